Source: an optimization exercise on an open RTL-to-GDS flow (aim: small area, a short achievable clock period and few clock cycles). Production flows keep margins and buffers that such runs may drop.
At most, simulation tests tie the RTL to the original design; equivalence was not proved.
Runs are listed by start time; runs that overlapped did not see each other's results, and the first one shown may already differ from the original design.
Not every run is shown, and edits may drop behaviour that the tests do not exercise.
No functional check of the RTL was part of run 3.
Power and IR drop assume default switching activity.

### design/flow/design.v
module ALU(
	input wire[3:0] ALUOp,
	input wire[31:0] InputA,
	input wire[31:0] InputB,
	output wire[31:0] Output
	);
wire [31:0]ans0000;	 
wire [31:0]ans0001;	 
wire [31:0]ans0010;	 
wire [31:0]ans0011;	 
wire [31:0]ans0100;	 
wire [31:0]ans0101;  
wire [31:0]ans0110;  
wire [31:0]ans0111;  
wire [31:0]ans1000;  
wire [31:0]ans1001;  
wire [31:0]ans1010;  
wire [31:0]ans1011;  
wire [31:0]ans1100;  
wire [31:0]ans1101;  
wire [31:0]ans000;	 
wire [31:0]ans001;	 
wire [31:0]ans010;	 
wire [31:0]ans011;	 
wire [31:0]ans100;	 
wire [31:0]ans101;	 
wire [31:0]ans110;	 
wire [31:0]ans00;
wire [31:0]ans01;
wire [31:0]ans10;
wire [31:0]ans11;
wire [31:0]ans0;
wire [31:0]ans1;
assign ans0000 = 0;
assign ans0001 = InputA;
assign ans0010 = InputB;
assign ans0011 = InputA + InputB;
assign ans0100 = InputA & InputB;
assign ans0101 = InputA | InputB;
assign ans0110 = InputA ^ InputB;
assign ans0111 = ~(InputA | InputB);
assign ans1000 = InputA << InputB[4:0];
assign ans1001 = InputA >> InputB[4:0];
assign ans1010 = ($signed(InputA)) >>> InputB[4:0];
assign ans1011 = InputA[31] ? 32'b0:(InputA[30] ? 32'b1:(InputA[29] ? 32'b10:(InputA[28] ? 32'b11:(InputA[27] ? 32'b100:(InputA[26] ? 32'b101:(InputA[25] ? 32'b110:(InputA[24] ? 32'b111:(InputA[23] ? 32'b1000:(InputA[22] ? 32'b1001:(InputA[21] ? 32'b1010:(InputA[20] ? 32'b1011:(InputA[19] ? 32'b1100:(InputA[18] ? 32'b1101:(InputA[17] ? 32'b1110:(InputA[16] ? 32'b1111:(InputA[15] ? 32'b10000:(InputA[14] ? 32'b10001:(InputA[13] ? 32'b10010:(InputA[12] ? 32'b10011:(InputA[11] ? 32'b10100:(InputA[10] ? 32'b10101:(InputA[9] ? 32'b10110:(InputA[8] ? 32'b10111:(InputA[7] ? 32'b11000:(InputA[6] ? 32'b11001:(InputA[5] ? 32'b11010:(InputA[4] ? 32'b11011:(InputA[3] ? 32'b11100:(InputA[2] ? 32'b11101:(InputA[1] ? 32'b11110:(InputA[0] ? 32'b11111:32'b100000)))))))))))))))))))))))))))))));
assign ans1100 = (InputA==32'b0) ? 32'b1:32'b0 ;
assign ans1101 = {InputB[15:0],16'b0};
assign ans000 = ALUOp[0] ? ans0001:ans0000;
assign ans001 = ALUOp[0] ? ans0011:ans0010;
assign ans010 = ALUOp[0] ? ans0101:ans0100;
assign ans011 = ALUOp[0] ? ans0111:ans0110;
assign ans100 = ALUOp[0] ? ans1001:ans1000;
assign ans101 = ALUOp[0] ? ans1011:ans1010;
assign ans110 = ALUOp[0] ? ans1101:ans1100;
assign ans00 = ALUOp[1] ? ans001:ans000;
assign ans01 = ALUOp[1] ? ans011:ans010;
assign ans10 = ALUOp[1] ? ans101:ans100;
assign ans11 = ans110;
assign ans0 = ALUOp[2] ? ans01:ans00;
assign ans1 = ALUOp[2] ? ans11:ans10;
assign Output = ALUOp[3] ? ans1:ans0;
endmodule
`timescale 1ns / 1ps
module Adder32(
	input wire[31:0] InputA,
	input wire[31:0] InputB,
	output reg[31:0] Output
    );
always @(*) begin
	Output<=InputB+InputA;
end
endmodule
`timescale 1ns / 1ps
module BranchSelector(
	input wire[1:0] BranchType,
	input wire[1:0] JumpType,
	input wire[31:0] EXRegA,
	input wire[31:0] EXRegB,
	output reg [1:0]BranchSelect, 
	output reg BranchHappen
    );
reg ShouldBranch;
reg ShouldJump;
always @(*) begin
	case (BranchType)
		0:ShouldBranch=0;
		1:ShouldBranch=EXRegA==EXRegB?1:0;
		2:ShouldBranch=EXRegA!=EXRegB?1:0;
		3:ShouldBranch=((EXRegA[31] == 0) && (EXRegA != 0)) ?1:0;
	endcase
end
always @(*) begin
	if (JumpType==0)
		ShouldJump=0;
	else 
		ShouldJump=1;
end
always @(*) begin
	if(ShouldJump || ShouldBranch)
		BranchHappen=1;
	else
		BranchHappen=0;
end
always @(*) begin 
	if (!BranchHappen) begin
		BranchSelect=0;
	end
	else begin
		if(BranchType!=0)
			BranchSelect=1;
		else begin
			if (JumpType==1) begin
				BranchSelect=3;
			end
			else begin
				BranchSelect=2;
			end
		end
	end
end
endmodule
`timescale 1ns / 1ps
module Controller(
	input wire[31:0] Instruction,
	output reg[1:0] ExResultSelect,
	output reg RegWrite,
	output reg MemRead,
	output reg MemWrite,
	output reg[1:0] BranchType,
	output reg[1:0] JumpType,
	output reg[5:0] RegSrcA,
	output reg[5:0] RegSrcB,
	output reg[5:0] RegDest,
	output reg ALUSrc,
	output reg MemToReg,
	output reg[1:0] MemReadSelect,
	output reg MemWriteSelect,
	output reg IsMOVZ,
	output reg[3:0] ALUOp
	);
always@(*)begin
	{ExResultSelect,RegWrite,MemRead,MemWrite,BranchType[1:0],JumpType[1:0],RegSrcA[5:0],RegSrcB[5:0],RegDest[5:0],ALUSrc,MemToReg,MemReadSelect,MemWriteSelect,IsMOVZ,ALUOp[3:0]}=0;
	case (Instruction[31:26])
		6'b0:begin
			case (Instruction[5:0])
				6'b100001: 
				begin
					{ExResultSelect,RegWrite,MemRead,MemWrite,BranchType[1:0],JumpType[1:0],RegSrcA[5:0],RegSrcB[5:0],RegDest[5:0],ALUSrc,MemToReg,MemReadSelect,MemWriteSelect,IsMOVZ,ALUOp[3:0]}=
					{2'b0,1'b1,1'b0,1'b0,2'b0,2'b0, 1'b0,Instruction[25:21], 1'b0,Instruction[20:16], 1'b0,Instruction[15:11],1'b0,1'b0,2'b0,1'b0,1'b0,4'h3};
				end
				6'b100100: 
				begin
					{ExResultSelect,RegWrite,MemRead,MemWrite,BranchType[1:0],JumpType[1:0],RegSrcA[5:0],RegSrcB[5:0],RegDest[5:0],ALUSrc,MemToReg,MemReadSelect,MemWriteSelect,IsMOVZ,ALUOp[3:0]}=
					{2'b00,1'b1,1'b0,1'b0,2'b0,2'b0, 1'b0,Instruction[25:21], 1'b0,Instruction[20:16], 1'b0,Instruction[15:11],1'b0,1'b0,2'b0,1'b0,1'b0,4'h4};
				end
				6'b001000: 
				begin
					{ExResultSelect,RegWrite,MemRead,MemWrite,BranchType[1:0],JumpType[1:0],RegSrcA[5:0],RegSrcB[5:0],RegDest[5:0],ALUSrc,MemToReg,MemReadSelect,MemWriteSelect,IsMOVZ,ALUOp[3:0]}=
					{2'b00,1'b0,1'b0,1'b0,2'b0,2'b10, 1'b0,Instruction[25:21], 1'b0,Instruction[25:21], 1'b0,5'b0,1'b0,1'b0,2'b0,1'b0,1'b0,4'h0};
				end
				6'b100101: 
				begin
					{ExResultSelect,RegWrite,MemRead,MemWrite,BranchType[1:0],JumpType[1:0],RegSrcA[5:0],RegSrcB[5:0],RegDest[5:0],ALUSrc,MemToReg,MemReadSelect,MemWriteSelect,IsMOVZ,ALUOp[3:0]}=
					{2'b00,1'b1,1'b0,1'b0,2'b0,2'b0, 1'b0,Instruction[25:21], 1'b0,Instruction[20:16], 1'b0,Instruction[15:11],1'b0,1'b0,2'b0,1'b0,1'b0,4'h5};
				end
				6'b000000: 
				begin
					if(Instruction!=0)
                        begin
                            {ExResultSelect,RegWrite,MemRead,MemWrite,BranchType[1:0],JumpType[1:0],RegSrcA[5:0],RegSrcB[5:0],RegDest[5:0],ALUSrc,MemToReg,MemReadSelect,MemWriteSelect,IsMOVZ,ALUOp[3:0]}=
                            {2'b00,1'b1,1'b0,1'b0,2'b0,2'b0, 1'b0,Instruction[20:16], 1'b0,Instruction[20:16], 1'b0,Instruction[15:11],1'b1,1'b0,2'b0,1'b0,1'b0,4'h8};
                        end
                    else
                        begin
                            {ExResultSelect,RegWrite,MemRead,MemWrite,BranchType[1:0],JumpType[1:0],RegSrcA[5:0],RegSrcB[5:0],RegDest[5:0],ALUSrc,MemToReg,MemReadSelect,MemWriteSelect,IsMOVZ,ALUOp[3:0]}=
                            {2'b00,1'b0,1'b0,1'b0,2'b0,2'b0, 1'b0,5'b0, 1'b0,5'b0, 1'b0,5'b0,1'b0,1'b0,2'b0,1'b0,1'b0,4'h0};
                        end
				end
				6'b000010: 
				begin
					{ExResultSelect,RegWrite,MemRead,MemWrite,BranchType[1:0],JumpType[1:0],RegSrcA[5:0],RegSrcB[5:0],RegDest[5:0],ALUSrc,MemToReg,MemReadSelect,MemWriteSelect,IsMOVZ,ALUOp[3:0]}=
					{2'b00,1'b1,1'b0,1'b0,2'b0,2'b0, 1'b0,Instruction[20:16], 1'b0,Instruction[20:16], 1'b0,Instruction[15:11],1'b1,1'b0,2'b0,1'b0,1'b0,4'h9};
				end
				6'b100110: 
				begin
					{ExResultSelect,RegWrite,MemRead,MemWrite,BranchType[1:0],JumpType[1:0],RegSrcA[5:0],RegSrcB[5:0],RegDest[5:0],ALUSrc,MemToReg,MemReadSelect,MemWriteSelect,IsMOVZ,ALUOp[3:0]}=
					{2'b00,1'b1,1'b0,1'b0,2'b0,2'b0, 1'b0,Instruction[25:21], 1'b0,Instruction[20:16], 1'b0,Instruction[15:11],1'b0,1'b0,2'b0,1'b0,1'b0,4'h6};
				end
				6'b000011: 
				begin
					{ExResultSelect,RegWrite,MemRead,MemWrite,BranchType[1:0],JumpType[1:0],RegSrcA[5:0],RegSrcB[5:0],RegDest[5:0],ALUSrc,MemToReg,MemReadSelect,MemWriteSelect,IsMOVZ,ALUOp[3:0]}=
					{2'b00,1'b1,1'b0,1'b0,2'b0,2'b0, 1'b0,Instruction[20:16], 1'b0,Instruction[20:16], 1'b0,Instruction[15:11],1'b1,1'b0,2'b0,1'b0,1'b0,4'ha};
				end
				6'b100111: 
				begin
					{ExResultSelect,RegWrite,MemRead,MemWrite,BranchType[1:0],JumpType[1:0],RegSrcA[5:0],RegSrcB[5:0],RegDest[5:0],ALUSrc,MemToReg,MemReadSelect,MemWriteSelect,IsMOVZ,ALUOp[3:0]}=
					{2'b00,1'b1,1'b0,1'b0,2'b0,2'b0, 1'b0,Instruction[25:21], 1'b0,Instruction[20:16], 1'b0,Instruction[15:11],1'b0,1'b0,2'b0,1'b0,1'b0,4'h7};
				end
				6'b001010: 
				begin
					{ExResultSelect,RegWrite,MemRead,MemWrite,BranchType[1:0],JumpType[1:0],RegSrcA[5:0],RegSrcB[5:0],RegDest[5:0],ALUSrc,MemToReg,MemReadSelect,MemWriteSelect,IsMOVZ,ALUOp[3:0]}=
					{2'b10,1'b1,1'b0,1'b0,2'b0,2'b0, 1'b0,Instruction[20:16], 1'b0,Instruction[25:21], 1'b0,Instruction[15:11],1'b0,1'b0,2'b0,1'b0,1'b1,4'hc};
				end
			endcase
		end
		6'b001001 : 
		begin
			{ExResultSelect,RegWrite,MemRead,MemWrite,BranchType[1:0],JumpType[1:0],RegSrcA[5:0],RegSrcB[5:0],RegDest[5:0],ALUSrc,MemToReg,MemReadSelect,MemWriteSelect,IsMOVZ,ALUOp[3:0]}=
			{2'b00,1'b1,1'b0,1'b0,2'b0,2'b0, 1'b0,Instruction[25:21], 1'b0,Instruction[25:21], 1'b0,Instruction[20:16],1'b1,1'b0,2'b0,1'b0,1'b0,4'h3};
		end
		6'b001100 : 
		begin
			{ExResultSelect,RegWrite,MemRead,MemWrite,BranchType[1:0],JumpType[1:0],RegSrcA[5:0],RegSrcB[5:0],RegDest[5:0],ALUSrc,MemToReg,MemReadSelect,MemWriteSelect,IsMOVZ,ALUOp[3:0]}=
			{2'b00,1'b1,1'b0,1'b0,2'b0,2'b0, 1'b0,Instruction[25:21], 1'b0,Instruction[25:21], 1'b0,Instruction[20:16],1'b1,1'b0,2'b0,1'b0,1'b0,4'h4};
		end
		6'b000100 : 
		begin
			{ExResultSelect,RegWrite,MemRead,MemWrite,BranchType[1:0],JumpType[1:0],RegSrcA[5:0],RegSrcB[5:0],RegDest[5:0],ALUSrc,MemToReg,MemReadSelect,MemWriteSelect,IsMOVZ,ALUOp[3:0]}=
			{2'b00,1'b0,1'b0,1'b0,2'b1,2'b0, 1'b0,Instruction[25:21], 1'b0,Instruction[20:16], 1'b0,5'b0,1'b1,1'b0,2'b0,1'b0,1'b0,4'h0};
		end
		6'b000111 : 
		begin
			{ExResultSelect,RegWrite,MemRead,MemWrite,BranchType[1:0],JumpType[1:0],RegSrcA[5:0],RegSrcB[5:0],RegDest[5:0],ALUSrc,MemToReg,MemReadSelect,MemWriteSelect,IsMOVZ,ALUOp[3:0]}=
			{2'b00,1'b0,1'b0,1'b0,2'b11,2'b0, 1'b0,Instruction[25:21], 1'b0,Instruction[25:21], 1'b0,5'b0,1'b1,1'b0,2'b0,1'b0,1'b0,4'h0};
		end
		6'b000101 : 
		begin
			{ExResultSelect,RegWrite,MemRead,MemWrite,BranchType[1:0],JumpType[1:0],RegSrcA[5:0],RegSrcB[5:0],RegDest[5:0],ALUSrc,MemToReg,MemReadSelect,MemWriteSelect,IsMOVZ,ALUOp[3:0]}=
			{2'b00,1'b0,1'b0,1'b0,2'b10,2'b0, 1'b0,Instruction[25:21], 1'b0,Instruction[20:16], 1'b0,5'b0,1'b1,1'b0,2'b0,1'b0,1'b0,4'h0};
		end
		6'b000010 : 
		begin
			{ExResultSelect,RegWrite,MemRead,MemWrite,BranchType[1:0],JumpType[1:0],RegSrcA[5:0],RegSrcB[5:0],RegDest[5:0],ALUSrc,MemToReg,MemReadSelect,MemWriteSelect,IsMOVZ,ALUOp[3:0]}=
			{2'b00,1'b0,1'b0,1'b0,2'b0,2'b1, 1'b0,5'b0, 1'b0,5'b0, 1'b0,5'b0,1'b0,1'b0,2'b0,1'b0,1'b0,4'h0};
		end
		6'b000011 : 
		begin
			{ExResultSelect,RegWrite,MemRead,MemWrite,BranchType[1:0],JumpType[1:0],RegSrcA[5:0],RegSrcB[5:0],RegDest[5:0],ALUSrc,MemToReg,MemReadSelect,MemWriteSelect,IsMOVZ,ALUOp[3:0]}=
			{2'b11,1'b1,1'b0,1'b0,2'b0,2'b1, 1'b0,5'b0, 1'b0,5'b0, 1'b0,5'b11111,1'b0,1'b0,2'b0,1'b0,1'b0,4'h0};
		end
		6'b100000 : 
		begin
			{ExResultSelect,RegWrite,MemRead,MemWrite,BranchType[1:0],JumpType[1:0],RegSrcA[5:0],RegSrcB[5:0],RegDest[5:0],ALUSrc,MemToReg,MemReadSelect,MemWriteSelect,IsMOVZ,ALUOp[3:0]}=
			{2'b00,1'b1,1'b1,1'b0,2'b0,2'b0, 1'b0,Instruction[25:21], 1'b0,Instruction[25:21], 1'b0,Instruction[20:16],1'b1,1'b1,2'b1,1'b0,1'b0,4'h3};
		end
		6'b001111 : 
		begin
			{ExResultSelect,RegWrite,MemRead,MemWrite,BranchType[1:0],JumpType[1:0],RegSrcA[5:0],RegSrcB[5:0],RegDest[5:0],ALUSrc,MemToReg,MemReadSelect,MemWriteSelect,IsMOVZ,ALUOp[3:0]}=
			{2'b00,1'b1,1'b0,1'b0,2'b0,2'b0, 1'b0,5'b0, 1'b0,5'b0, 1'b0,Instruction[20:16],1'b1,1'b0,2'b0,1'b0,1'b0,4'hd};
		end
		6'b100011 : 
		begin
			{ExResultSelect,RegWrite,MemRead,MemWrite,BranchType[1:0],JumpType[1:0],RegSrcA[5:0],RegSrcB[5:0],RegDest[5:0],ALUSrc,MemToReg,MemReadSelect,MemWriteSelect,IsMOVZ,ALUOp[3:0]}=
			{2'b00,1'b1,1'b1,1'b0,2'b0,2'b0, 1'b0,Instruction[25:21], 1'b0,Instruction[25:21], 1'b0,Instruction[20:16],1'b1,1'b1,2'b0,1'b0,1'b0,4'h3};
		end
		6'b001101 : 
		begin
			{ExResultSelect,RegWrite,MemRead,MemWrite,BranchType[1:0],JumpType[1:0],RegSrcA[5:0],RegSrcB[5:0],RegDest[5:0],ALUSrc,MemToReg,MemReadSelect,MemWriteSelect,IsMOVZ,ALUOp[3:0]}=
			{2'b00,1'b1,1'b0,1'b0,2'b0,2'b0, 1'b0,Instruction[25:21], 1'b0,Instruction[25:21], 1'b0,Instruction[20:16],1'b1,1'b0,2'b0,1'b0,1'b0,4'h5};
		end
		6'b101000 : 
		begin
			{ExResultSelect,RegWrite,MemRead,MemWrite,BranchType[1:0],JumpType[1:0],RegSrcA[5:0],RegSrcB[5:0],RegDest[5:0],ALUSrc,MemToReg,MemReadSelect,MemWriteSelect,IsMOVZ,ALUOp[3:0]}=
			{2'b00,1'b0,1'b0,1'b1,2'b0,2'b0, 1'b0,Instruction[25:21], 1'b0,Instruction[20:16], 1'b0,5'b0,1'b1,1'b0,2'b0,1'b1,1'b0,4'h3};
		end
		6'b101011 : 
		begin
			{ExResultSelect,RegWrite,MemRead,MemWrite,BranchType[1:0],JumpType[1:0],RegSrcA[5:0],RegSrcB[5:0],RegDest[5:0],ALUSrc,MemToReg,MemReadSelect,MemWriteSelect,IsMOVZ,ALUOp[3:0]}=
			{2'b00,1'b0,1'b0,1'b1,2'b0,2'b0, 1'b0,Instruction[25:21], 1'b0,Instruction[20:16], 1'b0,5'b0,1'b1,1'b0,2'b0,1'b0,1'b0,4'h3};
		end
		6'b001110 : 
		begin
			{ExResultSelect,RegWrite,MemRead,MemWrite,BranchType[1:0],JumpType[1:0],RegSrcA[5:0],RegSrcB[5:0],RegDest[5:0],ALUSrc,MemToReg,MemReadSelect,MemWriteSelect,IsMOVZ,ALUOp[3:0]}=
			{2'b00,1'b1,1'b0,1'b0,2'b0,2'b0, 1'b0,Instruction[25:21], 1'b0,Instruction[25:21], 1'b0,Instruction[20:16],1'b1,1'b0,2'b0,1'b0,1'b0,4'h6};
		end
		6'b100100 : 
		begin
			{ExResultSelect,RegWrite,MemRead,MemWrite,BranchType[1:0],JumpType[1:0],RegSrcA[5:0],RegSrcB[5:0],RegDest[5:0],ALUSrc,MemToReg,MemReadSelect,MemWriteSelect,IsMOVZ,ALUOp[3:0]}=
			{2'b00,1'b1,1'b1,1'b0,2'b0,2'b0, 1'b0,Instruction[25:21], 1'b0,Instruction[25:21], 1'b0,Instruction[20:16],1'b1,1'b1,2'b10,1'b0,1'b0,4'h3};
		end
		6'b011100:begin
			case (Instruction[5:0])
				6'b100000: 
				begin
					{ExResultSelect,RegWrite,MemRead,MemWrite,BranchType[1:0],JumpType[1:0],RegSrcA[5:0],RegSrcB[5:0],RegDest[5:0],ALUSrc,MemToReg,MemReadSelect,MemWriteSelect,IsMOVZ,ALUOp[3:0]}=
			        {2'b00,1'b1,1'b0,1'b0,2'b0,2'b0, 1'b0,Instruction[25:21], 1'b0,Instruction[20:16], 1'b0,Instruction[15:11],1'b0,1'b0,2'b0,1'b0,1'b0,4'hb};
				end
			endcase
		end
		default:;
	endcase;
end
endmodule
`timescale 1ns / 1ps
module Extender(
	input [31:0]PC,
	input [31:0]Instruction,
	output reg[31:0]ExtendImm 
    );
function [31:0] ZeroExtend_5to32; 
   input [4:0]InImm;
   begin
		ZeroExtend_5to32={27'b000000000000000000000000000,InImm};
	end
endfunction
function [31:0] Extend_26to32; 
   input [25:0]InImm;
   input [31:0]PC;
   begin
		Extend_26to32={PC[31:28],InImm,2'b00};
	end
endfunction
function [31:0] ZeroExtend_16to32; 
   input [15:0]InImm;
	begin
		ZeroExtend_16to32={16'b0000000000000000,InImm};
	end
endfunction
function [31:0] SignExtend_16to32; 
   input [15:0]InImm;
	begin
		if (InImm[15]==0) begin
			SignExtend_16to32={16'b0000000000000000,InImm};
		end
		else begin
			SignExtend_16to32={16'b1111111111111111,InImm};
		end
	end
endfunction
function [31:0] ShiftLeft2_SignExtend_16to32; 
   input [15:0]InImm;
	begin
		if (InImm[15]==0) begin
			ShiftLeft2_SignExtend_16to32={14'b00000000000000,InImm,2'b00};
		end
		else begin
			ShiftLeft2_SignExtend_16to32={14'b11111111111111,InImm,2'b00};
		end
	end
endfunction
always @(*) begin
	case (Instruction[31:26])
		6'b000000:begin
			case (Instruction[5:0])
				6'b000000,6'b000010,6'b000011:ExtendImm<=ZeroExtend_5to32(Instruction[10:6]); 
				default:ExtendImm<=0;
			endcase
		end
		6'b000100,6'b000111,6'b000101:
		begin
			ExtendImm<=ShiftLeft2_SignExtend_16to32(Instruction[15:0]);
		end
		6'b001001,6'b100000,6'b100011,6'b101000,6'b101011,6'b100100:
		begin
			ExtendImm<=SignExtend_16to32(Instruction[15:0]);
		end
		6'b001100,6'b001111,6'b001101,6'b001110:
		begin
			ExtendImm<=ZeroExtend_16to32(Instruction[15:0]);
		end
		6'b000010,6'b000011 : 
		begin
			ExtendImm<=Extend_26to32(Instruction[25:0],PC[31:0]);
		end
		default:ExtendImm<=0;
	endcase;
end
endmodule
`timescale 1ns / 1ps
module ForwardUnit(
    input wire EXMEMRegWrite,
    input wire MEMWBRegWrite,
    input wire [5:0]EXMEMRegDest,
    input wire [5:0]MEMWBRegDest,
    input wire [5:0]IDEXRegSrcA,
    input wire [5:0]IDEXRegSrcB,
    output reg [1:0]ForwardA, 
    output reg [1:0]ForwardB
);
always @(*) begin
	ForwardA=0;
	ForwardB=0;
	if(EXMEMRegWrite && EXMEMRegDest!=0)begin
		if(EXMEMRegDest==IDEXRegSrcA)
			ForwardA=1;
		if(EXMEMRegDest==IDEXRegSrcB)
			ForwardB=1;
	end
	if(MEMWBRegWrite && MEMWBRegDest!=0)begin
		if(MEMWBRegDest==IDEXRegSrcA && ForwardA==0)
			ForwardA=2;
		if(MEMWBRegDest==IDEXRegSrcB && ForwardB==0)
			ForwardB=2;
	end
end
endmodule
`timescale 1ns / 1ps
module HazardUnit(
	input wire IDEXMemRead,
	input wire [5:0]IDEXRegDest,
	input wire [5:0]IDRegSrcA,
	input wire [5:0]IDRegSrcB,
	output reg HazardHappen
);
always @(*) begin
	HazardHappen<=IDEXMemRead && (IDEXRegDest==IDRegSrcA || IDEXRegDest==IDRegSrcB);
end
endmodule
`timescale 1ns / 1ps
module MOVZController(
    input wire[31:0] EXResult,
    input wire IsMOVZ,
    input wire OldRegWrite,
    output reg NewRegWrite
    );
always @(*) begin
    if(IsMOVZ)begin
        if (EXResult==0) begin
            NewRegWrite=0;
        end
        else begin
            NewRegWrite=OldRegWrite;
        end
    end
    else begin
        NewRegWrite=OldRegWrite;
    end
end
endmodule
`timescale 1ns / 1ps
module RegEXMEM(
    input wire clk,
    input wire rst,
    input wire clr,
    input wire writeEN,
    input wire[31:0] EXResultInput,
    input wire[5:0] RegDestInput,
    input wire[31:0] RegDataBInput,
    input wire MemReadInput,
    input wire MemWriteInput,
    input wire[1:0] BranchTypeInput,
    input wire[1:0] JumpTypeInput,
    input wire[1:0] MemReadSelectInput,
    input wire MemWriteSelectInput,
    input wire RegWriteInput,
    input wire MemToRegInput,
    output wire[31:0] EXResultOutput,
    output wire[5:0] RegDestOutput,
    output wire[31:0] RegDataBOutput,
    output wire MemReadOutput,
    output wire MemWriteOutput,
    output wire[1:0] BranchTypeOutput,
    output wire[1:0] JumpTypeOutput,
    output wire[1:0] MemReadSelectOutput,
    output wire MemWriteSelectOutput,
    output wire RegWriteOutput,
    output wire MemToRegOutput
    );
reg[31:0] EXResult;
reg[5:0] RegDest;
reg[31:0] RegDataB;
reg MemRead;
reg MemWrite;
reg[1:0] BranchType;
reg[1:0] JumpType;
reg[1:0] MemReadSelect;
reg MemWriteSelect;
reg RegWrite;
reg MemToReg;
assign EXResultOutput=EXResult;
assign RegDestOutput=RegDest;
assign RegDataBOutput=RegDataB;
assign MemReadOutput=MemRead;
assign MemWriteOutput=MemWrite;
assign BranchTypeOutput=BranchType;
assign JumpTypeOutput=JumpType;
assign MemReadSelectOutput=MemReadSelect;
assign MemWriteSelectOutput=MemWriteSelect;
assign RegWriteOutput=RegWrite;
assign MemToRegOutput=MemToReg;
always@(posedge clk or posedge rst) begin
    if (rst) begin
        EXResult<=0;
        RegDest<=0;
        RegDataB<=0;
        MemRead<=0;
        MemWrite<=0;
        BranchType<=0;
        JumpType<=0;
        MemReadSelect<=0;
        MemWriteSelect<=0;
        RegWrite<=0;
        MemToReg<=0;
    end else begin
        if (clr) begin
            EXResult<=0;
            RegDest<=0;
            RegDataB<=0;
            MemRead<=0;
            MemWrite<=0;
            BranchType<=0;
            JumpType<=0;
            MemReadSelect<=0;
            MemWriteSelect<=0;
            RegWrite<=0;
            MemToReg<=0;
        end else if (writeEN) begin
            EXResult<=EXResultInput;
            RegDest<=RegDestInput;
            RegDataB<=RegDataBInput;
            MemRead<=MemReadInput;
            MemWrite<=MemWriteInput;
            BranchType<=BranchTypeInput;
            JumpType<=JumpTypeInput;
            MemReadSelect<=MemReadSelectInput;
            MemWriteSelect<=MemWriteSelectInput;
            RegWrite<=RegWriteInput;
            MemToReg<=MemToRegInput;
        end
    end
end
endmodule
`timescale 1ns / 1ps
module RegIDEX(
    input wire clk,
    input wire rst,
    input wire clr,
    input wire writeEN,
    input wire[31:0] NPCInput,
    input wire[5:0] RegSrcAInput,
    input wire[5:0] RegSrcBInput,
    input wire[5:0] RegDestInput,
    input wire[31:0] RegDataAInput,
    input wire[31:0] RegDataBInput,
    input wire[31:0] ExtendImmInput,
    input wire[3:0] ALUOpInput,
    input wire ALUSrcInput,
    input wire[1:0] EXResultSelectInput,
    input wire MemReadInput,
    input wire MemWriteInput,
    input wire[1:0] BranchTypeInput,
    input wire[1:0] JumpTypeInput,
    input wire[1:0] MemReadSelectInput,
    input wire MemWriteSelectInput,
    input wire RegWriteInput,
    input wire MemToRegInput,
    input wire IsMOVZInput,
    output wire[31:0] NPCOutput,
    output wire[5:0] RegSrcAOutput,
    output wire[5:0] RegSrcBOutput,
    output wire[5:0] RegDestOutput,
    output wire[31:0] RegDataAOutput,
    output wire[31:0] RegDataBOutput,
    output wire[31:0] ExtendImmOutput,
    output wire[3:0] ALUOpOutput,
    output wire ALUSrcOutput,
    output wire[1:0] EXResultSelectOutput,
    output wire MemReadOutput,
    output wire MemWriteOutput,
    output wire[1:0] BranchTypeOutput,
    output wire[1:0] JumpTypeOutput,
    output wire[1:0] MemReadSelectOutput,
    output wire MemWriteSelectOutput,
    output wire RegWriteOutput,
    output wire MemToRegOutput,
    output wire IsMOVZOutput
    );
reg[31:0] NPC;
reg[5:0] RegSrcA;
reg[5:0] RegSrcB;
reg[5:0] RegDest;
reg[31:0] RegDataA;
reg[31:0] RegDataB;
reg[31:0] ExtendImm;
reg[3:0] ALUOp;
reg ALUSrc;
reg[1:0] EXResultSelect;
reg MemRead;
reg MemWrite;
reg[1:0] BranchType;
reg[1:0] JumpType;
reg[1:0] MemReadSelect;
reg MemWriteSelect;
reg RegWrite;
reg MemToReg;
reg IsMOVZ;
assign NPCOutput=NPC;
assign RegSrcAOutput=RegSrcA;
assign RegSrcBOutput=RegSrcB;
assign RegDestOutput=RegDest;
assign RegDataAOutput=RegDataA;
assign RegDataBOutput=RegDataB;
assign ExtendImmOutput=ExtendImm;
assign ALUOpOutput=ALUOp;
assign ALUSrcOutput=ALUSrc;
assign EXResultSelectOutput=EXResultSelect;
assign MemReadOutput=MemRead;
assign MemWriteOutput=MemWrite;
assign BranchTypeOutput=BranchType;
assign JumpTypeOutput=JumpType;
assign MemReadSelectOutput=MemReadSelect;
assign MemWriteSelectOutput=MemWriteSelect;
assign RegWriteOutput=RegWrite;
assign MemToRegOutput=MemToReg;
assign IsMOVZOutput=IsMOVZ;
always@(posedge clk or posedge rst) begin
    if (rst) begin
        NPC<=0;
        RegSrcA<=0;
        RegSrcB<=0;
        RegDest<=0;
        RegDataA<=0;
        RegDataB<=0;
        ExtendImm<=0;
        ALUOp<=0;
        ALUSrc<=0;
        EXResultSelect<=0;
        MemRead<=0;
        MemWrite<=0;
        BranchType<=0;
        JumpType<=0;
        MemReadSelect<=0;
        MemWriteSelect<=0;
        RegWrite<=0;
        MemToReg<=0;
        IsMOVZ<=0;
    end 
    else begin
        if (clr) begin
            NPC<=0;
            RegSrcA<=0;
            RegSrcB<=0;
            RegDest<=0;
            RegDataA<=0;
            RegDataB<=0;
            ExtendImm<=0;
            ALUOp<=0;
            ALUSrc<=0;
            EXResultSelect<=0;
            MemRead<=0;
            MemWrite<=0;
            BranchType<=0;
            JumpType<=0;
            MemReadSelect<=0;
            MemWriteSelect<=0;
            RegWrite<=0;
            MemToReg<=0;
            IsMOVZ<=0;
        end 
        else if (writeEN) begin
            NPC<=NPCInput;
            RegSrcA<=RegSrcAInput;
            RegSrcB<=RegSrcBInput;
            RegDest<=RegDestInput;
            RegDataA<=RegDataAInput;
            RegDataB<=RegDataBInput;
            ExtendImm<=ExtendImmInput;
            ALUOp<=ALUOpInput;
            ALUSrc<=ALUSrcInput;
            EXResultSelect<=EXResultSelectInput;
            MemRead<=MemReadInput;
            MemWrite<=MemWriteInput;
            BranchType<=BranchTypeInput;
            JumpType<=JumpTypeInput;
            MemReadSelect<=MemReadSelectInput;
            MemWriteSelect<=MemWriteSelectInput;
            RegWrite<=RegWriteInput;
            MemToReg<=MemToRegInput;
            IsMOVZ<=IsMOVZInput;
        end
    end
end
endmodule
`timescale 1ns / 1ps
module RegIFID(
    input wire clk,
    input wire rst,
    input wire clr,
    input wire writeEN,
    input wire[31:0] InstructionInput,
    input wire[31:0] NPCInput,
    output wire[31:0] InstructionOutput,
    output wire[31:0] NPCOutput
    );
reg[31:0] NPC;
reg[31:0] Instruction;
assign NPCOutput=NPC;
assign InstructionOutput=Instruction;
always@(posedge clk or posedge rst) begin
    if (rst) begin
        NPC <= 0;
        Instruction <= 0;
    end else begin
        if (clr) begin
            NPC <= 0;
            Instruction <= 0;
        end else if (writeEN) begin
            NPC <= NPCInput;
            Instruction <= InstructionInput;
        end
    end
end
endmodule
`timescale 1ns / 1ps
module RegMEMWB(
    input wire clk,
    input wire rst,
    input wire clr,
    input wire writeEN,
    input wire[31:0] MemReadDataInput,
    input wire[31:0] EXResultInput,
    input wire[5:0] RegDestInput,
    input wire RegWriteInput,
    input wire MemToRegInput,
    output wire[31:0] MemReadDataOutput,    
    output wire[31:0] EXResultOutput,
    output wire[5:0] RegDestOutput,
    output wire RegWriteOutput,
    output wire MemToRegOutput
    );
reg[31:0] MemReadData;
reg[31:0] EXResult;
reg[5:0] RegDest;
reg RegWrite;
reg MemToReg;
assign MemReadDataOutput=MemReadData;
assign EXResultOutput=EXResult;
assign RegDestOutput=RegDest;
assign RegWriteOutput=RegWrite;
assign MemToRegOutput=MemToReg;
always@(posedge clk or posedge rst) begin
    if (rst) begin
        MemReadData<=0;
        EXResult<=0;
        RegDest<=0;
        RegWrite<=0;
        MemToReg<=0;
    end else begin
        if (clr) begin
            MemReadData<=0;
            EXResult<=0;
            RegDest<=0;
            RegWrite<=0;
            MemToReg<=0;
        end else if (writeEN) begin
            MemReadData<=MemReadDataInput;
            EXResult<=EXResultInput;
            RegDest<=RegDestInput;
            RegWrite<=RegWriteInput;
            MemToReg<=MemToRegInput;
        end
    end
end
endmodule
`timescale 1ns / 1ps
module RegPC(
    input wire clk,
    input wire rst,
    input wire clr,
    input wire writeEN,
    input wire PCControl,
    input wire[31:0] ExceptionPC,
    input wire[31:0] PCInput,
    output wire[31:0] PCOutput
    );
reg[31:0] PC;
assign PCOutput=PC;
always@(posedge clk or posedge rst) begin    
    if (rst) begin
        PC <= 0;
    end else begin
        if (clr) begin
            if(PCControl) begin
                PC <= ExceptionPC;
            end
            else begin
                PC <= 0;
            end
        end else if (writeEN) begin
            PC <= PCInput;
        end
    end
end
endmodule
`timescale 1ns / 1ps
module RegisterFile(
    input wire clk,
    input wire [5:0]ReadRegA,
    input wire [5:0]ReadRegB,
    input wire [31:0]NPCInput,
    input wire [5:0]WriteReg,
    input wire [31:0]WriteData,
    input wire RegWrite,
    output reg [31:0]ReadDataA,
    output reg [31:0]ReadDataB
    );
reg [31:0] registers [0:31];
wire BypassA = RegWrite && WriteReg[5]==0 && WriteReg[4:0]!=0 && WriteReg==ReadRegA;
wire BypassB = RegWrite && WriteReg[5]==0 && WriteReg[4:0]!=0 && WriteReg==ReadRegB;
always @(*)begin
    if(BypassA)
        ReadDataA=WriteData;
    else if(ReadRegA[5]==0)
        ReadDataA=(ReadRegA[4:0]==0) ? 32'b0 : registers[ReadRegA[4:0]];
    else begin
        if(ReadRegA[4:0]==0)
            ReadDataA=NPCInput;
        else begin
            ReadDataA=0;
        end
    end
    if(BypassB)
        ReadDataB=WriteData;
    else if(ReadRegB[5]==0)
        ReadDataB=(ReadRegB[4:0]==0) ? 32'b0 : registers[ReadRegB[4:0]];
    else begin
        if(ReadRegB[4:0]==0)
            ReadDataB=NPCInput;
        else begin
            ReadDataB=0;
        end
    end
end
always@(posedge clk)begin
    if(RegWrite)
        if(WriteReg[5]==0)
            if(WriteReg[4:0]==0)
                ;
            else begin
                registers[WriteReg[4:0]]<=WriteData;
            end
        else begin
        end
    else
        ;
end
endmodule
`timescale 1ns / 1ps
module Selector32_2to1(
	input wire[31:0]InputA,
	input wire[31:0]InputB,
	input wire Control,
	output reg[31:0]Output
    );
always @(*) begin
	case (Control)
		0:Output<=InputA;
		1:Output<=InputB;
	endcase
end
endmodule
`timescale 1ns / 1ps
module Selector32_4to1(
	input wire[31:0]InputA,
	input wire[31:0]InputB,
	input wire[31:0]InputC,
	input wire[31:0]InputD,
	input wire[1:0]Control,
	output reg[31:0]Output
    );
always @(*) begin
	case (Control)
		0:Output<=InputA;
		1:Output<=InputB;
		2:Output<=InputC;
		3:Output<=InputD;
	endcase
end
endmodule
`timescale 1ns / 1ps
module StallUnit(
	input wire BranchHappen,
    input wire HazardHappen,
    output reg PCWriteEN,
    output reg PCClear,
    output reg IFIDWriteEN,
    output reg IFIDClear,
    output reg IDEXWriteEN,
    output reg IDEXClear,
    output reg EXMEMWriteEN,
    output reg EXMEMClear,
    output reg MEMWBWriteEN,
    output reg MEMWBClear,
    output reg BothBranchAndHazard
    );
always @(*) begin
	PCWriteEN=1;
	IFIDWriteEN=1;
	IDEXWriteEN=1;
	EXMEMWriteEN=1;
	MEMWBWriteEN=1;
	PCClear=0;
	IFIDClear=0;
	IDEXClear=0;
	EXMEMClear=0;
	MEMWBClear=0;
	BothBranchAndHazard=0;
	if(BranchHappen)begin
		if(HazardHappen)
			BothBranchAndHazard=1;
		else begin
			IFIDClear=1;
		end
	end
	else if(HazardHappen)begin
		IFIDWriteEN=0;
		IDEXClear=1;
		PCWriteEN=0;
	end
end
endmodule
`timescale 1ns / 1ps
module CPU(
    input wire clk,
    input wire rst,
    output wire[31:0] InstAddress,
    input wire[31:0] InstInput,
    output wire[31:0] MemAddress,
    input wire[31:0] MemReadData,
    output wire[31:0] MemWriteData,
    output wire MemReadEN,
    output wire MemWriteEN,
    output wire[1:0] MemReadSelect,
    output wire MemWriteSelect
    );
wire[31:0] PC;
wire[31:0] IFIDNPC;
wire[31:0] IFIDInstruction;
wire[31:0] IDEXNPC;
wire[5:0] IDEXRegSrcA;
wire[5:0] IDEXRegSrcB;
wire[5:0] IDEXRegDest;
wire[31:0] IDEXRegDataA;
wire[31:0] IDEXRegDataB;
wire[31:0] IDEXExtendImm;
wire[3:0] IDEXALUOp;
wire IDEXALUSrc;
wire[1:0] IDEXEXResultSelect;
wire IDEXMemRead;
wire IDEXMemWrite;
wire[1:0] IDEXBranchType;
wire[1:0] IDEXJumpType;
wire[1:0] IDEXMemReadSelect;
wire IDEXMemWriteSelect;
wire IDEXRegWrite;
wire IDEXMemToReg;
wire IDEXIsMOVZ;
wire[31:0] EXMEMEXResult;
wire[5:0] EXMEMRegDest;
wire[31:0] EXMEMRegDataB;
wire EXMEMMemRead;
wire EXMEMMemWrite;
wire[1:0] EXMEMBranchType;
wire[1:0] EXMEMJumpType;
wire[1:0] EXMEMMemReadSelect;
wire EXMEMMemWriteSelect;
wire EXMEMRegWrite;
wire EXMEMMemToReg;
wire[31:0] MEMWBMemReadData;
wire[31:0] MEMWBEXResult;
wire[5:0] MEMWBRegDest;
wire MEMWBRegWrite;
wire MEMWBMemToReg;
wire[31:0] NewPC;
wire PCclr;
wire PCwriteEN;
wire IFIDclr, IFIDwriteEN, IDEXclr, IDEXwriteEN;
wire EXMEMclr, EXMEMwriteEN, MEMWBclr, MEMWBwriteEN;
RegPC RegPC_c(
    .clk(clk),
    .rst(rst),
    .clr(PCclr),
    .writeEN(PCwriteEN),
    .PCControl(1'b0),
    .ExceptionPC(32'b0),
    .PCInput(NewPC),
    .PCOutput(PC)
);
assign InstAddress=PC;
wire[31:0] IFNPC;
Adder32 PCAdder(
    .InputA(PC),
    .InputB(32'd4),
    .Output(IFNPC)
);
RegIFID RegIFID_c(
    .clk(clk),
    .rst(rst),
    .clr(IFIDclr),
    .writeEN(IFIDwriteEN),
    .NPCInput(IFNPC),
    .InstructionInput(InstInput),
    .NPCOutput(IFIDNPC),
    .InstructionOutput(IFIDInstruction)
);
wire[31:0] IDExtendImm;
Extender Extender_c(
    .PC(IFNPC-4),
    .Instruction(IFIDInstruction),
    .ExtendImm(IDExtendImm)
);
wire[1:0] IDEXResultSelect;
wire IDRegWrite;
wire IDMemRead;
wire IDMemWrite;
wire[1:0] IDBranchType;
wire[1:0] IDJumpType;
wire[5:0] IDRegSrcA;
wire[5:0] IDRegSrcB;
wire[5:0] IDRegDest;
wire IDALUSrc;
wire IDMemToReg;
wire[1:0] IDMemReadSelect;
wire IDMemWriteSelect;
wire IDIsMOVZ;
wire[3:0] IDALUOp;
Controller Controller_c(
    .Instruction(IFIDInstruction),
    .ExResultSelect(IDEXResultSelect),
    .RegWrite(IDRegWrite),
    .MemRead(IDMemRead),
    .MemWrite(IDMemWrite),
    .BranchType(IDBranchType),
    .JumpType(IDJumpType),
    .RegSrcA(IDRegSrcA),
    .RegSrcB(IDRegSrcB),
    .RegDest(IDRegDest),
    .ALUSrc(IDALUSrc),
    .MemToReg(IDMemToReg),
    .MemReadSelect(IDMemReadSelect),
    .MemWriteSelect(IDMemWriteSelect),
    .IsMOVZ(IDIsMOVZ),
    .ALUOp(IDALUOp)
);
wire[31:0] IDRegDataA;
wire[31:0] IDRegDataB;
wire[31:0] WBWriteData;  
RegisterFile RegisterFile_c(
    .clk(clk),
    .ReadRegA(IDRegSrcA),
    .ReadRegB(IDRegSrcB),
    .NPCInput(IFIDNPC),
    .ReadDataA(IDRegDataA),
    .ReadDataB(IDRegDataB),
    .RegWrite(MEMWBRegWrite),
    .WriteReg(MEMWBRegDest),
    .WriteData(WBWriteData)
);
wire IDHazardHappen;
HazardUnit HazardUnit_c(
    .IDEXMemRead(IDEXMemRead),
    .IDEXRegDest(IDEXRegDest),
    .IDRegSrcA(IDRegSrcA),
    .IDRegSrcB(IDRegSrcB),
    .HazardHappen(IDHazardHappen)
);
RegIDEX RegIDEX_c(
    .clk(clk),
    .rst(rst),
    .clr(IDEXclr),
    .writeEN(IDEXwriteEN),
    .NPCInput(IFIDNPC),
    .RegSrcAInput(IDRegSrcA),
    .RegSrcBInput(IDRegSrcB),
    .RegDestInput(IDRegDest),
    .RegDataAInput(IDRegDataA),
    .RegDataBInput(IDRegDataB),
    .ExtendImmInput(IDExtendImm),
    .ALUOpInput(IDALUOp),
    .ALUSrcInput(IDALUSrc),
    .EXResultSelectInput(IDEXResultSelect),
    .MemReadInput(IDMemRead),
    .MemWriteInput(IDMemWrite),
    .BranchTypeInput(IDBranchType),
    .JumpTypeInput(IDJumpType),
    .MemReadSelectInput(IDMemReadSelect),
    .MemWriteSelectInput(IDMemWriteSelect),
    .RegWriteInput(IDRegWrite),
    .MemToRegInput(IDMemToReg),
    .IsMOVZInput(IDIsMOVZ),
    .NPCOutput(IDEXNPC),
    .RegSrcAOutput(IDEXRegSrcA),
    .RegSrcBOutput(IDEXRegSrcB),
    .RegDestOutput(IDEXRegDest),
    .RegDataAOutput(IDEXRegDataA),
    .RegDataBOutput(IDEXRegDataB),
    .ExtendImmOutput(IDEXExtendImm),
    .ALUOpOutput(IDEXALUOp),
    .ALUSrcOutput(IDEXALUSrc),
    .EXResultSelectOutput(IDEXEXResultSelect),
    .MemReadOutput(IDEXMemRead),
    .MemWriteOutput(IDEXMemWrite),
    .BranchTypeOutput(IDEXBranchType),
    .JumpTypeOutput(IDEXJumpType),
    .MemReadSelectOutput(IDEXMemReadSelect),
    .MemWriteSelectOutput(IDEXMemWriteSelect),
    .RegWriteOutput(IDEXRegWrite),
    .MemToRegOutput(IDEXMemToReg),
    .IsMOVZOutput(IDEXIsMOVZ)
);
wire[1:0] EXForwardA;
wire[1:0] EXForwardB;
ForwardUnit ForwardUnit_c(
    .EXMEMRegWrite(EXMEMRegWrite),
    .MEMWBRegWrite(MEMWBRegWrite),
    .EXMEMRegDest(EXMEMRegDest),
    .MEMWBRegDest(MEMWBRegDest),
    .IDEXRegSrcA(IDEXRegSrcA),
    .IDEXRegSrcB(IDEXRegSrcB),
    .ForwardA(EXForwardA),
    .ForwardB(EXForwardB)
);
wire[31:0] EXRegA;
wire[31:0] EXRegB;
Selector32_4to1 EXRegASelector(
    .InputA(IDEXRegDataA),
    .InputB(EXMEMEXResult),
    .InputC(WBWriteData),
    .InputD(32'b0),
    .Control(EXForwardA),
    .Output(EXRegA)
);
Selector32_4to1 EXRegBSelector(
    .InputA(IDEXRegDataB),
    .InputB(EXMEMEXResult),
    .InputC(WBWriteData),
    .InputD(32'b0),
    .Control(EXForwardB),
    .Output(EXRegB)
);
wire[31:0] EXInputB;
Selector32_2to1 EXInputBSelector(
    .InputA(EXRegB),
    .InputB(IDEXExtendImm),
    .Control(IDEXALUSrc),
    .Output(EXInputB)
);
wire[31:0] EXOutput;
ALU ALU_c(
    .ALUOp(IDEXALUOp),
    .InputA(EXRegA),
    .InputB(EXInputB),
    .Output(EXOutput)
);
wire[31:0] EXEXResult;
Selector32_4to1 EXEXResultSelector(
    .InputA(EXOutput),
    .InputB(32'b0),
    .InputC(EXInputB),
    .InputD(IDEXNPC+4),
    .Control(IDEXEXResultSelect),
    .Output(EXEXResult)
);
wire EXRegWrite;
MOVZController MOVZController_c(
    .EXResult(EXOutput),
    .IsMOVZ(IDEXIsMOVZ),
    .OldRegWrite(IDEXRegWrite),
    .NewRegWrite(EXRegWrite)
);
wire[31:0] EXBranchPC;
Adder32 BranchPCAdder(
    .InputA(IDEXNPC),
    .InputB(IDEXExtendImm),
    .Output(EXBranchPC)
);
wire[1:0] EXBranchSelect;
wire EXBranchHappen;
BranchSelector BranchSelector_c(
    .BranchType(IDEXBranchType),
    .JumpType(IDEXJumpType),
    .EXRegA(EXRegA),
    .EXRegB(EXRegB),
    .BranchSelect(EXBranchSelect),
    .BranchHappen(EXBranchHappen)
);
Selector32_4to1 NewPCSelector(
    .InputA(IFNPC),
    .InputB(EXBranchPC),
    .InputC(EXRegA),
    .InputD(IDEXExtendImm),
    .Control(EXBranchSelect),
    .Output(NewPC)
);
RegEXMEM RegEXMEM_c(
    .clk(clk),
    .rst(rst),
    .clr(EXMEMclr),
    .writeEN(EXMEMwriteEN),
    .EXResultInput(EXEXResult),
    .RegDestInput(IDEXRegDest),
    .RegDataBInput(EXRegB),
    .MemReadInput(IDEXMemRead),
    .MemWriteInput(IDEXMemWrite),
    .BranchTypeInput(IDEXBranchType),
    .JumpTypeInput(IDEXJumpType),
    .MemReadSelectInput(IDEXMemReadSelect),
    .MemWriteSelectInput(IDEXMemWriteSelect),
    .RegWriteInput(EXRegWrite),
    .MemToRegInput(IDEXMemToReg),
    .EXResultOutput(EXMEMEXResult),
    .RegDestOutput(EXMEMRegDest),
    .RegDataBOutput(EXMEMRegDataB),
    .MemReadOutput(EXMEMMemRead),
    .MemWriteOutput(EXMEMMemWrite),
    .BranchTypeOutput(EXMEMBranchType),
    .JumpTypeOutput(EXMEMJumpType),
    .MemReadSelectOutput(EXMEMMemReadSelect),
    .MemWriteSelectOutput(EXMEMMemWriteSelect),
    .RegWriteOutput(EXMEMRegWrite),
    .MemToRegOutput(EXMEMMemToReg)
);
assign MemAddress=EXMEMEXResult;
assign MemWriteData=EXMEMRegDataB;
assign MemReadEN=EXMEMMemRead;
assign MemWriteEN=EXMEMMemWrite;
assign MemReadSelect=EXMEMMemReadSelect;
assign MemWriteSelect=EXMEMMemWriteSelect;
RegMEMWB RegMEMWB_c(
    .clk(clk),
    .rst(rst),
    .clr(MEMWBclr),
    .writeEN(MEMWBwriteEN),
    .MemReadDataInput(MemReadData),
    .EXResultInput(EXMEMEXResult),
    .RegDestInput(EXMEMRegDest),
    .RegWriteInput(EXMEMRegWrite),
    .MemToRegInput(EXMEMMemToReg),
    .MemReadDataOutput(MEMWBMemReadData),
    .EXResultOutput(MEMWBEXResult),
    .RegDestOutput(MEMWBRegDest),
    .RegWriteOutput(MEMWBRegWrite),
    .MemToRegOutput(MEMWBMemToReg)
);
Selector32_2to1 WBWriteDataSelector(
    .InputA(MEMWBEXResult),
    .InputB(MEMWBMemReadData),
    .Control(MEMWBMemToReg),
    .Output(WBWriteData)
);
StallUnit StallUnit_c(
    .BranchHappen(EXBranchHappen),
    .HazardHappen(IDHazardHappen),
    .PCWriteEN(PCwriteEN),
    .PCClear(PCclr),
    .IFIDWriteEN(IFIDwriteEN),
    .IFIDClear(IFIDclr),
    .IDEXWriteEN(IDEXwriteEN),
    .IDEXClear(IDEXclr),
    .EXMEMWriteEN(EXMEMwriteEN),
    .EXMEMClear(EXMEMclr),
    .MEMWBWriteEN(MEMWBwriteEN),
    .MEMWBClear(MEMWBclr)
);
endmodule
`timescale 1ns / 1ps
module mips_core(
    input wire clk,
    input wire rst,
    output wire[31:0] imem_addr,
    input wire[31:0] imem_rdata,
    output wire[31:0] dmem_addr,
    input wire[31:0] dmem_rdata,
    output reg[31:0] dmem_wdata,
    output reg[3:0] dmem_we
    );
wire[31:0] MemAddress;
wire[31:0] MemWriteData;
wire MemReadEN;
wire MemWriteEN;
wire[1:0] MemReadSelect;
wire MemWriteSelect;
reg[31:0] MemReadData;
CPU CPU_c(
    .clk(clk),
    .rst(rst),
    .InstAddress(imem_addr),
    .InstInput(imem_rdata),
    .MemAddress(MemAddress),
    .MemReadData(MemReadData),
    .MemWriteData(MemWriteData),
    .MemReadEN(MemReadEN),
    .MemWriteEN(MemWriteEN),
    .MemReadSelect(MemReadSelect),
    .MemWriteSelect(MemWriteSelect)
);
assign dmem_addr=MemAddress;
reg[7:0] ReadByte;
always @(*) begin
    case (MemAddress[1:0])
        0:ReadByte=dmem_rdata[7:0];
        1:ReadByte=dmem_rdata[15:8];
        2:ReadByte=dmem_rdata[23:16];
        default:ReadByte=dmem_rdata[31:24];
    endcase
    if (MemReadSelect==0)
        MemReadData=dmem_rdata;
    else if (MemReadSelect[0])
        MemReadData={{24{ReadByte[7]}},ReadByte};
    else
        MemReadData={24'b0,ReadByte};
end
always @(*) begin
    if (MemWriteSelect) begin
        case (MemAddress[1:0])
            0:begin dmem_wdata={24'h0,MemWriteData[7:0]}; dmem_we=4'b0001; end
            1:begin dmem_wdata={16'h0,MemWriteData[7:0],8'h0}; dmem_we=4'b0010; end
            2:begin dmem_wdata={8'h0,MemWriteData[7:0],16'h0}; dmem_we=4'b0100; end
            default:begin dmem_wdata={MemWriteData[7:0],24'h0}; dmem_we=4'b1000; end
        endcase
    end else begin
        dmem_wdata=MemWriteData;
        dmem_we=4'b1111;
    end
    if (!MemWriteEN)
        dmem_we=4'b0000;
end
endmodule
### design/flow/run.sh
#!/bin/bash
# synth_recipe.tcl (not shown) runs the flow's synth.tcl, then flattens the netlist and writes it again
# the make line also repeats each setting of config.mk as NAME=value (left out here)
make -C /OpenROAD-flow-scripts/flow DESIGN_CONFIG=/design/flow/config.mk WORK_HOME=/design/flow/orfs CLKGATE_MAP_FILE= SYNTH_SCRIPT=/design/flow/synth_recipe.tcl finish
### design/flow/config.mk
export PLATFORM = sky130hd
export DESIGN_NAME = mips_core
export DESIGN_NICKNAME = mips_core
export VERILOG_FILES = /design/flow/design.v
export SDC_FILE = /design/flow/constraint.sdc
export NUM_CORES = 4
export LEC_CHECK = 0
export CAP_MARGIN = 20
export CORE_MARGIN = 2
export CORE_UTILIZATION = 40
export SLEW_MARGIN = 20
### design/flow/constraint.sdc
create_clock -name core_clock -period 9.5 [get_ports {clk}]
set_input_delay 1.9000 -clock core_clock [delete_from_list [all_inputs] [get_ports {clk}]]
set_output_delay 1.9000 -clock core_clock [all_outputs]
set_load 0.01 [all_outputs]
==> impl_metrics.env, run 1 <==
export IMPL_drive_gt1_share_pct=7.59
export IMPL_grt_pass1_wl_um=531000
export IMPL_nets=8861
export IMPL_cts_setup_buffers=0
export IMPL_num_vias=74000
export IMPL_worstMarginPinSlew_ps=1200
export IMPL_hold_path_class="reg2reg"
export IMPL_viasPerCell=6.44
export IMPL_yosysWarningCount=17
export IMPL_power_mw=28.9
export IMPL_ys_ff_latch=1427
export IMPL_fmax_mhz=116
export IMPL_synth_cells=8822
export IMPL_gp_congestion=1.09
export IMPL_synth_avg_cell_area_um2=9.15
export IMPL_cts_root_buffer="clkbuf_16"
export IMPL_hold_path_cell_count=0
export IMPL_hold_path_end="CPU_c.RegEXMEM_c.MemWrite"
export IMPL_die_w_um=453
export IMPL_ys_seq_area_share_pct=50.6
export IMPL_grt_pass1_vias=69500
export IMPL_netlist_area_um2=80700
export IMPL_worstRegToRegCells=23
export IMPL_ir_worst_vdd_uv=186
export IMPL_clkSlewWorstSetupHoldPaths_ps=70
export IMPL_hold_path_startpoint="CPU_c.RegIDEX_c.MemWrite"
export IMPL_ys_async_sr_fraction_pct=28.2
export IMPL_wl_um=381000
export IMPL_drc=0
export IMPL_avgRoutedWirePerCell_um=33.2
export IMPL_final_common_cell="nand2_1"
export IMPL_start_kind="register"
export IMPL_rows=164
export IMPL_reg2reg_from="CPU_c.RegMEMWB_c.RegDest[2]"
export IMPL_cap_violations=0
export IMPL_maxSlewViolCount=0
export IMPL_start_util_pct=40.3
export IMPL_ant_nets=0
export IMPL_fillers=18900
export IMPL_io_pins=166
export IMPL_drtIter0Drc=10800
export IMPL_cts_buffers=160
export IMPL_timing_final_ws_setup_ps=875
export IMPL_crit_path_end_kind="register"
export IMPL_r2r_end="CPU_c.RegEXMEM_c.RegWrite"
export IMPL_netlist_area_leader_share_pct=38.1
export IMPL_cts_buffer_depth=3
export IMPL_layout_common_cells="nand2_1 (2466), edfxtp_1 (1024), nand3_1 (852)"
export IMPL_clk_latency_ps=850
export IMPL_r2r_slack_ps=880
export IMPL_worstSetupPathType="reg2reg"
export IMPL_cts_sinks=1427
export IMPL_dr_pass1_iters=9
export IMPL_skew_ps=70.7
export IMPL_cp_arrival_ps=9300
export IMPL_grt_antenna_before_repair=28
export IMPL_grt_max_degree=169
export IMPL_synth_edf_count=1024
export IMPL_powerDensity_nw_per_um2=318
export IMPL_gr_total_overflow=0
export IMPL_finalCoreUtilization_pct=45.4
export IMPL_stdcell_count=11500
export IMPL_slew_headroom_pct=19.7
export IMPL_dp_cells=11200
export IMPL_final_min_clock_period_ps=8620
export IMPL_area_growth_pct=12.6
export IMPL_period_share_pct=90.8
export IMPL_whs_ps=372
export IMPL_cts_hold_buf=0
export IMPL_grt_setup_unrepaired="false"
export IMPL_dpl_hpwl_um=249000
export IMPL_ys_types=105
export IMPL_crit_fanout=17
export IMPL_cts_tree="built"
export IMPL_setup_violations=0
export IMPL_placed_cell_area_um2=85400
export IMPL_finalHoldViolations=0
export IMPL_dp_slack_ps=1160
export IMPL_dieArea_um2=205000
export IMPL_synth_flop_cell="edfxtp_1"
export IMPL_htree_levels=4
export IMPL_status="finished clean"
export IMPL_worstPathRequired_ps=10170
export IMPL_p_leak_nw=34.6
export IMPL_synthTopCellsByArea="edfxtp_1 (38%), dfrtp_1 (12%), nand2_1 (11%), nand3_1 (5.3%), a311oi_1 (4.3%)"
export IMPL_die_height_um=453
export IMPL_yosysTopAreaCell="edfxtp_1"
export IMPL_stdcell_area_um2=90900
export IMPL_fp_coreArea_um2=200000
export IMPL_io_buffer_count=165
export IMPL_grt_util_all_layers_pct=36.1
export IMPL_fin_setup_tns_ps=0
export IMPL_cts_repair_resized=0
cell usage after synthesis, types with 16 or more instances:
cell type and number:
ha_1 98, a211oi_1 99, o31ai_1 19, edfxtp_1 1024, nor4_1 25, xor2_1 79
nand2b_1 24, a22oi_1 37, xnor2_1 153, inv_1 141, or3_1 22, nand2_1 2466
mux2i_1 137, nor2b_1 16, o22a_1 24, a222oi_1 20, a311oi_1 393, a31oi_1 112
clkbuf_1 533, o31ai_4 17, o21ai_0 270, o221ai_1 18, buf_1 59, a21o_1 60
nand4_1 43, a221oi_1 40, dfrtp_1 403, o22ai_1 73, nand3_1 852, mux2_2 40
and2_1 54, a21oi_1 276, a22o_1 70, and3_1 218, buf_2 110, o211ai_1 61
nor2_1 378, o21a_1 25, nor3_1 88
worst max-delay path by stage:
stage,from,end
global placement,CPU_c.RegMEMWB_c.RegDest[2],CPU_c.RegEXMEM_c.RegWrite
global route,CPU_c.RegMEMWB_c.RegDest[3],CPU_c.RegEXMEM_c.RegWrite
detailed placement,CPU_c.RegMEMWB_c.RegDest[3],CPU_c.RegEXMEM_c.RegWrite
floorplan,rst,CPU_c.RegEXMEM_c.EXResult[0]
finish,CPU_c.RegMEMWB_c.RegDest[2],CPU_c.RegEXMEM_c.RegWrite
CTS,CPU_c.RegMEMWB_c.RegDest[3],CPU_c.RegEXMEM_c.RegWrite
kinds of logic after synthesis:
| kind of cell | after synthesis | share of synthesized area, % |
|---|---|---|
| compound gates | 1750 | 15.8 |
| xor+xnor | 233 | 2.55 |
| fa+ha+maj | 100 | 1.57 |
| buf+inv | 875 | 4.35 |
| flops | 1427 | 50.6 |
| mux | 180 | 2.33 |
| other cells | 1 | 0.00464 |
| simple gates | 4256 | 22.9 |
power breakdown:
group	leakage, nW	total (mW)	internal (mW)	switching (mW)
registers	14.7	8.74	7.78	0.966
logic	17.3	13.7	3.92	9.75
clock network	2.62	6.46	3.67	2.79
total	34.6	28.9	15.4	13.5
per-layer routing:
layer | share of wire, % | GRT usage, % | vias up | wire [µm]
li1 | - | - | 31700 | -
met1 | 39 | 47.8 | 36600 | 150000
met2 | 44 | 54.8 | 4623 | 167000
met3 | 9.9 | 7.12 | 1071 | 37700
met4 | 7.0 | 21.5 | 12 | 26700
met5 | 0.021 | 0 | - | 81
state kept, by name, indices dropped and copies added (netlist names), 2 cells and up:
signal,count
CPU_c.RegIDEX_c.NPC,32
CPU_c.RegMEMWB_c.EXResult,32
CPU_c.RegIDEX_c.RegDest,5
CPU_c.RegIDEX_c.RegDataA,32
CPU_c.RegIDEX_c.BranchType,2
CPU_c.RegEXMEM_c.RegDataB,32
CPU_c.RegMEMWB_c.RegDest,5
CPU_c.RegIDEX_c.RegSrcA,5
CPU_c.RegEXMEM_c.MemReadSelect,2
CPU_c.RegEXMEM_c.RegDest,5
CPU_c.RegIDEX_c.ALUOp,4
CPU_c.RegIDEX_c.ExtendImm,32
CPU_c.RegMEMWB_c.MemReadData,32
CPU_c.RegIDEX_c.RegDataB,32
CPU_c.RegIFID_c.NPC,32
CPU_c.RegIDEX_c.RegSrcB,5
CPU_c.RegPC_c.PC,32
CPU_c.RegEXMEM_c.EXResult,32
CPU_c.RegIDEX_c.EXResultSelect,2
CPU_c.RegisterFile_c.registers,1024
CPU_c.RegIDEX_c.JumpType,2
CPU_c.RegIFID_c.Instruction,32
CPU_c.RegIDEX_c.MemReadSelect,2
critical path, cell delays in order (launching register included):
cell and delay [ps]:
dfrtp_1 540, or3_1 660, o31ai_4 440, or4_1 420
nand2_1 440, buf_4 330, o221ai_1 630, o21a_1 260
inv_1 100, ha_1 240, a211oi_1 470, nor2_1 220
xor2_1 190, o211a_1 220, o31ai_1 440, buf_4 240
o311ai_1 110, a211oi_1 250, a31oi_1 80, a22oi_1 260
nor4b_1 740, nand4_1 340, nor4_1 610, a41oi_1 200
area by class of cell:
class                      instances  area [µm²]  share of cell area [%]
clock inverter                    89        1160                    1.27
antenna                            9        22.5                  0.0248
timing repair buffer             401        3780                    4.15
tap                             2656        3320                    3.65
multi-input combinational       6551       36900                    40.6
sequential                      1427       40800                    44.9
clock buffer                     205        4270                    4.70
inverter                         154         582                   0.640
Testbench counts, summed over its fixed seeds: cycles 79,232.
==> run 2: changes to the inputs <==
==> design/flow/design.v (replaced) <==
`timescale 1ns / 1ps
module mips_core(
    input wire clk,
    input wire rst,
    output wire[31:0] imem_addr,
    input wire[31:0] imem_rdata,
    output wire[31:0] dmem_addr,
    input wire[31:0] dmem_rdata,
    output wire[31:0] dmem_wdata,
    output wire[3:0] dmem_we
    );
reg [11:0] pc;               
reg        e_we;             
reg [4:0]  e_rd;
reg        e_movz;
reg        e_add, e_and, e_or, e_xor, e_nor, e_passb, e_sh, e_clz;
reg        e_passa, e_link, e_load;
reg        e_sll, e_sra;
reg        e_lw, e_lb;
reg        e_store, e_sb;
reg        e_beq, e_bne, e_bgtz, e_jimm, e_jr;
reg [11:0] e_imm;            
reg [31:0] a;                
reg [31:0] b;                
reg [31:0] s;                
reg [31:0] rf [1:31];
wire [31:0] sum = a + b;
function [31:0] rev32(input [31:0] x);
    integer k;
    for (k = 0; k < 32; k = k + 1) rev32[k] = x[31-k];
endfunction
wire [4:0]  shamt = e_imm[10:6];
wire [31:0] sh_in = e_sll ? rev32(b) : b;
wire [63:0] sh_ext = {{32{e_sra & b[31]}}, sh_in} >> shamt;
wire [31:0] sh_r = sh_ext[31:0];
wire [31:0] sh_out = e_sll ? rev32(sh_r) : sh_r;
wire [15:0] z1; wire [15:0] c1;
wire [7:0]  z2; wire [15:0] c2;
wire [3:0]  z3; wire [11:0] c3;
wire [1:0]  z4; wire [7:0]  c4;
wire        z5; wire [4:0]  c5;
genvar g;
generate
    for (g = 0; g < 16; g = g + 1) begin : clz1
        assign z1[g] = ~a[2*g+1] & ~a[2*g];
        assign c1[g] = ~a[2*g+1];
    end
    for (g = 0; g < 8; g = g + 1) begin : clz2
        assign z2[g] = z1[2*g+1] & z1[2*g];
        assign c2[2*g+1:2*g] = z1[2*g+1] ? {1'b1, c1[2*g]} : {1'b0, c1[2*g+1]};
    end
    for (g = 0; g < 4; g = g + 1) begin : clz3
        assign z3[g] = z2[2*g+1] & z2[2*g];
        assign c3[3*g+2:3*g] = z2[2*g+1] ? {1'b1, c2[4*g+1:4*g]} : {1'b0, c2[4*g+3:4*g+2]};
    end
    for (g = 0; g < 2; g = g + 1) begin : clz4
        assign z4[g] = z3[2*g+1] & z3[2*g];
        assign c4[4*g+3:4*g] = z3[2*g+1] ? {1'b1, c3[6*g+2:6*g]} : {1'b0, c3[6*g+5:6*g+3]};
    end
endgenerate
assign z5 = z4[1] & z4[0];
assign c5 = z4[1] ? {1'b1, c4[3:0]} : {1'b0, c4[7:4]};
wire [5:0] clz = z5 ? 6'd32 : {1'b0, c5};
wire [12:0] pc_inc = {1'b0, pc} + 13'd1;
wire [31:0] alu =
      ({32{e_add}}   & sum)
    | ({32{e_and}}   & (a & b))
    | ({32{e_or}}    & (a | b))
    | ({32{e_xor}}   & (a ^ b))
    | ({32{e_nor}}   & ~(a | b))
    | ({32{e_passb}} & b)
    | ({32{e_passa}} & a)
    | ({32{e_sh}}    & sh_out)
    | ({32{e_clz}}   & {26'b0, clz})
    | ({32{e_link}}  & {17'b0, pc_inc, 2'b00});
reg [7:0] ld_byte;
always @(*) begin
    case (sum[1:0])
        2'd0: ld_byte = dmem_rdata[7:0];
        2'd1: ld_byte = dmem_rdata[15:8];
        2'd2: ld_byte = dmem_rdata[23:16];
        default: ld_byte = dmem_rdata[31:24];
    endcase
end
wire [31:0] ld = e_lw ? dmem_rdata : {{24{e_lb & ld_byte[7]}}, ld_byte};
wire [31:0] wb = e_load ? ld : alu;
wire        wen = e_we & ~(e_movz & (|b));
assign dmem_addr = sum;
assign dmem_wdata = e_sb ? {4{s[7:0]}} : s;
assign dmem_we = ~e_store ? 4'b0000 :
                 ~e_sb ? 4'b1111 : (4'b0001 << sum[1:0]);
wire eq = (a == b);
wire taken = (e_beq & eq) | (e_bne & ~eq) | (e_bgtz & ~a[31] & (|a))
           | e_jimm | e_jr;
wire [11:0] target = e_jimm ? e_imm : e_jr ? a[13:2] : (pc + e_imm);
wire [11:0] pc_next = taken ? target : pc_inc[11:0];
assign imem_addr = {18'b0, pc, 2'b00};
wire [31:0] ins = imem_rdata;
wire [5:0]  op = ins[31:26];
wire [5:0]  fn = ins[5:0];
wire [4:0]  rs = ins[25:21];
wire [4:0]  rt = ins[20:16];
wire [4:0]  rd = ins[15:11];
wire isr     = (op == 6'h00);
wire d_addu  = isr & (fn == 6'h21);
wire d_and   = isr & (fn == 6'h24);
wire d_or    = isr & (fn == 6'h25);
wire d_xor   = isr & (fn == 6'h26);
wire d_nor   = isr & (fn == 6'h27);
wire d_sll   = isr & (fn == 6'h00);
wire d_srl   = isr & (fn == 6'h02);
wire d_sra   = isr & (fn == 6'h03);
wire d_jr    = isr & (fn == 6'h08);
wire d_movz  = isr & (fn == 6'h0A);
wire d_clz   = (op == 6'h1C) & (fn == 6'h20);
wire d_addiu = (op == 6'h09);
wire d_andi  = (op == 6'h0C);
wire d_ori   = (op == 6'h0D);
wire d_xori  = (op == 6'h0E);
wire d_lui   = (op == 6'h0F);
wire d_lw    = (op == 6'h23);
wire d_lb    = (op == 6'h20);
wire d_lbu   = (op == 6'h24);
wire d_sw    = (op == 6'h2B);
wire d_sb    = (op == 6'h28);
wire d_beq   = (op == 6'h04);
wire d_bne   = (op == 6'h05);
wire d_bgtz  = (op == 6'h07);
wire d_j     = (op == 6'h02);
wire d_jal   = (op == 6'h03);
wire d_shift = d_sll | d_srl | d_sra;
wire d_load  = d_lw | d_lb | d_lbu;
wire d_store = d_sw | d_sb;
wire d_wr_rd = d_addu | d_and | d_or | d_xor | d_nor | d_shift | d_movz | d_clz;
wire d_wr_rt = d_addiu | d_andi | d_ori | d_xori | d_lui | d_load;
wire [4:0] d_dst = d_jal ? 5'd31 : d_wr_rd ? rd : rt;
wire d_we = (d_wr_rd | d_wr_rt | d_jal) & (d_dst != 5'd0);
wire d_sext = d_addiu | d_load | d_store;
wire d_zext = d_andi | d_ori | d_xori;
wire [31:0] d_imm = d_lui  ? {ins[15:0], 16'b0} :
                    d_zext ? {16'b0, ins[15:0]} :
                             {{16{ins[15]}}, ins[15:0]};
wire d_useimm = d_sext | d_zext | d_lui;
wire [31:0] rf_rs = (rs == 5'd0) ? 32'b0 : rf[rs];
wire [31:0] rf_rt = (rt == 5'd0) ? 32'b0 : rf[rt];
wire [31:0] rsv = (wen && e_rd == rs) ? wb : rf_rs;
wire [31:0] rtv = (wen && e_rd == rt) ? wb : rf_rt;
always @(posedge clk) begin
    a <= rsv;
    b <= d_useimm ? d_imm : rtv;
    s <= rtv;
    e_rd <= d_dst;
    e_imm <= ins[11:0];
    e_lw <= d_lw;
    e_lb <= d_lb;
    e_sb <= d_sb;
    e_sll <= d_sll;
    e_sra <= d_sra;
    if (wen) rf[e_rd] <= wb;
end
always @(posedge clk or posedge rst) begin
    if (rst) begin
        pc <= 12'd0;
        e_we <= 1'b0;
        e_movz <= 1'b0;
        {e_add, e_and, e_or, e_xor, e_nor, e_passb, e_sh, e_clz} <= 8'b0;
        {e_passa, e_link, e_load} <= 3'b0;
        {e_store, e_beq, e_bne, e_bgtz, e_jimm, e_jr} <= 6'b0;
    end else begin
        pc <= pc_next;
        e_we <= d_we;
        e_movz <= d_movz;
        e_add <= d_addu | d_addiu;
        e_and <= d_and | d_andi;
        e_or <= d_or | d_ori;
        e_xor <= d_xor | d_xori;
        e_nor <= d_nor;
        e_passb <= d_lui;
        e_sh <= d_shift;
        e_clz <= d_clz;
        e_passa <= d_movz;
        e_link <= d_jal;
        e_load <= d_load;
        e_store <= d_store;
        e_beq <= d_beq;
        e_bne <= d_bne;
        e_bgtz <= d_bgtz;
        e_jimm <= d_j | d_jal;
        e_jr <= d_jr;
    end
end
endmodule
==> impl_metrics.env, run 2 <==
export IMPL_status="finished clean"
export IMPL_grt_antenna_before_repair=5
export IMPL_worstRegToRegCells=9
export IMPL_cts_buffer_depth=3
export IMPL_grt_pass1_wl_um=333000
export IMPL_fp_coreArea_um2=154000
export IMPL_synth_common_cells="edfxtp_1 (992), mux4_2 (491), mux2i_1 (357)"
export IMPL_final_min_clock_period_ps=6660
export IMPL_hold_path_cell_count=2
export IMPL_ir_worst_vdd_uv=160
export IMPL_synthTopCellsByArea="edfxtp_1 (48%), mux4_2 (18%), mux2i_1 (5.8%), dfxtp_1 (3.8%), a21oi_1 (2.0%)"
export IMPL_start_util_pct=40.2
export IMPL_pwr_share_comb_pct=21.3
export IMPL_r2r_slack_ps=3940
export IMPL_hold_path_end="pc[2]"
export IMPL_drive_gt1_share_pct=20.8
export IMPL_final_common_cell="edfxtp_1"
export IMPL_nets=4595
export IMPL_skew_ps=62.8
export IMPL_grt_util_all_layers_pct=29.8
export IMPL_synthSimpleGateAreaFrac_pct=5.35
export IMPL_powerDensity_nw_per_um2=192
export IMPL_dieArea_um2=158000
export IMPL_layout_common_cells="edfxtp_1 (992), mux4_2 (491), mux2i_1 (357)"
export IMPL_grt_setup_unrepaired="false"
export IMPL_num_vias=44700
export IMPL_synth_top_family_by_area="multiplexers"
export IMPL_cts_root_buffer="clkbuf_16"
export IMPL_cts_repair_resized=0
export IMPL_gp_congestion=1.02
export IMPL_hold_path_startpoint="e_imm[2]"
export IMPL_io_pins=166
export IMPL_grt_max_degree=121
export IMPL_clkSlewWorstSetupHoldPaths_ps=60
export IMPL_dp_cells=6375
export IMPL_cts_setup_buffers=0
export IMPL_synth_compound_area_share_pct=10.8
export IMPL_max_stage_delay_ps=770
export IMPL_start_kind="register"
export IMPL_clockPowerShare_pct=35.5
export IMPL_synth_flop_cell="edfxtp_1"
export IMPL_dr_pass1_iters=8
export IMPL_crit_path_end_kind="primary output"
export IMPL_yosysTopAreaCell="edfxtp_1"
export IMPL_multi_input_area_um2=27100
export IMPL_finalHoldViolations=0
export IMPL_drtIter0Drc=6215
export IMPL_slowest_stage="dfxtp_1"
export IMPL_worstMarginPinSlew_ps=1210
export IMPL_worstPathRequired_ps=7600
export IMPL_stdcell_count=6600
export IMPL_internal_power_mw=9.39
export IMPL_maxSlewViolCount=0
export IMPL_fin_setup_tns_ps=0
export IMPL_regArea_um2=32900
export IMPL_p_leak_nw=23.7
export IMPL_synthMuxAreaShare_pct=24.6
export IMPL_grt_pass1_vias=42800
export IMPL_slew_headroom_pct=19.0
export IMPL_synth_xor_area_share_pct=0.777
export IMPL_drc=0
export IMPL_synth_cells=4433
export IMPL_sequentialPowerShare_pct=43.2
export IMPL_ys_async_sr_fraction_pct=2.63
export IMPL_cts_hold_buf=0
export IMPL_setup_violations=0
export IMPL_switchingPower_mw=3.96
export IMPL_gr_total_overflow=0
export IMPL_crit_buf_inv=2
export IMPL_cap_violations=0
export IMPL_period_share_pct=70.1
export IMPL_htree_levels=3
export IMPL_dpl_hpwl_um=154000
export IMPL_finalCoreUtilization_pct=45.2
export IMPL_cpLargestDelayFamily="compound AO/OA/AOI/OAI gates"
export IMPL_largest_reg_flops=992
export IMPL_clk_latency_ps=760
export IMPL_reg2reg_from="e_imm[6]"
export IMPL_yosysMostFrequentCell="edfxtp_1"
export IMPL_netlist_area_um2=62000
export IMPL_synth_avg_cell_area_um2=14.0
export IMPL_cts_sinks=1140
export IMPL_fillers=13600
export IMPL_hold_path_class="reg2reg"
export IMPL_wl_um=240000
export IMPL_area_growth_pct=12.4
export IMPL_ys_types=94
export IMPL_cp_arrival_ps=4760
export IMPL_switching_share_pct=29.7
export IMPL_netlist_area_leader_share_pct=48.1
export IMPL_ys_seq_area_share_pct=53.1
export IMPL_r2r_end="rf[16][3]"
export IMPL_io_buffer_count=145
export IMPL_synthAdderAreaFrac_pct=1.59
export IMPL_rows=144
export IMPL_viasPerCell=6.78
export IMPL_worstSetupPathType="reg2out"
export IMPL_ys_ff_latch=1140
export IMPL_ant_nets=0
export IMPL_cts_tree="built"
export IMPL_cp_cell_sequence="inv_1 -> ha_1 -> nand2_1 -> nor4_1 -> a21oi_1 -> o211ai_1 -> a311oi_1 -> a211oi_1 -> clkdlybuf4s50_1"
export IMPL_synth_edf_count=992
export IMPL_avgRoutedWirePerCell_um=36.3
export IMPL_die_w_um=398
export IMPL_crit_fanout=13
export IMPL_fmax_mhz=150
export IMPL_yosysWarningCount=1
export IMPL_cts_buffers=118
export IMPL_die_height_um=398
## run 2: cell count changes after synthesis, moves of 118 or more
cell	change
clkbuf_1	-285
dfxtp_1	+118
and3_1	-200
xnor2_1	-121
dfrtp_1	-373
nand3_1	-800
mux4_2	+489
nand2_1	-2275
mux2i_1	+220
a311oi_1	-382
## run 2: cells by family (layout without fill, tap and decap cells)
family,after synthesis,count (layout)
AOI/OAI and AO/OA,981,981
xor gates and xnor gates,55,55
and+or+nand+nor,728,728
other,1,23
DFF,1140,1140
buffers and inverters,550,651
muxes,900,900
adders and majority gates,78,78
## run 2: final cells by class
type	count	share of cell area, %
flip-flops and latches	1140	47.3
well taps	2044	3.67
repair buffers	282	3.68
clock buffers	156	4.59
clock inverters	66	1.06
inverters	147	0.796
multi-input cells	2762	39.0
diodes	3	0.0108
## run 2: worst max path at each step
stage	startpoint	end	slack [ps]	depth (start not counted)
finish	b[9]	dmem_addr[29]	2840	9
global route	b[9]	dmem_addr[31]	2550	11
CTS	b[9]	dmem_addr[29]	2970	9
detailed placement	b[9]	dmem_addr[29]	3760	9
global placement	b[9]	dmem_addr[29]	3760	9
floorplan	b[5]	dmem_addr[30]	4850	11
## run 2: metal layers
| layer | up-vias | track usage, % | share of wire [%] |
|---|---|---|---|
| met5 | - | 0 | 0.020 |
| met4 | 6 | 14.6 | 5.7 |
| met3 | 595 | 6.27 | 11 |
| met2 | 3002 | 45.4 | 45 |
| met1 | 23200 | 40.6 | 39 |
| li1 | 18000 | - | - |
## run 2: worst register-to-register path: cells and delay by family, from the launching register on
family	cells	cell delay (ps)
DFF	1	700
muxes	3	1360
AOI/OAI and AO/OA	3	1690
buffers and inverters	2	1080
and+or+nand+nor	1	260
## run 2: through the flow
step / hold slack, ps / setup slack [ps] / cell area (µm²) / power, mW
3_5_place_dp: 555 / 3760 / 65700 / 8.63
3_3_place_gp: 536 / 3760 / 65700 / 8.63
2_1_floorplan: 522 / 4850 / 62100 / 7.40
5_1_grt: 609 / 2550 / 69700 / 13.7
6_report: 569 / 2840 / 69700 / 13.4
4_1_cts: 571 / 2970 / 69700 / 13.3
## run 2: power groups by stage
| stage | logic, mW | clock network, mW | registers (mW) |
|---|---|---|---|
| finish | 2.84 | 4.74 | 5.78 |
| global placement | 2.76 | 0 | 5.87 |
| global route | 2.95 | 4.99 | 5.78 |
| floorplan | 1.64 | 0 | 5.77 |
| CTS | 2.77 | 4.79 | 5.77 |
| detailed placement | 2.76 | 0 | 5.87 |
Testbench counts for the RTL of run 2, summed over its fixed seeds: cycles 68,347.
==> run 3: changes to the inputs <==
--- a/design/flow/design.v
+++ b/design/flow/design.v
@@ -25,3 +25,7 @@
 reg [31:0] s;                
-reg [31:0] rf [1:31];
+reg [3:0]  st_we;
+reg [31:2] st_addr;
+reg [31:0] st_data;
+wire [31:0] rf [0:31];
+assign rf[0] = 32'b0;
 wire [31:0] sum = a + b;
@@ -86,7 +90,9 @@
 wire [31:0] wb = e_load ? ld : alu;
-wire        wen = e_we & ~(e_movz & (|b));
-assign dmem_addr = sum;
-assign dmem_wdata = e_sb ? {4{s[7:0]}} : s;
-assign dmem_we = ~e_store ? 4'b0000 :
-                 ~e_sb ? 4'b1111 : (4'b0001 << sum[1:0]);
+wire hold = e_load & (|st_we);
+wire wen = e_we & ~hold & ~(e_movz & (|b));
+assign dmem_addr = {st_addr[31:12], (|st_we) ? {st_addr[11:2], 2'b00} : sum[11:0]};
+assign dmem_wdata = st_data;
+assign dmem_we = st_we;
+wire [3:0] st_we_next = ~e_store ? 4'b0000 :
+                        ~e_sb ? 4'b1111 : (4'b0001 << sum[1:0]);
 wire eq = (a == b);
@@ -95,3 +101,3 @@
 wire [11:0] target = e_jimm ? e_imm : e_jr ? a[13:2] : (pc + e_imm);
-wire [11:0] pc_next = taken ? target : pc_inc[11:0];
+wire [11:0] pc_next = hold ? pc : taken ? target : pc_inc[11:0];
 assign imem_addr = {18'b0, pc, 2'b00};
@@ -143,4 +149,14 @@
 wire d_useimm = d_sext | d_zext | d_lui;
-wire [31:0] rf_rs = (rs == 5'd0) ? 32'b0 : rf[rs];
-wire [31:0] rf_rt = (rt == 5'd0) ? 32'b0 : rf[rt];
+wire [31:0] sel_rs = 32'd1 << rs;
+wire [31:0] sel_rt = 32'd1 << rt;
+reg  [31:0] rf_rs, rf_rt;
+integer i;
+always @(*) begin
+    rf_rs = 32'b0;
+    rf_rt = 32'b0;
+    for (i = 1; i < 32; i = i + 1) begin
+        rf_rs = rf_rs | ({32{sel_rs[i]}} & rf[i]);
+        rf_rt = rf_rt | ({32{sel_rt[i]}} & rf[i]);
+    end
+end
 wire [31:0] rsv = (wen && e_rd == rs) ? wb : rf_rs;
@@ -148,2 +164,6 @@
 always @(posedge clk) begin
+    st_addr <= sum[31:2];
+    st_data <= e_sb ? {4{s[7:0]}} : s;
+end
+always @(posedge clk) if (~hold) begin
     a <= rsv;
@@ -158,4 +178,11 @@
     e_sra <= d_sra;
-    if (wen) rf[e_rd] <= wb;
-end
+end
+generate
+    for (g = 1; g < 32; g = g + 1) begin : gpr
+        reg [31:0] q;
+        always @(posedge clk)
+            if (wen && e_rd == g) q <= wb;
+        assign rf[g] = q;
+    end
+endgenerate
 always @(posedge clk or posedge rst) begin
@@ -163,2 +190,3 @@
         pc <= 12'd0;
+        st_we <= 4'b0000;
         e_we <= 1'b0;
@@ -168,4 +196,8 @@
         {e_store, e_beq, e_bne, e_bgtz, e_jimm, e_jr} <= 6'b0;
+    end else if (hold) begin
+        pc <= pc;
+        st_we <= 4'b0000;
     end else begin
         pc <= pc_next;
+        st_we <= st_we_next;
         e_we <= d_we;
==> impl_metrics.env, run 3 <==
export IMPL_setup_violations=0
export IMPL_cp_cell_sequence="inv_1 -> ha_1 -> a211oi_1 -> o21ai_0 -> a21boi_0 -> xnor2_1 -> mux2_2 -> clkdlybuf4s50_1"
export IMPL_num_vias=51700
export IMPL_drc=0
export IMPL_switchingPower_mw=4.19
export IMPL_nets=4902
export IMPL_die_height_um=388
export IMPL_finalHoldViolations=0
export IMPL_hold_path_class="reg2reg"
export IMPL_cp_arrival_ps=4750
export IMPL_start_kind="register"
export IMPL_stdcell_count=6806
export IMPL_fp_coreArea_um2=147000
export IMPL_htree_levels=4
export IMPL_fin_setup_tns_ps=0
export IMPL_avgRoutedWirePerCell_um=43.9
export IMPL_ys_ff_latch=1206
export IMPL_largest_reg_flops=992
export IMPL_layout_common_cells="edfxtp_1 (1110), a22oi_1 (645), nand2_1 (232)"
export IMPL_ys_types=110
export IMPL_synth_cells=4687
export IMPL_crit_fanout=10
export IMPL_start_util_pct=40.2
export IMPL_fmax_mhz=150
export IMPL_ys_async_sr_fraction_pct=2.82
export IMPL_rows=141
export IMPL_dp_slack_ps=3370
export IMPL_skew_ps=52.0
export IMPL_cts_sinks=1206
export IMPL_switching_share_pct=29.4
export IMPL_hold_path_end="st_data[0]"
export IMPL_drive_gt1_share_pct=13.3
export IMPL_hold_path_cell_count=0
export IMPL_dr_pass1_iters=14
export IMPL_grt_pass1_wl_um=402000
export IMPL_timing_final_ws_setup_ps=2850
export IMPL_clkSlewWorstSetupHoldPaths_ps=60
export IMPL_dpl_hpwl_um=177000
export IMPL_clockPowerShare_pct=37.0
export IMPL_yosysWarningCount=1
export IMPL_period_share_pct=70.0
export IMPL_r2r_slack_ps=3780
export IMPL_worstSetupPathType="reg2out"
export IMPL_maxSlewViolCount=0
export IMPL_internal_power_mw=10.0
export IMPL_grt_max_degree=86
export IMPL_grt_util_met3_pct=17.4
export IMPL_grt_antenna_before_repair=20
export IMPL_synthTopCellsByArea="edfxtp_1 (56%), a22oi_1 (8.2%), a221oi_1 (2.2%), dfxtp_1 (2.1%), mux4_2 (2.1%)"
export IMPL_grt_util_all_layers_pct=38.5
export IMPL_gp_congestion=0.996
export IMPL_clk_latency_ps=790
export IMPL_dp_cells=6551
export IMPL_grt_pass1_vias=48000
export IMPL_yosysMostFrequentCell="edfxtp_1"
export IMPL_yosysTopAreaCell="edfxtp_1"
export IMPL_slowest_stage="edfxtp_1"
export IMPL_worstMarginPinSlew_ps=1250
export IMPL_viasPerCell=7.59
export IMPL_netlist_area_leader_share_pct=56.4
export IMPL_powerDensity_nw_per_um2=210
export IMPL_drtIter0Drc=11100
export IMPL_cts_repair_resized=0
export IMPL_cpLargestDelayFamily="compound AO/OA/AOI/OAI gates"
export IMPL_synth_flop_cell="edfxtp_1"
export IMPL_met1_usage_pct=46.7
export IMPL_grt_setup_unrepaired="false"
export IMPL_sequentialPowerShare_pct=44.8
export IMPL_grt_busiest_layer="met2"
export IMPL_cts_root_buffer="clkbuf_16"
export IMPL_fillers=13100
export IMPL_gr_total_overflow=0
export IMPL_worstPathRequired_ps=7600
export IMPL_slew_headroom_pct=15.9
export IMPL_cts_buffer_depth=3
export IMPL_synth_edf_count=1110
export IMPL_cts_hold_buf=0
export IMPL_die_w_um=388
export IMPL_globalRouteMet2Util_pct=55.3
export IMPL_crit_buf_inv=2
export IMPL_pwr_share_comb_pct=18.2
export IMPL_final_common_cell="edfxtp_1"
export IMPL_cts_setup_buffers=0
export IMPL_final_min_clock_period_ps=6650
export IMPL_crit_path_end_kind="primary output"
export IMPL_ys_seq_area_share_pct=60.0
export IMPL_synth_common_cells="edfxtp_1 (1110), a22oi_1 (647), clkbuf_1 (285)"
export IMPL_netlist_area_um2=59100
export IMPL_ant_nets=0
export IMPL_max_stage_delay_ps=670
export IMPL_p_leak_nw=23.0
export IMPL_io_buffer_count=145
export IMPL_dieArea_um2=151000
export IMPL_ir_worst_vdd_uv=139
export IMPL_r2r_end="b[31]"
export IMPL_wl_um=299000
export IMPL_status="finished clean"
export IMPL_area_growth_pct=14.9
export IMPL_io_pins=166
export IMPL_reg2reg_from="b[1]"
export IMPL_worstRegToRegCells=12
export IMPL_cts_buffers=130
export IMPL_synth_avg_cell_area_um2=12.6
export IMPL_hold_path_startpoint="s[0]"
export IMPL_cap_violations=0
export IMPL_cts_tree="built"
run 3: cells by family (layout without fill, tap and decap cells):
kind of cell,Yosys count,count (layout),share of synthesized area [%]
buffers and inverters,550,705,4.14
adder cells (fa/ha/maj),78,78,1.68
flip-flops,1206,1206,60.0
XOR/XNOR,57,57,0.845
AO/OA/AOI/OAI,1598,1598,20.3
multiplexers,187,187,4.57
AND/OR/NAND/NOR,1010,1010,8.49
other,1,35,0.00635
run 3: final cells by class:
class                      count  area [µm²]  area share, %
clock inverter                73         903           1.33
inverter                     132         500          0.737
multi-input combinational   2950       22200           32.6
tap                         1930        2410           3.56
timing repair buffer         338        2960           4.36
clock buffer                 162        3490           5.14
sequential                  1206       35400           52.2
antenna                       15        37.5         0.0553
run 3: worst max path at each step:
stage                              start      endpoint  slack, ps  cells past startpoint
after floorplan                 st_we[1]        e_load       4290                      6
after global placement    imem_rdata[16]         b[23]       3340                     10
after detailed placement  imem_rdata[16]         b[23]       3370                     10
after CTS                           b[1]  dmem_addr[9]       3080                      8
after global routing                b[1]  dmem_addr[9]       2830                      8
final                               b[1]  dmem_addr[9]       2850                      8
run 3: through the flow:
step	instance area [µm²]	power [mW]	hold slack, ps	utilization [%]
finish	67900	14.2	394	46.1
global route	67900	14.6	399	46.1
CTS	67700	14.1	389	46.0
detailed placement	63400	8.97	372	43.1
global placement	63400	8.96	371	43.1
floorplan	59200	7.76	348	-
run 3: worst reg2reg max path, delay by kind of cell (launching register included):
family / cells / cell delay, ps
AO/OA/AOI/OAI: 7 / 2300
XOR/XNOR: 1 / 830
adder cells (fa/ha/maj): 1 / 640
buffers and inverters: 2 / 640
flip-flops: 1 / 670
AND/OR/NAND/NOR: 1 / 490
run 3: power by group through the flow:
stage / Combinational [mW] / Sequential [mW] / Clock (mW)
floorplan: 1.44 / 6.32 / 0
global placement: 2.49 / 6.46 / 0
detailed placement: 2.50 / 6.47 / 0
CTS: 2.51 / 6.36 / 5.28
global route: 2.70 / 6.38 / 5.49
finish: 2.59 / 6.37 / 5.27
run 3: per-layer routing:
layer	up-vias	wire, µm
met3	1606	50300
li1	19300	-
met2	5652	122000
met4	22	26000
met5	-	345
met1	25100	100000
==> run 4: changes to the inputs <==
--- a/design/flow/design.v
+++ b/design/flow/design.v
@@ -15,5 +15,5 @@
 reg        e_movz;
-reg        e_add, e_and, e_or, e_xor, e_nor, e_passb, e_sh, e_clz;
-reg        e_passa, e_link, e_load;
-reg        e_sll, e_sra;
+reg        e_add, e_clz, e_load;
+reg [3:0]  e_lut;            
+reg        e_srl, e_sll, e_sra;
 reg        e_lw, e_lb;
@@ -30,2 +30,3 @@
 assign rf[0] = 32'b0;
+integer i;
 wire [31:0] sum = a + b;
@@ -36,6 +37,9 @@
 wire [4:0]  shamt = e_imm[10:6];
-wire [31:0] sh_in = e_sll ? rev32(b) : b;
-wire [63:0] sh_ext = {{32{e_sra & b[31]}}, sh_in} >> shamt;
-wire [31:0] sh_r = sh_ext[31:0];
-wire [31:0] sh_out = e_sll ? rev32(sh_r) : sh_r;
+wire        sh_f = e_sra & b[31];
+wire [31:0] sh0 = e_sll ? rev32(b) : b;
+wire [31:0] sh1 = shamt[0] ? {{1{sh_f}},  sh0[31:1]}  : sh0;
+wire [31:0] sh2 = shamt[1] ? {{2{sh_f}},  sh1[31:2]}  : sh1;
+wire [31:0] sh3 = shamt[2] ? {{4{sh_f}},  sh2[31:4]}  : sh2;
+wire [31:0] sh4 = shamt[3] ? {{8{sh_f}},  sh3[31:8]}  : sh3;
+wire [31:0] sh_r = shamt[4] ? {{16{sh_f}}, sh4[31:16]} : sh4;
 wire [15:0] z1; wire [15:0] c1;
@@ -67,2 +71,5 @@
 wire [5:0] clz = z5 ? 6'd32 : {1'b0, c5};
+reg [31:0] lg;
+always @(*)
+    for (i = 0; i < 32; i = i + 1) lg[i] = e_lut[{a[i], b[i]}];
 wire [12:0] pc_inc = {1'b0, pc} + 13'd1;
@@ -70,27 +77,27 @@
       ({32{e_add}}   & sum)
-    | ({32{e_and}}   & (a & b))
-    | ({32{e_or}}    & (a | b))
-    | ({32{e_xor}}   & (a ^ b))
-    | ({32{e_nor}}   & ~(a | b))
-    | ({32{e_passb}} & b)
-    | ({32{e_passa}} & a)
-    | ({32{e_sh}}    & sh_out)
-    | ({32{e_clz}}   & {26'b0, clz})
-    | ({32{e_link}}  & {17'b0, pc_inc, 2'b00});
+    | lg
+    | ({32{e_srl | e_sra}} & sh_r)
+    | ({32{e_sll}}   & rev32(sh_r))
+    | ({32{e_clz}}   & {26'b0, clz});
 reg [7:0] ld_byte;
+wire st_hit = (st_addr[11:2] == sum[11:2]);
+wire [3:0] fwd = st_we & {4{st_hit}};
+wire [31:0] mem_word = {fwd[3] ? st_data[31:24] : dmem_rdata[31:24],
+                        fwd[2] ? st_data[23:16] : dmem_rdata[23:16],
+                        fwd[1] ? st_data[15:8]  : dmem_rdata[15:8],
+                        fwd[0] ? st_data[7:0]   : dmem_rdata[7:0]};
 always @(*) begin
     case (sum[1:0])
-        2'd0: ld_byte = dmem_rdata[7:0];
-        2'd1: ld_byte = dmem_rdata[15:8];
-        2'd2: ld_byte = dmem_rdata[23:16];
-        default: ld_byte = dmem_rdata[31:24];
+        2'd0: ld_byte = mem_word[7:0];
+        2'd1: ld_byte = mem_word[15:8];
+        2'd2: ld_byte = mem_word[23:16];
+        default: ld_byte = mem_word[31:24];
     endcase
 end
-wire [31:0] ld = e_lw ? dmem_rdata : {{24{e_lb & ld_byte[7]}}, ld_byte};
+wire [31:0] ld = e_lw ? mem_word : {{24{e_lb & ld_byte[7]}}, ld_byte};
 wire [31:0] wb = e_load ? ld : alu;
-wire hold = e_load & (|st_we);
-wire wen = e_we & ~hold & ~(e_movz & (|b));
-assign dmem_addr = {st_addr[31:12], (|st_we) ? {st_addr[11:2], 2'b00} : sum[11:0]};
+wire wen = e_we & ~(e_movz & (|b));
+assign dmem_addr = {st_addr[31:12], e_load ? sum[11:0] : {st_addr[11:2], 2'b00}};
 assign dmem_wdata = st_data;
-assign dmem_we = st_we;
+assign dmem_we = e_load ? 4'b0000 : st_we;
 wire [3:0] st_we_next = ~e_store ? 4'b0000 :
@@ -101,3 +108,3 @@
 wire [11:0] target = e_jimm ? e_imm : e_jr ? a[13:2] : (pc + e_imm);
-wire [11:0] pc_next = hold ? pc : taken ? target : pc_inc[11:0];
+wire [11:0] pc_next = taken ? target : pc_inc[11:0];
 assign imem_addr = {18'b0, pc, 2'b00};
@@ -145,6 +152,14 @@
 wire d_zext = d_andi | d_ori | d_xori;
-wire [31:0] d_imm = d_lui  ? {ins[15:0], 16'b0} :
+wire [12:0] d_link = {1'b0, pc} + 13'd2;
+wire [31:0] d_imm = d_jal  ? {17'b0, d_link, 2'b00} :
+                    d_lui  ? {ins[15:0], 16'b0} :
                     d_zext ? {16'b0, ins[15:0]} :
                              {{16{ins[15]}}, ins[15:0]};
-wire d_useimm = d_sext | d_zext | d_lui;
+wire d_useimm = d_sext | d_zext | d_lui | d_jal;
+wire [3:0] d_lut = (d_and | d_andi) ? 4'b1000 :
+                   (d_or | d_ori)   ? 4'b1110 :
+                   (d_xor | d_xori) ? 4'b0110 :
+                   d_nor            ? 4'b0001 :
+                   d_movz           ? 4'b1100 :
+                   (d_lui | d_jal)  ? 4'b1010 : 4'b0000;
 wire [31:0] sel_rs = 32'd1 << rs;
@@ -152,3 +167,2 @@
 reg  [31:0] rf_rs, rf_rt;
-integer i;
 always @(*) begin
@@ -163,3 +177,3 @@
 wire [31:0] rtv = (wen && e_rd == rt) ? wb : rf_rt;
-always @(posedge clk) begin
+always @(posedge clk) if (e_store) begin
     st_addr <= sum[31:2];
@@ -167,3 +181,3 @@
 end
-always @(posedge clk) if (~hold) begin
+always @(posedge clk) begin
     a <= rsv;
@@ -177,2 +191,3 @@
     e_sll <= d_sll;
+    e_srl <= d_srl;
     e_sra <= d_sra;
@@ -193,11 +208,8 @@
         e_movz <= 1'b0;
-        {e_add, e_and, e_or, e_xor, e_nor, e_passb, e_sh, e_clz} <= 8'b0;
-        {e_passa, e_link, e_load} <= 3'b0;
+        {e_add, e_clz, e_load} <= 3'b0;
+        e_lut <= 4'b0000;
         {e_store, e_beq, e_bne, e_bgtz, e_jimm, e_jr} <= 6'b0;
-    end else if (hold) begin
-        pc <= pc;
-        st_we <= 4'b0000;
     end else begin
         pc <= pc_next;
-        st_we <= st_we_next;
+        if (e_store | ~e_load) st_we <= st_we_next;
         e_we <= d_we;
@@ -205,11 +217,4 @@
         e_add <= d_addu | d_addiu;
-        e_and <= d_and | d_andi;
-        e_or <= d_or | d_ori;
-        e_xor <= d_xor | d_xori;
-        e_nor <= d_nor;
-        e_passb <= d_lui;
-        e_sh <= d_shift;
+        e_lut <= d_lut;
         e_clz <= d_clz;
-        e_passa <= d_movz;
-        e_link <= d_jal;
         e_load <= d_load;
--- a/design/flow/config.mk
+++ b/design/flow/config.mk
@@ -7,5 +7,9 @@
 export LEC_CHECK = 0
+export ABC_CLOCK_PERIOD_IN_PS = 4000
 export CAP_MARGIN = 20
 export CORE_MARGIN = 2
-export CORE_UTILIZATION = 40
+export CORE_UTILIZATION = 35
+export PLACE_DENSITY = 0.5
+export SETUP_SLACK_MARGIN = 5
 export SLEW_MARGIN = 20
+export TNS_END_PERCENT = 5
==> impl_metrics.env, run 4 <==
export IMPL_ir_worst_vdd_uv=118
export IMPL_finalHoldViolations=0
export IMPL_yosysTopAreaCell="edfxtp_1"
export IMPL_cts_hold_buf=0
export IMPL_io_pins=166
export IMPL_htree_levels=4
export IMPL_grt_util_all_layers_pct=36.1
export IMPL_drtIter0Drc=10500
export IMPL_sequentialPowerShare_pct=43.8
export IMPL_netlist_area_leader_share_pct=55.5
export IMPL_netlist_area_um2=57000
export IMPL_fmax_mhz=200
export IMPL_layout_common_cells="edfxtp_1 (1054), a22oi_1 (517), buf_4 (249)"
export IMPL_setup_violations=0
export IMPL_crit_end="gpr[17].q[31]"
export IMPL_p_leak_nw=22.9
export IMPL_grt_antenna_before_repair=14
export IMPL_yosysWarningCount=1
export IMPL_ys_types=95
export IMPL_yosysMostFrequentCell="edfxtp_1"
export IMPL_viasPerCell=7.23
export IMPL_timing_final_ws_setup_ps=4510
export IMPL_cts_buffers=135
export IMPL_internal_power_mw=9.96
export IMPL_gp_congestion=0.995
export IMPL_crit_fanout=16
export IMPL_drc=0
export IMPL_cap_violations=0
export IMPL_ys_seq_area_share_pct=61.0
export IMPL_die_w_um=408
export IMPL_largest_reg_flops=992
export IMPL_r2r_slack_ps=4510
export IMPL_pwr_share_comb_pct=18.0
export IMPL_clk_latency_ps=820
export IMPL_io_buffer_count=145
export IMPL_grt_pass1_vias=46700
export IMPL_cp_common_cell="buf_4"
export IMPL_worstPathRequired_ps=9960
export IMPL_slew_headroom_pct=19.2
export IMPL_r2r_end="gpr[17].q[31]"
export IMPL_ys_ff_latch=1204
export IMPL_dieArea_um2=166000
export IMPL_gr_total_overflow=0
export IMPL_synth_edf_count=1054
export IMPL_dp_slack_ps=3310
export IMPL_clkSlewWorstSetupHoldPaths_ps=60
export IMPL_ant_nets=0
export IMPL_max_stage_delay_ps=530
export IMPL_nets=4742
export IMPL_synth_common_cells="edfxtp_1 (1054), a22oi_1 (517), clkbuf_1 (289)"
export IMPL_grt_setup_unrepaired="true"
export IMPL_cts_root_buffer="clkbuf_16"
export IMPL_drive_gt1_share_pct=19.2
export IMPL_crit_start="a[1]"
export IMPL_cp_arrival_ps=5450
export IMPL_worstSetupPathType="reg2reg"
export IMPL_num_vias=50100
export IMPL_grt_pass1_wl_um=411000
export IMPL_synthTopCellsByArea="edfxtp_1 (55%), a22oi_1 (6.8%), dfxtp_1 (4.2%), a221oi_1 (3.3%), mux4_2 (3.1%)"
export IMPL_final_min_clock_period_ps=4990
export IMPL_slowest_stage="o311ai_2"
export IMPL_synth_flop_cell="edfxtp_1"
export IMPL_dpl_hpwl_um=181000
export IMPL_wl_um=313000
export IMPL_synth_cells=4392
export IMPL_avgRoutedWirePerCell_um=45.2
export IMPL_die_height_um=408
export IMPL_switching_share_pct=29.7
export IMPL_period_share_pct=52.6
export IMPL_cts_buffer_depth=3
export IMPL_crit_path_end_kind="register"
export IMPL_status="finished clean"
export IMPL_synth_avg_cell_area_um2=13.0
export IMPL_maxSlewViolCount=0
export IMPL_fillers=14900
export IMPL_clockPowerShare_pct=38.2
export IMPL_fp_coreArea_um2=162000
export IMPL_fin_setup_tns_ps=0
export IMPL_cp_cell_sequence="ha_4 -> a211oi_4 -> o21ai_2 -> a31o_1 -> buf_4 -> buf_4 -> nor3_1 -> o21ai_0 -> o311ai_2 -> nand2_1 -> mux2i_1 -> a221o_1 -> o21ai_1 -> buf_4 -> clkinvlp_4"
export IMPL_area_growth_pct=20.4
export IMPL_grt_max_degree=61
export IMPL_skew_ps=40.5
export IMPL_cts_tree="built"
export IMPL_switchingPower_mw=4.21
export IMPL_powerDensity_nw_per_um2=206
export IMPL_cts_sinks=1204
export IMPL_start_kind="register"
export IMPL_rows=148
export IMPL_start_util_pct=35.2
export IMPL_reg2reg_from="a[1]"
export IMPL_worstRegToRegCells=15
export IMPL_ys_async_sr_fraction_pct=2.57
export IMPL_hold_path_class="reg2reg"
export IMPL_worstMarginPinSlew_ps=1210
export IMPL_final_common_cell="edfxtp_1"
export IMPL_dr_pass1_iters=12
-- run 4: cell types whose count changed after synthesis, moves of 37 or more --
cell,previous run,this run
a22oi_1,647,517
nand2_1,232,154
a21oi_1,183,114
a221oi_1,147,214
a22o_1,133,195
dfxtp_1,62,119
edfxtp_1,1110,1054
inv_1,126,72
nor2_1,228,277
nor3_1,76,39
-- run 4: power by group through the flow --
stage / Sequential (mW) / Clock, mW / Combinational (mW)
floorplan: 6.18 / 0 / 1.26
global placement: 6.30 / 0 / 2.16
detailed placement: 6.30 / 0 / 2.16
CTS: 6.19 / 5.41 / 2.36
global route: 6.21 / 5.62 / 2.63
finish: 6.21 / 5.41 / 2.55
-- run 4: layout make-up --
| type | instances | area, µm² | share of cell area, % |
|---|---|---|---|
| flip-flops and latches | 1204 | 34900 | 50.8 |
| multi-input cells | 2762 | 22100 | 32.2 |
| repair buffers | 445 | 4100 | 5.98 |
| clock buffers | 169 | 3650 | 5.32 |
| well taps | 2175 | 2720 | 3.96 |
| clock inverters | 77 | 838 | 1.22 |
| inverters | 77 | 304 | 0.443 |
| repair inverters | 5 | 35.0 | 0.0510 |
| diodes | 12 | 30.0 | 0.0437 |
-- run 4: cells by family (layout without fill, tap and decap cells) --
group / after synthesis / count (layout) / share of synthesized area [%]
AOI/OAI and AO/OA: 1481 / 1484 / 19.9
DFF: 1204 / 1204 / 61.0
and+or+nand+nor: 943 / 944 / 8.31
buffers and inverters: 449 / 773 / 3.29
muxes: 194 / 194 / 5.19
xor gates and xnor gates: 74 / 74 / 1.22
adders and majority gates: 46 / 46 / 1.04
other: 1 / 32 / 0.00658
-- run 4: critical path: cells and delay by family, from the launching register on --
kind	cells	cell delay [ps]
adders and majority gates	1	250
and+or+nand+nor	2	660
AOI/OAI and AO/OA	7	2200
DFF	1	370
buffers and inverters	4	880
muxes	1	260
-- run 4: worst min-delay path by stage --
stage / start / end / slack [ps] / depth (start not counted)
CTS: s[2] / st_data[2] / 450 / 0
finish: s[2] / st_data[2] / 450 / 0
floorplan: s[6] / st_data[6] / 410 / 0
global placement: s[2] / st_data[2] / 430 / 0
detailed placement: s[2] / st_data[2] / 420 / 0
global route: s[2] / st_data[2] / 460 / 0
-- run 4: per-layer routing --
layer  global-route usage [%]  vias to the layer above  share of wire [%]
li1                         -                    18600                  -
met1                     43.4                    24700                 34
met2                     53.1                     5208                 42
met3                     13.9                     1582                 15
met4                     25.2                       15                9.3
met5                        0                        -              0.068
-- run 4: stage by stage --
step | std cells | total power [mW] | util, % | cell area [µm²] | hold slack, ps
4_1_cts | 6856 | 14.0 | 41.6 | 67500 | 445
5_1_grt | 6914 | 14.5 | 42.3 | 68600 | 457
3_3_place_gp | 6543 | 8.46 | 38.1 | 61900 | 433
6_report | 6926 | 14.2 | 42.3 | 68700 | 450
2_1_floorplan | 4411 | 7.44 | - | 57100 | 408
3_5_place_dp | 6545 | 8.46 | 38.2 | 61900 | 419
-- run 4: what timing repair did --
| item | 4_1_cts | 5_1_grt |
|---|---|---|
| cloned | 7 | 6 |
| resized for setup | 151 | 137 |
| setup endpoints to repair | 1105 | 1062 |
| buffers inserted | 58 | 51 |
| pin swaps | 43 | 31 |
Testbench counts for the RTL of run 4, summed over its fixed seeds: cycles 68,379.
==> run 5: changes to the inputs <==
--- a/design/flow/design.v
+++ b/design/flow/design.v
@@ -82,3 +82,8 @@
 reg [7:0] ld_byte;
-wire st_hit = (st_addr[11:2] == sum[11:2]);
+wire [11:0] hk = {st_addr[11:2], 2'b00};
+wire [11:0] hx = a[11:0] ^ b[11:0];
+wire [11:0] hc = (a[11:0] & b[11:0]) | (hx & ~hk);    
+wire        hc1 = (a[1] & b[1]) | (hx[1] & a[0] & b[0]);
+wire [11:2] hm = hx[11:2] ^ hk[11:2] ^ {hc[10:2], hc1};
+wire st_hit = ~(|hm);
 wire [3:0] fwd = st_we & {4{st_hit}};
--- a/design/flow/config.mk
+++ b/design/flow/config.mk
@@ -11,2 +11,3 @@
 export CORE_UTILIZATION = 35
+export CTS_BUF_LIST = sky130_fd_sc_hd__clkbuf_4 sky130_fd_sc_hd__clkbuf_8
 export PLACE_DENSITY = 0.5
==> impl_metrics.env, run 5 <==
export IMPL_clk_latency_ps=960
export IMPL_globalRouteMet2Util_pct=55.2
export IMPL_setup_violations=0
export IMPL_area_growth_pct=18.1
export IMPL_drive_gt1_share_pct=20.3
export IMPL_powerDensity_nw_per_um2=200
export IMPL_grt_pass1_vias=49400
export IMPL_die_height_um=413
export IMPL_largest_reg_flops=992
export IMPL_final_min_clock_period_ps=5120
export IMPL_ant_nets=0
export IMPL_slowest_stage="dfxtp_4"
export IMPL_synth_compound_area_share_pct=20.0
export IMPL_p_leak_nw=23.3
export IMPL_synth_xor_area_share_pct=1.12
export IMPL_cts_buffer_depth=3
export IMPL_drc=0
export IMPL_ys_types=88
export IMPL_fmax_mhz=195
export IMPL_met1_usage_pct=45.2
export IMPL_fp_coreArea_um2=165000
export IMPL_yosysTopAreaCell="edfxtp_1"
export IMPL_ys_ff_latch=1204
export IMPL_cpLargestDelayFamily="compound AO/OA/AOI/OAI gates"
export IMPL_finalHoldViolations=0
export IMPL_dr_pass1_iters=12
export IMPL_cts_tree="built"
export IMPL_synth_common_cells="edfxtp_1 (1054), a22oi_1 (666), clkbuf_1 (294)"
export IMPL_grt_setup_unrepaired="true"
export IMPL_synth_edf_count=1054
export IMPL_dieArea_um2=170000
export IMPL_wl_um=329000
export IMPL_maxSlewViolCount=0
export IMPL_synthTopCellsByArea="edfxtp_1 (54%), a22oi_1 (8.6%), dfxtp_1 (4.1%), mux4_2 (3.8%), a221oi_1 (1.9%)"
export IMPL_dpl_hpwl_um=193000
export IMPL_synth_top_family_by_area="compound AO/OA/AOI/OAI gates"
export IMPL_rows=149
export IMPL_grt_util_met3_pct=14.8
export IMPL_grt_pass1_wl_um=434000
export IMPL_grt_util_all_layers_pct=37.5
export IMPL_nets=4995
export IMPL_synthSimpleGateAreaFrac_pct=9.04
export IMPL_clkSlewWorstSetupHoldPaths_ps=60
export IMPL_max_stage_delay_ps=360
export IMPL_start_util_pct=35.3
export IMPL_cts_buffers=199
export IMPL_io_pins=166
export IMPL_layout_common_cells="edfxtp_1 (1054), a22oi_1 (666), buf_4 (261)"
export IMPL_avgRoutedWirePerCell_um=45.4
export IMPL_viasPerCell=7.30
export IMPL_die_w_um=413
export IMPL_worstMarginPinSlew_ps=1300
export IMPL_io_buffer_count=145
export IMPL_worstPathRequired_ps=7600
export IMPL_slew_headroom_pct=12.5
export IMPL_ys_seq_area_share_pct=59.6
export IMPL_cts_root_buffer="clkbuf_8"
export IMPL_final_common_cell="edfxtp_1"
export IMPL_gp_congestion=1.00
export IMPL_cts_hold_buf=0
export IMPL_skew_ps=65.2
export IMPL_synthAdderAreaFrac_pct=1.32
export IMPL_finalCoreUtilization_pct=41.7
export IMPL_whs_ps=436
export IMPL_htree_levels=4
export IMPL_yosysWarningCount=1
export IMPL_status="finished clean"
export IMPL_worstSetupPathType="reg2out"
export IMPL_hold_path_class="reg2reg"
export IMPL_cp_arrival_ps=3220
export IMPL_crit_path_end_kind="primary output"
export IMPL_period_share_pct=53.9
export IMPL_ys_async_sr_fraction_pct=2.57
export IMPL_power_mw=13.8
export IMPL_yosysMostFrequentCell="edfxtp_1"
export IMPL_cts_sinks=1204
export IMPL_grt_max_degree=64
export IMPL_num_vias=52900
export IMPL_synthMuxAreaShare_pct=5.79
export IMPL_synth_cells=4620
export IMPL_grt_antenna_before_repair=25
export IMPL_stdcell_area_um2=69000
export IMPL_placed_cell_area_um2=63300
export IMPL_netlist_area_um2=58400
export IMPL_crit_fanout=4
export IMPL_gr_total_overflow=0
export IMPL_cp_cell_sequence="ha_4 -> a211oi_2 -> o21bai_2 -> o211a_4 -> or2_4 -> xor2_4 -> mux2_4 -> buf_6"
export IMPL_synth_flop_cell="edfxtp_1"
export IMPL_start_kind="register"
export IMPL_drtIter0Drc=10700
export IMPL_fin_setup_tns_ps=0
export IMPL_cap_violations=0
export IMPL_r2r_slack_ps=4540
export IMPL_synth_avg_cell_area_um2=12.6
export IMPL_ir_worst_vdd_uv=145
export IMPL_netlist_area_leader_share_pct=54.2
export IMPL_grt_busiest_layer="met2"
export IMPL_crit_buf_inv=1
## run 5: report_power, final
group / switching, mW / leakage (nW) / internal, mW
logic: 1.70 / 10.0 / 0.960
registers: 0.292 / 11.1 / 5.95
clock network: 2.32 / 2.18 / 2.61
total: 4.32 / 23.3 / 9.52
## run 5: final cells by class
class                   count  area (µm²)
fillers                 15300       96300
flip-flops and latches   1204       34900
multi-input cells        2970       23200
repair buffers            421        3620
clock buffers             264        3320
well taps                2189        2740
clock inverters           100         885
inverters                  77         298
diodes                     16        40.0
repair inverters            1        5.00
## run 5: final timing paths
kind	start	to	cells past startpoint
min reg2reg	s[4]	st_data[4]	0
max reg2reg	b[13]	gpr[31].q[14]	9
max	b[1]	dmem_addr[11]	8
min in group asynchronous	rst	e_we	3
max in group asynchronous	rst	e_store	3
min	s[4]	st_data[4]	0
## run 5: cell families (layout without fill, tap and decap cells)
kind of cell | after synthesis | count (layout)
buffers and inverters | 466 | 863
adder cells (fa/ha/maj) | 55 | 55
AO/OA/AOI/OAI | 1546 | 1546
XOR/XNOR | 73 | 73
multiplexers | 212 | 212
flip-flops | 1204 | 1204
other | 1 | 36
AND/OR/NAND/NOR | 1063 | 1064
## run 5: what timing repair did
action / CTS / global route
pin swaps: 32 / 21
setup endpoints to repair: 1160 / 969
gates cloned: 1 / 1
resized for setup: 166 / 51
buffers inserted: 79 / 19
## run 5: metal layers
metal  routed length [µm]  vias up  share of wire (%)
met5                  241        -              0.073
met3                49800     1678                 15
met4                29600       18                9.0
met1               112000    26000                 34
met2               137000     5645                 42
li1                     -    19500                  -
## run 5: through the flow
stage | worst slack [ps] | instances
floorplan | 4410 | 4639
global placement | 3140 | 6761
detailed placement | 3060 | 6762
CTS | 4330 | 7206
global route | 4340 | 7230
finish | 4380 | 7242
Testbench counts for the RTL of run 5, summed over its fixed seeds: cycles 68,379.
==> run 6: changes to the inputs <==
--- a/design/flow/config.mk
+++ b/design/flow/config.mk
@@ -11,3 +11,2 @@
 export CORE_UTILIZATION = 35
-export CTS_BUF_LIST = sky130_fd_sc_hd__clkbuf_4 sky130_fd_sc_hd__clkbuf_8
 export PLACE_DENSITY = 0.5
@@ -15,2 +14,2 @@
 export SLEW_MARGIN = 20
-export TNS_END_PERCENT = 5
+export TNS_END_PERCENT = 25
==> impl_metrics.env, run 6 <==
export IMPL_final_min_clock_period_ps=5030
export IMPL_worstPathRequired_ps=7600
export IMPL_cts_buffers=136
export IMPL_cts_tree="built"
export IMPL_sequentialPowerShare_pct=42.6
export IMPL_clkSlewWorstSetupHoldPaths_ps=50
export IMPL_ys_ff_latch=1204
export IMPL_worstRegToRegCells=8
export IMPL_r2r_end="gpr[31].q[6]"
export IMPL_grt_max_degree=64
export IMPL_hold_path_startpoint="s[5]"
export IMPL_drc=0
export IMPL_cts_sinks=1204
export IMPL_dr_pass1_iters=15
export IMPL_yosysWarningCount=1
export IMPL_fp_coreArea_um2=165000
export IMPL_yosysTopAreaCell="edfxtp_1"
export IMPL_clockPowerShare_pct=38.7
export IMPL_finalHoldViolations=0
export IMPL_synth_avg_cell_area_um2=12.6
export IMPL_fmax_mhz=199
export IMPL_crit_buf_inv=1
export IMPL_gr_total_overflow=0
export IMPL_start_util_pct=35.3
export IMPL_final_common_cell="edfxtp_1"
export IMPL_die_w_um=413
export IMPL_largest_reg_flops=992
export IMPL_cts_root_buffer="clkbuf_16"
export IMPL_setup_violations=0
export IMPL_cts_buffer_depth=3
export IMPL_area_growth_pct=20.1
export IMPL_clk_latency_ps=830
export IMPL_crit_path_end_kind="primary output"
export IMPL_skew_ps=80.3
export IMPL_p_leak_nw=23.7
export IMPL_viasPerCell=7.41
export IMPL_grt_pass1_wl_um=434000
export IMPL_slowest_stage="dfxtp_4"
export IMPL_grt_antenna_before_repair=19
export IMPL_io_buffer_count=145
export IMPL_internal_power_mw=10.2
export IMPL_cp_cell_sequence="ha_4 -> a211oi_2 -> o21bai_2 -> o211a_4 -> or2_4 -> xor2_4 -> mux2_4 -> buf_6"
export IMPL_grt_util_all_layers_pct=37.6
export IMPL_ir_worst_vdd_uv=197
export IMPL_synth_cells=4620
export IMPL_max_stage_delay_ps=360
export IMPL_synth_flop_cell="edfxtp_1"
export IMPL_wl_um=332000
export IMPL_grt_pass1_vias=49000
export IMPL_nets=4961
export IMPL_grt_setup_unrepaired="true"
export IMPL_ys_seq_area_share_pct=59.6
export IMPL_yosysMostFrequentCell="edfxtp_1"
export IMPL_hold_path_cell_count=0
export IMPL_die_height_um=413
export IMPL_ys_types=88
export IMPL_layout_common_cells="edfxtp_1 (1054), a22oi_1 (666), buf_4 (272)"
export IMPL_dpl_hpwl_um=193000
export IMPL_rows=149
export IMPL_htree_levels=4
export IMPL_synth_edf_count=1054
export IMPL_drtIter0Drc=10900
export IMPL_netlist_area_um2=58400
export IMPL_pwr_share_comb_pct=18.7
export IMPL_maxSlewViolCount=0
export IMPL_ys_async_sr_fraction_pct=2.57
export IMPL_gp_congestion=1.00
export IMPL_cp_arrival_ps=3130
export IMPL_hold_path_class="reg2reg"
export IMPL_dieArea_um2=170000
export IMPL_r2r_slack_ps=4780
export IMPL_cpLargestDelayFamily="compound AO/OA/AOI/OAI gates"
export IMPL_crit_fanout=4
export IMPL_cts_hold_buf=0
export IMPL_fin_setup_tns_ps=0
export IMPL_cap_violations=0
export IMPL_status="finished clean"
export IMPL_whs_ps=437
export IMPL_num_vias=53100
export IMPL_io_pins=166
export IMPL_worstMarginPinSlew_ps=1220
export IMPL_powerDensity_nw_per_um2=208
export IMPL_synthTopCellsByArea="edfxtp_1 (54%), a22oi_1 (8.6%), dfxtp_1 (4.1%), mux4_2 (3.8%), a221oi_1 (1.9%)"
export IMPL_netlist_area_leader_share_pct=54.2
export IMPL_switching_share_pct=30.3
export IMPL_start_kind="register"
export IMPL_slew_headroom_pct=18.4
export IMPL_switchingPower_mw=4.42
export IMPL_synth_common_cells="edfxtp_1 (1054), a22oi_1 (666), clkbuf_1 (294)"
export IMPL_reg2reg_from="e_imm[8]"
export IMPL_ant_nets=0
export IMPL_worstSetupPathType="reg2out"
export IMPL_hold_path_end="st_data[5]"
export IMPL_period_share_pct=52.9
export IMPL_drive_gt1_share_pct=19.5
export IMPL_avgRoutedWirePerCell_um=46.3
run 6: cell counts after synthesis:
No cell type changed its count.
run 6: logic make-up (layout without fill, tap and decap cells):
kind of cell | Yosys count | in the layout | share of synthesized area (%)
AOI/OAI and AO/OA | 1546 | 1548 | 20.0
and+or+nand+nor | 1063 | 1064 | 9.04
buffers and inverters | 466 | 779 | 3.15
other | 1 | 40 | 0.00642
muxes | 212 | 212 | 5.79
DFF | 1204 | 1204 | 59.6
xor gates and xnor gates | 73 | 73 | 1.12
adders and majority gates | 55 | 55 | 1.32
run 6: worst max-delay path by stage:
stage,startpoint,end,depth (start not counted)
global placement,b[10],b[31],11
finish,b[1],dmem_addr[11],8
detailed placement,b[10],b[31],11
global route,b[1],dmem_addr[11],8
floorplan,b[9],gpr[2].q[0],7
CTS,a[0],dmem_addr[1],5
run 6: power groups by stage:
| stage | registers (mW) | logic (mW) | clock network, mW |
|---|---|---|---|
| CTS | 6.22 | 2.53 | 5.65 |
| global placement | 6.37 | 2.28 | 0 |
| detailed placement | 6.37 | 2.28 | 0 |
| global route | 6.24 | 2.81 | 5.87 |
| finish | 6.23 | 2.73 | 5.66 |
| floorplan | 6.17 | 1.38 | 0 |
run 6: area by class of cell:
class	instances	area, µm²
clock inverters	85	1150
repair buffers	448	3990
multi-input cells	2972	23400
clock buffers	168	3600
fillers	15100	95200
repair inverters	1	5.00
well taps	2189	2740
inverters	77	303
diodes	20	50.0
flip-flops and latches	1204	34900
run 6: repair_timing:
action | CTS | global route
cloned | 1 | 4
setup endpoints to repair | 1161 | 457
setup buffers | 90 | 32
pin swaps | 41 | 24
gates resized for setup | 206 | 82
run 6: per-stage QoR:
| step | utilization (%) | total power [mW] | instances | setup slack, ps | cell area [µm²] |
|---|---|---|---|---|---|
| after floorplan | - | 7.55 | 4639 | 4410 | 58500 |
| after global placement | 38.3 | 8.65 | 6761 | 3140 | 63300 |
| after detailed placement | 38.3 | 8.65 | 6762 | 3060 | 63300 |
| after CTS | 42.0 | 14.4 | 7106 | 4490 | 69500 |
| after global routing | 42.4 | 14.9 | 7144 | 4480 | 70100 |
| final | 42.4 | 14.6 | 7164 | 4470 | 70200 |
run 6: layer usage:
layer  up-vias  routed length [µm]  global-route usage [%]
li1      19400                   -                       -
met1     26300              113000                    45.6
met2      5669              138000                    55.1
met3      1689               50100                    14.4
met4        12               29800                    26.0
met5         -                 253                   0.452
==> run 7: changes to the inputs <==
--- a/design/flow/design.v
+++ b/design/flow/design.v
@@ -20,3 +20,4 @@
 reg        e_store, e_sb;
-reg        e_beq, e_bne, e_bgtz, e_jimm, e_jr;
+reg        e_beq, e_bne, e_bgtz, e_jimm, e_jr, e_jal;
+reg [11:0] la;               
 reg [11:0] e_imm;            
@@ -82,8 +83,3 @@
 reg [7:0] ld_byte;
-wire [11:0] hk = {st_addr[11:2], 2'b00};
-wire [11:0] hx = a[11:0] ^ b[11:0];
-wire [11:0] hc = (a[11:0] & b[11:0]) | (hx & ~hk);    
-wire        hc1 = (a[1] & b[1]) | (hx[1] & a[0] & b[0]);
-wire [11:2] hm = hx[11:2] ^ hk[11:2] ^ {hc[10:2], hc1};
-wire st_hit = ~(|hm);
+wire st_hit = (la[11:2] == st_addr[11:2]);
 wire [3:0] fwd = st_we & {4{st_hit}};
@@ -94,3 +90,3 @@
 always @(*) begin
-    case (sum[1:0])
+    case (la[1:0])
         2'd0: ld_byte = mem_word[7:0];
@@ -104,3 +100,3 @@
 wire wen = e_we & ~(e_movz & (|b));
-assign dmem_addr = {st_addr[31:12], e_load ? sum[11:0] : {st_addr[11:2], 2'b00}};
+assign dmem_addr = {st_addr[31:12], e_load ? la : {st_addr[11:2], 2'b00}};
 assign dmem_wdata = st_data;
@@ -182,2 +178,4 @@
 wire [31:0] rtv = (wen && e_rd == rt) ? wb : rf_rt;
+wire [11:0] d_base = (e_jal && rs == 5'd31) ? b[11:0] : rf_rs[11:0];
+wire d_hold = d_load & wen & (e_rd == rs) & ~e_jal;
 always @(posedge clk) if (e_store) begin
@@ -189,2 +187,3 @@
     b <= d_useimm ? d_imm : rtv;
+    la <= d_base + d_imm[11:0];
     s <= rtv;
@@ -215,3 +214,10 @@
         e_lut <= 4'b0000;
-        {e_store, e_beq, e_bne, e_bgtz, e_jimm, e_jr} <= 6'b0;
+        {e_store, e_beq, e_bne, e_bgtz, e_jimm, e_jr, e_jal} <= 7'b0;
+    end else if (d_hold) begin
+        if (e_store | ~e_load) st_we <= st_we_next;
+        e_we <= 1'b0;
+        e_movz <= 1'b0;
+        {e_add, e_clz, e_load} <= 3'b0;
+        e_lut <= 4'b0000;
+        {e_store, e_beq, e_bne, e_bgtz, e_jimm, e_jr, e_jal} <= 7'b0;
     end else begin
@@ -231,2 +237,3 @@
         e_jr <= d_jr;
+        e_jal <= d_jal;
     end
--- a/design/flow/config.mk
+++ b/design/flow/config.mk
@@ -14,2 +14,2 @@
 export SLEW_MARGIN = 20
-export TNS_END_PERCENT = 25
+export TNS_END_PERCENT = 100
==> impl_metrics.env, run 7 <==
export IMPL_whs_ps=433
export IMPL_cts_buffer_depth=3
export IMPL_final_common_cell="edfxtp_1"
export IMPL_ir_worst_vdd_uv=191
export IMPL_maxSlewViolCount=0
export IMPL_yosysTopAreaCell="edfxtp_1"
export IMPL_period_share_pct=50.0
export IMPL_clk_latency_ps=830
export IMPL_dpl_hpwl_um=233000
export IMPL_io_pins=166
export IMPL_setup_violations=0
export IMPL_nets=5436
export IMPL_skew_ps=42.9
export IMPL_drive_gt1_share_pct=19.4
export IMPL_grt_pass1_vias=52300
export IMPL_fin_setup_tns_ps=0
export IMPL_status="finished clean"
export IMPL_p_leak_nw=25.1
export IMPL_cts_tree="built"
export IMPL_synth_cells=5033
export IMPL_gp_congestion=1.02
export IMPL_netlist_area_um2=61000
export IMPL_synth_common_cells="edfxtp_1 (1054), a22oi_1 (858), nand2_1 (370)"
export IMPL_cp_cell_sequence="buf_12 -> nand3b_1 -> buf_6 -> buf_4 -> buf_4 -> nor2_4 -> buf_6 -> a22oi_1 -> nand2_1 -> nor3_1 -> a31oi_1 -> ha_1 -> nand2b_1 -> nor3_1 -> a2111oi_2 -> o311ai_2"
export IMPL_crit_path_end_kind="register"
export IMPL_die_w_um=422
export IMPL_grt_max_degree=63
export IMPL_synth_edf_count=1054
export IMPL_cap_violations=0
export IMPL_htree_levels=4
export IMPL_num_vias=55900
export IMPL_ys_ff_latch=1217
export IMPL_grt_antenna_before_repair=28
export IMPL_grt_pass1_wl_um=479000
export IMPL_cts_buffers=138
export IMPL_drc=0
export IMPL_largest_reg_flops=992
export IMPL_worstMarginPinSlew_ps=1160
export IMPL_max_stage_delay_ps=540
export IMPL_cpLargestDelayFamily="simple AND/OR/NAND/NOR gates"
export IMPL_grt_util_all_layers_pct=39.8
export IMPL_cts_root_buffer="clkbuf_16"
export IMPL_slew_headroom_pct=21.6
export IMPL_clkSlewWorstSetupHoldPaths_ps=70
export IMPL_dr_pass1_iters=13
export IMPL_synth_avg_cell_area_um2=12.1
export IMPL_gr_total_overflow=0
export IMPL_crit_fanout=24
export IMPL_netlist_area_leader_share_pct=51.9
export IMPL_avgRoutedWirePerCell_um=47.5
export IMPL_cts_sinks=1217
export IMPL_powerDensity_nw_per_um2=201
export IMPL_drtIter0Drc=10500
export IMPL_worstSetupPathType="in2reg"
export IMPL_dieArea_um2=178000
export IMPL_final_min_clock_period_ps=4750
export IMPL_fp_coreArea_um2=174000
export IMPL_synthTopCellsByArea="edfxtp_1 (52%), a22oi_1 (11%), dfxtp_1 (4.3%), mux4_2 (3.4%), nand2_1 (2.3%)"
export IMPL_ys_types=105
export IMPL_ys_seq_area_share_pct=57.5
export IMPL_hold_path_class="reg2reg"
export IMPL_area_growth_pct=19.8
export IMPL_cts_hold_buf=0
export IMPL_slowest_stage="buf_6"
export IMPL_finalHoldViolations=0
export IMPL_crit_buf_inv=5
export IMPL_die_height_um=422
export IMPL_start_util_pct=35.1
export IMPL_fmax_mhz=211
export IMPL_cp_arrival_ps=5440
export IMPL_start_kind="input port"
export IMPL_wl_um=369000
export IMPL_yosysMostFrequentCell="edfxtp_1"
export IMPL_layout_common_cells="edfxtp_1 (1054), a22oi_1 (848), nand2_1 (366)"
export IMPL_ant_nets=0
export IMPL_ys_async_sr_fraction_pct=2.63
export IMPL_synth_flop_cell="edfxtp_1"
export IMPL_worstPathRequired_ps=10190
export IMPL_grt_setup_unrepaired="true"
export IMPL_yosysWarningCount=1
export IMPL_rows=153
export IMPL_io_buffer_count=145
export IMPL_viasPerCell=7.20
[run 7: cell count changes in the layout (fill, tap and decap cells not counted), sizes merged, moves of 13 or more]
cell	previous run	this run
a22oi	666	858
nand2	231	370
buf	306	404
a22o	123	29
a221oi	127	41
mux2	30	88
nor3	83	123
and3	13	44
nor2	260	280
a21oi	117	99
mux2i	84	66
o31ai	10	26
o21ai	144	131
[run 7: where the power goes]
| group | switching, mW | internal (mW) | total [mW] |
|---|---|---|---|
| combinational | 1.89 | 0.969 | 2.86 |
| sequential | 0.343 | 6.01 | 6.36 |
| clock | 2.39 | 3.10 | 5.49 |
[run 7: area by class of cell]
| class | count | area, µm² |
|---|---|---|
| fill | 16200 | 101000 |
| timing repair buffer | 544 | 5070 |
| inverter | 82 | 313 |
| clock buffer | 173 | 3660 |
| antenna | 23 | 57.6 |
| clock inverter | 73 | 907 |
| tap | 2325 | 2910 |
| multi-input combinational | 3329 | 25100 |
| sequential | 1217 | 35100 |
[run 7: metal layers]
metal | GRT usage [%] | part of all wire [%] | vias to the layer above
li1 | - | - | 20900
met1 | 46.0 | 34 | 27600
met2 | 59.9 | 43 | 5616
met3 | 13.7 | 13 | 1831
met4 | 31.7 | 10 | 14
met5 | 0.860 | 0.090 | -
[run 7: timing repair]
action | in CTS | in global routing
pin swaps | 43 | 31
resized for setup | 149 | 66
buffers inserted | 114 | 42
gates cloned | 3 | 3
setup endpoints to repair | 664 | 356
[run 7: path summary, 6_finish.rpt]
path,slack [ps],start,cells past startpoint,end
min in group asynchronous,1590,rst,3,e_jimm
setup / recovery,4750,imem_rdata[25],16,la[10]
setup reg to reg,4890,a[5],8,a[9]
hold / removal,430,s[1],0,st_data[1]
hold reg to reg,430,s[1],0,st_data[1]
max in group asynchronous,7390,rst,3,e_load
[run 7: kinds of logic (layout without fill, tap and decap cells)]
group                      Yosys count  in the layout  share of synthesized area (%)
muxes                              250            250                           6.31
other                                1             43                        0.00614
and+or+nand+nor                   1336           1338                           10.8
DFF                               1217           1217                           57.5
buffers and inverters              512            872                           3.72
xor gates and xnor gates            74             74                           1.06
AOI/OAI and AO/OA                 1585           1589                           19.5
adders and majority gates           58             58                           1.23
[run 7: metrics by stage]
step | area [µm²] | power [mW] | std cells | utilization [%] | setup slack (ps)
after floorplan | 61400 | 7.74 | 5052 | - | 4320
after global placement | 66300 | 9.08 | 7330 | 38.2 | 2550
after detailed placement | 66300 | 9.07 | 7332 | 38.2 | 2520
after CTS | 72300 | 14.5 | 7695 | 41.7 | 4690
after global routing | 73100 | 15.0 | 7749 | 42.1 | 4700
final | 73100 | 14.7 | 7766 | 42.1 | 4750
Testbench counts for the RTL of run 7, summed over its fixed seeds: cycles 68,489.
==> run 8: changes to the inputs <==
--- a/design/flow/config.mk
+++ b/design/flow/config.mk
@@ -14,2 +14,2 @@
 export SLEW_MARGIN = 20
-export TNS_END_PERCENT = 100
+export TNS_END_PERCENT = 25
==> impl_metrics.env, run 8 <==
export IMPL_status="finished clean"
export IMPL_gr_total_overflow=0
export IMPL_die_w_um=422
export IMPL_ys_ff_latch=1217
export IMPL_drc=0
export IMPL_netlist_area_um2=61000
export IMPL_yosysTopAreaCell="edfxtp_1"
export IMPL_htree_levels=4
export IMPL_wl_um=361000
export IMPL_period_share_pct=51.3
export IMPL_cts_root_buffer="clkbuf_16"
export IMPL_cp_cell_sequence="buf_8 -> or3b_4 -> buf_12 -> nor2_4 -> buf_4 -> a22oi_1 -> and4_1 -> nand4_1 -> or3_1 -> mux2_2 -> ha_1 -> nand2b_1 -> nor3_1 -> a2111oi_1 -> o311ai_2"
export IMPL_num_vias=55600
export IMPL_ys_seq_area_share_pct=57.5
export IMPL_cp_arrival_ps=5490
export IMPL_synthMuxAreaShare_pct=6.31
export IMPL_worstPathRequired_ps=10120
export IMPL_setup_violations=0
export IMPL_netlist_area_leader_share_pct=51.9
export IMPL_ys_types=105
export IMPL_synth_avg_cell_area_um2=12.1
export IMPL_powerDensity_nw_per_um2=201
export IMPL_finalHoldViolations=0
export IMPL_final_common_cell="edfxtp_1"
export IMPL_die_height_um=422
export IMPL_viasPerCell=7.18
export IMPL_skew_ps=71.8
export IMPL_hold_path_class="reg2reg"
export IMPL_clk_latency_ps=830
export IMPL_grt_setup_unrepaired="true"
export IMPL_ir_worst_vdd_uv=188
export IMPL_grt_pass1_vias=51700
export IMPL_rows=153
export IMPL_gp_congestion=1.07
export IMPL_dpl_hpwl_um=230000
export IMPL_max_stage_delay_ps=520
export IMPL_synth_compound_area_share_pct=19.5
export IMPL_crit_fanout=19
export IMPL_fmax_mhz=205
export IMPL_synth_common_cells="edfxtp_1 (1054), a22oi_1 (858), nand2_1 (370)"
export IMPL_cts_buffer_depth=3
export IMPL_synthAdderAreaFrac_pct=1.23
export IMPL_internal_power_mw=10.1
export IMPL_area_growth_pct=19.4
export IMPL_yosysMostFrequentCell="edfxtp_1"
export IMPL_grt_util_all_layers_pct=39.0
export IMPL_ant_nets=0
export IMPL_switching_share_pct=31.3
export IMPL_avgRoutedWirePerCell_um=46.6
export IMPL_io_pins=166
export IMPL_grt_max_degree=71
export IMPL_yosysWarningCount=1
export IMPL_clkSlewWorstSetupHoldPaths_ps=60
export IMPL_synthSimpleGateAreaFrac_pct=10.8
export IMPL_cap_violations=0
export IMPL_synthTopCellsByArea="edfxtp_1 (52%), a22oi_1 (11%), dfxtp_1 (4.3%), mux4_2 (3.4%), nand2_1 (2.3%)"
export IMPL_synth_edf_count=1054
export IMPL_fillers=16200
export IMPL_pwr_share_comb_pct=19.2
export IMPL_cts_buffers=138
export IMPL_dieArea_um2=178000
export IMPL_synth_xor_area_share_pct=1.06
export IMPL_drive_gt1_share_pct=19.1
export IMPL_crit_path_end_kind="register"
export IMPL_ys_async_sr_fraction_pct=2.63
export IMPL_whs_ps=444
export IMPL_io_buffer_count=145
export IMPL_cts_sinks=1217
export IMPL_start_kind="input port"
export IMPL_synth_top_family_by_area="compound AO/OA/AOI/OAI gates"
export IMPL_synth_cells=5033
export IMPL_final_min_clock_period_ps=4870
export IMPL_fp_coreArea_um2=174000
export IMPL_fin_setup_tns_ps=0
export IMPL_grt_pass1_wl_um=472000
export IMPL_worstMarginPinSlew_ps=1270
export IMPL_switchingPower_mw=4.59
export IMPL_grt_antenna_before_repair=27
export IMPL_slew_headroom_pct=14.7
export IMPL_drtIter0Drc=11300
export IMPL_nets=5403
export IMPL_maxSlewViolCount=0
export IMPL_layout_common_cells="edfxtp_1 (1054), a22oi_1 (843), nand2_1 (366)"
export IMPL_start_util_pct=35.1
export IMPL_worstSetupPathType="in2reg"
export IMPL_sequentialPowerShare_pct=43.3
export IMPL_cts_tree="built"
export IMPL_p_leak_nw=25.0
export IMPL_slowest_stage="a2111oi_1"
export IMPL_synth_flop_cell="edfxtp_1"
export IMPL_clockPowerShare_pct=37.5
export IMPL_largest_reg_flops=992
export IMPL_dr_pass1_iters=14
-- run 8: cell counts after synthesis --
No cell type changed its count.
-- run 8: cell families (layout without fill, tap and decap cells) --
kind of cell,count (synthesis),count (layout)
adders and majority gates,58,58
other,1,39
DFF,1217,1217
AOI/OAI and AO/OA,1585,1587
buffers and inverters,512,848
and+or+nand+nor,1336,1337
muxes,250,250
xor gates and xnor gates,74,74
-- run 8: power groups by stage --
stage | sequential (mW) | combinational [mW] | clock (mW)
final | 6.35 | 2.82 | 5.50
after global routing | 6.34 | 2.89 | 5.73
after CTS | 6.33 | 2.65 | 5.53
after detailed placement | 6.44 | 2.60 | 0
after global placement | 6.44 | 2.60 | 0
after floorplan | 6.26 | 1.48 | 0
-- run 8: final timing paths --
path,startpoint,to,slack (ps),cells after the start
max,imem_rdata[24],la[10],4630,15
max reg2reg,e_sll,b[5],4780,10
min reg2reg,s[2],st_data[2],440,0
min,s[2],st_data[2],440,0
min in group asynchronous,rst,pc[6],1590,3
max in group asynchronous,rst,e_store,7350,3
-- run 8: area by class of cell --
class	instances	area, µm²	area share [%]
sequential	1217	35100	48.2
multi-input combinational	3326	25100	34.4
timing repair buffer	514	4800	6.59
clock buffer	172	3680	5.06
tap	2325	2910	3.99
clock inverter	80	923	1.27
inverter	82	313	0.429
antenna	19	47.5	0.0653
-- run 8: what timing repair did --
item | 4_1_cts | 5_1_grt
buffers inserted | 100 | 38
endpoints found under the setup margin | 610 | 117
hold buffers | 0 | 0
pin swaps | 40 | 38
resized for setup | 137 | 82
gates cloned | 3 | 3
-- run 8: critical path: cells and delay by family --
kind	cells	cell delay, ps
buffers and inverters	3	770
AO/OA/AOI/OAI	3	870
multiplexers	1	250
adder cells (fa/ha/maj)	1	250
AND/OR/NAND/NOR	7	1410
-- run 8: layer usage --
layer / vias to the layer above / wire (µm) / GRT usage (%)
li1: 20900 / - / -
met1: 27500 / 123000 / 46.2
met2: 5415 / 153000 / 57.6
met3: 1760 / 47400 / 13.8
met4: 24 / 36300 / 30.4
met5: - / 433 / 0
-- run 8: per-stage QoR --
step	instance area, µm²	worst slack, ps	total power [mW]	utilization, %	std cells
floorplan	61400	4320	7.74	-	5052
global placement	66100	2470	9.04	38.1	7316
detailed placement	66200	2450	9.04	38.1	7320
CTS	72000	4700	14.5	41.5	7675
global route	72800	4580	15.0	41.9	7720
finish	72800	4630	14.7	42.0	7735
==> run 9: changes to the inputs <==
--- a/design/flow/design.v
+++ b/design/flow/design.v
@@ -105,4 +105,4 @@
                         ~e_sb ? 4'b1111 : (4'b0001 << sum[1:0]);
-wire eq = (a == b);
-wire taken = (e_beq & eq) | (e_bne & ~eq) | (e_bgtz & ~a[31] & (|a))
+wire lg_nz = |lg;
+wire taken = (e_beq & ~lg_nz) | (e_bne & lg_nz) | (e_bgtz & ~a[31] & lg_nz)
            | e_jimm | e_jr;
@@ -161,5 +161,5 @@
                    (d_or | d_ori)   ? 4'b1110 :
-                   (d_xor | d_xori) ? 4'b0110 :
+                   (d_xor | d_xori | d_beq | d_bne) ? 4'b0110 :
                    d_nor            ? 4'b0001 :
-                   d_movz           ? 4'b1100 :
+                   (d_movz | d_bgtz) ? 4'b1100 :
                    (d_lui | d_jal)  ? 4'b1010 : 4'b0000;
--- a/design/flow/config.mk
+++ b/design/flow/config.mk
@@ -11,2 +11,4 @@
 export CORE_UTILIZATION = 35
+export CTS_CLUSTER_DIAMETER = 80
+export CTS_CLUSTER_SIZE = 24
 export PLACE_DENSITY = 0.5
@@ -14,2 +16,2 @@
 export SLEW_MARGIN = 20
-export TNS_END_PERCENT = 25
+export TNS_END_PERCENT = 100
==> impl_metrics.env, run 9 <==
export IMPL_layout_common_cells="edfxtp_1 (1054), a22oi_1 (828), nand2_1 (359)"
export IMPL_fmax_mhz=208
export IMPL_cts_root_buffer="clkbuf_16"
export IMPL_clkSlewWorstSetupHoldPaths_ps=90
export IMPL_status="finished clean"
export IMPL_crit_fanout=10
export IMPL_synthTopCellsByArea="edfxtp_1 (52%), a22oi_1 (10%), dfxtp_1 (4.3%), mux4_2 (3.8%), nand2_1 (2.2%)"
export IMPL_cp_arrival_ps=5460
export IMPL_largest_reg_flops=992
export IMPL_worstMarginPinSlew_ps=1180
export IMPL_ant_nets=0
export IMPL_reg2reg_from="la[11]"
export IMPL_cts_tree="built"
export IMPL_period_share_pct=50.6
export IMPL_ys_types=89
export IMPL_io_buffer_count=145
export IMPL_io_pins=166
export IMPL_grt_pass1_vias=51000
export IMPL_start_kind="input port"
export IMPL_yosysWarningCount=1
export IMPL_maxSlewViolCount=0
export IMPL_ys_ff_latch=1217
export IMPL_synth_flop_cell="edfxtp_1"
export IMPL_synth_common_cells="edfxtp_1 (1054), a22oi_1 (836), nand2_1 (364)"
export IMPL_grt_antenna_before_repair=22
export IMPL_grt_util_all_layers_pct=38.4
export IMPL_slew_headroom_pct=20.8
export IMPL_netlist_area_leader_share_pct=52.0
export IMPL_avgRoutedWirePerCell_um=46.8
export IMPL_finalHoldViolations=0
export IMPL_clk_latency_ps=760
export IMPL_grt_pass1_wl_um=465000
export IMPL_netlist_area_um2=60900
export IMPL_wl_um=355000
export IMPL_synth_avg_cell_area_um2=12.2
export IMPL_gr_total_overflow=0
export IMPL_skew_ps=70.5
export IMPL_drc=0
export IMPL_cts_buffer_depth=3
export IMPL_grt_max_degree=71
export IMPL_cts_sinks=1217
export IMPL_dieArea_um2=177000
export IMPL_htree_levels=3
export IMPL_p_leak_nw=24.2
export IMPL_yosysMostFrequentCell="edfxtp_1"
export IMPL_power_mw=13.1
export IMPL_dr_pass1_iters=14
export IMPL_grt_setup_unrepaired="true"
export IMPL_final_min_clock_period_ps=4800
export IMPL_crit_path_end_kind="register"
export IMPL_ys_async_sr_fraction_pct=2.63
export IMPL_drive_gt1_share_pct=17.9
export IMPL_die_w_um=421
export IMPL_synth_cells=5010
export IMPL_rows=153
export IMPL_fp_coreArea_um2=173000
export IMPL_gp_congestion=1.04
export IMPL_start_util_pct=35.1
export IMPL_cap_violations=0
export IMPL_num_vias=54800
export IMPL_synth_edf_count=1054
export IMPL_hold_path_startpoint="s[5]"
export IMPL_ys_seq_area_share_pct=57.6
export IMPL_timing_final_ws_setup_ps=4700
export IMPL_area_growth_pct=16.8
export IMPL_final_common_cell="edfxtp_1"
export IMPL_drtIter0Drc=12000
export IMPL_yosysTopAreaCell="edfxtp_1"
export IMPL_worstPathRequired_ps=10160
export IMPL_hold_path_class="reg2reg"
export IMPL_ir_worst_vdd_uv=158
export IMPL_worstSetupPathType="in2reg"
export IMPL_cts_buffers=80
export IMPL_die_height_um=421
export IMPL_setup_violations=0
export IMPL_crit_start="imem_rdata[22]"
export IMPL_powerDensity_nw_per_um2=185
export IMPL_viasPerCell=7.22
export IMPL_fin_setup_tns_ps=0
export IMPL_dpl_hpwl_um=225000
export IMPL_dp_slack_ps=2440
export IMPL_nets=5317
run 9: cell count changes in the layout (fill, tap and decap cells not counted), sizes merged, moves of 10 or more:
cell    change
a21oi      +29
clkbuf     -83
a22oi      -22
nand3      -19
nor2       -26
and2       +10
o21ai      -20
clkinv     -25
mux2       -19
mux2i      +32
o21a       -13
inv        +10
a22o       +14
nor3       -13
run 9: final timing paths:
| check | endpoint | slack (ps) | depth (start not counted) |
|---|---|---|---|
| max | la[11] | 4700 | 18 |
| min in group asynchronous | e_we | 1650 | 3 |
| max in group asynchronous | e_store | 7390 | 3 |
| max reg2reg | gpr[26].q[3] | 4980 | 9 |
| min | st_data[5] | 430 | 0 |
| min reg2reg | st_data[5] | 430 | 0 |
run 9: cells by family (layout without fill, tap and decap cells):
group	count (synthesis)	in the layout	share of synthesized area, %
AND/OR/NAND/NOR	1293	1294	10.6
XOR/XNOR	74	74	1.06
multiplexers	269	269	6.68
buffers and inverters	523	742	3.62
adder cells (fa/ha/maj)	58	58	1.23
AO/OA/AOI/OAI	1575	1576	19.2
flip-flops	1217	1217	57.6
other	1	32	0.00616
run 9: critical path, cell delays in order:
cell,delay [ps]
buf_12,110
nand2b_4,220
nor2_4,100
buf_12,160
a22oi_1,180
and4_1,220
nand4_1,100
or4_4,650
mux2_4,320
ha_4,260
a21o_1,150
a21oi_2,80
nor2b_2,150
o21ai_2,90
a211oi_2,310
nor2_1,100
a21oi_1,200
xnor2_1,130
run 9: what timing repair did:
item                       in CTS  in global routing
setup buffers                 124                  9
pin swaps                      73                 27
cloned                          7                  5
setup endpoints to repair     806                337
hold buffers                    0                  0
resized for setup             233                 46
run 9: final cells by class:
cell class                      instances  area [µm²]
Antenna cell                           12        30.0
Clock buffer                           89        2090
Clock inverter                         50         737
Fill cell                           16300      102000
Inverter                               87         345
Multi-Input combinational cell       3291       24900
Sequential cell                      1217       35100
Tap cell                             2325        2910
Timing Repair Buffer                  512        4920
Timing Repair inverter                  4        30.0
run 9: power by group:
part / switching (mW) / leakage (nW) / internal (mW)
combinational: 1.84 / 11.6 / 0.982
sequential: 0.340 / 11.2 / 6.04
clock: 2.17 / 1.36 / 1.77
run 9: per-stage QoR:
step | hold WS (ps) | cell area, µm² | util [%] | std cells
floorplan | 408 | 61400 | - | 5029
global route | 446 | 71100 | 41.0 | 7578
detailed placement | 417 | 66100 | 38.1 | 7291
finish | 435 | 71100 | 41.0 | 7587
global placement | 422 | 66000 | 38.1 | 7288
CTS | 434 | 70800 | 40.8 | 7561
run 9: metal layers:
metal / part of all wire, % / up-vias / track usage, %
met1: 34 / 27000 / 46.3
met2: 42 / 5543 / 56.7
met3: 14 / 1675 / 13.8
met5: 0.020 / - / 0
met4: 9.6 / 12 / 27.6
li1: - / 20600 / -
Testbench counts for the RTL of run 9, summed over its fixed seeds: cycles 68,489.
==> run 10: changes to the inputs <==
--- a/design/flow/design.v
+++ b/design/flow/design.v
@@ -20,4 +20,3 @@
 reg        e_store, e_sb;
-reg        e_beq, e_bne, e_bgtz, e_jimm, e_jr, e_jal;
-reg [11:0] la;               
+reg        e_beq, e_bne, e_bgtz, e_jimm, e_jr;
 reg [11:0] e_imm;            
@@ -83,3 +82,3 @@
 reg [7:0] ld_byte;
-wire st_hit = (la[11:2] == st_addr[11:2]);
+wire st_hit = (st_addr[11:2] == sum[11:2]);
 wire [3:0] fwd = st_we & {4{st_hit}};
@@ -90,3 +89,3 @@
 always @(*) begin
-    case (la[1:0])
+    case (sum[1:0])
         2'd0: ld_byte = mem_word[7:0];
@@ -100,3 +99,3 @@
 wire wen = e_we & ~(e_movz & (|b));
-assign dmem_addr = {st_addr[31:12], e_load ? la : {st_addr[11:2], 2'b00}};
+assign dmem_addr = {st_addr[31:12], e_load ? sum[11:0] : {st_addr[11:2], 2'b00}};
 assign dmem_wdata = st_data;
@@ -178,4 +177,2 @@
 wire [31:0] rtv = (wen && e_rd == rt) ? wb : rf_rt;
-wire [11:0] d_base = (e_jal && rs == 5'd31) ? b[11:0] : rf_rs[11:0];
-wire d_hold = d_load & wen & (e_rd == rs) & ~e_jal;
 always @(posedge clk) if (e_store) begin
@@ -187,3 +184,2 @@
     b <= d_useimm ? d_imm : rtv;
-    la <= d_base + d_imm[11:0];
     s <= rtv;
@@ -214,10 +210,3 @@
         e_lut <= 4'b0000;
-        {e_store, e_beq, e_bne, e_bgtz, e_jimm, e_jr, e_jal} <= 7'b0;
-    end else if (d_hold) begin
-        if (e_store | ~e_load) st_we <= st_we_next;
-        e_we <= 1'b0;
-        e_movz <= 1'b0;
-        {e_add, e_clz, e_load} <= 3'b0;
-        e_lut <= 4'b0000;
-        {e_store, e_beq, e_bne, e_bgtz, e_jimm, e_jr, e_jal} <= 7'b0;
+        {e_store, e_beq, e_bne, e_bgtz, e_jimm, e_jr} <= 6'b0;
     end else begin
@@ -237,3 +226,2 @@
         e_jr <= d_jr;
-        e_jal <= d_jal;
     end
--- a/design/flow/config.mk
+++ b/design/flow/config.mk
@@ -16,2 +16,2 @@
 export SLEW_MARGIN = 20
-export TNS_END_PERCENT = 100
+export TNS_END_PERCENT = 5
==> impl_metrics.env, run 10 <==
export IMPL_grt_max_degree=64
export IMPL_rows=148
export IMPL_clkSlewWorstSetupHoldPaths_ps=100
export IMPL_multi_input_area_um2=22000
export IMPL_area_growth_pct=16.8
export IMPL_ys_ff_latch=1204
export IMPL_yosysMostFrequentCell="edfxtp_1"
export IMPL_hold_path_class="reg2reg"
export IMPL_viasPerCell=7.25
export IMPL_die_w_um=408
export IMPL_skew_ps=63.6
export IMPL_num_vias=49900
export IMPL_cts_root_buffer="clkbuf_16"
export IMPL_drtIter0Drc=9959
export IMPL_cts_buffers=76
export IMPL_io_buffer_count=145
export IMPL_start_util_pct=35.2
export IMPL_cts_sinks=1204
export IMPL_grt_pass1_vias=47100
export IMPL_dpl_hpwl_um=192000
export IMPL_drc=0
export IMPL_start_kind="input port"
export IMPL_worstSetupPathType="in2reg"
export IMPL_dr_pass1_iters=11
export IMPL_yosysWarningCount=1
export IMPL_synthTopCellsByArea="edfxtp_1 (55%), a22oi_1 (5.7%), dfxtp_1 (4.2%), a221oi_1 (3.7%), a22o_1 (3.6%)"
export IMPL_r2r_slack_ps=4380
export IMPL_fp_coreArea_um2=162000
export IMPL_ys_async_sr_fraction_pct=2.57
export IMPL_whs_ps=443
export IMPL_cap_violations=0
export IMPL_stdcell_area_um2=66700
export IMPL_period_share_pct=54.0
export IMPL_fin_setup_tns_ps=0
export IMPL_netlist_area_leader_share_pct=55.4
export IMPL_avgRoutedWirePerCell_um=46.1
export IMPL_grt_pass1_wl_um=419000
export IMPL_crit_path_end_kind="register"
export IMPL_ys_seq_area_share_pct=60.9
export IMPL_status="finished clean"
export IMPL_final_min_clock_period_ps=5130
export IMPL_placed_cell_area_um2=61800
export IMPL_cts_buffer_depth=3
export IMPL_regArea_um2=34900
export IMPL_drive_gt1_share_pct=17.8
export IMPL_grt_setup_unrepaired="true"
export IMPL_largest_reg_flops=992
export IMPL_crit_fanout=18
export IMPL_nets=4737
export IMPL_gp_congestion=1.08
export IMPL_synth_cells=4429
export IMPL_netlist_area_um2=57100
export IMPL_htree_levels=3
export IMPL_wl_um=317000
export IMPL_finalHoldViolations=0
export IMPL_yosysTopAreaCell="edfxtp_1"
export IMPL_gr_total_overflow=0
export IMPL_die_height_um=408
export IMPL_p_leak_nw=21.8
export IMPL_grt_antenna_before_repair=23
export IMPL_setup_violations=0
export IMPL_synth_avg_cell_area_um2=12.9
export IMPL_synth_flop_cell="edfxtp_1"
export IMPL_ys_types=101
export IMPL_synth_edf_count=1054
export IMPL_ant_nets=0
export IMPL_maxSlewViolCount=0
export IMPL_finalCoreUtilization_pct=41.1
export IMPL_slew_headroom_pct=5.27
export IMPL_cp_arrival_ps=5650
export IMPL_fillers=15100
export IMPL_fmax_mhz=195
export IMPL_worstMarginPinSlew_ps=1410
export IMPL_synth_common_cells="edfxtp_1 (1054), a22oi_1 (431), nor2_1 (305)"
export IMPL_layout_common_cells="edfxtp_1 (1054), a22oi_1 (431), buf_4 (273)"
export IMPL_final_common_cell="edfxtp_1"
export IMPL_cts_tree="built"
export IMPL_dieArea_um2=166000
export IMPL_powerDensity_nw_per_um2=189
export IMPL_worstPathRequired_ps=10030
export IMPL_clk_latency_ps=750
export IMPL_grt_util_all_layers_pct=36.8
export IMPL_io_pins=166
export IMPL_ir_worst_vdd_uv=148
[run 10: cell count changes after synthesis, sizes merged, moves of 31 or more]
cell    before  now
nor2       253  305
nor3       110   43
a221oi      45  243
buf        142   78
and2        39    8
nand2      364  170
a22o        43  236
mux2        69   29
a22oi      836  432
o21ai      111  148
mux2i       98   58
and3        43   11
[run 10: worst paths after layout]
kind / endpoint / start / cells past startpoint
setup / recovery: a[7] / imem_rdata[21] / 10
hold / removal: st_data[2] / s[2] / 0
setup reg to reg: a[21] / b[13] / 9
hold reg to reg: st_data[2] / s[2] / 0
max in group asynchronous: st_we[0] / rst / 3
min in group asynchronous: e_we / rst / 3
[run 10: metal layers]
layer / part of all wire [%] / up-vias / track usage (%)
met5: 0.038 / - / 0.345
met1: 34 / 24700 / 42.9
met2: 42 / 5019 / 53.5
li1: - / 18600 / -
met4: 9.7 / 18 / 27.5
met3: 15 / 1521 / 16.0
[run 10: through the flow]
step	cells	total power [mW]	worst slack, ps
after global routing	6860	12.9	4460
after CTS	6802	12.5	4700
after detailed placement	6570	8.57	3200
final	6879	12.6	4370
after global placement	6570	8.58	3250
after floorplan	4448	7.51	4560
[run 10: area by class of cell]
class,instances,share of cell area (%)
clock buffer,96,3.06
timing repair buffer,448,5.98
clock inverter,41,0.821
sequential,1204,52.2
tap,2175,4.08
timing repair inverter,19,0.210
antenna,20,0.0750
inverter,89,0.621
multi-input combinational,2787,32.9
[run 10: report_power, final]
part,total (mW),switching (mW),internal [mW]
clock network,3.75,2.09,1.66
registers,6.25,0.281,5.97
logic,2.64,1.69,0.949
total,12.6,4.06,8.57
[run 10: what timing repair did]
item	CTS	global route
buffers inserted	78	51
cloned	17	4
endpoints found under the setup margin	1174	1314
hold buffers	0	0
pin swaps	33	26
gates resized for setup	193	64
[run 10: critical path, cell delays in order]
cell	delay (ps)
clkdlybuf4s50_1	640
nand2b_2	480
nor2_4	60
buf_4	290
buf_4	390
a22o_1	290
a221oi_1	320
nand4_1	160
nor3_1	770
o22ai_1	280
[run 10: cell families after synthesis]
kind of cell    after synthesis  share of synthesized area (%)
buf+inv                     459                           3.33
flops                      1204                           60.9
compound gates             1508                           20.3
xor+xnor                     73                           1.22
fa+ha+maj                    46                           1.03
simple gates                972                           8.44
mux                         166                           4.71
other cells                   1                        0.00656
Testbench counts for the RTL of run 10, summed over its fixed seeds: cycles 68,379.
==> run 11: changes to the inputs <==
--- a/design/flow/config.mk
+++ b/design/flow/config.mk
@@ -16,2 +16,2 @@
 export SLEW_MARGIN = 20
-export TNS_END_PERCENT = 5
+export TNS_END_PERCENT = 100
==> impl_metrics.env, run 11 <==
export IMPL_status="finished clean"
export IMPL_synth_edf_count=1054
export IMPL_num_vias=50900
export IMPL_final_common_cell="edfxtp_1"
export IMPL_nets=4871
export IMPL_crit_path_end_kind="primary output"
export IMPL_yosysWarningCount=1
export IMPL_netlist_area_um2=57100
export IMPL_wl_um=324000
export IMPL_start_kind="register"
export IMPL_r2r_slack_ps=4730
export IMPL_drtIter0Drc=10400
export IMPL_cts_tree="built"
export IMPL_synth_cells=4429
export IMPL_synthTopCellsByArea="edfxtp_1 (55%), a22oi_1 (5.7%), dfxtp_1 (4.2%), a221oi_1 (3.7%), a22o_1 (3.6%)"
export IMPL_grt_pass1_wl_um=424000
export IMPL_viasPerCell=7.27
export IMPL_placed_cell_area_um2=61800
export IMPL_drc=0
export IMPL_stdcell_area_um2=68700
export IMPL_cpLargestDelayFamily="compound AO/OA/AOI/OAI gates"
export IMPL_period_share_pct=50.4
export IMPL_avgRoutedWirePerCell_um=46.3
export IMPL_area_growth_pct=20.2
export IMPL_fin_setup_tns_ps=0
export IMPL_ys_types=101
export IMPL_worstRegToRegCells=17
export IMPL_drive_gt1_share_pct=21.5
export IMPL_grt_setup_unrepaired="true"
export IMPL_netlist_area_leader_share_pct=55.4
export IMPL_grt_max_degree=64
export IMPL_reg2reg_from="a[1]"
export IMPL_clk_latency_ps=750
export IMPL_grt_busiest_layer="met2"
export IMPL_grt_antenna_before_repair=19
export IMPL_htree_levels=3
export IMPL_r2r_end="gpr[30].q[26]"
export IMPL_hold_path_cell_count=0
export IMPL_crit_buf_inv=4
export IMPL_p_leak_nw=22.6
export IMPL_cts_hold_buf=0
export IMPL_start_util_pct=35.2
export IMPL_hold_path_class="reg2reg"
export IMPL_skew_ps=61.1
export IMPL_ys_async_sr_fraction_pct=2.57
export IMPL_dieArea_um2=166000
export IMPL_die_height_um=408
export IMPL_yosysMostFrequentCell="edfxtp_1"
export IMPL_grt_util_all_layers_pct=37.3
export IMPL_worstPathRequired_ps=7600
export IMPL_cap_violations=0
export IMPL_dp_cells=6570
export IMPL_largest_reg_flops=992
export IMPL_io_buffer_count=145
export IMPL_clkSlewWorstSetupHoldPaths_ps=100
export IMPL_io_pins=166
export IMPL_die_w_um=408
export IMPL_ant_nets=0
export IMPL_met1_usage_pct=43.4
export IMPL_slowest_stage="dfxtp_4"
export IMPL_ys_seq_area_share_pct=60.9
export IMPL_synth_flop_cell="edfxtp_1"
export IMPL_synth_avg_cell_area_um2=12.9
export IMPL_gr_total_overflow=0
export IMPL_final_min_clock_period_ps=4790
export IMPL_fp_coreArea_um2=162000
export IMPL_ir_worst_vdd_uv=149
export IMPL_stdcell_count=7006
export IMPL_whs_ps=438
export IMPL_hold_path_startpoint="s[2]"
export IMPL_finalHoldViolations=0
export IMPL_cts_sinks=1204
export IMPL_worstSetupPathType="reg2out"
export IMPL_power_mw=12.9
export IMPL_powerDensity_nw_per_um2=188
export IMPL_synth_common_cells="edfxtp_1 (1054), a22oi_1 (431), nor2_1 (305)"
export IMPL_setup_violations=0
export IMPL_cp_cell_sequence="ha_4 -> buf_4 -> a211o_1 -> a31oi_4 -> buf_6 -> buf_6 -> a21oi_4 -> xor2_2 -> mux2_4 -> buf_6"
export IMPL_hold_path_end="st_data[2]"
export IMPL_worstMarginPinSlew_ps=1260
export IMPL_grt_util_met3_pct=16.1
export IMPL_cts_root_buffer="clkbuf_16"
export IMPL_cp_common_cell="buf_6"
export IMPL_dr_pass1_iters=13
export IMPL_grt_pass1_vias=47700
export IMPL_fmax_mhz=209
export IMPL_ys_ff_latch=1204
export IMPL_gp_congestion=1.08
export IMPL_cts_buffers=76
export IMPL_cp_arrival_ps=2890
export IMPL_rows=148
export IMPL_maxSlewViolCount=0
export IMPL_max_stage_delay_ps=400
export IMPL_globalRouteMet2Util_pct=54.2
export IMPL_layout_common_cells="edfxtp_1 (1054), a22oi_1 (430), buf_4 (331)"
export IMPL_fillers=14900
export IMPL_crit_fanout=4
export IMPL_slew_headroom_pct=15.7
export IMPL_cts_buffer_depth=3
export IMPL_dpl_hpwl_um=192000
export IMPL_yosysTopAreaCell="edfxtp_1"
-- run 11: cell counts after synthesis --
Identical to the previous run, type by type.
-- run 11: worst max-delay path by stage --
| stage | from | to | cells past startpoint |
|---|---|---|---|
| after floorplan | b[31] | gpr[2].q[0] | 7 |
| after global placement | a[3] | gpr[25].q[30] | 11 |
| after detailed placement | a[3] | gpr[14].q[30] | 11 |
| after CTS | b[0] | dmem_addr[6] | 8 |
| after global routing | b[0] | dmem_addr[8] | 8 |
| final | b[0] | dmem_addr[7] | 10 |
-- run 11: metrics by stage --
step,utilization [%],setup slack (ps)
5_1_grt,42.3,4670
6_report,42.3,4710
4_1_cts,41.2,4710
3_3_place_gp,38.1,3250
3_5_place_dp,38.1,3200
2_1_floorplan,-,4560
-- run 11: logic make-up (layout without fill, tap and decap cells) --
logic type / Yosys count / after routing / synth area share, %
flip-flops: 1204 / 1204 / 60.9
AO/OA/AOI/OAI: 1508 / 1511 / 20.3
buffers and inverters: 459 / 823 / 3.33
multiplexers: 166 / 166 / 4.71
other: 1 / 33 / 0.00656
XOR/XNOR: 73 / 73 / 1.22
AND/OR/NAND/NOR: 972 / 975 / 8.44
adder cells (fa/ha/maj): 46 / 46 / 1.03
-- run 11: worst register-to-register path: cells and delay by family (launching register included) --
kind,cells,cell delay [ps]
XOR/XNOR,1,240
AO/OA/AOI/OAI,6,1760
AND/OR/NAND/NOR,2,460
adder cells (fa/ha/maj),1,440
flip-flops,1,370
buffers and inverters,7,1260
-- run 11: layer usage --
layer / share of wire, % / up-vias
li1: - / 18900
met5: 0.16 / -
met3: 15 / 1648
met1: 33 / 25000
met4: 10 / 28
met2: 41 / 5329
-- run 11: what timing repair did --
| action | in CTS | in global routing |
|---|---|---|
| cloned | 25 | 23 |
| buffers inserted | 143 | 95 |
| resized for setup | 290 | 174 |
| endpoints found under the hold margin | 0 | 0 |
| setup endpoints to repair | 1174 | 1354 |
| pin swaps | 62 | 57 |
-- run 11: area by class of cell --
| type | instances | area [µm²] | share of cell area, % |
|---|---|---|---|
| diodes | 13 | 32.5 | 0.0474 |
| clock buffers | 96 | 2040 | 2.97 |
| clock inverters | 41 | 548 | 0.798 |
| inverters | 89 | 419 | 0.610 |
| multi-input cells | 2791 | 22600 | 32.9 |
| flip-flops and latches | 1204 | 34900 | 50.8 |
| well taps | 2175 | 2720 | 3.96 |
| repair buffers | 558 | 5180 | 7.55 |
| repair inverters | 39 | 293 | 0.426 |
-- run 11: report_power, final --
group          switching [mW]  internal (mW)  total [mW]
clock network            2.09           1.66        3.75
logic                    1.79           1.09        2.88
registers               0.287           5.96        6.25
total                    4.17           8.72        12.9
==> run 12: changes to the inputs <==
--- a/design/flow/design.v
+++ b/design/flow/design.v
@@ -20,3 +20,4 @@
 reg        e_store, e_sb;
-reg        e_beq, e_bne, e_bgtz, e_jimm, e_jr;
+reg        e_beq, e_bne, e_bgtz, e_jimm, e_jr, e_jal;
+reg [11:0] la;               
 reg [11:0] e_imm;            
@@ -82,3 +83,3 @@
 reg [7:0] ld_byte;
-wire st_hit = (st_addr[11:2] == sum[11:2]);
+wire st_hit = (la[11:2] == st_addr[11:2]);
 wire [3:0] fwd = st_we & {4{st_hit}};
@@ -89,3 +90,3 @@
 always @(*) begin
-    case (sum[1:0])
+    case (la[1:0])
         2'd0: ld_byte = mem_word[7:0];
@@ -99,3 +100,3 @@
 wire wen = e_we & ~(e_movz & (|b));
-assign dmem_addr = {st_addr[31:12], e_load ? sum[11:0] : {st_addr[11:2], 2'b00}};
+assign dmem_addr = {st_addr[31:12], e_load ? la : {st_addr[11:2], 2'b00}};
 assign dmem_wdata = st_data;
@@ -177,2 +178,3 @@
 wire [31:0] rtv = (wen && e_rd == rt) ? wb : rf_rt;
+wire d_hold = d_load & wen & (e_rd == rs);
 always @(posedge clk) if (e_store) begin
@@ -184,5 +186,6 @@
     b <= d_useimm ? d_imm : rtv;
+    la <= rf_rs[11:0] + d_imm[11:0];
     s <= rtv;
     e_rd <= d_dst;
-    e_imm <= ins[11:0];
+    e_imm <= (d_hold & e_jal) ? e_imm : ins[11:0];
     e_lw <= d_lw;
@@ -210,3 +213,11 @@
         e_lut <= 4'b0000;
-        {e_store, e_beq, e_bne, e_bgtz, e_jimm, e_jr} <= 6'b0;
+        {e_store, e_beq, e_bne, e_bgtz, e_jimm, e_jr, e_jal} <= 7'b0;
+    end else if (d_hold) begin
+        if (e_store | ~e_load) st_we <= st_we_next;
+        e_we <= 1'b0;
+        e_movz <= 1'b0;
+        {e_add, e_clz, e_load} <= 3'b0;
+        e_lut <= 4'b0000;
+        {e_store, e_beq, e_bne, e_bgtz, e_jr, e_jal} <= 6'b0;
+        e_jimm <= e_jal;
     end else begin
@@ -226,2 +237,3 @@
         e_jr <= d_jr;
+        e_jal <= d_jal;
     end
==> impl_metrics.env, run 12 <==
export IMPL_status="finished clean"
export IMPL_yosysMostFrequentCell="edfxtp_1"
export IMPL_yosysTopAreaCell="edfxtp_1"
export IMPL_powerDensity_nw_per_um2=187
export IMPL_ys_async_sr_fraction_pct=2.63
export IMPL_slew_headroom_pct=15.9
export IMPL_switching_share_pct=32.8
export IMPL_layout_common_cells="edfxtp_1 (1066), a22oi_1 (856), nand2_1 (360)"
export IMPL_synth_flop_cell="edfxtp_1"
export IMPL_switchingPower_mw=4.32
export IMPL_worstSetupPathType="in2reg"
export IMPL_maxSlewViolCount=0
export IMPL_max_stage_delay_ps=480
export IMPL_largest_reg_flops=992
export IMPL_io_buffer_count=145
export IMPL_clockPowerShare_pct=31.0
export IMPL_grt_util_all_layers_pct=38.5
export IMPL_synth_cells=4968
export IMPL_cts_hold_buf=0
export IMPL_setup_violations=0
export IMPL_cp_common_cell="nand2_1"
export IMPL_avgRoutedWirePerCell_um=46.4
export IMPL_yosysWarningCount=1
export IMPL_dp_cells=7228
export IMPL_ys_seq_area_share_pct=58.0
export IMPL_dieArea_um2=177000
export IMPL_clkSlewWorstSetupHoldPaths_ps=90
export IMPL_cts_tree="built"
export IMPL_cp_arrival_ps=5160
export IMPL_nets=5279
export IMPL_cp_cell_sequence="clkbuf_4 -> or3b_4 -> nor2_4 -> buf_12 -> buf_4 -> a22oi_1 -> nand2_1 -> nor3_1 -> nand2_1 -> ha_1 -> and2_1 -> o21ai_0 -> o31ai_2 -> o41ai_2 -> xnor2_1"
export IMPL_synthTopCellsByArea="edfxtp_1 (53%), a22oi_1 (11%), dfxtp_1 (3.9%), mux4_2 (3.8%), nand2_1 (2.3%)"
export IMPL_cts_buffer_depth=3
export IMPL_dpl_hpwl_um=222000
export IMPL_fin_setup_tns_ps=0
export IMPL_fmax_mhz=221
export IMPL_cts_buffers=84
export IMPL_cts_sinks=1217
export IMPL_gp_congestion=0.997
export IMPL_whs_ps=439
export IMPL_ant_nets=0
export IMPL_netlist_area_leader_share_pct=52.8
export IMPL_final_common_cell="edfxtp_1"
export IMPL_clk_latency_ps=760
export IMPL_internal_power_mw=8.85
export IMPL_sequentialPowerShare_pct=48.7
export IMPL_final_min_clock_period_ps=4520
export IMPL_start_kind="input port"
export IMPL_synth_edf_count=1066
export IMPL_num_vias=54200
export IMPL_drc=0
export IMPL_cap_violations=0
export IMPL_cts_root_buffer="clkbuf_16"
export IMPL_dp_slack_ps=2370
export IMPL_skew_ps=68.6
export IMPL_synth_common_cells="edfxtp_1 (1066), a22oi_1 (860), nand2_1 (371)"
export IMPL_viasPerCell=7.19
export IMPL_power_mw=13.2
export IMPL_worstPathRequired_ps=10140
export IMPL_netlist_area_um2=60700
export IMPL_ys_ff_latch=1217
export IMPL_htree_levels=3
export IMPL_worstMarginPinSlew_ps=1260
export IMPL_crit_fanout=16
export IMPL_grt_antenna_before_repair=31
export IMPL_grt_pass1_vias=50200
export IMPL_wl_um=350000
export IMPL_drtIter0Drc=10900
export IMPL_io_pins=166
export IMPL_grt_setup_unrepaired="true"
export IMPL_hold_path_class="reg2reg"
export IMPL_cpLargestDelayFamily="simple AND/OR/NAND/NOR gates"
export IMPL_area_growth_pct=16.4
export IMPL_gr_total_overflow=0
export IMPL_crit_path_end_kind="register"
export IMPL_fp_coreArea_um2=172000
export IMPL_ys_types=104
export IMPL_grt_pass1_wl_um=460000
export IMPL_crit_buf_inv=3
export IMPL_drive_gt1_share_pct=17.8
export IMPL_start_util_pct=35.3
export IMPL_rows=152
export IMPL_timing_final_ws_setup_ps=4980
export IMPL_period_share_pct=47.6
export IMPL_slowest_stage="or3b_4"
export IMPL_p_leak_nw=23.8
export IMPL_synth_avg_cell_area_um2=12.2
export IMPL_grt_max_degree=70
export IMPL_die_w_um=420
export IMPL_ir_worst_vdd_uv=162
export IMPL_die_height_um=420
export IMPL_pwr_share_comb_pct=20.3
export IMPL_stdcell_count=7541
export IMPL_finalHoldViolations=0
export IMPL_dr_pass1_iters=10
[run 12: changes by cell type after synthesis, moves of 27 or more]
cell	before	now
buf_2	10	37
a22oi_1	431	860
a21oi_1	144	103
nor3_1	42	102
mux2_2	28	69
nand2_1	170	371
a221oi_1	241	32
a22o_1	236	26
[run 12: cell families after synthesis]
family | synth area share, %
adder cells (fa/ha/maj) | 1.23
AO/OA/AOI/OAI | 19.0
AND/OR/NAND/NOR | 10.6
buffers and inverters | 3.58
flip-flops | 58.0
XOR/XNOR | 1.05
other | 0.00618
multiplexers | 6.52
[run 12: worst reg2reg max path, cell delays in order (launching register included)]
cell and delay (ps):
dfxtp_1 510, xnor2_1 200, nand4_2 440, nor3_4 720
o311ai_1 250, a41o_2 520, nand2_1 390, o32ai_1 150
buf_4 250, a22oi_1 890
[run 12: worst paths after layout]
| path | endpoint | slack (ps) | depth (start not counted) | from |
|---|---|---|---|---|
| worst max-delay path | la[11] | 4980 | 15 | imem_rdata[25] |
| worst min register to register | st_data[5] | 440 | 0 | s[5] |
| worst min-delay path | st_data[5] | 440 | 0 | s[5] |
| worst max register to register | a[27] | 4980 | 9 | la[9] |
| min in group asynchronous | e_lut[1] | 1650 | 3 | rst |
| max in group asynchronous | e_store | 7350 | 3 | rst |
[run 12: metrics by stage]
step / utilization (%) / instance area (µm²)
detailed placement: 38.2 / 65700
CTS: 40.7 / 70000
finish: 41.1 / 70600
floorplan: - / 61100
global route: 41.1 / 70600
global placement: 38.2 / 65700
[run 12: per-layer routing]
layer	global-route usage [%]	wire length, µm	up-vias
met4	26.6	31500	24
met5	0	179	-
met2	57.5	149000	5225
met3	13.2	47300	1581
li1	-	-	20500
met1	46.8	122000	26900
[run 12: power by group through the flow]
stage / clock, mW / sequential [mW] / combinational [mW]
2_1_floorplan: 0 / 6.28 / 1.52
3_3_place_gp: 0 / 6.51 / 2.49
3_5_place_dp: 0 / 6.52 / 2.49
4_1_cts: 4.09 / 6.39 / 2.54
5_1_grt: 4.29 / 6.41 / 2.77
6_report: 4.09 / 6.41 / 2.68
[run 12: area by class of cell]
type / count / area [µm²]
Antenna cell: 16 / 40.0
Timing Repair Buffer: 493 / 4530
Tap cell: 2310 / 2890
Fill cell: 16100 / 101000
Timing Repair inverter: 3 / 22.5
Sequential cell: 1217 / 35200
Clock inverter: 52 / 719
Multi-Input combinational cell: 3271 / 24600
Inverter: 85 / 330
Clock buffer: 94 / 2230
[run 12: what timing repair did]
| action | in CTS | in global routing |
|---|---|---|
| endpoints found under the setup margin | 705 | 346 |
| cloned | 5 | 4 |
| setup buffers | 111 | 31 |
| pin swaps | 45 | 32 |
| gates resized for setup | 124 | 93 |
Testbench counts for the RTL of run 12, summed over its fixed seeds: cycles 68,489.
==> run 13: changes to the inputs <==
--- a/design/flow/config.mk
+++ b/design/flow/config.mk
@@ -10,6 +10,6 @@
 export CORE_MARGIN = 2
-export CORE_UTILIZATION = 35
+export CORE_UTILIZATION = 40
 export CTS_CLUSTER_DIAMETER = 80
 export CTS_CLUSTER_SIZE = 24
-export PLACE_DENSITY = 0.5
+export PLACE_DENSITY = 0.55
 export SETUP_SLACK_MARGIN = 5
==> impl_metrics.env, run 13 <==
export IMPL_maxSlewViolCount=0
export IMPL_clk_latency_ps=750
export IMPL_cts_hold_buf=0
export IMPL_ant_nets=0
export IMPL_cp_arrival_ps=5400
export IMPL_power_mw=12.8
export IMPL_wl_um=332000
export IMPL_cts_buffer_depth=3
export IMPL_worstMarginPinSlew_ps=1280
export IMPL_viasPerCell=7.47
export IMPL_r2r_slack_ps=4770
export IMPL_io_pins=166
export IMPL_start_util_pct=40.4
export IMPL_synthTopCellsByArea="edfxtp_1 (53%), a22oi_1 (11%), dfxtp_1 (3.9%), mux4_2 (3.8%), nand2_1 (2.3%)"
export IMPL_ys_ff_latch=1217
export IMPL_start_kind="input port"
export IMPL_yosysWarningCount=1
export IMPL_hold_path_startpoint="s[3]"
export IMPL_hold_path_class="reg2reg"
export IMPL_grt_antenna_before_repair=24
export IMPL_synth_flop_cell="edfxtp_1"
export IMPL_nets=5269
export IMPL_reg2reg_from="b[27]"
export IMPL_ys_async_sr_fraction_pct=2.63
export IMPL_avgRoutedWirePerCell_um=46.0
export IMPL_slew_headroom_pct=13.7
export IMPL_p_leak_nw=23.6
export IMPL_synth_avg_cell_area_um2=12.2
export IMPL_hold_path_end="st_data[3]"
export IMPL_grt_setup_unrepaired="true"
export IMPL_pwr_share_comb_pct=21.1
export IMPL_grt_util_all_layers_pct=41.5
export IMPL_gp_congestion=1.04
export IMPL_ir_worst_vdd_uv=151
export IMPL_stdcell_area_um2=69800
export IMPL_yosysMostFrequentCell="edfxtp_1"
export IMPL_largest_reg_flops=992
export IMPL_finalHoldViolations=0
export IMPL_htree_levels=3
export IMPL_grt_pass1_wl_um=442000
export IMPL_switching_share_pct=32.7
export IMPL_switchingPower_mw=4.19
export IMPL_clkSlewWorstSetupHoldPaths_ps=90
export IMPL_io_buffer_count=145
export IMPL_r2r_end="s[28]"
export IMPL_dieArea_um2=155000
export IMPL_internal_power_mw=8.61
export IMPL_crit_path_end_kind="register"
export IMPL_fillers=13500
export IMPL_worstRegToRegCells=9
export IMPL_cts_tree="built"
export IMPL_clockPowerShare_pct=28.9
export IMPL_rows=142
export IMPL_cap_violations=0
export IMPL_powerDensity_nw_per_um2=183
export IMPL_grt_pass1_vias=50600
export IMPL_gr_total_overflow=0
export IMPL_ys_types=104
export IMPL_cts_root_buffer="clkbuf_16"
export IMPL_setup_violations=0
export IMPL_die_w_um=393
export IMPL_worstSetupPathType="in2reg"
export IMPL_fp_coreArea_um2=150000
export IMPL_yosysTopAreaCell="edfxtp_1"
export IMPL_skew_ps=63.2
export IMPL_cts_buffers=77
export IMPL_die_height_um=393
export IMPL_layout_common_cells="edfxtp_1 (1066), a22oi_1 (856), nand2_1 (359)"
export IMPL_synth_common_cells="edfxtp_1 (1066), a22oi_1 (860), nand2_1 (371)"
export IMPL_cts_sinks=1217
export IMPL_num_vias=54000
export IMPL_drtIter0Drc=11200
export IMPL_crit_fanout=21
export IMPL_drive_gt1_share_pct=17.3
export IMPL_netlist_area_leader_share_pct=52.8
export IMPL_final_min_clock_period_ps=4790
export IMPL_drc=0
export IMPL_netlist_area_um2=60700
export IMPL_fmax_mhz=209
export IMPL_synth_cells=4968
export IMPL_final_common_cell="edfxtp_1"
export IMPL_ys_seq_area_share_pct=58.0
export IMPL_fin_setup_tns_ps=0
export IMPL_dr_pass1_iters=13
export IMPL_area_growth_pct=15.1
export IMPL_worstPathRequired_ps=10110
export IMPL_dp_slack_ps=2670
export IMPL_hold_path_cell_count=0
export IMPL_sequentialPowerShare_pct=50.0
export IMPL_timing_final_ws_setup_ps=4710
export IMPL_placed_cell_area_um2=65300
export IMPL_grt_max_degree=71
export IMPL_status="finished clean"
export IMPL_synth_edf_count=1066
export IMPL_period_share_pct=50.4
export IMPL_dpl_hpwl_um=205000
==> run 13: cell counts after synthesis <==
Identical to the previous run, type by type.
==> run 13: worst max-delay path, cell delays in order <==
cell and delay, ps:
clkbuf_4 180, or3_4 450, nor2_4 250, buf_4 540, a22oi_1 190, nand2_1 90
nor3_1 50, nand2_1 360, ha_1 380, and2_1 180, o21ai_0 140, o31ai_1 110
o41ai_1 400, xnor2_1 140
==> run 13: final cells by class <==
class | instances | area, µm² | area share (%)
Antenna cell | 20 | 50.0 | 0.0717
Timing Repair inverter | 2 | 12.5 | 0.0179
Clock inverter | 41 | 548 | 0.785
Multi-Input combinational cell | 3269 | 24600 | 35.3
Clock buffer | 85 | 2000 | 2.86
Sequential cell | 1217 | 35200 | 50.4
Inverter | 85 | 334 | 0.478
Timing Repair Buffer | 493 | 4540 | 6.50
Tap cell | 2016 | 2520 | 3.61
==> run 13: power groups by stage <==
| stage | Clock [mW] | Combinational [mW] | Sequential (mW) |
|---|---|---|---|
| finish | 3.69 | 2.70 | 6.41 |
| detailed placement | 0 | 2.49 | 6.51 |
| global route | 3.88 | 2.79 | 6.40 |
| CTS | 3.70 | 2.55 | 6.38 |
| floorplan | 0 | 1.52 | 6.28 |
| global placement | 0 | 2.49 | 6.51 |
==> run 13: metal layers <==
layer | global-route usage (%) | part of all wire (%) | vias to the layer above
met3 | 16.4 | 15 | 1844
met5 | 0.708 | 0.094 | -
li1 | - | - | 20400
met4 | 32.6 | 11 | 26
met2 | 60.7 | 42 | 5528
met1 | 48.5 | 33 | 26200
==> run 13: timing repair <==
item                                    CTS  global route
gates resized for setup                 115            91
cloned                                    4             2
pin swaps                                43            22
setup buffers                           125            16
endpoints found under the setup margin  634           325
==> run 13: cell families after synthesis <==
logic type	Yosys count	share of synthesized area [%]
AOI/OAI and AO/OA	1555	19.0
xor gates and xnor gates	73	1.05
adders and majority gates	58	1.23
buffers and inverters	503	3.58
DFF	1217	58.0
muxes	244	6.52
other	1	0.00618
and+or+nand+nor	1317	10.6
==> run 13: per-stage QoR <==
| step | instances | util [%] | hold slack, ps |
|---|---|---|---|
| finish | 7228 | 46.5 | 439 |
| floorplan | 4987 | - | 408 |
| global route | 7212 | 46.4 | 455 |
| global placement | 6935 | 43.4 | 421 |
| CTS | 7190 | 46.2 | 443 |
| detailed placement | 6935 | 43.4 | 419 |
==> run 13: how the worst max path moves through the flow <==
stage / depth (start not counted) / from / slack [ps] / endpoint
CTS: 16 / imem_rdata[28] / 4810 / la[11]
global placement: 16 / imem_rdata[23] / 2720 / la[11]
global route: 18 / imem_rdata[23] / 4730 / la[11]
finish: 14 / imem_rdata[25] / 4710 / la[11]
floorplan: 7 / b[24] / 4390 / gpr[2].q[0]
detailed placement: 16 / imem_rdata[23] / 2670 / la[11]

-- separate check: timing with driven ports --
No port has a modelled driver above. Below, the same layouts with a new extraction and two added sets of constraints. Step 1: set_driving_cell puts a clkbuf_16 on clk and a buf_2 on each other input, an assumption about the parent block. Step 2 times the ports against the registers' clock, not the clock port: input delays grow and output delays shrink by t, the midpoint of the rising clock arrivals with the driver on. a / b / c = no drivers / after step 1 / after step 2; a / b = the first two.
run	shift t [ns]	slack for setup (ns)	worst hold slack (ns)	worst setup path after step 2	slew at the worst register clock pin (ns)
run 1	0.909	0.875 / 0.875 / 0.875	0.372 / 0.372 / 0.372	register to register	0.07 / 0.07
run 2	0.806	2.844 / 2.769 / 3.575	0.569 / 0.569 / 0.569	register to output	0.09 / 0.09
run 3	0.837	2.851 / 2.776 / 3.051	0.394 / 0.394 / 0.394	input to register	0.07 / 0.07
run 4	0.881	4.507 / 4.507 / 3.922	0.450 / 0.450 / 0.450	input to register	0.07 / 0.07
run 5	1.015	4.376 / 4.291 / 3.453	0.436 / 0.436 / 0.436	input to register	0.08 / 0.08
run 6	0.874	4.474 / 4.391 / 3.951	0.437 / 0.437 / 0.437	input to register	0.07 / 0.07
run 7	0.895	4.750 / 4.782 / 3.887	0.433 / 0.433 / 0.433	input to register	0.07 / 0.07
run 8	0.878	4.628 / 4.543 / 3.665	0.444 / 0.444 / 0.444	input to register	0.08 / 0.08
run 9	0.799	4.696 / 4.651 / 3.852	0.435 / 0.435 / 0.435	input to register	0.10 / 0.10
run 10	0.805	4.371 / 4.376 / 3.623	0.443 / 0.443 / 0.443	input to register	0.11 / 0.11
run 11	0.803	4.713 / 4.630 / 4.020	0.438 / 0.438 / 0.438	input to register	0.11 / 0.11
run 12	0.809	4.975 / 4.924 / 4.115	0.439 / 0.439 / 0.439	input to register	0.10 / 0.10
run 13	0.787	4.708 / 4.642 / 3.855	0.439 / 0.439 / 0.439	input to register	0.10 / 0.10
After both steps setup and hold are still met in every run listed. The setup slack of run 8, which loses most, moves by -0.085 ns with the drivers and by -0.963 ns with both steps.
